From an optimization exercise on the open Yosys and OpenROAD flow, aimed at small area, a short achievable clock period and few clock cycles per item; shortcuts taken in it are not production practice.
At most, simulation tests tie the RTL to the original design; equivalence was not proved.
The runs stand in the order in which they began. Some may have run side by side, so a run need not build on the results above it, and the first need not be the original design.
Not every run is shown, and edits may drop behaviour that the tests do not exercise.
The RTL of runs 1 to 4, 6, 7 and 10 to 15 was laid out without a check of its function.

==> flow/design.v <==
package cordic_pkg;
    localparam int XY_W = 16;
    localparam int ANGLE_W = 32;
    localparam int MAX_ITER = 32;  
    localparam logic signed [31:0] ANG_PI = 32'sh8000_0000;
    localparam logic signed [31:0] ANG_PI_2 = 32'sh4000_0000;
    localparam logic signed [15:0] KINV_Q15 = 16'sd19898;  
    localparam int KINV_SHIFT = 15;
    localparam real PI = 3.14159265358979323846;
    function automatic logic signed [MAX_ITER-1:0] atan_lut(input int unsigned idx);
        case (idx)
          0: atan_lut = 32'sh2000_0000;
          1: atan_lut = 32'sh12E4_051D;
          2: atan_lut = 32'sh09FB_385B;
          3: atan_lut = 32'sh0511_11D4;
          4: atan_lut = 32'sh028B_0D43;
          5: atan_lut = 32'sh0145_77E1;
          6: atan_lut = 32'sh00A2_EC1E;
          7: atan_lut = 32'sh0051_F155;
          8: atan_lut = 32'sh0028_F953;
          9: atan_lut = 32'sh0014_7E6E;
          10: atan_lut = 32'sh000A_7CC8;
          11: atan_lut = 32'sh0005_3E64;
          12: atan_lut = 32'sh0002_9F32;
          13: atan_lut = 32'sh0001_4F99;
          14: atan_lut = 32'sh0000_A7CC;
          15: atan_lut = 32'sh0000_53E6;
          default: atan_lut = 32'sd0;
        endcase
    endfunction
endpackage
module cordic_stage #(
    parameter int XYI = 19,
    parameter int ANGLE_W = 32,
    parameter int I = 0,
    parameter logic MODE = 1'b0  
)(
    input logic clk,
    input logic rst_n,
    input logic ce,
    input logic signed [XYI:0] x_in,
    input logic signed [XYI:0] y_in,
    input logic signed [ANGLE_W-1:0] z_in,
    output logic signed [XYI:0] x_out,
    output logic signed [XYI:0] y_out,
    output logic signed [ANGLE_W-1:0] z_out
);
    typedef enum logic {MODE_ROT = 1'b0, MODE_VEC = 1'b1} cordic_mode_e;
    logic signed [XYI:0] x_shr;
    logic signed [XYI:0] y_shr;
    logic signed [ANGLE_W-1:0] atan_i;
    logic dir;
    always_comb begin
        x_shr = x_in >>> I;
        y_shr = y_in >>> I;
        atan_i = $signed(cordic_pkg::atan_lut(I));
        dir = (MODE == MODE_ROT) ? z_in[ANGLE_W-1] : y_in[XYI];
    end
    always_ff @(posedge clk or negedge rst_n) begin
        if (!rst_n) begin
            x_out <= '0;
            y_out <= '0;
            z_out <= '0;
        end else if (ce) begin
            if (MODE == MODE_ROT) begin
                x_out <= dir ? (x_in + y_shr) : (x_in - y_shr);
                y_out <= dir ? (y_in - x_shr) : (y_in + x_shr);
                z_out <= dir ? (z_in + atan_i) : (z_in - atan_i);
            end else begin
                x_out <= dir ? (x_in - y_shr) : (x_in + y_shr);
                y_out <= dir ? (y_in + x_shr) : (y_in - x_shr);
                z_out <= dir ? (z_in - atan_i) : (z_in + atan_i);
            end
        end
      end
endmodule
module cordic_preproc #(
  parameter int XY_W = 16,
  parameter int XYI = 19,
  parameter int ANGLE_W = 32
)(
  input logic clk,
  input logic rst_n,
  input logic ce,
  input logic load,
  input logic signed [XY_W-1:0] x_in,
  input logic signed [XY_W-1:0] y_in,
  input logic [ANGLE_W-1:0] angle_in,
  output logic signed [XYI:0] x0,
  output logic signed [XYI:0] y0,
  output logic signed [ANGLE_W-1:0] z0
);
  logic signed [ANGLE_W-1:0] ang_s;
  logic [1:0] quadrant;
  logic signed [XYI:0] x_ext, y_ext;
  always_comb begin
    ang_s = $signed(angle_in);
    quadrant = ang_s[ANGLE_W-1 -: 2];
    x_ext = {{(XYI-XY_W+1){x_in[XY_W-1]}}, x_in};
    y_ext = {{(XYI-XY_W+1){y_in[XY_W-1]}}, y_in};
  end
  always_ff @(posedge clk or negedge rst_n) begin
    if (!rst_n) begin
      x0 <= '0;
      y0 <= '0;
      z0 <= '0;
    end else if (ce) begin
      if (load) begin
        unique case (quadrant)
          2'b00, 2'b11: begin
            x0 <= x_ext;
            y0 <= y_ext;
            z0 <= ang_s;
          end
          2'b01: begin
            x0 <= -y_ext;
            y0 <= x_ext;
            z0 <= ang_s - $signed(cordic_pkg::ANG_PI_2);
          end
          2'b10: begin
            x0 <= y_ext;
            y0 <= -x_ext;
            z0 <= ang_s + $signed(cordic_pkg::ANG_PI_2);
          end
        endcase
      end
    end
  end
endmodule
module cordic_rotator #(
    parameter int XY_W = 16,
    parameter int ANGLE_W = 32,
    parameter int ITER = 16,
    parameter int GUARD = 3,
    parameter int GAIN_COMP = 0
)(
    input logic clk,
    input logic rst_n,
    input logic in_valid,
    output logic in_ready,
    input logic signed [XY_W-1:0] x_start,
    input logic signed [XY_W-1:0] y_start,
    input logic signed [ANGLE_W-1:0] angle,
    output logic out_valid,
    input logic out_ready,
    output logic signed [XY_W-1:0] cosine,
    output logic signed [XY_W-1:0] sine
);
    logic stall;
    logic accept;
    assign stall = out_valid && !out_ready;
    assign in_ready = !stall;
    assign accept = in_valid && in_ready;
    logic [ITER:0] vld;
    always_ff @(posedge clk or negedge rst_n) begin
        if (!rst_n) begin
            vld <= '0;
        end else if (!stall) begin
            vld <= {vld[ITER-1:0], accept};
        end
    end
    assign out_valid = vld[ITER];
    localparam int XYI = XY_W + GUARD;
    logic signed [XYI:0] x0;
    logic signed [XYI:0] y0;
    logic signed [ANGLE_W-1:0] z0;
    cordic_preproc #(
        .XY_W(XY_W),
        .XYI(XYI),
        .ANGLE_W(ANGLE_W)
    ) u_preproc (
        .clk(clk),
        .rst_n(rst_n),
        .ce(!stall),
        .load(accept),
        .x_in(x_start),
        .y_in(y_start),
        .angle_in(angle),
        .x0(x0),
        .y0(y0),
        .z0(z0)
    );
    logic signed [XYI:0] x_pipe [0:ITER];
    logic signed [XYI:0] y_pipe [0:ITER];
    logic signed [ANGLE_W-1:0] z_pipe [0:ITER];
    assign x_pipe[0] = x0;
    assign y_pipe[0] = y0;
    assign z_pipe[0] = z0;
    genvar i;
    generate
        for (i = 0; i < ITER; i++) begin : STG
            cordic_stage #(
                .XYI(XYI),
                .ANGLE_W(ANGLE_W),
                .I(i),
                .MODE(1'b0) 
            ) u_stage (
                .clk(clk),
                .rst_n(rst_n),
                .ce(!stall),
                .x_in(x_pipe[i]),
                .y_in(y_pipe[i]),
                .z_in(z_pipe[i]),
                .x_out(x_pipe[i+1]),
                .y_out(y_pipe[i+1]),
                .z_out(z_pipe[i+1])
            );
         end
    endgenerate
    logic signed [XYI:0] cos_raw, sin_raw;
    assign cos_raw = x_pipe[ITER];
    assign sin_raw = y_pipe[ITER];
    localparam int MULT_W = (XYI+1) + 16;
    logic signed [MULT_W-1:0] cos_prod, sin_prod;
    logic signed [XYI:0] cos_sc, sin_sc;
    always_comb begin
        cos_prod = $signed(cos_raw) * $signed(cordic_pkg::KINV_Q15);
        sin_prod = $signed(sin_raw) * $signed(cordic_pkg::KINV_Q15);
        cos_sc = $signed(cos_prod >>> cordic_pkg::KINV_SHIFT);
        sin_sc = $signed(sin_prod >>> cordic_pkg::KINV_SHIFT);
    end
    logic signed [XYI:0] cos_sel, sin_sel;
    always_comb begin
      if (GAIN_COMP) begin
        cos_sel = cos_sc;
        sin_sel = sin_sc;
      end else begin
        cos_sel = cos_raw;
        sin_sel = sin_raw;
      end
    end
    assign cosine = cos_sel[XY_W-1:0];
    assign sine = sin_sel[XY_W-1:0];
endmodule
module cordic_rot_top (
    input logic clk,
    input logic rst_n,
    input logic in_valid,
    output logic in_ready,
    input logic signed [15:0] x_start,
    input logic signed [15:0] y_start,
    input logic signed [31:0] angle,
    output logic out_valid,
    input logic out_ready,
    output logic signed [15:0] cosine,
    output logic signed [15:0] sine
);
    cordic_rotator #(
        .XY_W(16),
        .ANGLE_W(32),
        .ITER(16),
        .GUARD(3),
        .GAIN_COMP(1)
    ) u_rot (
        .clk(clk),
        .rst_n(rst_n),
        .in_valid(in_valid),
        .in_ready(in_ready),
        .x_start(x_start),
        .y_start(y_start),
        .angle(angle),
        .out_valid(out_valid),
        .out_ready(out_ready),
        .cosine(cosine),
        .sine(sine)
    );
endmodule
==> flow/run.sh <==
#!/bin/bash
# synth_recipe.tcl (not shown) runs the flow's synth.tcl, then flattens the netlist and writes it again
# the make line also repeats each setting of config.mk as NAME=value (left out here)
make -C /OpenROAD-flow-scripts/flow DESIGN_CONFIG=/design/flow/config.mk WORK_HOME=/design/flow/orfs CLKGATE_MAP_FILE= SYNTH_SCRIPT=/design/flow/synth_recipe.tcl finish
==> flow/config.mk <==
export PLATFORM = sky130hd
export DESIGN_NAME = cordic_rot_top
export DESIGN_NICKNAME = cordic_rot_top
export VERILOG_FILES = /design/flow/design.v
export SDC_FILE = /design/flow/constraint.sdc
export NUM_CORES = 4
export LEC_CHECK = 0
export CAP_MARGIN = 20
export CORE_MARGIN = 2
export CORE_UTILIZATION = 40
export SLEW_MARGIN = 20
==> flow/constraint.sdc <==
create_clock -name core_clock -period 8.5 [get_ports {clk}]
set_input_delay 1.7000 -clock core_clock [delete_from_list [all_inputs] [get_ports {clk}]]
set_output_delay 1.7000 -clock core_clock [all_outputs]
set_load 0.01 [all_outputs]
==> impl_metrics.yaml, run 1 <==
synth:
  postSynth.asyncResetShare_pct: 100
  ys_top_cells_by_area: "sky130_fd_sc_hd__dfrtp_1, sky130_fd_sc_hd__ha_1, sky130_fd_sc_hd__a21oi_1, sky130_fd_sc_hd__xnor2_1, sky130_fd_sc_hd__fa_1"
  syn-instance-count: 12700
  ys_types: 90
  netlist_area_sq_mm: 0.106
  number_of_synthesized_flops_with_an_enable_pin: 0
  primary_ff_master_synth: "sky130_fd_sc_hd__dfrtp_1"
  syn-num-nets: 14400
  seq_cells_post_synth: 1175
  synth_top_cell_area_share_pct: 27.7
  yosysWarnings: 24
  yosys.area.top_type: "sky130_fd_sc_hd__dfrtp_1"
  part_of_the_yosys_area_used_for_sequential_elements_pct: 27.7
  avgSynthCellArea_sq_um: 8.38
setup_path:
  cp.required_ns: 6.80
  worst_setup_path_startpoint: "u_rot.STG[15].u_stage.x_out[9]"
  r2r-start: "u_rot.STG[2].u_stage.z_out[31]"
  critical_path.startpoint_type: "flip-flop"
  critPathArrivalTime_ns: 6.66
  worst-setup-path-type: "flip-flop to output port"
  cp_max_fo: 7
  crit_path_max_incr_delay_ns: 0.60
  buffering_stage_count_on_the_worst_path_with_inverters_included: 8
  setup.worst_path.end_class: "output port"
  cp_top_family: "adder cells"
  slowest_stage: "sky130_fd_sc_hd__fa_1"
placed_design:
  port-buffer-count: 101
  globalplace.congestion: 0.869
  hpwl_um: 209000
  placement.cell_area_sq_mm: 0.111
sta:
  worstMarginPinSlew_ns: 1.19
  final.setup_skew_ns: 0.0512
  finalWorstPathRequiredPeriod_ns: 8.36
  fmax_mhz: 120
  finalHoldViolCount: 0
  min_period_over_period_pct: 98.4
  fin_worst_hold_slack_ns: 0.466
  setup_viol: 0
  rsz0062_at_grt: "true"
  drv_slew: 0
  max_slew_margin_pct: 19.8
drt:
  detail-route-antenna-nets: 0
  drt_pre_antenna_iters: 5
  via_count: 86400
  drc: 0
  route.detailed.vias_per_inst: 5.28
  drt_wl_total_um: 269000
  first_iter_violations: 4260
  avgRoutedWirePerCell_um: 16.5
layout:
  drive_gt1_share_pct: 4.58
  fin_nets: 14400
  layout.cells.most_common_list: "sky130_fd_sc_hd__a21oi_1, sky130_fd_sc_hd__ha_1, sky130_fd_sc_hd__nand2_1"
  final_common_cell: "sky130_fd_sc_hd__a21oi_1"
  post-route-cell-area_sq_mm: 0.117
  area_growth_pct: 10.1
clocking:
  cts-htree-levels: 4
  numClockSinks: 1175
  clock_root_buffer: "sky130_fd_sc_hd__clkbuf_16"
  tritoncts: "done"
  clock_latency_ns: 0.83
  cts.path.max_buffers: 3
  clk_pin_slew_ns: 0.06
  cts_made_buffers: 150
floorplanning:
  floorplan.initialDensity_pct: 40.2
  io-pin-count: 102
  die_w_um: 519
  die_height_um: 519
  num_rows: 189
  fp.dieArea_sq_mm: 0.270
  core_region_area_sq_mm: 0.265
grt:
  antenna_found_initial: 10
  grt_start_max_net_pins: 198
  grt_pass1_vias: 84800
  grt_pass1_wl_um: 443000
  globalRoute.totalOverflow: 0
  globalRouteTotalUtil_pct: 19.7
worst_hold_path:
  hold_path_class: "flip-flop to flip-flop"
  hp-start: "u_rot.vld[14]"
flow_run:
  max-cap-violations: 0
outcome:
  status: "no timing/DRC/antenna violations"
==> cells in the mapped netlist, drive strengths merged (134+ instances only) <==
cell and instances:
nor2 1210, inv 817, a21oi 1422, dfrtp 1175, nor3 303, nand2b 176, nand3 165, a21o 336
xnor2 709, clkbuf 341, fa 256, o21ai 917, xor2 509, o21bai 134, nand2 1311, ha 1362
==> area by class of cell <==
cell class,instances,area (sq um)
Timing Repair Buffer,236,2130
Clock buffer,213,4300
Multi-Input combinational cell,10300,72800
Fill cell,26600,148000
Tap cell,3533,4420
Sequential cell,1175,29400
Inverter,823,3100
Clock inverter,57,805
Antenna cell,7,17.5
==> tightest hold or removal path, stage by stage, from the launching register on <==
cell and delay (ns):
sky130_fd_sc_hd__dfrtp_1 0.34, sky130_fd_sc_hd__nand2_1 0.05, sky130_fd_sc_hd__nand2_1 0.05
==> flip-flops by register name, summed over array words and instances (netlist names) <==
name / flops
u_rot.STG.u_stage.x_out: 319
u_rot.STG.u_stage.y_out: 320
u_rot.STG.u_stage.z_out: 447
u_rot.u_preproc.x0: 20
u_rot.u_preproc.y0: 20
u_rot.u_preproc.z0: 32
u_rot.vld: 17
==> path summary, 6_finish.rpt <==
check                                                 end  slack (ns)  depth (start not counted)
setup / recovery                               cosine[15]        0.14                         27
hold / removal                              u_rot.vld[14]        0.47                          2
setup reg to reg           u_rot.STG[3].u_stage.x_out[18]        3.65                         14
hold reg to reg                             u_rot.vld[14]        0.47                          2
max in group asynchronous   u_rot.STG[5].u_stage.x_out[5]        5.90                          3
min in group asynchronous  u_rot.STG[0].u_stage.z_out[19]        0.84                          1
==> metal layers <==
| layer | GRT usage, % | vias to the layer above | wire length [um] |
|---|---|---|---|
| met2 | 34.7 | 1051 | 131000 |
| met3 | 1.96 | 375 | 7260 |
| met1 | 25.7 | 40400 | 125000 |
| li1 | - | 44600 | - |
| met5 | 0 | - | 0 |
| met4 | 5.09 | 0 | 6480 |
==> cell families after synthesis <==
kind of cell               after synthesis  synth area share [%]
buffers and inverters                 1194                  4.22
adders and majority gates             1618                  20.9
AOI/OAI and AO/OA                     3683                  20.9
DFF                                   1175                  27.7
xor gates and xnor gates              1218                  10.0
muxes                                   78                 0.783
and+or+nand+nor                       3709                  15.6
==> metrics by stage <==
stage                      TNS, ns  std cells  util, %  worst slack (ns)
after floorplan                  0      12700        -             0.990
after global placement           0      16000     42.0            0.0640
after detailed placement   -0.0439      16000     42.0           -0.0439
after CTS                 -0.00487      16300     44.1          -0.00487
after global routing        -0.321      16400     44.2            -0.133
final                            0      16400     44.2             0.136
==> repair_timing <==
action / CTS / global route
pin swaps: 12 / 46
hold buffers: 0 / 0
setup buffers: 13 / 15
hold endpoints to repair: 0 / 0
endpoints found under the setup margin: 22 / 19
gates resized for setup: 66 / 78
Power of run 1 is left out: the tool's default activity adds up to more than one toggle a clock period on the data nets, which glitch-free logic cannot reach.
==> run 2: changes to the inputs <==
==> flow/design.v (replaced) <==
package cordic_pkg;
    localparam int XY_W = 16;
    localparam int ANGLE_W = 32;
    localparam int MAX_ITER = 32;  
    localparam logic signed [31:0] ANG_PI = 32'sh8000_0000;
    localparam logic signed [31:0] ANG_PI_2 = 32'sh4000_0000;
    localparam logic signed [15:0] KINV_Q15 = 16'sd19898;  
    localparam int KINV_SHIFT = 15;
    localparam real PI = 3.14159265358979323846;
    function automatic logic signed [MAX_ITER-1:0] atan_lut(input int unsigned idx);
        case (idx)
          0: atan_lut = 32'sh2000_0000;
          1: atan_lut = 32'sh12E4_051D;
          2: atan_lut = 32'sh09FB_385B;
          3: atan_lut = 32'sh0511_11D4;
          4: atan_lut = 32'sh028B_0D43;
          5: atan_lut = 32'sh0145_77E1;
          6: atan_lut = 32'sh00A2_EC1E;
          7: atan_lut = 32'sh0051_F155;
          8: atan_lut = 32'sh0028_F953;
          9: atan_lut = 32'sh0014_7E6E;
          10: atan_lut = 32'sh000A_7CC8;
          11: atan_lut = 32'sh0005_3E64;
          12: atan_lut = 32'sh0002_9F32;
          13: atan_lut = 32'sh0001_4F99;
          14: atan_lut = 32'sh0000_A7CC;
          15: atan_lut = 32'sh0000_53E6;
          default: atan_lut = 32'sd0;
        endcase
    endfunction
endpackage
module cordic_stage #(
    parameter int XW = 18,
    parameter int ZWI = 31,
    parameter int ZWO = 30,
    parameter int I = 0,
    parameter logic [31:0] ATAN = 32'h0
)(
    input  logic signed [XW-1:0]  x_in,
    input  logic signed [XW-1:0]  y_in,
    input  logic signed [ZWI-1:0] z_in,
    output logic signed [XW-1:0]  x_out,
    output logic signed [XW-1:0]  y_out,
    output logic signed [ZWO-1:0] z_out
);
    logic dir;
    logic [XW-1:0] xs, ys;
    logic [ZWO-1:0] zl, at;
    assign dir = z_in[ZWI-1];
    assign xs = x_in >>> I;
    assign ys = y_in >>> I;
    assign zl = z_in[ZWO-1:0];
    assign at = ATAN[ZWO-1:0];
    assign x_out = x_in + (dir ? ys : ~ys) + {{(XW-1){1'b0}}, ~dir};
    assign y_out = y_in + (dir ? ~xs : xs) + {{(XW-1){1'b0}}, dir};
    assign z_out = zl + (dir ? at : ~at) + {{(ZWO-1){1'b0}}, ~dir};
endmodule
module cordic_preproc (
    input  logic signed [15:0] x_in,
    input  logic signed [15:0] y_in,
    input  logic [31:0]        angle_in,
    output logic signed [16:0] x0,
    output logic signed [16:0] y0,
    output logic signed [30:0] z0
);
    logic signed [16:0] xe, ye;
    assign xe = {x_in[15], x_in};
    assign ye = {y_in[15], y_in};
    always_comb begin
        case (angle_in[31:30])
            2'b01: begin x0 = -ye; y0 = xe; end
            2'b10: begin x0 = ye;  y0 = -xe; end
            default: begin x0 = xe; y0 = ye; end
        endcase
    end
    assign z0 = {angle_in[31], angle_in[29:0]};
endmodule
module cordic_rotator #(
    parameter logic [16:0] CUT = 17'b1_0101_0101_0101_0100
)(
    input  logic               clk,
    input  logic               rst_n,
    input  logic               ce,
    input  logic               in_valid,
    input  logic signed [15:0] x_start,
    input  logic signed [15:0] y_start,
    input  logic [31:0]        angle,
    output logic               pv,
    output logic [15:0]        cos_o,
    output logic [15:0]        sin_o
);
    function automatic int zw(input int p);
        case (p)
            0: zw = 31;  1: zw = 30;  2: zw = 30;  3: zw = 29;
            4: zw = 28;  5: zw = 27;  6: zw = 26;  7: zw = 25;
            8: zw = 24;  9: zw = 23; 10: zw = 22; 11: zw = 21;
            12: zw = 20; 13: zw = 19; 14: zw = 18; 15: zw = 17;
            default: zw = 1;
        endcase
    endfunction
    function automatic int nregs(input logic [16:0] c);
        nregs = 1;
        for (int k = 0; k <= 16; k++) nregs += c[k];
    endfunction
    localparam int NR = nregs(CUT);
    logic [NR-1:0] v;
    always_ff @(posedge clk or negedge rst_n) begin
        if (!rst_n) v <= '0;
        else if (ce) v <= {v[NR-2:0], in_valid};
    end
    assign pv = v[NR-1];
    logic signed [15:0] xr, yr;
    logic [31:0] ar;
    always_ff @(posedge clk) begin
        if (ce) begin
            xr <= x_start;
            yr <= y_start;
            ar <= angle;
        end
    end
    logic signed [16:0] x0, y0;
    logic signed [30:0] z0;
    cordic_preproc u_pre (
        .x_in(xr), .y_in(yr), .angle_in(ar),
        .x0(x0), .y0(y0), .z0(z0)
    );
    logic signed [17:0] xc [0:16];
    logic signed [17:0] yc [0:16];
    logic signed [30:0] zc [0:16];
    logic signed [17:0] xq [0:16];
    logic signed [17:0] yq [0:16];
    logic signed [30:0] zq [0:16];
    assign xc[0] = 18'(x0);
    assign yc[0] = 18'(y0);
    assign zc[0] = z0;
    genvar p;
    generate
        for (p = 0; p <= 16; p++) begin : P
            localparam int ZW = zw(p);
            localparam int XW = (p == 0) ? 17 : 18;
            if (CUT[p]) begin : R
                logic signed [XW-1:0] xr_q, yr_q;
                logic signed [ZW-1:0] zr_q;
                always_ff @(posedge clk) begin
                    if (ce) begin
                        xr_q <= xc[p][XW-1:0];
                        yr_q <= yc[p][XW-1:0];
                        zr_q <= zc[p][ZW-1:0];
                    end
                end
                assign xq[p] = 18'(xr_q);
                assign yq[p] = 18'(yr_q);
                assign zq[p] = 31'(zr_q);
            end else begin : W
                assign xq[p] = xc[p];
                assign yq[p] = yc[p];
                assign zq[p] = zc[p];
            end
            if (p < 16) begin : S
                localparam int ZWO = (p < 15) ? zw(p + 1) : 1;
                logic signed [ZWO-1:0] zo;
                cordic_stage #(
                    .XW(18), .ZWI(ZW), .ZWO(ZWO), .I(p),
                    .ATAN(cordic_pkg::atan_lut(p))
                ) u_stage (
                    .x_in(xq[p]), .y_in(yq[p]), .z_in(zq[p][ZW-1:0]),
                    .x_out(xc[p+1]), .y_out(yc[p+1]), .z_out(zo)
                );
                assign zc[p+1] = 31'(zo);
            end
        end
    endgenerate
    logic signed [30:0] cprod, sprod;
    assign cprod = 31'(xq[16]) * 31'sd19898;
    assign sprod = 31'(yq[16]) * 31'sd19898;
    assign cos_o = cprod[30:15];
    assign sin_o = sprod[30:15];
endmodule
module cordic_rot_top (
    input logic clk,
    input logic rst_n,
    input logic in_valid,
    output logic in_ready,
    input logic signed [15:0] x_start,
    input logic signed [15:0] y_start,
    input logic signed [31:0] angle,
    output logic out_valid,
    input logic out_ready,
    output logic signed [15:0] cosine,
    output logic signed [15:0] sine
);
    logic ce;
    logic pv;
    logic [15:0] pc, ps;
    cordic_rotator u_rot (
        .clk(clk), .rst_n(rst_n), .ce(ce), .in_valid(in_valid),
        .x_start(x_start), .y_start(y_start), .angle(angle),
        .pv(pv), .cos_o(pc), .sin_o(ps)
    );
    logic [31:0] e0, e1;
    logic wp, rp, ov;
    logic [1:0] cnt, cnt_n;
    logic push, pop;
    assign push = ce & pv;
    assign pop = ov & out_ready;
    assign cnt_n = cnt + {1'b0, push} - {1'b0, pop};
    always_ff @(posedge clk) begin
        if (push & ~wp) e0 <= {pc, ps};
        if (push & wp) e1 <= {pc, ps};
    end
    always_ff @(posedge clk or negedge rst_n) begin
        if (!rst_n) begin
            wp <= 1'b0;
            rp <= 1'b0;
            cnt <= 2'd0;
            ov <= 1'b0;
            ce <= 1'b1;
        end else begin
            wp <= wp ^ push;
            rp <= rp ^ pop;
            cnt <= cnt_n;
            ov <= (cnt_n != 2'd0);
            ce <= (cnt_n != 2'd2);
        end
    end
    assign in_ready = ce;
    assign out_valid = ov;
    assign {cosine, sine} = rp ? e1 : e0;
endmodule
==> impl_metrics.yaml, run 2 <==
outcome:
  status: "no timing/DRC/antenna violations"
drt:
  detail-route-antenna-nets: 0
  drt_wl_total_um: 161000
  avgRoutedWirePerCell_um: 16.0
  via_count: 52900
  drt_pre_antenna_iters: 6
  route.detailed.vias_per_inst: 5.26
  drc: 0
  first_iter_violations: 2243
placed_design:
  globalplace.congestion: 0.908
  hpwl_um: 133000
  port-buffer-count: 101
setup_path:
  critPathMostFrequentCell: "sky130_fd_sc_hd__a21oi_1"
  slowest_stage: "sky130_fd_sc_hd__xor2_1"
  cp.required_ns: 9.00
  critPathArrivalTime_ns: 7.68
  setup.worst_path.end_class: "flip-flop"
  critical_path.startpoint_type: "flip-flop"
  cp_max_fo: 20
  worst-setup-path-type: "flip-flop to flip-flop"
  crit_path_max_incr_delay_ns: 0.68
clocking:
  clk_pin_slew_ns: 0.06
  clock_latency_ns: 0.73
  post-cts-setup-buffer-count: 0
  clock_root_buffer: "sky130_fd_sc_hd__clkbuf_16"
  cts.path.max_buffers: 3
  cts-htree-levels: 3
  post_cts_resized: 0
  numClockSinks: 597
  tritoncts: "done"
  cts-hold-fix-buffers: 0
  cts_made_buffers: 83
synth:
  seq_cells_post_synth: 597
  part_of_the_yosys_area_used_for_sequential_elements_pct: 25.1
  avgSynthCellArea_sq_um: 9.50
  primary_ff_master_synth: "sky130_fd_sc_hd__edfxtp_1"
  syn-instance-count: 7482
  number_of_synthesized_flops_with_an_enable_pin: 582
  yosysMostFrequentCell: "sky130_fd_sc_hd__ha_1"
  postSynth.asyncResetShare_pct: 2.51
  synth_top_cells_by_count: "sky130_fd_sc_hd__ha_1, sky130_fd_sc_hd__xnor2_1, sky130_fd_sc_hd__inv_1"
  ys_types: 99
  yosysWarnings: 15
  yosys.area.top_type: "sky130_fd_sc_hd__edfxtp_1"
  syn-num-nets: 8902
  synth_top_cell_area_share_pct: 24.6
  netlist_area_sq_mm: 0.0710
  ys_top_cells_by_area: "sky130_fd_sc_hd__edfxtp_1, sky130_fd_sc_hd__ha_1, sky130_fd_sc_hd__xnor2_1, sky130_fd_sc_hd__fa_1, sky130_fd_sc_hd__a21oi_1"
sta:
  worstMarginPinSlew_ns: 1.03
  final.setup_skew_ns: 0.0604
  rsz0062_at_grt: "false"
  max_slew_margin_pct: 29.3
  fin_setup_tns_ns: 0
  min_period_over_period_pct: 84.5
  fmax_mhz: 139
  finalHoldViolCount: 0
  drv_slew: 0
  finalWorstPathRequiredPeriod_ns: 7.19
  setup_viol: 0
floorplanning:
  die_w_um: 425
  io-pin-count: 102
  core_region_area_sq_mm: 0.176
  num_rows: 154
  fp.dieArea_sq_mm: 0.181
  die_height_um: 425
  floorplan.initialDensity_pct: 40.3
grt:
  antenna_found_initial: 0
  grt_pass1_wl_um: 265000
  grt_pass1_vias: 54000
  grt_start_max_net_pins: 82
  globalRoute.totalOverflow: 0
  globalRouteTotalUtil_pct: 17.7
flow_run:
  max-cap-violations: 0
layout:
  final_common_cell: "sky130_fd_sc_hd__ha_1"
  diodes: 0
  largest_register_ff_count: 166
  drive_gt1_share_pct: 4.20
  top_register: "u_rot.P.R.zr_q"
  layout.cells.most_common_list: "sky130_fd_sc_hd__ha_1, sky130_fd_sc_hd__xnor2_1, sky130_fd_sc_hd__inv_1"
  fin_nets: 9074
  area_growth_pct: 9.82
  layout_top_registers: "u_rot.P.R.zr_q x166, u_rot.P.R.xr_q x144, u_rot.P.R.yr_q x144"
worst_hold_path:
  hold_path_class: "flip-flop to flip-flop"
==> run 2: area by class of cell <==
| type | instances | area (sq um) |
|---|---|---|
| clock inverters | 56 | 736 |
| fillers | 16900 | 98300 |
| well taps | 2340 | 2930 |
| flip-flops and latches | 597 | 17900 |
| clock buffers | 95 | 2120 |
| repair buffers | 152 | 1410 |
| multi-input cells | 6149 | 50400 |
| inverters | 671 | 2520 |
==> run 2: through the flow <==
step	util [%]	hold WS, ns	setup WS (ns)	instances	area, sq um
finish	44.3	0.501	1.31	10100	78000
global route	44.3	0.520	0.763	10100	78000
CTS	44.2	0.506	1.24	10100	78000
detailed placement	42.6	0.494	1.26	9909	75200
global placement	42.6	0.488	1.43	9909	75200
floorplan	-	0.475	0.150	7482	71000
==> run 2: worst max-delay path: cells and delay by family, from the launching register on <==
kind                     cells  cell delay [ns]
flip-flops                   1             0.32
XOR/XNOR                     4             1.25
adder cells (fa/ha/maj)      2             0.92
buffers and inverters        1             0.28
AND/OR/NAND/NOR              2             0.21
AO/OA/AOI/OAI               18             3.96
==> run 2: logic make-up (layout without fill, tap and decap cells) <==
kind of cell / count (synthesis) / in the layout / synth area share [%]
multiplexers: 70 / 70 / 1.10
buffers and inverters: 736 / 974 / 3.92
AO/OA/AOI/OAI: 1988 / 1988 / 18.2
XOR/XNOR: 1136 / 1136 / 14.1
flip-flops: 597 / 597 / 25.1
AND/OR/NAND/NOR: 1603 / 1603 / 10.8
adder cells (fa/ha/maj): 1352 / 1352 / 26.7
==> run 2: worst paths after layout <==
path | start | end | slack, ns | depth (start not counted)
worst max-delay path | u_rot.P[14].R.zr_q[17] | u_rot.P[16].R.xr_q[16] | 1.31 | 27
worst min-delay path | u_rot.v[3] | u_rot.v[3] | 0.50 | 1
worst max register to register | u_rot.P[14].R.zr_q[17] | u_rot.P[16].R.xr_q[16] | 1.31 | 27
worst min register to register | u_rot.v[3] | u_rot.v[3] | 0.50 | 1
max in group asynchronous | rst_n | rp | 6.68 | 1
min in group asynchronous | rst_n | wp | 1.37 | 1
==> run 2: layer usage <==
layer,GRT usage (%),part of all wire (%),vias to the layer above
met4,6.10,3.5,0
met2,34.2,53,628
met1,19.6,41,24700
li1,-,-,27300
met3,2.13,2.3,301
met5,0,0,-
Power of run 2 is left out for the same reason.
==> run 3: changes to the inputs <==
==> flow/design.v (replaced) <==
package cordic_pkg;
    localparam int XY_W = 16;
    localparam int ANGLE_W = 32;
    localparam int MAX_ITER = 32;  
    localparam logic signed [31:0] ANG_PI = 32'sh8000_0000;
    localparam logic signed [31:0] ANG_PI_2 = 32'sh4000_0000;
    localparam logic signed [15:0] KINV_Q15 = 16'sd19898;  
    localparam int KINV_SHIFT = 15;
    localparam real PI = 3.14159265358979323846;
    function automatic logic signed [MAX_ITER-1:0] atan_lut(input int unsigned idx);
        case (idx)
          0: atan_lut = 32'sh2000_0000;
          1: atan_lut = 32'sh12E4_051D;
          2: atan_lut = 32'sh09FB_385B;
          3: atan_lut = 32'sh0511_11D4;
          4: atan_lut = 32'sh028B_0D43;
          5: atan_lut = 32'sh0145_77E1;
          6: atan_lut = 32'sh00A2_EC1E;
          7: atan_lut = 32'sh0051_F155;
          8: atan_lut = 32'sh0028_F953;
          9: atan_lut = 32'sh0014_7E6E;
          10: atan_lut = 32'sh000A_7CC8;
          11: atan_lut = 32'sh0005_3E64;
          12: atan_lut = 32'sh0002_9F32;
          13: atan_lut = 32'sh0001_4F99;
          14: atan_lut = 32'sh0000_A7CC;
          15: atan_lut = 32'sh0000_53E6;
          default: atan_lut = 32'sd0;
        endcase
    endfunction
endpackage
module addsub_rc #(
    parameter int W = 18
)(
    input  logic [W-1:0] a,
    input  logic [W-1:0] b,
    input  logic         sub,
    output logic [W-1:0] s
);
    logic [W:0] c;
    logic [W-1:0] bb;
    assign c[0] = sub;
    assign bb = b ^ {W{sub}};
    genvar j;
    generate
        for (j = 0; j < W; j++) begin : B
            assign s[j] = a[j] ^ bb[j] ^ c[j];
            assign c[j+1] = (a[j] & bb[j]) | (a[j] & c[j]) | (bb[j] & c[j]);
        end
    endgenerate
endmodule
module cordic_preproc (
    input  logic signed [15:0] x_in,
    input  logic signed [15:0] y_in,
    input  logic [1:0]         q,
    output logic signed [17:0] x0,
    output logic signed [17:0] y0
);
    logic signed [17:0] xe, ye;
    assign xe = 18'(x_in);
    assign ye = 18'(y_in);
    assign x0 = (q == 2'b01) ? -ye : (q == 2'b10) ? ye : xe;
    assign y0 = (q == 2'b01) ? xe : (q == 2'b10) ? -xe : ye;
endmodule
module cordic_rotator (
    input  logic        clk,
    input  logic        rst_n,
    input  logic        ce,
    input  logic        in_valid,
    input  logic [15:0] x_start,
    input  logic [15:0] y_start,
    input  logic [31:0] angle,
    output logic        pv,
    output logic [15:0] cos_o,
    output logic [15:0] sin_o
);
    logic [16:0] v;
    always_ff @(posedge clk or negedge rst_n) begin
        if (!rst_n) v <= '0;
        else if (ce) v <= {v[15:0], in_valid};
    end
    assign pv = v[16];
    logic [15:0] xr0, yr0;
    logic [31:0] ar0;
    always_ff @(posedge clk) if (ce) begin xr0 <= x_start; yr0 <= y_start; ar0 <= angle; end
    logic signed [17:0] x_0, y_0;
    cordic_preproc u_pre (.x_in(xr0), .y_in(yr0), .q(ar0[31:30]), .x0(x_0), .y0(y_0));
    logic d_0, d_1;
    assign d_0 = ar0[31];
    assign d_1 = ~ar0[29];
    logic [29:0] z_1;
    assign z_1 = {~ar0[29], ar0[28:0]};
    logic signed [17:0] x_1, y_1;
    logic signed [17:0] x_0_sh, y_0_sh;
    assign x_0_sh = x_0 >>> 0;
    assign y_0_sh = y_0 >>> 0;
    assign x_1 = x_0 + (d_0 ? y_0_sh : ~y_0_sh) + {17'd0, ~d_0};
    assign y_1 = y_0 + (d_0 ? ~x_0_sh : x_0_sh) + {17'd0, d_0};
    logic signed [17:0] x_1_r;
    always_ff @(posedge clk) if (ce) x_1_r <= x_1;
    logic signed [17:0] y_1_r;
    always_ff @(posedge clk) if (ce) y_1_r <= y_1;
    logic [29:0] z_1_r;
    always_ff @(posedge clk) if (ce) z_1_r <= z_1;
    logic d_1_s1;
    assign d_1_s1 = z_1_r[29];
    logic signed [17:0] x_2, y_2;
    logic signed [17:0] x_1_r_sh, y_1_r_sh;
    assign x_1_r_sh = x_1_r >>> 1;
    assign y_1_r_sh = y_1_r >>> 1;
    assign x_2 = x_1_r + (d_1_s1 ? y_1_r_sh : ~y_1_r_sh) + {17'd0, ~d_1_s1};
    assign y_2 = y_1_r + (d_1_s1 ? ~x_1_r_sh : x_1_r_sh) + {17'd0, d_1_s1};
    logic [29:0] z_2;
    assign z_2 = z_1_r[29:0] + (d_1_s1 ? 30'h12E4051D : ~30'h12E4051D) + {29'd0, ~d_1_s1};
    logic d_2;
    assign d_2 = z_2[29];
    logic signed [17:0] x_2_r;
    always_ff @(posedge clk) if (ce) x_2_r <= x_2;
    logic signed [17:0] y_2_r;
    always_ff @(posedge clk) if (ce) y_2_r <= y_2;
    logic [29:0] z_2_r;
    always_ff @(posedge clk) if (ce) z_2_r <= z_2;
    logic d_2_s2;
    assign d_2_s2 = z_2_r[29];
    logic signed [17:0] x_3, y_3;
    logic signed [17:0] x_2_r_sh, y_2_r_sh;
    assign x_2_r_sh = x_2_r >>> 2;
    assign y_2_r_sh = y_2_r >>> 2;
    assign x_3 = x_2_r + (d_2_s2 ? y_2_r_sh : ~y_2_r_sh) + {17'd0, ~d_2_s2};
    assign y_3 = y_2_r + (d_2_s2 ? ~x_2_r_sh : x_2_r_sh) + {17'd0, d_2_s2};
    logic [28:0] z_3;
    assign z_3 = z_2_r[28:0] + (d_2_s2 ? 29'h9FB385B : ~29'h9FB385B) + {28'd0, ~d_2_s2};
    logic d_3;
    assign d_3 = z_3[28];
    logic signed [17:0] x_3_r;
    always_ff @(posedge clk) if (ce) x_3_r <= x_3;
    logic signed [17:0] y_3_r;
    always_ff @(posedge clk) if (ce) y_3_r <= y_3;
    logic [28:0] z_3_r;
    always_ff @(posedge clk) if (ce) z_3_r <= z_3;
    logic d_3_s3;
    assign d_3_s3 = z_3_r[28];
    logic signed [17:0] x_4, y_4;
    logic signed [17:0] x_3_r_sh, y_3_r_sh;
    assign x_3_r_sh = x_3_r >>> 3;
    assign y_3_r_sh = y_3_r >>> 3;
    assign x_4 = x_3_r + (d_3_s3 ? y_3_r_sh : ~y_3_r_sh) + {17'd0, ~d_3_s3};
    assign y_4 = y_3_r + (d_3_s3 ? ~x_3_r_sh : x_3_r_sh) + {17'd0, d_3_s3};
    logic [27:0] z_4;
    assign z_4 = z_3_r[27:0] + (d_3_s3 ? 28'h51111D4 : ~28'h51111D4) + {27'd0, ~d_3_s3};
    logic d_4;
    assign d_4 = z_4[27];
    logic signed [17:0] x_4_r;
    always_ff @(posedge clk) if (ce) x_4_r <= x_4;
    logic signed [17:0] y_4_r;
    always_ff @(posedge clk) if (ce) y_4_r <= y_4;
    logic [27:0] z_4_r;
    always_ff @(posedge clk) if (ce) z_4_r <= z_4;
    logic d_4_s4;
    assign d_4_s4 = z_4_r[27];
    logic signed [17:0] x_5, y_5;
    logic signed [17:0] x_4_r_sh, y_4_r_sh;
    assign x_4_r_sh = x_4_r >>> 4;
    assign y_4_r_sh = y_4_r >>> 4;
    assign x_5 = x_4_r + (d_4_s4 ? y_4_r_sh : ~y_4_r_sh) + {17'd0, ~d_4_s4};
    assign y_5 = y_4_r + (d_4_s4 ? ~x_4_r_sh : x_4_r_sh) + {17'd0, d_4_s4};
    logic [26:0] z_5;
    assign z_5 = z_4_r[26:0] + (d_4_s4 ? 27'h28B0D43 : ~27'h28B0D43) + {26'd0, ~d_4_s4};
    logic d_5;
    assign d_5 = z_5[26];
    logic signed [17:0] x_5_r;
    always_ff @(posedge clk) if (ce) x_5_r <= x_5;
    logic signed [17:0] y_5_r;
    always_ff @(posedge clk) if (ce) y_5_r <= y_5;
    logic [26:0] z_5_r;
    always_ff @(posedge clk) if (ce) z_5_r <= z_5;
    logic d_5_s5;
    assign d_5_s5 = z_5_r[26];
    logic signed [17:0] x_6, y_6;
    logic signed [17:0] x_5_r_sh, y_5_r_sh;
    assign x_5_r_sh = x_5_r >>> 5;
    assign y_5_r_sh = y_5_r >>> 5;
    assign x_6 = x_5_r + (d_5_s5 ? y_5_r_sh : ~y_5_r_sh) + {17'd0, ~d_5_s5};
    assign y_6 = y_5_r + (d_5_s5 ? ~x_5_r_sh : x_5_r_sh) + {17'd0, d_5_s5};
    logic [25:0] z_6;
    assign z_6 = z_5_r[25:0] + (d_5_s5 ? 26'h14577E1 : ~26'h14577E1) + {25'd0, ~d_5_s5};
    logic d_6;
    assign d_6 = z_6[25];
    logic signed [17:0] x_6_r;
    always_ff @(posedge clk) if (ce) x_6_r <= x_6;
    logic signed [17:0] y_6_r;
    always_ff @(posedge clk) if (ce) y_6_r <= y_6;
    logic [25:0] z_6_r;
    always_ff @(posedge clk) if (ce) z_6_r <= z_6;
    logic d_6_s6;
    assign d_6_s6 = z_6_r[25];
    logic signed [17:0] x_7, y_7;
    logic signed [17:0] x_6_r_sh, y_6_r_sh;
    assign x_6_r_sh = x_6_r >>> 6;
    assign y_6_r_sh = y_6_r >>> 6;
    assign x_7 = x_6_r + (d_6_s6 ? y_6_r_sh : ~y_6_r_sh) + {17'd0, ~d_6_s6};
    assign y_7 = y_6_r + (d_6_s6 ? ~x_6_r_sh : x_6_r_sh) + {17'd0, d_6_s6};
    logic [24:0] z_7;
    assign z_7 = z_6_r[24:0] + (d_6_s6 ? 25'hA2EC1E : ~25'hA2EC1E) + {24'd0, ~d_6_s6};
    logic d_7;
    assign d_7 = z_7[24];
    logic signed [17:0] x_7_r;
    always_ff @(posedge clk) if (ce) x_7_r <= x_7;
    logic signed [17:0] y_7_r;
    always_ff @(posedge clk) if (ce) y_7_r <= y_7;
    logic [24:0] z_7_r;
    always_ff @(posedge clk) if (ce) z_7_r <= z_7;
    logic d_7_s7;
    assign d_7_s7 = z_7_r[24];
    logic signed [17:0] x_8, y_8;
    logic signed [17:0] x_7_r_sh, y_7_r_sh;
    assign x_7_r_sh = x_7_r >>> 7;
    assign y_7_r_sh = y_7_r >>> 7;
    assign x_8 = x_7_r + (d_7_s7 ? y_7_r_sh : ~y_7_r_sh) + {17'd0, ~d_7_s7};
    assign y_8 = y_7_r + (d_7_s7 ? ~x_7_r_sh : x_7_r_sh) + {17'd0, d_7_s7};
    logic [23:0] z_8;
    assign z_8 = z_7_r[23:0] + (d_7_s7 ? 24'h51F155 : ~24'h51F155) + {23'd0, ~d_7_s7};
    logic d_8;
    assign d_8 = z_8[23];
    logic signed [17:0] x_8_r;
    always_ff @(posedge clk) if (ce) x_8_r <= x_8;
    logic signed [17:0] y_8_r;
    always_ff @(posedge clk) if (ce) y_8_r <= y_8;
    logic [23:0] z_8_r;
    always_ff @(posedge clk) if (ce) z_8_r <= z_8;
    logic d_8_s8;
    assign d_8_s8 = z_8_r[23];
    logic signed [17:0] x_9, y_9;
    logic signed [17:0] x_8_r_sh, y_8_r_sh;
    assign x_8_r_sh = x_8_r >>> 8;
    assign y_8_r_sh = y_8_r >>> 8;
    assign x_9 = x_8_r + (d_8_s8 ? y_8_r_sh : ~y_8_r_sh) + {17'd0, ~d_8_s8};
    assign y_9 = y_8_r + (d_8_s8 ? ~x_8_r_sh : x_8_r_sh) + {17'd0, d_8_s8};
    logic [22:0] z_9;
    assign z_9 = z_8_r[22:0] + (d_8_s8 ? 23'h28F953 : ~23'h28F953) + {22'd0, ~d_8_s8};
    logic d_9;
    assign d_9 = z_9[22];
    logic signed [17:0] x_9_r;
    always_ff @(posedge clk) if (ce) x_9_r <= x_9;
    logic signed [17:0] y_9_r;
    always_ff @(posedge clk) if (ce) y_9_r <= y_9;
    logic [22:0] z_9_r;
    always_ff @(posedge clk) if (ce) z_9_r <= z_9;
    logic d_9_s9;
    assign d_9_s9 = z_9_r[22];
    logic signed [17:0] x_10, y_10;
    logic signed [17:0] x_9_r_sh, y_9_r_sh;
    assign x_9_r_sh = x_9_r >>> 9;
    assign y_9_r_sh = y_9_r >>> 9;
    assign x_10 = x_9_r + (d_9_s9 ? y_9_r_sh : ~y_9_r_sh) + {17'd0, ~d_9_s9};
    assign y_10 = y_9_r + (d_9_s9 ? ~x_9_r_sh : x_9_r_sh) + {17'd0, d_9_s9};
    logic [21:0] z_10;
    assign z_10 = z_9_r[21:0] + (d_9_s9 ? 22'h147E6E : ~22'h147E6E) + {21'd0, ~d_9_s9};
    logic d_10;
    assign d_10 = z_10[21];
    logic signed [17:0] x_10_r;
    always_ff @(posedge clk) if (ce) x_10_r <= x_10;
    logic signed [17:0] y_10_r;
    always_ff @(posedge clk) if (ce) y_10_r <= y_10;
    logic [21:0] z_10_r;
    always_ff @(posedge clk) if (ce) z_10_r <= z_10;
    logic d_10_s10;
    assign d_10_s10 = z_10_r[21];
    logic signed [17:0] x_11, y_11;
    logic signed [17:0] x_10_r_sh, y_10_r_sh;
    assign x_10_r_sh = x_10_r >>> 10;
    assign y_10_r_sh = y_10_r >>> 10;
    assign x_11 = x_10_r + (d_10_s10 ? y_10_r_sh : ~y_10_r_sh) + {17'd0, ~d_10_s10};
    assign y_11 = y_10_r + (d_10_s10 ? ~x_10_r_sh : x_10_r_sh) + {17'd0, d_10_s10};
    logic [20:0] z_11;
    assign z_11 = z_10_r[20:0] + (d_10_s10 ? 21'hA7CC8 : ~21'hA7CC8) + {20'd0, ~d_10_s10};
    logic d_11;
    assign d_11 = z_11[20];
    logic signed [17:0] x_11_r;
    always_ff @(posedge clk) if (ce) x_11_r <= x_11;
    logic signed [17:0] y_11_r;
    always_ff @(posedge clk) if (ce) y_11_r <= y_11;
    logic [20:0] z_11_r;
    always_ff @(posedge clk) if (ce) z_11_r <= z_11;
    logic d_11_s11;
    assign d_11_s11 = z_11_r[20];
    logic signed [17:0] x_12, y_12;
    logic signed [17:0] x_11_r_sh, y_11_r_sh;
    assign x_11_r_sh = x_11_r >>> 11;
    assign y_11_r_sh = y_11_r >>> 11;
    assign x_12 = x_11_r + (d_11_s11 ? y_11_r_sh : ~y_11_r_sh) + {17'd0, ~d_11_s11};
    assign y_12 = y_11_r + (d_11_s11 ? ~x_11_r_sh : x_11_r_sh) + {17'd0, d_11_s11};
    logic [19:0] z_12;
    assign z_12 = z_11_r[19:0] + (d_11_s11 ? 20'h53E64 : ~20'h53E64) + {19'd0, ~d_11_s11};
    logic d_12;
    assign d_12 = z_12[19];
    logic signed [17:0] x_12_r;
    always_ff @(posedge clk) if (ce) x_12_r <= x_12;
    logic signed [17:0] y_12_r;
    always_ff @(posedge clk) if (ce) y_12_r <= y_12;
    logic [19:0] z_12_r;
    always_ff @(posedge clk) if (ce) z_12_r <= z_12;
    logic d_12_s12;
    assign d_12_s12 = z_12_r[19];
    logic signed [17:0] x_13, y_13;
    logic signed [17:0] x_12_r_sh, y_12_r_sh;
    assign x_12_r_sh = x_12_r >>> 12;
    assign y_12_r_sh = y_12_r >>> 12;
    assign x_13 = x_12_r + (d_12_s12 ? y_12_r_sh : ~y_12_r_sh) + {17'd0, ~d_12_s12};
    assign y_13 = y_12_r + (d_12_s12 ? ~x_12_r_sh : x_12_r_sh) + {17'd0, d_12_s12};
    logic [18:0] z_13;
    assign z_13 = z_12_r[18:0] + (d_12_s12 ? 19'h29F32 : ~19'h29F32) + {18'd0, ~d_12_s12};
    logic d_13;
    assign d_13 = z_13[18];
    logic signed [17:0] x_13_r;
    always_ff @(posedge clk) if (ce) x_13_r <= x_13;
    logic signed [17:0] y_13_r;
    always_ff @(posedge clk) if (ce) y_13_r <= y_13;
    logic [18:0] z_13_r;
    always_ff @(posedge clk) if (ce) z_13_r <= z_13;
    logic d_13_s13;
    assign d_13_s13 = z_13_r[18];
    logic signed [17:0] x_14, y_14;
    logic signed [17:0] x_13_r_sh, y_13_r_sh;
    assign x_13_r_sh = x_13_r >>> 13;
    assign y_13_r_sh = y_13_r >>> 13;
    assign x_14 = x_13_r + (d_13_s13 ? y_13_r_sh : ~y_13_r_sh) + {17'd0, ~d_13_s13};
    assign y_14 = y_13_r + (d_13_s13 ? ~x_13_r_sh : x_13_r_sh) + {17'd0, d_13_s13};
    logic [17:0] z_14;
    assign z_14 = z_13_r[17:0] + (d_13_s13 ? 18'h14F99 : ~18'h14F99) + {17'd0, ~d_13_s13};
    logic d_14;
    assign d_14 = z_14[17];
    logic signed [17:0] x_14_r;
    always_ff @(posedge clk) if (ce) x_14_r <= x_14;
    logic signed [17:0] y_14_r;
    always_ff @(posedge clk) if (ce) y_14_r <= y_14;
    logic [17:0] z_14_r;
    always_ff @(posedge clk) if (ce) z_14_r <= z_14;
    logic d_14_s14;
    assign d_14_s14 = z_14_r[17];
    logic signed [17:0] x_15, y_15;
    logic signed [17:0] x_14_r_sh, y_14_r_sh;
    assign x_14_r_sh = x_14_r >>> 14;
    assign y_14_r_sh = y_14_r >>> 14;
    assign x_15 = x_14_r + (d_14_s14 ? y_14_r_sh : ~y_14_r_sh) + {17'd0, ~d_14_s14};
    assign y_15 = y_14_r + (d_14_s14 ? ~x_14_r_sh : x_14_r_sh) + {17'd0, d_14_s14};
    logic [16:0] z_15;
    assign z_15 = z_14_r[16:0] + (d_14_s14 ? 17'hA7CC : ~17'hA7CC) + {16'd0, ~d_14_s14};
    logic d_15;
    assign d_15 = z_15[16];
    logic [0:0] d_15_r;
    always_ff @(posedge clk) if (ce) d_15_r <= d_15;
    logic signed [17:0] x_15_r;
    always_ff @(posedge clk) if (ce) x_15_r <= x_15;
    logic signed [17:0] y_15_r;
    always_ff @(posedge clk) if (ce) y_15_r <= y_15;
    logic signed [17:0] x_16, y_16;
    logic signed [17:0] x_15_r_sh, y_15_r_sh;
    assign x_15_r_sh = x_15_r >>> 15;
    assign y_15_r_sh = y_15_r >>> 15;
    assign x_16 = x_15_r + (d_15_r ? y_15_r_sh : ~y_15_r_sh) + {17'd0, ~d_15_r};
    assign y_16 = y_15_r + (d_15_r ? ~x_15_r_sh : x_15_r_sh) + {17'd0, d_15_r};
    logic signed [17:0] x_16_r;
    always_ff @(posedge clk) if (ce) x_16_r <= x_16;
    logic signed [17:0] y_16_r;
    always_ff @(posedge clk) if (ce) y_16_r <= y_16;
    logic [30:0] cprod, sprod;
    assign cprod = 31'(x_16_r) * 31'd19898;
    assign sprod = 31'(y_16_r) * 31'd19898;
    assign cos_o = cprod[30:15];
    assign sin_o = sprod[30:15];
endmodule
module cordic_rot_top (
    input logic clk,
    input logic rst_n,
    input logic in_valid,
    output logic in_ready,
    input logic signed [15:0] x_start,
    input logic signed [15:0] y_start,
    input logic signed [31:0] angle,
    output logic out_valid,
    input logic out_ready,
    output logic signed [15:0] cosine,
    output logic signed [15:0] sine
);
    logic ce;
    logic pv;
    logic [15:0] pc, ps;
    cordic_rotator u_rot (
        .clk(clk), .rst_n(rst_n), .ce(ce), .in_valid(in_valid),
        .x_start(x_start), .y_start(y_start), .angle(angle),
        .pv(pv), .cos_o(pc), .sin_o(ps)
    );
    logic [31:0] e0, e1;
    logic wp, rp, ov;
    logic [1:0] cnt, cnt_n;
    logic push, pop;
    assign push = ce & pv;
    assign pop = ov & out_ready;
    assign cnt_n = cnt + {1'b0, push} - {1'b0, pop};
    always_ff @(posedge clk) begin
        if (push & ~wp) e0 <= {pc, ps};
        if (push & wp) e1 <= {pc, ps};
    end
    always_ff @(posedge clk or negedge rst_n) begin
        if (!rst_n) begin
            wp <= 1'b0;
            rp <= 1'b0;
            cnt <= 2'd0;
            ov <= 1'b0;
            ce <= 1'b1;
        end else begin
            wp <= wp ^ push;
            rp <= rp ^ pop;
            cnt <= cnt_n;
            ov <= (cnt_n != 2'd0);
            ce <= (cnt_n != 2'd2);
        end
    end
    assign in_ready = ce;
    assign out_valid = ov;
    assign {cosine, sine} = rp ? e1 : e0;
endmodule
--- a/flow/config.mk
+++ b/flow/config.mk
@@ -7,2 +7,3 @@
 export LEC_CHECK = 0
+export ABC_CLOCK_PERIOD_IN_PS = 3500
 export CAP_MARGIN = 20
@@ -10,2 +11,3 @@
 export CORE_UTILIZATION = 40
+export SETUP_SLACK_MARGIN = 5
 export SLEW_MARGIN = 20
==> impl_metrics.yaml, run 3 <==
outcome:
  status: "no timing/DRC/antenna violations"
clocking:
  cts-htree-levels: 4
  cts.path.max_buffers: 3
  clock_latency_ns: 0.80
  numClockSinks: 1069
  clk_pin_slew_ns: 0.06
  tritoncts: "done"
  cts_made_buffers: 132
  cts-hold-fix-buffers: 0
  clock_root_buffer: "sky130_fd_sc_hd__clkbuf_16"
synth:
  syn-instance-count: 8159
  ys_top_cells_by_area: "sky130_fd_sc_hd__edfxtp_1, sky130_fd_sc_hd__ha_1, sky130_fd_sc_hd__xnor2_1, sky130_fd_sc_hd__fa_1, sky130_fd_sc_hd__xor2_1"
  number_of_synthesized_flops_with_an_enable_pin: 1046
  primary_ff_master_synth: "sky130_fd_sc_hd__edfxtp_1"
  yosysWarnings: 2
  syn-num-nets: 9569
  ys_types: 90
  netlist_area_sq_mm: 0.0856
  synth_top_cell_area_share_pct: 36.7
  avgSynthCellArea_sq_um: 10.5
  yosysMostFrequentCell: "sky130_fd_sc_hd__ha_1"
  postSynth.asyncResetShare_pct: 2.15
  yosys.area.top_type: "sky130_fd_sc_hd__edfxtp_1"
  part_of_the_yosys_area_used_for_sequential_elements_pct: 37.4
  seq_cells_post_synth: 1069
  synth_top_cells_by_count: "sky130_fd_sc_hd__ha_1, sky130_fd_sc_hd__edfxtp_1, sky130_fd_sc_hd__inv_1"
setup_path:
  critPathArrivalTime_ns: 6.62
  worstPathCellList: "buf_6 > ha_1 > inv_1 > fa_1 > inv_1 > fa_1 > fa_1 > fa_1 > inv_1 > fa_1 > inv_1 > ha_1 > a21oi_2 > o21ai_2 > and2_1 > a221o_1 > o41a_1 > buf_4 > buf_6 > a21o_1 > o21ai_1 > nand2b_1 > xor2_1"
  worst-setup-path-type: "flip-flop to flip-flop"
  setup.worst_path.end_class: "flip-flop"
  crit_path_max_incr_delay_ns: 0.56
  buffering_stage_count_on_the_worst_path_with_inverters_included: 7
  cp_top_family: "adder cells"
  critical_path.startpoint_type: "flip-flop"
  ff2ff_setup_slack_ns: 2.41
  slowest_stage: "sky130_fd_sc_hd__fa_1"
  critPathMostFrequentCell: "sky130_fd_sc_hd__fa_1"
  cp_max_fo: 4
  cp.required_ns: 9.04
sta:
  fmax_mhz: 164
  min_period_over_period_pct: 71.6
  rsz0062_at_grt: "true"
  finalHoldViolCount: 0
  drv_slew: 0
  worstMarginPinSlew_ns: 1.06
  finalWorstPathRequiredPeriod_ns: 6.09
  fin_setup_tns_ns: 0
  setup_viol: 0
  final.setup_skew_ns: 0.0319
  max_slew_margin_pct: 29.3
drt:
  first_iter_violations: 3115
  drt_pre_antenna_iters: 8
  route.detailed.vias_per_inst: 5.24
  detail-route-antenna-nets: 0
  drc: 0
  drt_wl_total_um: 200000
  via_count: 61700
  avgRoutedWirePerCell_um: 17.0
grt:
  grt_pass1_vias: 62300
  antenna_found_initial: 2
  globalRouteTotalUtil_pct: 17.9
  grt_start_max_net_pins: 174
  globalRoute.totalOverflow: 0
  grt_pass1_wl_um: 318000
placed_design:
  port-buffer-count: 101
  hpwl_um: 138000
  globalplace.congestion: 0.861
layout:
  drive_gt1_share_pct: 17.3
  layout_top_registers: "e0 x32, e1 x32, u_rot.ar0 x32"
  layout.cells.most_common_list: "sky130_fd_sc_hd__edfxtp_1, sky130_fd_sc_hd__ha_1, sky130_fd_sc_hd__inv_1"
  area_growth_pct: 20.8
  fin_nets: 10200
  final_common_cell: "sky130_fd_sc_hd__edfxtp_1"
floorplanning:
  floorplan.initialDensity_pct: 40.3
  io-pin-count: 102
  die_height_um: 467
  die_w_um: 467
  num_rows: 169
  core_region_area_sq_mm: 0.212
  fp.dieArea_sq_mm: 0.218
worst_hold_path:
  hold_path_class: "flip-flop to flip-flop"
flow_run:
  max-cap-violations: 0
run 3: changes by cell type in the layout (fill, tap and decap cells not counted), sizes merged, moves of 50 or more:
cell and change:
a21oi -147, edfxtp +464, nor3 +76, o21a -50, inv +124, clkbuf +69, xor2 +122, nand2 +50
buf +490, xnor2 -201, o21bai -63
run 3: metal layers:
layer	global-route usage, %	share of wire, %	vias to the layer above
met1	20.1	40	29600
met4	7.07	3.9	0
met2	34.2	53	928
met5	0	0	-
met3	2.13	2.7	352
li1	-	-	30800
run 3: cells by family after synthesis:
family,share of synthesized area (%)
and+or+nand+nor,10.7
xor gates and xnor gates,10.8
buffers and inverters,3.95
DFF,37.4
adders and majority gates,22.0
muxes,0.924
AOI/OAI and AO/OA,14.3
run 3: what timing repair did:
item / 4_1_cts / 5_1_grt
pin swaps: 269 / 325
resized for setup: 786 / 505
setup buffers: 298 / 164
cloned: 20 / 5
endpoints found under the hold margin: 0 / 0
endpoints found under the setup margin: 555 / 453
run 3: cell type report:
class                   count  area, sq um
clock inverters            79          871
well taps                2821         3530
fillers                 19100       109000
clock buffers             160         3480
repair buffers            625         6320
diodes                      2         5.00
multi-input cells        6196        54100
inverters                 810         3140
flip-flops and latches   1069        32000
run 3: worst register-to-register path, delay by kind of cell (launching register included):
family / cells / cell delay (ns)
AO/OA/AOI/OAI: 6 / 1.25
XOR/XNOR: 1 / 0.15
adder cells (fa/ha/maj): 7 / 3.06
buffers and inverters: 7 / 0.67
flip-flops: 1 / 0.48
AND/OR/NAND/NOR: 2 / 0.23
run 3: through the flow:
| stage | hold WS (ns) | setup slack, ns | utilization [%] | area (sq um) | cells |
|---|---|---|---|---|---|
| after global placement | 0.403 | 1.65 | 42.5 | 90200 | 11000 |
| final | 0.417 | 2.41 | 48.7 | 103000 | 11800 |
| after global routing | 0.421 | 2.18 | 48.7 | 103000 | 11800 |
| after detailed placement | 0.405 | 1.60 | 42.5 | 90200 | 11000 |
| after floorplan | 0.400 | 0.488 | - | 85700 | 8159 |
| after CTS | 0.419 | 2.20 | 47.1 | 100000 | 11600 |
run 3: worst paths after layout:
kind,cells after the start,endpoint,from
hold / removal,0,u_rot.z_1_r[20],u_rot.ar0[20]
hold reg to reg,0,u_rot.z_1_r[20],u_rot.ar0[20]
setup / recovery,23,e1[12],u_rot.y_16_r[9]
max in group asynchronous,1,rp,rst_n
min in group asynchronous,1,rp,rst_n
setup reg to reg,23,e1[12],u_rot.y_16_r[9]
Power of run 3 is left out for the same reason.
==> run 4: changes to the inputs <==
==> flow/design.v (replaced) <==
package cordic_pkg;
    localparam int XY_W = 16;
    localparam int ANGLE_W = 32;
    localparam int MAX_ITER = 32;  
    localparam logic signed [31:0] ANG_PI = 32'sh8000_0000;
    localparam logic signed [31:0] ANG_PI_2 = 32'sh4000_0000;
    localparam logic signed [15:0] KINV_Q15 = 16'sd19898;  
    localparam int KINV_SHIFT = 15;
    localparam real PI = 3.14159265358979323846;
    function automatic logic signed [MAX_ITER-1:0] atan_lut(input int unsigned idx);
        case (idx)
          0: atan_lut = 32'sh2000_0000;
          1: atan_lut = 32'sh12E4_051D;
          2: atan_lut = 32'sh09FB_385B;
          3: atan_lut = 32'sh0511_11D4;
          4: atan_lut = 32'sh028B_0D43;
          5: atan_lut = 32'sh0145_77E1;
          6: atan_lut = 32'sh00A2_EC1E;
          7: atan_lut = 32'sh0051_F155;
          8: atan_lut = 32'sh0028_F953;
          9: atan_lut = 32'sh0014_7E6E;
          10: atan_lut = 32'sh000A_7CC8;
          11: atan_lut = 32'sh0005_3E64;
          12: atan_lut = 32'sh0002_9F32;
          13: atan_lut = 32'sh0001_4F99;
          14: atan_lut = 32'sh0000_A7CC;
          15: atan_lut = 32'sh0000_53E6;
          default: atan_lut = 32'sd0;
        endcase
    endfunction
endpackage
module addsub_rc #(
    parameter int W = 18
)(
    input  logic [W-1:0] a,
    input  logic [W-1:0] b,
    input  logic         sub,
    output logic [W-1:0] s
);
    logic [W:0] c;
    logic [W-1:0] bb;
    assign c[0] = sub;
    assign bb = b ^ {W{sub}};
    genvar j;
    generate
        for (j = 0; j < W; j++) begin : B
            assign s[j] = a[j] ^ bb[j] ^ c[j];
            assign c[j+1] = (a[j] & bb[j]) | (a[j] & c[j]) | (bb[j] & c[j]);
        end
    endgenerate
endmodule
module cordic_preproc (
    input  logic signed [15:0] x_in,
    input  logic signed [15:0] y_in,
    input  logic [1:0]         q,
    output logic signed [17:0] x0,
    output logic signed [17:0] y0
);
    logic signed [17:0] xe, ye;
    assign xe = 18'(x_in);
    assign ye = 18'(y_in);
    assign x0 = (q == 2'b01) ? -ye : (q == 2'b10) ? ye : xe;
    assign y0 = (q == 2'b01) ? xe : (q == 2'b10) ? -xe : ye;
endmodule
module cordic_rotator (
    input  logic        clk,
    input  logic        rst_n,
    input  logic        ce,
    input  logic        in_valid,
    input  logic [15:0] x_start,
    input  logic [15:0] y_start,
    input  logic [31:0] angle,
    output logic        pv,
    output logic [15:0] cos_o,
    output logic [15:0] sin_o
);
    logic [8:0] v;
    always_ff @(posedge clk or negedge rst_n) begin
        if (!rst_n) v <= '0;
        else if (ce) v <= {v[7:0], in_valid};
    end
    assign pv = v[8];
    logic [15:0] xr0, yr0;
    logic [31:0] ar0;
    always_ff @(posedge clk) if (ce) begin xr0 <= x_start; yr0 <= y_start; ar0 <= angle; end
    logic signed [17:0] x_0, y_0;
    cordic_preproc u_pre (.x_in(xr0), .y_in(yr0), .q(ar0[31:30]), .x0(x_0), .y0(y_0));
    logic d_0, d_1;
    assign d_0 = ar0[31];
    assign d_1 = ~ar0[29];
    logic [29:0] z_1;
    assign z_1 = {~ar0[29], ar0[28:0]};
    logic signed [17:0] x_1, y_1;
    logic signed [17:0] x_0_sh, y_0_sh;
    assign x_0_sh = x_0 >>> 0;
    assign y_0_sh = y_0 >>> 0;
    assign x_1 = x_0 + (d_0 ? y_0_sh : ~y_0_sh) + {17'd0, ~d_0};
    assign y_1 = y_0 + (d_0 ? ~x_0_sh : x_0_sh) + {17'd0, d_0};
    logic signed [17:0] x_2, y_2;
    logic signed [17:0] x_1_sh, y_1_sh;
    assign x_1_sh = x_1 >>> 1;
    assign y_1_sh = y_1 >>> 1;
    assign x_2 = x_1 + (d_1 ? y_1_sh : ~y_1_sh) + {17'd0, ~d_1};
    assign y_2 = y_1 + (d_1 ? ~x_1_sh : x_1_sh) + {17'd0, d_1};
    logic [29:0] z_2;
    assign z_2 = z_1[29:0] + (d_1 ? 30'h12E4051D : ~30'h12E4051D) + {29'd0, ~d_1};
    logic d_2;
    assign d_2 = z_2[29];
    logic [28:0] z_3;
    assign z_3 = z_2[28:0] + (d_2 ? 29'h9FB385B : ~29'h9FB385B) + {28'd0, ~d_2};
    logic d_3;
    assign d_3 = z_3[28];
    logic [0:0] d_2_r;
    always_ff @(posedge clk) if (ce) d_2_r <= d_2;
    logic signed [17:0] x_2_r;
    always_ff @(posedge clk) if (ce) x_2_r <= x_2;
    logic signed [17:0] y_2_r;
    always_ff @(posedge clk) if (ce) y_2_r <= y_2;
    logic [28:0] z_3_r;
    always_ff @(posedge clk) if (ce) z_3_r <= z_3;
    logic d_3_s1;
    assign d_3_s1 = z_3_r[28];
    logic signed [17:0] x_3, y_3;
    logic signed [17:0] x_2_r_sh, y_2_r_sh;
    assign x_2_r_sh = x_2_r >>> 2;
    assign y_2_r_sh = y_2_r >>> 2;
    assign x_3 = x_2_r + (d_2_r ? y_2_r_sh : ~y_2_r_sh) + {17'd0, ~d_2_r};
    assign y_3 = y_2_r + (d_2_r ? ~x_2_r_sh : x_2_r_sh) + {17'd0, d_2_r};
    logic signed [17:0] x_4, y_4;
    logic signed [17:0] x_3_sh, y_3_sh;
    assign x_3_sh = x_3 >>> 3;
    assign y_3_sh = y_3 >>> 3;
    assign x_4 = x_3 + (d_3_s1 ? y_3_sh : ~y_3_sh) + {17'd0, ~d_3_s1};
    assign y_4 = y_3 + (d_3_s1 ? ~x_3_sh : x_3_sh) + {17'd0, d_3_s1};
    logic [27:0] z_4;
    assign z_4 = z_3_r[27:0] + (d_3_s1 ? 28'h51111D4 : ~28'h51111D4) + {27'd0, ~d_3_s1};
    logic d_4;
    assign d_4 = z_4[27];
    logic [26:0] z_5;
    assign z_5 = z_4[26:0] + (d_4 ? 27'h28B0D43 : ~27'h28B0D43) + {26'd0, ~d_4};
    logic d_5;
    assign d_5 = z_5[26];
    logic [0:0] d_4_r;
    always_ff @(posedge clk) if (ce) d_4_r <= d_4;
    logic signed [17:0] x_4_r;
    always_ff @(posedge clk) if (ce) x_4_r <= x_4;
    logic signed [17:0] y_4_r;
    always_ff @(posedge clk) if (ce) y_4_r <= y_4;
    logic [26:0] z_5_r;
    always_ff @(posedge clk) if (ce) z_5_r <= z_5;
    logic d_5_s2;
    assign d_5_s2 = z_5_r[26];
    logic signed [17:0] x_5, y_5;
    logic signed [17:0] x_4_r_sh, y_4_r_sh;
    assign x_4_r_sh = x_4_r >>> 4;
    assign y_4_r_sh = y_4_r >>> 4;
    assign x_5 = x_4_r + (d_4_r ? y_4_r_sh : ~y_4_r_sh) + {17'd0, ~d_4_r};
    assign y_5 = y_4_r + (d_4_r ? ~x_4_r_sh : x_4_r_sh) + {17'd0, d_4_r};
    logic signed [17:0] x_6, y_6;
    logic signed [17:0] x_5_sh, y_5_sh;
    assign x_5_sh = x_5 >>> 5;
    assign y_5_sh = y_5 >>> 5;
    assign x_6 = x_5 + (d_5_s2 ? y_5_sh : ~y_5_sh) + {17'd0, ~d_5_s2};
    assign y_6 = y_5 + (d_5_s2 ? ~x_5_sh : x_5_sh) + {17'd0, d_5_s2};
    logic [25:0] z_6;
    assign z_6 = z_5_r[25:0] + (d_5_s2 ? 26'h14577E1 : ~26'h14577E1) + {25'd0, ~d_5_s2};
    logic d_6;
    assign d_6 = z_6[25];
    logic [24:0] z_7;
    assign z_7 = z_6[24:0] + (d_6 ? 25'hA2EC1E : ~25'hA2EC1E) + {24'd0, ~d_6};
    logic d_7;
    assign d_7 = z_7[24];
    logic [0:0] d_6_r;
    always_ff @(posedge clk) if (ce) d_6_r <= d_6;
    logic signed [17:0] x_6_r;
    always_ff @(posedge clk) if (ce) x_6_r <= x_6;
    logic signed [17:0] y_6_r;
    always_ff @(posedge clk) if (ce) y_6_r <= y_6;
    logic [24:0] z_7_r;
    always_ff @(posedge clk) if (ce) z_7_r <= z_7;
    logic d_7_s3;
    assign d_7_s3 = z_7_r[24];
    logic signed [17:0] x_7, y_7;
    logic signed [17:0] x_6_r_sh, y_6_r_sh;
    assign x_6_r_sh = x_6_r >>> 6;
    assign y_6_r_sh = y_6_r >>> 6;
    assign x_7 = x_6_r + (d_6_r ? y_6_r_sh : ~y_6_r_sh) + {17'd0, ~d_6_r};
    assign y_7 = y_6_r + (d_6_r ? ~x_6_r_sh : x_6_r_sh) + {17'd0, d_6_r};
    logic signed [17:0] x_8, y_8;
    logic signed [17:0] x_7_sh, y_7_sh;
    assign x_7_sh = x_7 >>> 7;
    assign y_7_sh = y_7 >>> 7;
    assign x_8 = x_7 + (d_7_s3 ? y_7_sh : ~y_7_sh) + {17'd0, ~d_7_s3};
    assign y_8 = y_7 + (d_7_s3 ? ~x_7_sh : x_7_sh) + {17'd0, d_7_s3};
    logic [23:0] z_8;
    assign z_8 = z_7_r[23:0] + (d_7_s3 ? 24'h51F155 : ~24'h51F155) + {23'd0, ~d_7_s3};
    logic d_8;
    assign d_8 = z_8[23];
    logic [22:0] z_9;
    assign z_9 = z_8[22:0] + (d_8 ? 23'h28F953 : ~23'h28F953) + {22'd0, ~d_8};
    logic d_9;
    assign d_9 = z_9[22];
    logic [0:0] d_8_r;
    always_ff @(posedge clk) if (ce) d_8_r <= d_8;
    logic signed [17:0] x_8_r;
    always_ff @(posedge clk) if (ce) x_8_r <= x_8;
    logic signed [17:0] y_8_r;
    always_ff @(posedge clk) if (ce) y_8_r <= y_8;
    logic [22:0] z_9_r;
    always_ff @(posedge clk) if (ce) z_9_r <= z_9;
    logic d_9_s4;
    assign d_9_s4 = z_9_r[22];
    logic signed [17:0] x_9, y_9;
    logic signed [17:0] x_8_r_sh, y_8_r_sh;
    assign x_8_r_sh = x_8_r >>> 8;
    assign y_8_r_sh = y_8_r >>> 8;
    assign x_9 = x_8_r + (d_8_r ? y_8_r_sh : ~y_8_r_sh) + {17'd0, ~d_8_r};
    assign y_9 = y_8_r + (d_8_r ? ~x_8_r_sh : x_8_r_sh) + {17'd0, d_8_r};
    logic signed [17:0] x_10, y_10;
    logic signed [17:0] x_9_sh, y_9_sh;
    assign x_9_sh = x_9 >>> 9;
    assign y_9_sh = y_9 >>> 9;
    assign x_10 = x_9 + (d_9_s4 ? y_9_sh : ~y_9_sh) + {17'd0, ~d_9_s4};
    assign y_10 = y_9 + (d_9_s4 ? ~x_9_sh : x_9_sh) + {17'd0, d_9_s4};
    logic [21:0] z_10;
    assign z_10 = z_9_r[21:0] + (d_9_s4 ? 22'h147E6E : ~22'h147E6E) + {21'd0, ~d_9_s4};
    logic d_10;
    assign d_10 = z_10[21];
    logic [20:0] z_11;
    assign z_11 = z_10[20:0] + (d_10 ? 21'hA7CC8 : ~21'hA7CC8) + {20'd0, ~d_10};
    logic d_11;
    assign d_11 = z_11[20];
    logic [0:0] d_10_r;
    always_ff @(posedge clk) if (ce) d_10_r <= d_10;
    logic signed [17:0] x_10_r;
    always_ff @(posedge clk) if (ce) x_10_r <= x_10;
    logic signed [17:0] y_10_r;
    always_ff @(posedge clk) if (ce) y_10_r <= y_10;
    logic [20:0] z_11_r;
    always_ff @(posedge clk) if (ce) z_11_r <= z_11;
    logic d_11_s5;
    assign d_11_s5 = z_11_r[20];
    logic signed [17:0] x_11, y_11;
    logic signed [17:0] x_10_r_sh, y_10_r_sh;
    assign x_10_r_sh = x_10_r >>> 10;
    assign y_10_r_sh = y_10_r >>> 10;
    assign x_11 = x_10_r + (d_10_r ? y_10_r_sh : ~y_10_r_sh) + {17'd0, ~d_10_r};
    assign y_11 = y_10_r + (d_10_r ? ~x_10_r_sh : x_10_r_sh) + {17'd0, d_10_r};
    logic signed [17:0] x_12, y_12;
    logic signed [17:0] x_11_sh, y_11_sh;
    assign x_11_sh = x_11 >>> 11;
    assign y_11_sh = y_11 >>> 11;
    assign x_12 = x_11 + (d_11_s5 ? y_11_sh : ~y_11_sh) + {17'd0, ~d_11_s5};
    assign y_12 = y_11 + (d_11_s5 ? ~x_11_sh : x_11_sh) + {17'd0, d_11_s5};
    logic [19:0] z_12;
    assign z_12 = z_11_r[19:0] + (d_11_s5 ? 20'h53E64 : ~20'h53E64) + {19'd0, ~d_11_s5};
    logic d_12;
    assign d_12 = z_12[19];
    logic [18:0] z_13;
    assign z_13 = z_12[18:0] + (d_12 ? 19'h29F32 : ~19'h29F32) + {18'd0, ~d_12};
    logic d_13;
    assign d_13 = z_13[18];
    logic [0:0] d_12_r;
    always_ff @(posedge clk) if (ce) d_12_r <= d_12;
    logic signed [17:0] x_12_r;
    always_ff @(posedge clk) if (ce) x_12_r <= x_12;
    logic signed [17:0] y_12_r;
    always_ff @(posedge clk) if (ce) y_12_r <= y_12;
    logic [18:0] z_13_r;
    always_ff @(posedge clk) if (ce) z_13_r <= z_13;
    logic d_13_s6;
    assign d_13_s6 = z_13_r[18];
    logic signed [17:0] x_13, y_13;
    logic signed [17:0] x_12_r_sh, y_12_r_sh;
    assign x_12_r_sh = x_12_r >>> 12;
    assign y_12_r_sh = y_12_r >>> 12;
    assign x_13 = x_12_r + (d_12_r ? y_12_r_sh : ~y_12_r_sh) + {17'd0, ~d_12_r};
    assign y_13 = y_12_r + (d_12_r ? ~x_12_r_sh : x_12_r_sh) + {17'd0, d_12_r};
    logic signed [17:0] x_14, y_14;
    logic signed [17:0] x_13_sh, y_13_sh;
    assign x_13_sh = x_13 >>> 13;
    assign y_13_sh = y_13 >>> 13;
    assign x_14 = x_13 + (d_13_s6 ? y_13_sh : ~y_13_sh) + {17'd0, ~d_13_s6};
    assign y_14 = y_13 + (d_13_s6 ? ~x_13_sh : x_13_sh) + {17'd0, d_13_s6};
    logic [17:0] z_14;
    assign z_14 = z_13_r[17:0] + (d_13_s6 ? 18'h14F99 : ~18'h14F99) + {17'd0, ~d_13_s6};
    logic d_14;
    assign d_14 = z_14[17];
    logic [16:0] z_15;
    assign z_15 = z_14[16:0] + (d_14 ? 17'hA7CC : ~17'hA7CC) + {16'd0, ~d_14};
    logic d_15;
    assign d_15 = z_15[16];
    logic [0:0] d_14_r;
    always_ff @(posedge clk) if (ce) d_14_r <= d_14;
    logic [0:0] d_15_r;
    always_ff @(posedge clk) if (ce) d_15_r <= d_15;
    logic signed [17:0] x_14_r;
    always_ff @(posedge clk) if (ce) x_14_r <= x_14;
    logic signed [17:0] y_14_r;
    always_ff @(posedge clk) if (ce) y_14_r <= y_14;
    logic signed [17:0] x_15, y_15;
    logic signed [17:0] x_14_r_sh, y_14_r_sh;
    assign x_14_r_sh = x_14_r >>> 14;
    assign y_14_r_sh = y_14_r >>> 14;
    assign x_15 = x_14_r + (d_14_r ? y_14_r_sh : ~y_14_r_sh) + {17'd0, ~d_14_r};
    assign y_15 = y_14_r + (d_14_r ? ~x_14_r_sh : x_14_r_sh) + {17'd0, d_14_r};
    logic signed [17:0] x_16, y_16;
    logic signed [17:0] x_15_sh, y_15_sh;
    assign x_15_sh = x_15 >>> 15;
    assign y_15_sh = y_15 >>> 15;
    assign x_16 = x_15 + (d_15_r ? y_15_sh : ~y_15_sh) + {17'd0, ~d_15_r};
    assign y_16 = y_15 + (d_15_r ? ~x_15_sh : x_15_sh) + {17'd0, d_15_r};
    logic signed [17:0] x_16_r;
    always_ff @(posedge clk) if (ce) x_16_r <= x_16;
    logic signed [17:0] y_16_r;
    always_ff @(posedge clk) if (ce) y_16_r <= y_16;
    logic [30:0] cprod, sprod;
    assign cprod = 31'(x_16_r) * 31'd19898;
    assign sprod = 31'(y_16_r) * 31'd19898;
    assign cos_o = cprod[30:15];
    assign sin_o = sprod[30:15];
endmodule
module cordic_rot_top (
    input logic clk,
    input logic rst_n,
    input logic in_valid,
    output logic in_ready,
    input logic signed [15:0] x_start,
    input logic signed [15:0] y_start,
    input logic signed [31:0] angle,
    output logic out_valid,
    input logic out_ready,
    output logic signed [15:0] cosine,
    output logic signed [15:0] sine
);
    logic ce;
    logic pv;
    logic [15:0] pc, ps;
    cordic_rotator u_rot (
        .clk(clk), .rst_n(rst_n), .ce(ce), .in_valid(in_valid),
        .x_start(x_start), .y_start(y_start), .angle(angle),
        .pv(pv), .cos_o(pc), .sin_o(ps)
    );
    logic [31:0] e0, e1;
    logic wp, rp, ov;
    logic [1:0] cnt, cnt_n;
    logic push, pop;
    assign push = ce & pv;
    assign pop = ov & out_ready;
    assign cnt_n = cnt + {1'b0, push} - {1'b0, pop};
    always_ff @(posedge clk) begin
        if (push & ~wp) e0 <= {pc, ps};
        if (push & wp) e1 <= {pc, ps};
    end
    always_ff @(posedge clk or negedge rst_n) begin
        if (!rst_n) begin
            wp <= 1'b0;
            rp <= 1'b0;
            cnt <= 2'd0;
            ov <= 1'b0;
            ce <= 1'b1;
        end else begin
            wp <= wp ^ push;
            rp <= rp ^ pop;
            cnt <= cnt_n;
            ov <= (cnt_n != 2'd0);
            ce <= (cnt_n != 2'd2);
        end
    end
    assign in_ready = ce;
    assign out_valid = ov;
    assign {cosine, sine} = rp ? e1 : e0;
endmodule
==> impl_metrics.yaml, run 4 <==
outcome:
  status: "no timing/DRC/antenna violations"
synth:
  ys_types: 85
  yosys.area.top_type: "sky130_fd_sc_hd__edfxtp_1"
  part_of_the_yosys_area_used_for_sequential_elements_pct: 25.1
  syn-num-nets: 8657
  avgSynthCellArea_sq_um: 9.54
  syn-instance-count: 7268
  seq_cells_post_synth: 583
  ys_top_cells_by_area: "sky130_fd_sc_hd__edfxtp_1, sky130_fd_sc_hd__ha_1, sky130_fd_sc_hd__xnor2_1, sky130_fd_sc_hd__fa_1, sky130_fd_sc_hd__a21oi_1"
  yosysMostFrequentCell: "sky130_fd_sc_hd__ha_1"
  synth_top_cells_by_count: "sky130_fd_sc_hd__ha_1, sky130_fd_sc_hd__xnor2_1, sky130_fd_sc_hd__inv_1"
  yosysWarnings: 2
  number_of_synthesized_flops_with_an_enable_pin: 568
  synth_top_cell_area_share_pct: 24.6
  primary_ff_master_synth: "sky130_fd_sc_hd__edfxtp_1"
  netlist_area_sq_mm: 0.0693
  postSynth.asyncResetShare_pct: 2.57
placed_design:
  placement.setup.worst_slack_ns: 1.40
  hpwl_um: 122000
  globalplace.congestion: 0.866
  place_inst: 9614
  port-buffer-count: 101
grt:
  globalRoute.totalOverflow: 0
  grt_start_max_net_pins: 163
  grt_pass1_vias: 58500
  globalRouteTotalUtil_pct: 19.6
  antenna_found_initial: 2
  grt_pass1_wl_um: 287000
drt:
  drc: 0
  avgRoutedWirePerCell_um: 16.9
  via_count: 58200
  detail-route-antenna-nets: 0
  drt_wl_total_um: 186000
  first_iter_violations: 2650
  route.detailed.vias_per_inst: 5.29
  drt_pre_antenna_iters: 5
clocking:
  cts_made_buffers: 78
  numClockSinks: 583
  cts-hold-fix-buffers: 0
  clock_root_buffer: "sky130_fd_sc_hd__clkbuf_16"
  cts-htree-levels: 3
  clock_latency_ns: 0.71
  clk_pin_slew_ns: 0.06
  cts.path.max_buffers: 3
  tritoncts: "done"
sta:
  setup_viol: 0
  final.setup_skew_ns: 0.0494
  drv_slew: 0
  rsz0062_at_grt: "true"
  finalHoldViolCount: 0
  finalWorstPathRequiredPeriod_ns: 6.10
  fmax_mhz: 164
  fin_setup_tns_ns: 0
  postLayoutSetupSlackWorst_ns: 2.40
  max_slew_margin_pct: 21.2
  min_period_over_period_pct: 71.7
  worstMarginPinSlew_ns: 1.17
layout:
  final_common_cell: "sky130_fd_sc_hd__buf_4"
  drive_gt1_share_pct: 35.8
  layout.cells.most_common_list: "sky130_fd_sc_hd__buf_4, sky130_fd_sc_hd__ha_1, sky130_fd_sc_hd__inv_1"
  area_growth_pct: 43.2
  final_cell_count_no_fill: 11000
  layout_top_registers: "e0 x32, e1 x32, u_rot.ar0 x32"
  filler_cell_count: 13900
  fin_nets: 10000
  post-route-util_pct: 57.8
worst_hold_path:
  min_path_cells: 1
  hold_path_class: "flip-flop to flip-flop"
floorplanning:
  die_w_um: 420
  num_rows: 152
  fp.dieArea_sq_mm: 0.177
  die_height_um: 420
  io-pin-count: 102
  floorplan.initialDensity_pct: 40.3
  core_region_area_sq_mm: 0.172
setup_path:
  reg2regPathDepth: 29
  slowest_stage: "sky130_fd_sc_hd__edfxtp_1"
  stages_on_worst_setup_path: 29
  cp_top_family: "compound AO/OA/AOI/OAI gates"
  buffering_stage_count_on_the_worst_path_with_inverters_included: 4
  critPathArrivalTime_ns: 6.55
  worst-setup-path-type: "flip-flop to flip-flop"
  setup.worst_path.end_class: "flip-flop"
  cp_max_fo: 4
  cp.required_ns: 8.95
  critical_path.startpoint_type: "flip-flop"
  crit_path_max_incr_delay_ns: 0.45
flow_run:
  max-cap-violations: 0
## run 4: cell count changes after synthesis, moves of 77 or more
| cell | delta |
|---|---|
| sky130_fd_sc_hd__xor2_1 | -92 |
| sky130_fd_sc_hd__o21bai_1 | +77 |
| sky130_fd_sc_hd__xnor2_1 | +127 |
| sky130_fd_sc_hd__inv_1 | -94 |
| sky130_fd_sc_hd__edfxtp_1 | -478 |
| sky130_fd_sc_hd__nor2_1 | -162 |
| sky130_fd_sc_hd__a21oi_1 | +153 |
## run 4: final timing paths
check	startpoint	to	slack (ns)
setup / recovery	u_rot.z_7_r[24]	u_rot.z_9_r[21]	2.40
hold / removal	u_rot.v[6]	u_rot.v[6]	0.52
setup reg to reg	u_rot.z_7_r[24]	u_rot.z_9_r[21]	2.40
hold reg to reg	u_rot.v[6]	u_rot.v[6]	0.52
max in group asynchronous	rst_n	rp	6.60
min in group asynchronous	rst_n	u_rot.v[2]	1.41
## run 4: timing repair
action,4_1_cts,5_1_grt
endpoints found under the setup margin,506,491
cloned,23,6
setup buffers,851,372
pin swaps,760,734
resized for setup,1157,798
## run 4: final cells by class
type / instances / area (sq um) / area share (%)
clock inverters: 51 / 676 / 0.680
well taps: 2310 / 2890 / 2.91
diodes: 1 / 2.50 / 0.00252
inverters: 722 / 2950 / 2.97
repair inverters: 8 / 88.8 / 0.0895
multi-input cells: 5872 / 60200 / 60.6
repair buffers: 1371 / 13000 / 13.1
clock buffers: 91 / 2080 / 2.10
flip-flops and latches: 583 / 17400 / 17.6
## run 4: logic make-up after synthesis
family | Yosys count | share of synthesized area (%)
compound gates | 1916 | 17.8
xor+xnor | 1107 | 14.3
fa+ha+maj | 1321 | 26.9
buf+inv | 815 | 4.44
flops | 583 | 25.1
mux | 71 | 1.13
simple gates | 1455 | 10.3
## run 4: metal layers
layer	global-route usage, %	routed length, um	vias to the layer above
met1	21.6	73500	28100
li1	-	-	28900
met5	0	0	-
met4	7.20	6980	0
met2	38.0	100000	884
met3	2.34	4950	349
## run 4: through the flow
step,hold WS [ns],area (sq um)
2_1_floorplan,0.482,73400
3_3_place_gp,0.491,76800
3_5_place_dp,0.496,76800
4_1_cts,0.517,92300
5_1_grt,0.534,99300
6_report,0.518,99300
Power of run 4 is left out for the same reason.
==> run 5: changes to the inputs <==
==> flow/design.v (replaced) <==
package cordic_pkg;
    localparam int XY_W = 16;
    localparam int ANGLE_W = 32;
    localparam int MAX_ITER = 32;  
    localparam logic signed [31:0] ANG_PI = 32'sh8000_0000;
    localparam logic signed [31:0] ANG_PI_2 = 32'sh4000_0000;
    localparam logic signed [15:0] KINV_Q15 = 16'sd19898;  
    localparam int KINV_SHIFT = 15;
    localparam real PI = 3.14159265358979323846;
    function automatic logic signed [MAX_ITER-1:0] atan_lut(input int unsigned idx);
        case (idx)
          0: atan_lut = 32'sh2000_0000;
          1: atan_lut = 32'sh12E4_051D;
          2: atan_lut = 32'sh09FB_385B;
          3: atan_lut = 32'sh0511_11D4;
          4: atan_lut = 32'sh028B_0D43;
          5: atan_lut = 32'sh0145_77E1;
          6: atan_lut = 32'sh00A2_EC1E;
          7: atan_lut = 32'sh0051_F155;
          8: atan_lut = 32'sh0028_F953;
          9: atan_lut = 32'sh0014_7E6E;
          10: atan_lut = 32'sh000A_7CC8;
          11: atan_lut = 32'sh0005_3E64;
          12: atan_lut = 32'sh0002_9F32;
          13: atan_lut = 32'sh0001_4F99;
          14: atan_lut = 32'sh0000_A7CC;
          15: atan_lut = 32'sh0000_53E6;
          default: atan_lut = 32'sd0;
        endcase
    endfunction
endpackage
module cordic_preproc (
    input  logic signed [15:0] x_in,
    input  logic signed [15:0] y_in,
    input  logic [1:0]         q,
    output logic signed [17:0] x0,
    output logic signed [17:0] y0
);
    logic signed [17:0] xe, ye;
    assign xe = 18'(x_in);
    assign ye = 18'(y_in);
    assign x0 = (q == 2'b01) ? -ye : (q == 2'b10) ? ye : xe;
    assign y0 = (q == 2'b01) ? xe : (q == 2'b10) ? -xe : ye;
endmodule
module cordic_rotator (
    input  logic        clk,
    input  logic        rst_n,
    input  logic        ir,
    input  logic        ce,
    input  logic        in_valid,
    input  logic [15:0] x_start,
    input  logic [15:0] y_start,
    input  logic [31:0] angle,
    output logic        pv,
    output logic [31:0] res
);
    logic [17:0] v;
    always_ff @(posedge clk or negedge rst_n) begin
        if (!rst_n) v[0] <= 1'b0;
        else if (ir) v[0] <= in_valid;
    end
    always_ff @(posedge clk or negedge rst_n) begin
        if (!rst_n) v[17:1] <= '0;
        else if (ce) v[17:1] <= v[16:0];
    end
    assign pv = v[17];
    logic signed [17:0] x_0, y_0;
    cordic_preproc u_pre (.x_in(x_start), .y_in(y_start), .q(angle[31:30]), .x0(x_0), .y0(y_0));
    logic [29:0] z_1;
    assign z_1 = {~angle[29], angle[28:0]};
    logic d_0, d_1;
    assign d_0 = angle[31];
    assign d_1 = ~angle[29];
    logic [0:0] d_0_r;
    always_ff @(posedge clk) if (ir) d_0_r <= d_0;
    logic [16:0] x_0_r_q;
    always_ff @(posedge clk) if (ir) x_0_r_q <= x_0[16:0];
    logic signed [17:0] x_0_r;
    assign x_0_r = {{1{x_0_r_q[16]}}, x_0_r_q};
    logic [16:0] y_0_r_q;
    always_ff @(posedge clk) if (ir) y_0_r_q <= y_0[16:0];
    logic signed [17:0] y_0_r;
    assign y_0_r = {{1{y_0_r_q[16]}}, y_0_r_q};
    logic [29:0] z_1_r;
    always_ff @(posedge clk) if (ir) z_1_r <= z_1;
    logic d_1_s0;
    assign d_1_s0 = z_1_r[29];
    logic signed [17:0] x_1, y_1;
    logic signed [17:0] x_0_r_sh, y_0_r_sh;
    assign x_0_r_sh = x_0_r >>> 0;
    assign y_0_r_sh = y_0_r >>> 0;
    logic [18:0] x_1_w, y_1_w;
    assign x_1_w = {x_0_r, 1'b1} + {(d_0_r ? y_0_r_sh : ~y_0_r_sh), ~d_0_r};
    assign y_1_w = {y_0_r, 1'b1} + {(d_0_r ? ~x_0_r_sh : x_0_r_sh), d_0_r};
    assign x_1 = x_1_w[18:1];
    assign y_1 = y_1_w[18:1];
    logic signed [17:0] x_1_r;
    always_ff @(posedge clk) if (ce) x_1_r <= x_1;
    logic signed [17:0] y_1_r;
    always_ff @(posedge clk) if (ce) y_1_r <= y_1;
    logic [29:0] z_1_r_r;
    always_ff @(posedge clk) if (ce) z_1_r_r <= z_1_r;
    logic d_1_s1;
    assign d_1_s1 = z_1_r_r[29];
    logic signed [17:0] x_2, y_2;
    logic signed [17:0] x_1_r_sh, y_1_r_sh;
    assign x_1_r_sh = x_1_r >>> 1;
    assign y_1_r_sh = y_1_r >>> 1;
    logic [18:0] x_2_w, y_2_w;
    assign x_2_w = {x_1_r, 1'b1} + {(d_1_s1 ? y_1_r_sh : ~y_1_r_sh), ~d_1_s1};
    assign y_2_w = {y_1_r, 1'b1} + {(d_1_s1 ? ~x_1_r_sh : x_1_r_sh), d_1_s1};
    assign x_2 = x_2_w[18:1];
    assign y_2 = y_2_w[18:1];
    logic [29:0] z_2;
    assign z_2 = z_1_r_r[29:0] + (d_1_s1 ? 30'h12E4051D : 30'h2D1BFAE3);
    logic d_2;
    assign d_2 = z_2[29];
    logic signed [17:0] x_2_r;
    always_ff @(posedge clk) if (ce) x_2_r <= x_2;
    logic signed [17:0] y_2_r;
    always_ff @(posedge clk) if (ce) y_2_r <= y_2;
    logic [29:0] z_2_r;
    always_ff @(posedge clk) if (ce) z_2_r <= z_2;
    logic d_2_s2;
    assign d_2_s2 = z_2_r[29];
    logic signed [17:0] x_3, y_3;
    logic signed [17:0] x_2_r_sh, y_2_r_sh;
    assign x_2_r_sh = x_2_r >>> 2;
    assign y_2_r_sh = y_2_r >>> 2;
    logic [18:0] x_3_w, y_3_w;
    assign x_3_w = {x_2_r, 1'b1} + {(d_2_s2 ? y_2_r_sh : ~y_2_r_sh), ~d_2_s2};
    assign y_3_w = {y_2_r, 1'b1} + {(d_2_s2 ? ~x_2_r_sh : x_2_r_sh), d_2_s2};
    assign x_3 = x_3_w[18:1];
    assign y_3 = y_3_w[18:1];
    logic [28:0] z_3;
    assign z_3 = z_2_r[28:0] + (d_2_s2 ? 29'h9FB385B : 29'h1604C7A5);
    logic d_3;
    assign d_3 = z_3[28];
    logic signed [17:0] x_3_r;
    always_ff @(posedge clk) if (ce) x_3_r <= x_3;
    logic signed [17:0] y_3_r;
    always_ff @(posedge clk) if (ce) y_3_r <= y_3;
    logic [28:0] z_3_r;
    always_ff @(posedge clk) if (ce) z_3_r <= z_3;
    logic d_3_s3;
    assign d_3_s3 = z_3_r[28];
    logic signed [17:0] x_4, y_4;
    logic signed [17:0] x_3_r_sh, y_3_r_sh;
    assign x_3_r_sh = x_3_r >>> 3;
    assign y_3_r_sh = y_3_r >>> 3;
    logic [18:0] x_4_w, y_4_w;
    assign x_4_w = {x_3_r, 1'b1} + {(d_3_s3 ? y_3_r_sh : ~y_3_r_sh), ~d_3_s3};
    assign y_4_w = {y_3_r, 1'b1} + {(d_3_s3 ? ~x_3_r_sh : x_3_r_sh), d_3_s3};
    assign x_4 = x_4_w[18:1];
    assign y_4 = y_4_w[18:1];
    logic [27:0] z_4;
    assign z_4 = z_3_r[27:0] + (d_3_s3 ? 28'h51111D4 : 28'hAEEEE2C);
    logic d_4;
    assign d_4 = z_4[27];
    logic signed [17:0] x_4_r;
    always_ff @(posedge clk) if (ce) x_4_r <= x_4;
    logic signed [17:0] y_4_r;
    always_ff @(posedge clk) if (ce) y_4_r <= y_4;
    logic [27:0] z_4_r;
    always_ff @(posedge clk) if (ce) z_4_r <= z_4;
    logic d_4_s4;
    assign d_4_s4 = z_4_r[27];
    logic signed [17:0] x_5, y_5;
    logic signed [17:0] x_4_r_sh, y_4_r_sh;
    assign x_4_r_sh = x_4_r >>> 4;
    assign y_4_r_sh = y_4_r >>> 4;
    logic [18:0] x_5_w, y_5_w;
    assign x_5_w = {x_4_r, 1'b1} + {(d_4_s4 ? y_4_r_sh : ~y_4_r_sh), ~d_4_s4};
    assign y_5_w = {y_4_r, 1'b1} + {(d_4_s4 ? ~x_4_r_sh : x_4_r_sh), d_4_s4};
    assign x_5 = x_5_w[18:1];
    assign y_5 = y_5_w[18:1];
    logic [26:0] z_5;
    assign z_5 = z_4_r[26:0] + (d_4_s4 ? 27'h28B0D43 : 27'h574F2BD);
    logic d_5;
    assign d_5 = z_5[26];
    logic signed [17:0] x_5_r;
    always_ff @(posedge clk) if (ce) x_5_r <= x_5;
    logic signed [17:0] y_5_r;
    always_ff @(posedge clk) if (ce) y_5_r <= y_5;
    logic [26:0] z_5_r;
    always_ff @(posedge clk) if (ce) z_5_r <= z_5;
    logic d_5_s5;
    assign d_5_s5 = z_5_r[26];
    logic signed [17:0] x_6, y_6;
    logic signed [17:0] x_5_r_sh, y_5_r_sh;
    assign x_5_r_sh = x_5_r >>> 5;
    assign y_5_r_sh = y_5_r >>> 5;
    logic [18:0] x_6_w, y_6_w;
    assign x_6_w = {x_5_r, 1'b1} + {(d_5_s5 ? y_5_r_sh : ~y_5_r_sh), ~d_5_s5};
    assign y_6_w = {y_5_r, 1'b1} + {(d_5_s5 ? ~x_5_r_sh : x_5_r_sh), d_5_s5};
    assign x_6 = x_6_w[18:1];
    assign y_6 = y_6_w[18:1];
    logic [25:0] z_6;
    assign z_6 = z_5_r[25:0] + (d_5_s5 ? 26'h14577E1 : 26'h2BA881F);
    logic d_6;
    assign d_6 = z_6[25];
    logic signed [17:0] x_6_r;
    always_ff @(posedge clk) if (ce) x_6_r <= x_6;
    logic signed [17:0] y_6_r;
    always_ff @(posedge clk) if (ce) y_6_r <= y_6;
    logic [25:0] z_6_r;
    always_ff @(posedge clk) if (ce) z_6_r <= z_6;
    logic d_6_s6;
    assign d_6_s6 = z_6_r[25];
    logic signed [17:0] x_7, y_7;
    logic signed [17:0] x_6_r_sh, y_6_r_sh;
    assign x_6_r_sh = x_6_r >>> 6;
    assign y_6_r_sh = y_6_r >>> 6;
    logic [18:0] x_7_w, y_7_w;
    assign x_7_w = {x_6_r, 1'b1} + {(d_6_s6 ? y_6_r_sh : ~y_6_r_sh), ~d_6_s6};
    assign y_7_w = {y_6_r, 1'b1} + {(d_6_s6 ? ~x_6_r_sh : x_6_r_sh), d_6_s6};
    assign x_7 = x_7_w[18:1];
    assign y_7 = y_7_w[18:1];
    logic [24:0] z_7;
    assign z_7 = z_6_r[24:0] + (d_6_s6 ? 25'hA2EC1E : 25'h15D13E2);
    logic d_7;
    assign d_7 = z_7[24];
    logic signed [17:0] x_7_r;
    always_ff @(posedge clk) if (ce) x_7_r <= x_7;
    logic signed [17:0] y_7_r;
    always_ff @(posedge clk) if (ce) y_7_r <= y_7;
    logic [24:0] z_7_r;
    always_ff @(posedge clk) if (ce) z_7_r <= z_7;
    logic d_7_s7;
    assign d_7_s7 = z_7_r[24];
    logic signed [17:0] x_8, y_8;
    logic signed [17:0] x_7_r_sh, y_7_r_sh;
    assign x_7_r_sh = x_7_r >>> 7;
    assign y_7_r_sh = y_7_r >>> 7;
    logic [18:0] x_8_w, y_8_w;
    assign x_8_w = {x_7_r, 1'b1} + {(d_7_s7 ? y_7_r_sh : ~y_7_r_sh), ~d_7_s7};
    assign y_8_w = {y_7_r, 1'b1} + {(d_7_s7 ? ~x_7_r_sh : x_7_r_sh), d_7_s7};
    assign x_8 = x_8_w[18:1];
    assign y_8 = y_8_w[18:1];
    logic [23:0] z_8;
    assign z_8 = z_7_r[23:0] + (d_7_s7 ? 24'h51F155 : 24'hAE0EAB);
    logic d_8;
    assign d_8 = z_8[23];
    logic signed [17:0] x_8_r;
    always_ff @(posedge clk) if (ce) x_8_r <= x_8;
    logic signed [17:0] y_8_r;
    always_ff @(posedge clk) if (ce) y_8_r <= y_8;
    logic [23:0] z_8_r;
    always_ff @(posedge clk) if (ce) z_8_r <= z_8;
    logic d_8_s8;
    assign d_8_s8 = z_8_r[23];
    logic signed [17:0] x_9, y_9;
    logic signed [17:0] x_8_r_sh, y_8_r_sh;
    assign x_8_r_sh = x_8_r >>> 8;
    assign y_8_r_sh = y_8_r >>> 8;
    logic [18:0] x_9_w, y_9_w;
    assign x_9_w = {x_8_r, 1'b1} + {(d_8_s8 ? y_8_r_sh : ~y_8_r_sh), ~d_8_s8};
    assign y_9_w = {y_8_r, 1'b1} + {(d_8_s8 ? ~x_8_r_sh : x_8_r_sh), d_8_s8};
    assign x_9 = x_9_w[18:1];
    assign y_9 = y_9_w[18:1];
    logic [22:0] z_9;
    assign z_9 = z_8_r[22:0] + (d_8_s8 ? 23'h28F953 : 23'h5706AD);
    logic d_9;
    assign d_9 = z_9[22];
    logic signed [17:0] x_9_r;
    always_ff @(posedge clk) if (ce) x_9_r <= x_9;
    logic signed [17:0] y_9_r;
    always_ff @(posedge clk) if (ce) y_9_r <= y_9;
    logic [22:0] z_9_r;
    always_ff @(posedge clk) if (ce) z_9_r <= z_9;
    logic d_9_s9;
    assign d_9_s9 = z_9_r[22];
    logic signed [17:0] x_10, y_10;
    logic signed [17:0] x_9_r_sh, y_9_r_sh;
    assign x_9_r_sh = x_9_r >>> 9;
    assign y_9_r_sh = y_9_r >>> 9;
    logic [18:0] x_10_w, y_10_w;
    assign x_10_w = {x_9_r, 1'b1} + {(d_9_s9 ? y_9_r_sh : ~y_9_r_sh), ~d_9_s9};
    assign y_10_w = {y_9_r, 1'b1} + {(d_9_s9 ? ~x_9_r_sh : x_9_r_sh), d_9_s9};
    assign x_10 = x_10_w[18:1];
    assign y_10 = y_10_w[18:1];
    logic [21:0] z_10;
    assign z_10 = z_9_r[21:0] + (d_9_s9 ? 22'h147E6E : 22'h2B8192);
    logic d_10;
    assign d_10 = z_10[21];
    logic signed [17:0] x_10_r;
    always_ff @(posedge clk) if (ce) x_10_r <= x_10;
    logic signed [17:0] y_10_r;
    always_ff @(posedge clk) if (ce) y_10_r <= y_10;
    logic [21:0] z_10_r;
    always_ff @(posedge clk) if (ce) z_10_r <= z_10;
    logic d_10_s10;
    assign d_10_s10 = z_10_r[21];
    logic signed [17:0] x_11, y_11;
    logic signed [17:0] x_10_r_sh, y_10_r_sh;
    assign x_10_r_sh = x_10_r >>> 10;
    assign y_10_r_sh = y_10_r >>> 10;
    logic [18:0] x_11_w, y_11_w;
    assign x_11_w = {x_10_r, 1'b1} + {(d_10_s10 ? y_10_r_sh : ~y_10_r_sh), ~d_10_s10};
    assign y_11_w = {y_10_r, 1'b1} + {(d_10_s10 ? ~x_10_r_sh : x_10_r_sh), d_10_s10};
    assign x_11 = x_11_w[18:1];
    assign y_11 = y_11_w[18:1];
    logic [20:0] z_11;
    assign z_11 = z_10_r[20:0] + (d_10_s10 ? 21'hA7CC8 : 21'h158338);
    logic d_11;
    assign d_11 = z_11[20];
    logic signed [17:0] x_11_r;
    always_ff @(posedge clk) if (ce) x_11_r <= x_11;
    logic signed [17:0] y_11_r;
    always_ff @(posedge clk) if (ce) y_11_r <= y_11;
    logic [20:0] z_11_r;
    always_ff @(posedge clk) if (ce) z_11_r <= z_11;
    logic d_11_s11;
    assign d_11_s11 = z_11_r[20];
    logic signed [17:0] x_12, y_12;
    logic signed [17:0] x_11_r_sh, y_11_r_sh;
    assign x_11_r_sh = x_11_r >>> 11;
    assign y_11_r_sh = y_11_r >>> 11;
    logic [18:0] x_12_w, y_12_w;
    assign x_12_w = {x_11_r, 1'b1} + {(d_11_s11 ? y_11_r_sh : ~y_11_r_sh), ~d_11_s11};
    assign y_12_w = {y_11_r, 1'b1} + {(d_11_s11 ? ~x_11_r_sh : x_11_r_sh), d_11_s11};
    assign x_12 = x_12_w[18:1];
    assign y_12 = y_12_w[18:1];
    logic [19:0] z_12;
    assign z_12 = z_11_r[19:0] + (d_11_s11 ? 20'h53E64 : 20'hAC19C);
    logic d_12;
    assign d_12 = z_12[19];
    logic signed [17:0] x_12_r;
    always_ff @(posedge clk) if (ce) x_12_r <= x_12;
    logic signed [17:0] y_12_r;
    always_ff @(posedge clk) if (ce) y_12_r <= y_12;
    logic [19:0] z_12_r;
    always_ff @(posedge clk) if (ce) z_12_r <= z_12;
    logic d_12_s12;
    assign d_12_s12 = z_12_r[19];
    logic signed [17:0] x_13, y_13;
    logic signed [17:0] x_12_r_sh, y_12_r_sh;
    assign x_12_r_sh = x_12_r >>> 12;
    assign y_12_r_sh = y_12_r >>> 12;
    logic [18:0] x_13_w, y_13_w;
    assign x_13_w = {x_12_r, 1'b1} + {(d_12_s12 ? y_12_r_sh : ~y_12_r_sh), ~d_12_s12};
    assign y_13_w = {y_12_r, 1'b1} + {(d_12_s12 ? ~x_12_r_sh : x_12_r_sh), d_12_s12};
    assign x_13 = x_13_w[18:1];
    assign y_13 = y_13_w[18:1];
    logic [18:0] z_13;
    assign z_13 = z_12_r[18:0] + (d_12_s12 ? 19'h29F32 : 19'h560CE);
    logic d_13;
    assign d_13 = z_13[18];
    logic signed [17:0] x_13_r;
    always_ff @(posedge clk) if (ce) x_13_r <= x_13;
    logic signed [17:0] y_13_r;
    always_ff @(posedge clk) if (ce) y_13_r <= y_13;
    logic [18:0] z_13_r;
    always_ff @(posedge clk) if (ce) z_13_r <= z_13;
    logic d_13_s13;
    assign d_13_s13 = z_13_r[18];
    logic signed [17:0] x_14, y_14;
    logic signed [17:0] x_13_r_sh, y_13_r_sh;
    assign x_13_r_sh = x_13_r >>> 13;
    assign y_13_r_sh = y_13_r >>> 13;
    logic [18:0] x_14_w, y_14_w;
    assign x_14_w = {x_13_r, 1'b1} + {(d_13_s13 ? y_13_r_sh : ~y_13_r_sh), ~d_13_s13};
    assign y_14_w = {y_13_r, 1'b1} + {(d_13_s13 ? ~x_13_r_sh : x_13_r_sh), d_13_s13};
    assign x_14 = x_14_w[18:1];
    assign y_14 = y_14_w[18:1];
    logic [17:0] z_14;
    assign z_14 = z_13_r[17:0] + (d_13_s13 ? 18'h14F99 : 18'h2B067);
    logic d_14;
    assign d_14 = z_14[17];
    logic signed [17:0] x_14_r;
    always_ff @(posedge clk) if (ce) x_14_r <= x_14;
    logic signed [17:0] y_14_r;
    always_ff @(posedge clk) if (ce) y_14_r <= y_14;
    logic [17:0] z_14_r;
    always_ff @(posedge clk) if (ce) z_14_r <= z_14;
    logic d_14_s14;
    assign d_14_s14 = z_14_r[17];
    logic signed [17:0] x_15, y_15;
    logic signed [17:0] x_14_r_sh, y_14_r_sh;
    assign x_14_r_sh = x_14_r >>> 14;
    assign y_14_r_sh = y_14_r >>> 14;
    logic [18:0] x_15_w, y_15_w;
    assign x_15_w = {x_14_r, 1'b1} + {(d_14_s14 ? y_14_r_sh : ~y_14_r_sh), ~d_14_s14};
    assign y_15_w = {y_14_r, 1'b1} + {(d_14_s14 ? ~x_14_r_sh : x_14_r_sh), d_14_s14};
    assign x_15 = x_15_w[18:1];
    assign y_15 = y_15_w[18:1];
    logic [16:0] z_15;
    assign z_15 = z_14_r[16:0] + (d_14_s14 ? 17'hA7CC : 17'h15834);
    logic d_15;
    assign d_15 = z_15[16];
    logic [0:0] d_15_r;
    always_ff @(posedge clk) if (ce) d_15_r <= d_15;
    logic signed [17:0] x_15_r;
    always_ff @(posedge clk) if (ce) x_15_r <= x_15;
    logic signed [17:0] y_15_r;
    always_ff @(posedge clk) if (ce) y_15_r <= y_15;
    logic signed [17:0] x_16, y_16;
    logic signed [17:0] x_15_r_sh, y_15_r_sh;
    assign x_15_r_sh = x_15_r >>> 15;
    assign y_15_r_sh = y_15_r >>> 15;
    logic [18:0] x_16_w, y_16_w;
    assign x_16_w = {x_15_r, 1'b1} + {(d_15_r ? y_15_r_sh : ~y_15_r_sh), ~d_15_r};
    assign y_16_w = {y_15_r, 1'b1} + {(d_15_r ? ~x_15_r_sh : x_15_r_sh), d_15_r};
    assign x_16 = x_16_w[18:1];
    assign y_16 = y_16_w[18:1];
    logic signed [17:0] x_16_r;
    always_ff @(posedge clk) if (ce) x_16_r <= x_16;
    logic signed [17:0] y_16_r;
    always_ff @(posedge clk) if (ce) y_16_r <= y_16;
    logic [30:0] c_e;
    assign c_e = 31'(x_16_r);
    logic [30:0] c_t [0:5];
    assign c_t[0] = c_e << 14;
    assign c_t[1] = c_e << 12;
    assign c_t[2] = (~c_e) << 9;
    assign c_t[3] = (~c_e) << 6;
    assign c_t[4] = (~c_e) << 3;
    assign c_t[5] = c_e << 1;
    logic [17:0] c_lo;
    assign c_lo = 18'(c_t[0][14:0]) + 18'(c_t[1][14:0]) + 18'(c_t[2][14:0]) + 18'(c_t[3][14:0]) + 18'(c_t[4][14:0]) + 18'(c_t[5][14:0]) + 18'd584;
    logic [15:0] c_ha, c_hb;
    assign c_ha = c_t[0][30:15] + c_t[1][30:15] + c_t[2][30:15];
    assign c_hb = c_t[3][30:15] + c_t[4][30:15] + c_t[5][30:15];
    logic [2:0] c_cr;
    logic [15:0] c_har, c_hbr;
    always_ff @(posedge clk) if (ce) begin c_cr <= c_lo[17:15]; c_har <= c_ha; c_hbr <= c_hb; end
    logic [15:0] c_o;
    assign c_o = c_har + c_hbr + 16'(c_cr);
    logic [30:0] s_e;
    assign s_e = 31'(y_16_r);
    logic [30:0] s_t [0:5];
    assign s_t[0] = s_e << 14;
    assign s_t[1] = s_e << 12;
    assign s_t[2] = (~s_e) << 9;
    assign s_t[3] = (~s_e) << 6;
    assign s_t[4] = (~s_e) << 3;
    assign s_t[5] = s_e << 1;
    logic [17:0] s_lo;
    assign s_lo = 18'(s_t[0][14:0]) + 18'(s_t[1][14:0]) + 18'(s_t[2][14:0]) + 18'(s_t[3][14:0]) + 18'(s_t[4][14:0]) + 18'(s_t[5][14:0]) + 18'd584;
    logic [15:0] s_ha, s_hb;
    assign s_ha = s_t[0][30:15] + s_t[1][30:15] + s_t[2][30:15];
    assign s_hb = s_t[3][30:15] + s_t[4][30:15] + s_t[5][30:15];
    logic [2:0] s_cr;
    logic [15:0] s_har, s_hbr;
    always_ff @(posedge clk) if (ce) begin s_cr <= s_lo[17:15]; s_har <= s_ha; s_hbr <= s_hb; end
    logic [15:0] s_o;
    assign s_o = s_har + s_hbr + 16'(s_cr);
    assign res = {c_o, s_o};
endmodule
module cordic_rot_top (
    input logic clk,
    input logic rst_n,
    input logic in_valid,
    output logic in_ready,
    input logic signed [15:0] x_start,
    input logic signed [15:0] y_start,
    input logic signed [31:0] angle,
    output logic out_valid,
    input logic out_ready,
    output logic signed [15:0] cosine,
    output logic signed [15:0] sine
);
    logic ir, ce;
    logic pv;
    logic [31:0] pres;
    cordic_rotator u_rot (
        .clk(clk), .rst_n(rst_n), .ir(ir), .ce(ce), .in_valid(in_valid),
        .x_start(x_start), .y_start(y_start), .angle(angle),
        .pv(pv), .res(pres)
    );
    logic [31:0] main_q, skid_q;
    logic ov, sv;
    logic push, pop, sv_n;
    assign push = ce & pv;
    assign pop = ov & out_ready;
    assign sv_n = sv ? ~pop : (push & ov & ~pop);
    always_ff @(posedge clk) begin
        if (push) skid_q <= pres;
        if (~ov | out_ready) main_q <= sv ? skid_q : pres;
    end
    always_ff @(posedge clk or negedge rst_n) begin
        if (!rst_n) begin
            ov <= 1'b0;
            sv <= 1'b0;
            ir <= 1'b1;
            ce <= 1'b0;
        end else begin
            if (~ov | out_ready) ov <= sv | push;
            sv <= sv_n;
            ir <= ~sv_n;
            ce <= ~sv_n;
        end
    end
    assign in_ready = ir;
    assign out_valid = ov;
    assign cosine = main_q[31:16];
    assign sine = main_q[15:0];
endmodule
--- a/flow/config.mk
+++ b/flow/config.mk
@@ -7,3 +7,3 @@
 export LEC_CHECK = 0
-export ABC_CLOCK_PERIOD_IN_PS = 3500
+export ABC_CLOCK_PERIOD_IN_PS = 3000
 export CAP_MARGIN = 20
==> impl_metrics.yaml, run 5 <==
outcome:
  status: "no timing/DRC/antenna violations"
clocking:
  cts-hold-fix-buffers: 0
  cts_made_buffers: 138
  cts-htree-levels: 4
  clock_latency_ns: 0.78
  numClockSinks: 1136
  cts.path.max_buffers: 3
  clk_pin_slew_ns: 0.06
  tritoncts: "done"
  clock_root_buffer: "sky130_fd_sc_hd__clkbuf_16"
drt:
  avgRoutedWirePerCell_um: 16.2
  drc: 0
  detail-route-antenna-nets: 0
  via_count: 59400
  drt_wl_total_um: 180000
  drt_pre_antenna_iters: 9
  first_iter_violations: 3019
  route.detailed.vias_per_inst: 5.33
grt:
  grt_pass1_wl_um: 294000
  globalRoute.totalOverflow: 0
  globalRouteTotalUtil_pct: 16.3
  antenna_found_initial: 1
  grt_start_max_net_pins: 197
  grt_pass1_vias: 59300
sta:
  fin_setup_tns_ns: 0
  final.setup_skew_ns: 0.0334
  setup_viol: 0
  worstMarginPinSlew_ns: 1.14
  min_period_over_period_pct: 41.3
  finalWorstPathRequiredPeriod_ns: 3.51
  rsz0062_at_grt: "true"
  drv_slew: 0
  max_slew_margin_pct: 23.7
  fmax_mhz: 285
  finalHoldViolCount: 0
setup_path:
  worst-setup-path-type: "flip-flop to flip-flop"
  cp_max_fo: 2
  critical_path.startpoint_type: "flip-flop"
  setup.worst_path.end_class: "flip-flop"
  critPathArrivalTime_ns: 4.02
  cp.required_ns: 9.01
floorplanning:
  die_w_um: 463
  io-pin-count: 102
  floorplan.initialDensity_pct: 40.2
  fp.dieArea_sq_mm: 0.214
  die_height_um: 463
  num_rows: 168
  core_region_area_sq_mm: 0.209
layout:
  post-route-cell-area_sq_mm: 0.0951
  fin_nets: 9388
  multiInputGateArea_sq_mm: 0.0490
  post-route-util_pct: 45.4
  filler_cell_count: 19400
  layout.cells.most_common_list: "sky130_fd_sc_hd__edfxtp_1, sky130_fd_sc_hd__ha_1, sky130_fd_sc_hd__xnor2_1"
  final_common_cell: "sky130_fd_sc_hd__edfxtp_1"
  layout_top_registers: "main_q x32, skid_q x32"
  drive_gt1_share_pct: 7.18
  sequential_cell_area_sq_mm: 0.0340
  area_growth_pct: 12.9
placed_design:
  globalplace.congestion: 0.846
  hpwl_um: 135000
  placement.cell_area_sq_mm: 0.0889
  port-buffer-count: 101
synth:
  synth_top_cells_by_count: "sky130_fd_sc_hd__edfxtp_1, sky130_fd_sc_hd__ha_1, sky130_fd_sc_hd__xnor2_1"
  avgSynthCellArea_sq_um: 10.6
  yosysMostFrequentCell: "sky130_fd_sc_hd__edfxtp_1"
  synth_top_cell_area_share_pct: 39.7
  yosysWarnings: 4
  syn-instance-count: 7945
  ys_types: 96
  netlist_area_sq_mm: 0.0842
  seq_cells_post_synth: 1136
  yosys.area.top_type: "sky130_fd_sc_hd__edfxtp_1"
  primary_ff_master_synth: "sky130_fd_sc_hd__edfxtp_1"
  syn-num-nets: 9106
  ys_top_cells_by_area: "sky130_fd_sc_hd__edfxtp_1, sky130_fd_sc_hd__ha_1, sky130_fd_sc_hd__xnor2_1, sky130_fd_sc_hd__xor2_1, sky130_fd_sc_hd__a21oi_1"
  part_of_the_yosys_area_used_for_sequential_elements_pct: 40.4
  number_of_synthesized_flops_with_an_enable_pin: 1114
  postSynth.asyncResetShare_pct: 1.94
flow_run:
  max-cap-violations: 0
worst_hold_path:
  hold_path_class: "flip-flop to flip-flop"
-- run 5: kinds of logic after synthesis --
family                   share of synthesized area [%]
AO/OA/AOI/OAI                                     16.2
multiplexers                                      1.27
XOR/XNOR                                          12.0
AND/OR/NAND/NOR                                   10.6
adder cells (fa/ha/maj)                           17.1
flip-flops                                        40.4
buffers and inverters                             2.38
-- run 5: final timing paths --
path	start	end	slack, ns	cells past startpoint
min	u_rot.z_1_r[14]	u_rot.z_1_r_r[14]	0.41	0
max in group asynchronous	rst_n	ce	6.35	1
min in group asynchronous	rst_n	ov	1.46	1
max	u_rot.x_16_r[0]	u_rot.c_cr[1]	4.99	14
min reg2reg	u_rot.z_1_r[14]	u_rot.z_1_r_r[14]	0.41	0
max reg2reg	u_rot.x_16_r[0]	u_rot.c_cr[1]	4.99	14
-- run 5: cell type report --
cell class	instances	share of cell area, %
multi-input combinational	6282	51.5
antenna	1	0.00263
inverter	440	1.81
clock inverter	73	0.825
clock buffer	178	4.01
tap	2805	3.69
sequential	1136	35.8
timing repair buffer	229	2.37
-- run 5: critical path: stages, from the launching register on --
cell                       delay (ns)
sky130_fd_sc_hd__edfxtp_1        0.41
sky130_fd_sc_hd__ha_1            0.31
sky130_fd_sc_hd__inv_2           0.04
sky130_fd_sc_hd__fa_1            0.54
sky130_fd_sc_hd__inv_2           0.04
sky130_fd_sc_hd__fa_1            0.46
sky130_fd_sc_hd__fa_1            0.50
sky130_fd_sc_hd__inv_2           0.05
sky130_fd_sc_hd__ha_4            0.26
sky130_fd_sc_hd__nand4_1         0.08
sky130_fd_sc_hd__nor3_2          0.17
sky130_fd_sc_hd__nor2_1          0.05
sky130_fd_sc_hd__nand2_1         0.11
sky130_fd_sc_hd__a21oi_2         0.09
sky130_fd_sc_hd__xor2_1          0.14
-- run 5: per-stage QoR --
stage / hold slack [ns] / instances / setup WS, ns
after floorplan: 0.400 / 7945 / 0.369
after global placement: 0.402 / 10800 / 4.06
after detailed placement: 0.405 / 10800 / 4.09
after CTS: 0.418 / 11100 / 5.00
after global routing: 0.420 / 11100 / 4.83
final: 0.412 / 11100 / 4.99
-- run 5: routing by layer --
metal | vias up | part of all wire [%] | GRT usage (%)
met5 | - | 0 | 0
met4 | 0 | 3.1 | 5.25
met3 | 295 | 2.9 | 2.32
met2 | 757 | 49 | 29.2
met1 | 28200 | 45 | 20.2
li1 | 30200 | - | -
-- run 5: what timing repair did --
action | in CTS | in global routing
gates cloned | 1 | 5
setup buffers | 44 | 42
resized for setup | 66 | 125
pin swaps | 16 | 51
endpoints found under the setup margin | 214 | 134
Testbench counts for the RTL of run 5, summed over its fixed seeds: cycles 16,152, items 16,000.
Power of run 5 is left out for the same reason.
==> run 6: changes to the inputs <==
--- a/flow/design.v
+++ b/flow/design.v
@@ -31,3 +31,3 @@
 endpackage
-module cordic_preproc (
+module cordic_preproc0 (
     input  logic signed [15:0] x_in,
@@ -44,2 +44,29 @@
 endmodule
+module cordic_preproc (
+    input  logic signed [15:0] x_in,
+    input  logic signed [15:0] y_in,
+    input  logic [1:0]         q,
+    output logic signed [17:0] x1,
+    output logic signed [17:0] y1
+);
+    logic signed [17:0] xe, ye, nxe;
+    logic swap;                  
+    assign xe = 18'(x_in);
+    assign ye = 18'(y_in);
+    assign nxe = -xe;
+    assign swap = q[1] ^ q[0];
+    logic [17:0] ax, bx, ay, by;
+    logic cx, cy;
+    assign ax = swap ? nxe : xe;
+    assign bx = q[1] ? ye : ~ye;
+    assign cx = ~q[1];
+    assign ay = q[1] ? nxe : xe;
+    assign by = swap ? ~ye : ye;
+    assign cy = swap;
+    logic [18:0] sx, sy;
+    assign sx = {ax, 1'b1} + {bx, cx};
+    assign sy = {ay, 1'b1} + {by, cy};
+    assign x1 = sx[18:1];
+    assign y1 = sy[18:1];
+endmodule
 module cordic_rotator (
@@ -56,3 +83,3 @@
 );
-    logic [17:0] v;
+    logic [16:0] v;
     always_ff @(posedge clk or negedge rst_n) begin
@@ -62,8 +89,8 @@
     always_ff @(posedge clk or negedge rst_n) begin
-        if (!rst_n) v[17:1] <= '0;
-        else if (ce) v[17:1] <= v[16:0];
+        if (!rst_n) v[16:1] <= '0;
+        else if (ce) v[16:1] <= v[15:0];
     end
-    assign pv = v[17];
-    logic signed [17:0] x_0, y_0;
-    cordic_preproc u_pre (.x_in(x_start), .y_in(y_start), .q(angle[31:30]), .x0(x_0), .y0(y_0));
+    assign pv = v[16];
+    logic signed [17:0] x_1, y_1;
+    cordic_preproc u_pre (.x_in(x_start), .y_in(y_start), .q(angle[31:30]), .x1(x_1), .y1(y_1));
     logic [29:0] z_1;
@@ -73,12 +100,6 @@
     assign d_1 = ~angle[29];
-    logic [0:0] d_0_r;
-    always_ff @(posedge clk) if (ir) d_0_r <= d_0;
-    logic [16:0] x_0_r_q;
-    always_ff @(posedge clk) if (ir) x_0_r_q <= x_0[16:0];
-    logic signed [17:0] x_0_r;
-    assign x_0_r = {{1{x_0_r_q[16]}}, x_0_r_q};
-    logic [16:0] y_0_r_q;
-    always_ff @(posedge clk) if (ir) y_0_r_q <= y_0[16:0];
-    logic signed [17:0] y_0_r;
-    assign y_0_r = {{1{y_0_r_q[16]}}, y_0_r_q};
+    logic signed [17:0] x_1_r;
+    always_ff @(posedge clk) if (ir) x_1_r <= x_1;
+    logic signed [17:0] y_1_r;
+    always_ff @(posedge clk) if (ir) y_1_r <= y_1;
     logic [29:0] z_1_r;
@@ -87,19 +108,2 @@
     assign d_1_s0 = z_1_r[29];
-    logic signed [17:0] x_1, y_1;
-    logic signed [17:0] x_0_r_sh, y_0_r_sh;
-    assign x_0_r_sh = x_0_r >>> 0;
-    assign y_0_r_sh = y_0_r >>> 0;
-    logic [18:0] x_1_w, y_1_w;
-    assign x_1_w = {x_0_r, 1'b1} + {(d_0_r ? y_0_r_sh : ~y_0_r_sh), ~d_0_r};
-    assign y_1_w = {y_0_r, 1'b1} + {(d_0_r ? ~x_0_r_sh : x_0_r_sh), d_0_r};
-    assign x_1 = x_1_w[18:1];
-    assign y_1 = y_1_w[18:1];
-    logic signed [17:0] x_1_r;
-    always_ff @(posedge clk) if (ce) x_1_r <= x_1;
-    logic signed [17:0] y_1_r;
-    always_ff @(posedge clk) if (ce) y_1_r <= y_1;
-    logic [29:0] z_1_r_r;
-    always_ff @(posedge clk) if (ce) z_1_r_r <= z_1_r;
-    logic d_1_s1;
-    assign d_1_s1 = z_1_r_r[29];
     logic signed [17:0] x_2, y_2;
@@ -109,4 +113,4 @@
     logic [18:0] x_2_w, y_2_w;
-    assign x_2_w = {x_1_r, 1'b1} + {(d_1_s1 ? y_1_r_sh : ~y_1_r_sh), ~d_1_s1};
-    assign y_2_w = {y_1_r, 1'b1} + {(d_1_s1 ? ~x_1_r_sh : x_1_r_sh), d_1_s1};
+    assign x_2_w = {x_1_r, 1'b1} + {(d_1_s0 ? y_1_r_sh : ~y_1_r_sh), ~d_1_s0};
+    assign y_2_w = {y_1_r, 1'b1} + {(d_1_s0 ? ~x_1_r_sh : x_1_r_sh), d_1_s0};
     assign x_2 = x_2_w[18:1];
@@ -114,3 +118,3 @@
     logic [29:0] z_2;
-    assign z_2 = z_1_r_r[29:0] + (d_1_s1 ? 30'h12E4051D : 30'h2D1BFAE3);
+    assign z_2 = z_1_r[29:0] + (d_1_s0 ? 30'h12E4051D : 30'h2D1BFAE3);
     logic d_2;
@@ -123,4 +127,4 @@
     always_ff @(posedge clk) if (ce) z_2_r <= z_2;
-    logic d_2_s2;
-    assign d_2_s2 = z_2_r[29];
+    logic d_2_s1;
+    assign d_2_s1 = z_2_r[29];
     logic signed [17:0] x_3, y_3;
@@ -130,4 +134,4 @@
     logic [18:0] x_3_w, y_3_w;
-    assign x_3_w = {x_2_r, 1'b1} + {(d_2_s2 ? y_2_r_sh : ~y_2_r_sh), ~d_2_s2};
-    assign y_3_w = {y_2_r, 1'b1} + {(d_2_s2 ? ~x_2_r_sh : x_2_r_sh), d_2_s2};
+    assign x_3_w = {x_2_r, 1'b1} + {(d_2_s1 ? y_2_r_sh : ~y_2_r_sh), ~d_2_s1};
+    assign y_3_w = {y_2_r, 1'b1} + {(d_2_s1 ? ~x_2_r_sh : x_2_r_sh), d_2_s1};
     assign x_3 = x_3_w[18:1];
@@ -135,3 +139,3 @@
     logic [28:0] z_3;
-    assign z_3 = z_2_r[28:0] + (d_2_s2 ? 29'h9FB385B : 29'h1604C7A5);
+    assign z_3 = z_2_r[28:0] + (d_2_s1 ? 29'h9FB385B : 29'h1604C7A5);
     logic d_3;
@@ -144,4 +148,4 @@
     always_ff @(posedge clk) if (ce) z_3_r <= z_3;
-    logic d_3_s3;
-    assign d_3_s3 = z_3_r[28];
+    logic d_3_s2;
+    assign d_3_s2 = z_3_r[28];
     logic signed [17:0] x_4, y_4;
@@ -151,4 +155,4 @@
     logic [18:0] x_4_w, y_4_w;
-    assign x_4_w = {x_3_r, 1'b1} + {(d_3_s3 ? y_3_r_sh : ~y_3_r_sh), ~d_3_s3};
-    assign y_4_w = {y_3_r, 1'b1} + {(d_3_s3 ? ~x_3_r_sh : x_3_r_sh), d_3_s3};
+    assign x_4_w = {x_3_r, 1'b1} + {(d_3_s2 ? y_3_r_sh : ~y_3_r_sh), ~d_3_s2};
+    assign y_4_w = {y_3_r, 1'b1} + {(d_3_s2 ? ~x_3_r_sh : x_3_r_sh), d_3_s2};
     assign x_4 = x_4_w[18:1];
@@ -156,3 +160,3 @@
     logic [27:0] z_4;
-    assign z_4 = z_3_r[27:0] + (d_3_s3 ? 28'h51111D4 : 28'hAEEEE2C);
+    assign z_4 = z_3_r[27:0] + (d_3_s2 ? 28'h51111D4 : 28'hAEEEE2C);
     logic d_4;
@@ -165,4 +169,4 @@
     always_ff @(posedge clk) if (ce) z_4_r <= z_4;
-    logic d_4_s4;
-    assign d_4_s4 = z_4_r[27];
+    logic d_4_s3;
+    assign d_4_s3 = z_4_r[27];
     logic signed [17:0] x_5, y_5;
@@ -172,4 +176,4 @@
     logic [18:0] x_5_w, y_5_w;
-    assign x_5_w = {x_4_r, 1'b1} + {(d_4_s4 ? y_4_r_sh : ~y_4_r_sh), ~d_4_s4};
-    assign y_5_w = {y_4_r, 1'b1} + {(d_4_s4 ? ~x_4_r_sh : x_4_r_sh), d_4_s4};
+    assign x_5_w = {x_4_r, 1'b1} + {(d_4_s3 ? y_4_r_sh : ~y_4_r_sh), ~d_4_s3};
+    assign y_5_w = {y_4_r, 1'b1} + {(d_4_s3 ? ~x_4_r_sh : x_4_r_sh), d_4_s3};
     assign x_5 = x_5_w[18:1];
@@ -177,3 +181,3 @@
     logic [26:0] z_5;
-    assign z_5 = z_4_r[26:0] + (d_4_s4 ? 27'h28B0D43 : 27'h574F2BD);
+    assign z_5 = z_4_r[26:0] + (d_4_s3 ? 27'h28B0D43 : 27'h574F2BD);
     logic d_5;
@@ -186,4 +190,4 @@
     always_ff @(posedge clk) if (ce) z_5_r <= z_5;
-    logic d_5_s5;
-    assign d_5_s5 = z_5_r[26];
+    logic d_5_s4;
+    assign d_5_s4 = z_5_r[26];
     logic signed [17:0] x_6, y_6;
@@ -193,4 +197,4 @@
     logic [18:0] x_6_w, y_6_w;
-    assign x_6_w = {x_5_r, 1'b1} + {(d_5_s5 ? y_5_r_sh : ~y_5_r_sh), ~d_5_s5};
-    assign y_6_w = {y_5_r, 1'b1} + {(d_5_s5 ? ~x_5_r_sh : x_5_r_sh), d_5_s5};
+    assign x_6_w = {x_5_r, 1'b1} + {(d_5_s4 ? y_5_r_sh : ~y_5_r_sh), ~d_5_s4};
+    assign y_6_w = {y_5_r, 1'b1} + {(d_5_s4 ? ~x_5_r_sh : x_5_r_sh), d_5_s4};
     assign x_6 = x_6_w[18:1];
@@ -198,3 +202,3 @@
     logic [25:0] z_6;
-    assign z_6 = z_5_r[25:0] + (d_5_s5 ? 26'h14577E1 : 26'h2BA881F);
+    assign z_6 = z_5_r[25:0] + (d_5_s4 ? 26'h14577E1 : 26'h2BA881F);
     logic d_6;
@@ -207,4 +211,4 @@
     always_ff @(posedge clk) if (ce) z_6_r <= z_6;
-    logic d_6_s6;
-    assign d_6_s6 = z_6_r[25];
+    logic d_6_s5;
+    assign d_6_s5 = z_6_r[25];
     logic signed [17:0] x_7, y_7;
@@ -214,4 +218,4 @@
     logic [18:0] x_7_w, y_7_w;
-    assign x_7_w = {x_6_r, 1'b1} + {(d_6_s6 ? y_6_r_sh : ~y_6_r_sh), ~d_6_s6};
-    assign y_7_w = {y_6_r, 1'b1} + {(d_6_s6 ? ~x_6_r_sh : x_6_r_sh), d_6_s6};
+    assign x_7_w = {x_6_r, 1'b1} + {(d_6_s5 ? y_6_r_sh : ~y_6_r_sh), ~d_6_s5};
+    assign y_7_w = {y_6_r, 1'b1} + {(d_6_s5 ? ~x_6_r_sh : x_6_r_sh), d_6_s5};
     assign x_7 = x_7_w[18:1];
@@ -219,3 +223,3 @@
     logic [24:0] z_7;
-    assign z_7 = z_6_r[24:0] + (d_6_s6 ? 25'hA2EC1E : 25'h15D13E2);
+    assign z_7 = z_6_r[24:0] + (d_6_s5 ? 25'hA2EC1E : 25'h15D13E2);
     logic d_7;
@@ -228,4 +232,4 @@
     always_ff @(posedge clk) if (ce) z_7_r <= z_7;
-    logic d_7_s7;
-    assign d_7_s7 = z_7_r[24];
+    logic d_7_s6;
+    assign d_7_s6 = z_7_r[24];
     logic signed [17:0] x_8, y_8;
@@ -235,4 +239,4 @@
     logic [18:0] x_8_w, y_8_w;
-    assign x_8_w = {x_7_r, 1'b1} + {(d_7_s7 ? y_7_r_sh : ~y_7_r_sh), ~d_7_s7};
-    assign y_8_w = {y_7_r, 1'b1} + {(d_7_s7 ? ~x_7_r_sh : x_7_r_sh), d_7_s7};
+    assign x_8_w = {x_7_r, 1'b1} + {(d_7_s6 ? y_7_r_sh : ~y_7_r_sh), ~d_7_s6};
+    assign y_8_w = {y_7_r, 1'b1} + {(d_7_s6 ? ~x_7_r_sh : x_7_r_sh), d_7_s6};
     assign x_8 = x_8_w[18:1];
@@ -240,3 +244,3 @@
     logic [23:0] z_8;
-    assign z_8 = z_7_r[23:0] + (d_7_s7 ? 24'h51F155 : 24'hAE0EAB);
+    assign z_8 = z_7_r[23:0] + (d_7_s6 ? 24'h51F155 : 24'hAE0EAB);
     logic d_8;
@@ -249,4 +253,4 @@
     always_ff @(posedge clk) if (ce) z_8_r <= z_8;
-    logic d_8_s8;
-    assign d_8_s8 = z_8_r[23];
+    logic d_8_s7;
+    assign d_8_s7 = z_8_r[23];
     logic signed [17:0] x_9, y_9;
@@ -256,4 +260,4 @@
     logic [18:0] x_9_w, y_9_w;
-    assign x_9_w = {x_8_r, 1'b1} + {(d_8_s8 ? y_8_r_sh : ~y_8_r_sh), ~d_8_s8};
-    assign y_9_w = {y_8_r, 1'b1} + {(d_8_s8 ? ~x_8_r_sh : x_8_r_sh), d_8_s8};
+    assign x_9_w = {x_8_r, 1'b1} + {(d_8_s7 ? y_8_r_sh : ~y_8_r_sh), ~d_8_s7};
+    assign y_9_w = {y_8_r, 1'b1} + {(d_8_s7 ? ~x_8_r_sh : x_8_r_sh), d_8_s7};
     assign x_9 = x_9_w[18:1];
@@ -261,3 +265,3 @@
     logic [22:0] z_9;
-    assign z_9 = z_8_r[22:0] + (d_8_s8 ? 23'h28F953 : 23'h5706AD);
+    assign z_9 = z_8_r[22:0] + (d_8_s7 ? 23'h28F953 : 23'h5706AD);
     logic d_9;
@@ -270,4 +274,4 @@
     always_ff @(posedge clk) if (ce) z_9_r <= z_9;
-    logic d_9_s9;
-    assign d_9_s9 = z_9_r[22];
+    logic d_9_s8;
+    assign d_9_s8 = z_9_r[22];
     logic signed [17:0] x_10, y_10;
@@ -277,4 +281,4 @@
     logic [18:0] x_10_w, y_10_w;
-    assign x_10_w = {x_9_r, 1'b1} + {(d_9_s9 ? y_9_r_sh : ~y_9_r_sh), ~d_9_s9};
-    assign y_10_w = {y_9_r, 1'b1} + {(d_9_s9 ? ~x_9_r_sh : x_9_r_sh), d_9_s9};
+    assign x_10_w = {x_9_r, 1'b1} + {(d_9_s8 ? y_9_r_sh : ~y_9_r_sh), ~d_9_s8};
+    assign y_10_w = {y_9_r, 1'b1} + {(d_9_s8 ? ~x_9_r_sh : x_9_r_sh), d_9_s8};
     assign x_10 = x_10_w[18:1];
@@ -282,3 +286,3 @@
     logic [21:0] z_10;
-    assign z_10 = z_9_r[21:0] + (d_9_s9 ? 22'h147E6E : 22'h2B8192);
+    assign z_10 = z_9_r[21:0] + (d_9_s8 ? 22'h147E6E : 22'h2B8192);
     logic d_10;
@@ -291,4 +295,4 @@
     always_ff @(posedge clk) if (ce) z_10_r <= z_10;
-    logic d_10_s10;
-    assign d_10_s10 = z_10_r[21];
+    logic d_10_s9;
+    assign d_10_s9 = z_10_r[21];
     logic signed [17:0] x_11, y_11;
@@ -298,4 +302,4 @@
     logic [18:0] x_11_w, y_11_w;
-    assign x_11_w = {x_10_r, 1'b1} + {(d_10_s10 ? y_10_r_sh : ~y_10_r_sh), ~d_10_s10};
-    assign y_11_w = {y_10_r, 1'b1} + {(d_10_s10 ? ~x_10_r_sh : x_10_r_sh), d_10_s10};
+    assign x_11_w = {x_10_r, 1'b1} + {(d_10_s9 ? y_10_r_sh : ~y_10_r_sh), ~d_10_s9};
+    assign y_11_w = {y_10_r, 1'b1} + {(d_10_s9 ? ~x_10_r_sh : x_10_r_sh), d_10_s9};
     assign x_11 = x_11_w[18:1];
@@ -303,3 +307,3 @@
     logic [20:0] z_11;
-    assign z_11 = z_10_r[20:0] + (d_10_s10 ? 21'hA7CC8 : 21'h158338);
+    assign z_11 = z_10_r[20:0] + (d_10_s9 ? 21'hA7CC8 : 21'h158338);
     logic d_11;
@@ -312,4 +316,4 @@
     always_ff @(posedge clk) if (ce) z_11_r <= z_11;
-    logic d_11_s11;
-    assign d_11_s11 = z_11_r[20];
+    logic d_11_s10;
+    assign d_11_s10 = z_11_r[20];
     logic signed [17:0] x_12, y_12;
@@ -319,4 +323,4 @@
     logic [18:0] x_12_w, y_12_w;
-    assign x_12_w = {x_11_r, 1'b1} + {(d_11_s11 ? y_11_r_sh : ~y_11_r_sh), ~d_11_s11};
-    assign y_12_w = {y_11_r, 1'b1} + {(d_11_s11 ? ~x_11_r_sh : x_11_r_sh), d_11_s11};
+    assign x_12_w = {x_11_r, 1'b1} + {(d_11_s10 ? y_11_r_sh : ~y_11_r_sh), ~d_11_s10};
+    assign y_12_w = {y_11_r, 1'b1} + {(d_11_s10 ? ~x_11_r_sh : x_11_r_sh), d_11_s10};
     assign x_12 = x_12_w[18:1];
@@ -324,3 +328,3 @@
     logic [19:0] z_12;
-    assign z_12 = z_11_r[19:0] + (d_11_s11 ? 20'h53E64 : 20'hAC19C);
+    assign z_12 = z_11_r[19:0] + (d_11_s10 ? 20'h53E64 : 20'hAC19C);
     logic d_12;
@@ -333,4 +337,4 @@
     always_ff @(posedge clk) if (ce) z_12_r <= z_12;
-    logic d_12_s12;
-    assign d_12_s12 = z_12_r[19];
+    logic d_12_s11;
+    assign d_12_s11 = z_12_r[19];
     logic signed [17:0] x_13, y_13;
@@ -340,4 +344,4 @@
     logic [18:0] x_13_w, y_13_w;
-    assign x_13_w = {x_12_r, 1'b1} + {(d_12_s12 ? y_12_r_sh : ~y_12_r_sh), ~d_12_s12};
-    assign y_13_w = {y_12_r, 1'b1} + {(d_12_s12 ? ~x_12_r_sh : x_12_r_sh), d_12_s12};
+    assign x_13_w = {x_12_r, 1'b1} + {(d_12_s11 ? y_12_r_sh : ~y_12_r_sh), ~d_12_s11};
+    assign y_13_w = {y_12_r, 1'b1} + {(d_12_s11 ? ~x_12_r_sh : x_12_r_sh), d_12_s11};
     assign x_13 = x_13_w[18:1];
@@ -345,3 +349,3 @@
     logic [18:0] z_13;
-    assign z_13 = z_12_r[18:0] + (d_12_s12 ? 19'h29F32 : 19'h560CE);
+    assign z_13 = z_12_r[18:0] + (d_12_s11 ? 19'h29F32 : 19'h560CE);
     logic d_13;
@@ -354,4 +358,4 @@
     always_ff @(posedge clk) if (ce) z_13_r <= z_13;
-    logic d_13_s13;
-    assign d_13_s13 = z_13_r[18];
+    logic d_13_s12;
+    assign d_13_s12 = z_13_r[18];
     logic signed [17:0] x_14, y_14;
@@ -361,4 +365,4 @@
     logic [18:0] x_14_w, y_14_w;
-    assign x_14_w = {x_13_r, 1'b1} + {(d_13_s13 ? y_13_r_sh : ~y_13_r_sh), ~d_13_s13};
-    assign y_14_w = {y_13_r, 1'b1} + {(d_13_s13 ? ~x_13_r_sh : x_13_r_sh), d_13_s13};
+    assign x_14_w = {x_13_r, 1'b1} + {(d_13_s12 ? y_13_r_sh : ~y_13_r_sh), ~d_13_s12};
+    assign y_14_w = {y_13_r, 1'b1} + {(d_13_s12 ? ~x_13_r_sh : x_13_r_sh), d_13_s12};
     assign x_14 = x_14_w[18:1];
@@ -366,3 +370,3 @@
     logic [17:0] z_14;
-    assign z_14 = z_13_r[17:0] + (d_13_s13 ? 18'h14F99 : 18'h2B067);
+    assign z_14 = z_13_r[17:0] + (d_13_s12 ? 18'h14F99 : 18'h2B067);
     logic d_14;
@@ -375,4 +379,4 @@
     always_ff @(posedge clk) if (ce) z_14_r <= z_14;
-    logic d_14_s14;
-    assign d_14_s14 = z_14_r[17];
+    logic d_14_s13;
+    assign d_14_s13 = z_14_r[17];
     logic signed [17:0] x_15, y_15;
@@ -382,4 +386,4 @@
     logic [18:0] x_15_w, y_15_w;
-    assign x_15_w = {x_14_r, 1'b1} + {(d_14_s14 ? y_14_r_sh : ~y_14_r_sh), ~d_14_s14};
-    assign y_15_w = {y_14_r, 1'b1} + {(d_14_s14 ? ~x_14_r_sh : x_14_r_sh), d_14_s14};
+    assign x_15_w = {x_14_r, 1'b1} + {(d_14_s13 ? y_14_r_sh : ~y_14_r_sh), ~d_14_s13};
+    assign y_15_w = {y_14_r, 1'b1} + {(d_14_s13 ? ~x_14_r_sh : x_14_r_sh), d_14_s13};
     assign x_15 = x_15_w[18:1];
@@ -387,3 +391,3 @@
     logic [16:0] z_15;
-    assign z_15 = z_14_r[16:0] + (d_14_s14 ? 17'hA7CC : 17'h15834);
+    assign z_15 = z_14_r[16:0] + (d_14_s13 ? 17'hA7CC : 17'h15834);
     logic d_15;
==> impl_metrics.yaml, run 6 <==
floorplanning:
  die_height_um: 450
  floorplan.initialDensity_pct: 40.3
  die_w_um: 450
  num_rows: 163
  fp.dieArea_sq_mm: 0.203
  core_region_area_sq_mm: 0.198
  io-pin-count: 102
synth:
  synth_xor_xnor_area_share_pct: 13.6
  yosysWarnings: 4
  simple_gate_share_of_the_synthesized_area_pct: 9.43
  ys_types: 82
  synthAdderAreaFrac_pct: 18.1
  syn-instance-count: 7414
  postSynth.asyncResetShare_pct: 1.96
  seq_cells_post_synth: 1069
  synth_top_cells_by_count: "sky130_fd_sc_hd__edfxtp_1, sky130_fd_sc_hd__ha_1, sky130_fd_sc_hd__xnor2_1"
  part_of_the_yosys_area_used_for_sequential_elements_pct: 40.2
  synth_top_cell_area_share_pct: 39.5
  syn-num-nets: 8574
  netlist_area_sq_mm: 0.0797
  yosysMostFrequentCell: "sky130_fd_sc_hd__edfxtp_1"
  main_combinational_cell_family_by_area_after_synthesis: "adder cells"
  synth_compound_area_share_pct: 15.7
  portion_of_netlist_area_occupied_by_mux_cells_pct: 0.794
  yosys.area.top_type: "sky130_fd_sc_hd__edfxtp_1"
  number_of_synthesized_flops_with_an_enable_pin: 1048
  avgSynthCellArea_sq_um: 10.7
  primary_ff_master_synth: "sky130_fd_sc_hd__edfxtp_1"
  ys_top_cells_by_area: "sky130_fd_sc_hd__edfxtp_1, sky130_fd_sc_hd__ha_1, sky130_fd_sc_hd__xnor2_1, sky130_fd_sc_hd__xor2_1, sky130_fd_sc_hd__a21oi_1"
layout:
  area_growth_pct: 15.6
  drive_gt1_share_pct: 10.7
  final_cell_count_no_fill: 10600
  post-route-util_pct: 46.6
  fin_nets: 8984
  final_common_cell: "sky130_fd_sc_hd__edfxtp_1"
  layout_top_registers: "main_q x32, skid_q x32"
  filler_cell_count: 17900
  layout.cells.most_common_list: "sky130_fd_sc_hd__edfxtp_1, sky130_fd_sc_hd__ha_1, sky130_fd_sc_hd__xnor2_1"
grt:
  antenna_found_initial: 1
  global_route.usage.met1_pct: 19.0
  met2_usage_pct: 30.4
  grt_start_max_net_pins: 186
  grt_pass1_vias: 56100
  grt_busiest_layer: "met2"
  grt_use_met3_pct: 2.10
  globalRoute.totalOverflow: 0
  grt_pass1_wl_um: 277000
  globalRouteTotalUtil_pct: 16.4
setup_path:
  worstPathCellList: "buf_8 > or3_4 > or3_4 > or3_4 > or3_4 > buf_4 > nand2_4 > xnor2_2 > ha_1 > and2_4 > a311oi_2 > o21ai_2 > and4_4 > a2111oi_4 > o2bb2ai_2 > xnor2_1"
  slowest_stage: "sky130_fd_sc_hd__or3_4"
  cp.required_ns: 9.00
  critical_path.startpoint_type: "input port"
  worst-setup-path-type: "input port to flip-flop"
  critPathArrivalTime_ns: 5.04
  crit_path_max_incr_delay_ns: 0.38
  cp_max_fo: 3
  cp_top_family: "simple AND/OR/NAND/NOR gates"
  setup.worst_path.end_class: "flip-flop"
  buffering_stage_count_on_the_worst_path_with_inverters_included: 2
  critPathMostFrequentCell: "sky130_fd_sc_hd__or3_4"
placed_design:
  placement.setup.worst_slack_ns: 2.39
  port-buffer-count: 101
  place_inst: 10100
  globalplace.congestion: 0.853
  hpwl_um: 127000
clocking:
  clock_latency_ns: 0.77
  cts.path.max_buffers: 3
  cts-htree-levels: 4
  numClockSinks: 1069
  clock_root_buffer: "sky130_fd_sc_hd__clkbuf_16"
  cts-hold-fix-buffers: 0
  cts_made_buffers: 132
  clk_pin_slew_ns: 0.06
  tritoncts: "done"
sta:
  finalWorstPathRequiredPeriod_ns: 4.55
  fmax_mhz: 220
  setup_viol: 0
  postLayoutSetupSlackWorst_ns: 3.95
  rsz0062_at_grt: "true"
  drv_slew: 0
  min_period_over_period_pct: 53.5
  finalHoldViolCount: 0
  final.setup_skew_ns: 0.0275
  fin_setup_tns_ns: 0
  max_slew_margin_pct: 19.5
  worstMarginPinSlew_ns: 1.21
drt:
  drt_pre_antenna_iters: 7
  first_iter_violations: 2476
  via_count: 56000
  drc: 0
  detail-route-antenna-nets: 0
  avgRoutedWirePerCell_um: 16.4
  drt_wl_total_um: 173000
  route.detailed.vias_per_inst: 5.30
worst_hold_path:
  hold_path_class: "flip-flop to flip-flop"
flow_run:
  max-cap-violations: 0
outcome:
  status: "no timing/DRC/antenna violations"
run 6: changes by cell type in the layout (fill, tap and decap cells not counted), moves of 47 or more:
cell	delta
sky130_fd_sc_hd__nand2_1	-50
sky130_fd_sc_hd__xnor2_1	+53
sky130_fd_sc_hd__nor2b_1	-78
sky130_fd_sc_hd__buf_4	+102
sky130_fd_sc_hd__nand3_1	-88
sky130_fd_sc_hd__nor3_1	-61
sky130_fd_sc_hd__a221oi_1	-48
sky130_fd_sc_hd__inv_1	-47
sky130_fd_sc_hd__o21ai_1	-50
sky130_fd_sc_hd__nor2_1	-92
sky130_fd_sc_hd__o211ai_1	-49
sky130_fd_sc_hd__edfxtp_1	-66
run 6: cells by family (layout without fill, tap and decap cells):
| kind of cell | Yosys count | in the layout |
|---|---|---|
| AO/OA/AOI/OAI | 1950 | 1950 |
| XOR/XNOR | 1239 | 1240 |
| multiplexers | 58 | 58 |
| flip-flops | 1069 | 1069 |
| buffers and inverters | 469 | 984 |
| other | 0 | 2 |
| AND/OR/NAND/NOR | 1537 | 1537 |
| adder cells (fa/ha/maj) | 1092 | 1092 |
run 6: per-stage QoR:
stage | instance area (sq um) | hold WS (ns)
final | 92100 | 0.428
after global routing | 92100 | 0.435
after CTS | 90200 | 0.433
after floorplan | 80000 | 0.400
after detailed placement | 84300 | 0.416
after global placement | 84300 | 0.406
run 6: final timing paths:
| check | start | endpoint | slack [ns] | cells after the start |
|---|---|---|---|---|
| setup / recovery | x_start[2] | u_rot.x_1_r[16] | 3.95 | 16 |
| hold reg to reg | u_rot.z_3_r[1] | u_rot.z_4_r[1] | 0.43 | 0 |
| setup reg to reg | u_rot.y_16_r[5] | u_rot.s_har[5] | 4.95 | 20 |
| max in group asynchronous | rst_n | ce | 7.23 | 1 |
| min in group asynchronous | rst_n | ov | 0.89 | 1 |
| hold / removal | u_rot.z_3_r[1] | u_rot.z_4_r[1] | 0.43 | 0 |
run 6: final cells by class:
class | count | area, sq um | area share, %
antenna | 2 | 5.00 | 0.00543
clock inverter | 82 | 800 | 0.868
timing repair inverter | 1 | 5.00 | 0.00543
sequential | 1069 | 32000 | 34.8
inverter | 391 | 1540 | 1.67
tap | 2640 | 3300 | 3.59
clock buffer | 158 | 3420 | 3.72
multi-input combinational | 5877 | 47500 | 51.6
timing repair buffer | 352 | 3480 | 3.78
run 6: repair_timing:
item                       CTS  global route
pin swaps                   59           121
gates resized for setup    208           245
setup endpoints to repair  230           164
cloned                       4             8
setup buffers              112            85
run 6: layer usage:
metal,part of all wire [%],wire (um),vias to the layer above
li1,-,-,28300
met1,42,72600,26600
met2,51,89200,798
met3,2.7,4710,341
met4,4.0,6950,0
met5,0,0,-
Power of run 6 is left out for the same reason.
==> run 7: changes to the inputs <==
--- a/flow/design.v
+++ b/flow/design.v
@@ -83,3 +83,3 @@
 );
-    logic [16:0] v;
+    logic [15:0] v;
     always_ff @(posedge clk or negedge rst_n) begin
@@ -89,6 +89,6 @@
     always_ff @(posedge clk or negedge rst_n) begin
-        if (!rst_n) v[16:1] <= '0;
-        else if (ce) v[16:1] <= v[15:0];
+        if (!rst_n) v[15:1] <= '0;
+        else if (ce) v[15:1] <= v[14:0];
     end
-    assign pv = v[16];
+    assign pv = v[15];
     logic signed [17:0] x_1, y_1;
@@ -422,12 +422,6 @@
     assign c_t[5] = c_e << 1;
-    logic [17:0] c_lo;
-    assign c_lo = 18'(c_t[0][14:0]) + 18'(c_t[1][14:0]) + 18'(c_t[2][14:0]) + 18'(c_t[3][14:0]) + 18'(c_t[4][14:0]) + 18'(c_t[5][14:0]) + 18'd584;
-    logic [15:0] c_ha, c_hb;
-    assign c_ha = c_t[0][30:15] + c_t[1][30:15] + c_t[2][30:15];
-    assign c_hb = c_t[3][30:15] + c_t[4][30:15] + c_t[5][30:15];
-    logic [2:0] c_cr;
-    logic [15:0] c_har, c_hbr;
-    always_ff @(posedge clk) if (ce) begin c_cr <= c_lo[17:15]; c_har <= c_ha; c_hbr <= c_hb; end
+    logic [30:0] c_p;
+    assign c_p = c_t[0] + c_t[1] + c_t[2] + c_t[3] + c_t[4] + c_t[5] + 31'd584;
     logic [15:0] c_o;
-    assign c_o = c_har + c_hbr + 16'(c_cr);
+    assign c_o = c_p[30:15];
     logic [30:0] s_e;
@@ -441,12 +435,6 @@
     assign s_t[5] = s_e << 1;
-    logic [17:0] s_lo;
-    assign s_lo = 18'(s_t[0][14:0]) + 18'(s_t[1][14:0]) + 18'(s_t[2][14:0]) + 18'(s_t[3][14:0]) + 18'(s_t[4][14:0]) + 18'(s_t[5][14:0]) + 18'd584;
-    logic [15:0] s_ha, s_hb;
-    assign s_ha = s_t[0][30:15] + s_t[1][30:15] + s_t[2][30:15];
-    assign s_hb = s_t[3][30:15] + s_t[4][30:15] + s_t[5][30:15];
-    logic [2:0] s_cr;
-    logic [15:0] s_har, s_hbr;
-    always_ff @(posedge clk) if (ce) begin s_cr <= s_lo[17:15]; s_har <= s_ha; s_hbr <= s_hb; end
+    logic [30:0] s_p;
+    assign s_p = s_t[0] + s_t[1] + s_t[2] + s_t[3] + s_t[4] + s_t[5] + 31'd584;
     logic [15:0] s_o;
-    assign s_o = s_har + s_hbr + 16'(s_cr);
+    assign s_o = s_p[30:15];
     assign res = {c_o, s_o};
==> impl_metrics.yaml, run 7 <==
outcome:
  status: "no timing/DRC/antenna violations"
setup_path:
  slowest_stage: "sky130_fd_sc_hd__fa_1"
  critPathMostFrequentCell: "sky130_fd_sc_hd__fa_1"
  crit_path_max_incr_delay_ns: 0.53
  buffering_stage_count_on_the_worst_path_with_inverters_included: 4
  cp_max_fo: 4
  critPathArrivalTime_ns: 4.99
  worst-setup-path-type: "flip-flop to flip-flop"
  cp.required_ns: 9.01
  critical_path.startpoint_type: "flip-flop"
  worstPathCellList: "clkinvlp_4 > fa_1 > inv_2 > fa_1 > inv_1 > fa_1 > inv_2 > ha_4 > and3_4 > o2111ai_4 > o21ai_4 > a21oi_4 > o31ai_4 > o211ai_1 > nand3b_1 > xor2_1 > mux2_4"
  setup.worst_path.end_class: "flip-flop"
  cp_top_family: "adder cells"
sta:
  finalHoldViolCount: 0
  worstMarginPinSlew_ns: 1.11
  fmax_mhz: 223
  min_period_over_period_pct: 52.7
  finalWorstPathRequiredPeriod_ns: 4.48
  fin_setup_tns_ns: 0
  final.setup_skew_ns: 0.0450
  drv_slew: 0
  setup_viol: 0
  max_slew_margin_pct: 26.0
  rsz0062_at_grt: "true"
worst_hold_path:
  hold_path_class: "flip-flop to flip-flop"
layout:
  fin_nets: 8950
  final_common_cell: "sky130_fd_sc_hd__edfxtp_1"
  layout.cells.most_common_list: "sky130_fd_sc_hd__edfxtp_1, sky130_fd_sc_hd__ha_1, sky130_fd_sc_hd__xnor2_1"
  multiInputGateArea_sq_mm: 0.0485
  filler_cell_count: 17400
  diodes: 0
  sequential_cell_area_sq_mm: 0.0299
  drive_gt1_share_pct: 12.0
  area_growth_pct: 17.0
  layout_top_registers: "main_q x32, skid_q x32"
synth:
  synth_top_cells_by_count: "sky130_fd_sc_hd__edfxtp_1, sky130_fd_sc_hd__ha_1, sky130_fd_sc_hd__xnor2_1"
  part_of_the_yosys_area_used_for_sequential_elements_pct: 38.5
  synthAdderAreaFrac_pct: 18.6
  postSynth.asyncResetShare_pct: 2.00
  synth_compound_area_share_pct: 16.1
  simple_gate_share_of_the_synthesized_area_pct: 10.6
  yosys.area.top_type: "sky130_fd_sc_hd__edfxtp_1"
  avgSynthCellArea_sq_um: 10.5
  yosysMostFrequentCell: "sky130_fd_sc_hd__edfxtp_1"
  syn-num-nets: 8527
  netlist_area_sq_mm: 0.0778
  synth_xor_xnor_area_share_pct: 13.0
  main_combinational_cell_family_by_area_after_synthesis: "adder cells"
  yosysWarnings: 4
  ys_top_cells_by_area: "sky130_fd_sc_hd__edfxtp_1, sky130_fd_sc_hd__ha_1, sky130_fd_sc_hd__xnor2_1, sky130_fd_sc_hd__xor2_1, sky130_fd_sc_hd__a21oi_1"
  primary_ff_master_synth: "sky130_fd_sc_hd__edfxtp_1"
  portion_of_netlist_area_occupied_by_mux_cells_pct: 0.889
  ys_types: 88
  number_of_synthesized_flops_with_an_enable_pin: 980
  synth_top_cell_area_share_pct: 37.8
  seq_cells_post_synth: 1000
  syn-instance-count: 7383
clocking:
  cts-htree-levels: 3
  clock_root_buffer: "sky130_fd_sc_hd__clkbuf_16"
  cts.path.max_buffers: 3
  tritoncts: "done"
  numClockSinks: 1000
  clk_pin_slew_ns: 0.06
  clock_latency_ns: 0.76
  cts_made_buffers: 120
grt:
  grt_pass1_wl_um: 276000
  globalRouteTotalUtil_pct: 16.9
  globalRoute.totalOverflow: 0
  grt_start_max_net_pins: 171
  grt_pass1_vias: 55300
  antenna_found_initial: 3
placed_design:
  globalplace.congestion: 0.866
  port-buffer-count: 101
  hpwl_um: 126000
floorplanning:
  num_rows: 161
  die_w_um: 445
  fp.dieArea_sq_mm: 0.198
  floorplan.initialDensity_pct: 40.3
  io-pin-count: 102
  core_region_area_sq_mm: 0.193
  die_height_um: 445
drt:
  drc: 0
  first_iter_violations: 2381
  route.detailed.vias_per_inst: 5.34
  avgRoutedWirePerCell_um: 16.6
  drt_pre_antenna_iters: 5
  detail-route-antenna-nets: 0
  drt_wl_total_um: 174000
  via_count: 55700
flow_run:
  max-cap-violations: 0
[run 7: final cells by class]
class / count / area share, %
clock buffers: 147 / 3.58
clock inverters: 76 / 0.937
inverters: 387 / 1.72
multi-input cells: 5909 / 53.2
flip-flops and latches: 1000 / 32.9
well taps: 2526 / 3.47
repair buffers: 388 / 4.22
[run 7: kinds of logic (layout without fill, tap and decap cells)]
logic type               after synthesis  after routing
multiplexers                          63             63
AND/OR/NAND/NOR                     1687           1687
buffers and inverters                474            998
XOR/XNOR                            1152           1152
flip-flops                          1000           1000
adder cells (fa/ha/maj)             1076           1076
AO/OA/AOI/OAI                       1931           1931
[run 7: per-stage QoR]
| stage | hold slack [ns] | area [sq um] | setup WS [ns] | instances | util, % |
|---|---|---|---|---|---|
| floorplan | 0.400 | 78200 | 1.42 | 7383 | - |
| global placement | 0.404 | 82200 | 2.76 | 9957 | 42.6 |
| detailed placement | 0.405 | 82200 | 2.82 | 9957 | 42.6 |
| global route | 0.421 | 91100 | 3.84 | 10400 | 47.2 |
| finish | 0.411 | 91100 | 4.02 | 10400 | 47.2 |
| CTS | 0.401 | 89100 | 4.09 | 10300 | 46.2 |
[run 7: routing by layer]
layer	routed length (um)	part of all wire (%)	track usage, %
met4	6830	3.9	6.44
met5	0	0	0
met2	87200	50	30.6
met1	73900	43	20.3
met3	5560	3.2	2.15
[run 7: path summary, 6_finish.rpt]
check	from	endpoint	slack [ns]	cells after the start
worst max-delay path	u_rot.x_16_r[13]	main_q[31]	4.02	17
worst min-delay path	u_rot.z_3_r[0]	u_rot.z_4_r[0]	0.41	0
worst max register to register	u_rot.x_16_r[13]	main_q[31]	4.02	17
worst min register to register	u_rot.z_3_r[0]	u_rot.z_4_r[0]	0.41	0
max in group asynchronous	rst_n	ce	6.42	1
min in group asynchronous	rst_n	ov	1.44	1
[run 7: what timing repair did]
action | in CTS | in global routing
pin swaps | 115 | 86
buffers inserted | 149 | 90
gates resized for setup | 362 | 245
cloned | 9 | 5
hold buffers | 0 | 0
setup endpoints to repair | 355 | 241
Power of run 7 is left out for the same reason.
==> run 8: changes to the inputs <==
--- a/flow/design.v
+++ b/flow/design.v
@@ -83,3 +83,3 @@
 );
-    logic [15:0] v;
+    logic [17:0] v;
     always_ff @(posedge clk or negedge rst_n) begin
@@ -89,8 +89,8 @@
     always_ff @(posedge clk or negedge rst_n) begin
-        if (!rst_n) v[15:1] <= '0;
-        else if (ce) v[15:1] <= v[14:0];
+        if (!rst_n) v[17:1] <= '0;
+        else if (ce) v[17:1] <= v[16:0];
     end
-    assign pv = v[15];
-    logic signed [17:0] x_1, y_1;
-    cordic_preproc u_pre (.x_in(x_start), .y_in(y_start), .q(angle[31:30]), .x1(x_1), .y1(y_1));
+    assign pv = v[17];
+    logic signed [17:0] x_0, y_0;
+    cordic_preproc0 u_pre (.x_in(x_start), .y_in(y_start), .q(angle[31:30]), .x0(x_0), .y0(y_0));
     logic [29:0] z_1;
@@ -100,6 +100,12 @@
     assign d_1 = ~angle[29];
-    logic signed [17:0] x_1_r;
-    always_ff @(posedge clk) if (ir) x_1_r <= x_1;
-    logic signed [17:0] y_1_r;
-    always_ff @(posedge clk) if (ir) y_1_r <= y_1;
+    logic [0:0] d_0_r;
+    always_ff @(posedge clk) if (ir) d_0_r <= d_0;
+    logic [16:0] x_0_r_q;
+    always_ff @(posedge clk) if (ir) x_0_r_q <= x_0[16:0];
+    logic signed [17:0] x_0_r;
+    assign x_0_r = {{1{x_0_r_q[16]}}, x_0_r_q};
+    logic [16:0] y_0_r_q;
+    always_ff @(posedge clk) if (ir) y_0_r_q <= y_0[16:0];
+    logic signed [17:0] y_0_r;
+    assign y_0_r = {{1{y_0_r_q[16]}}, y_0_r_q};
     logic [29:0] z_1_r;
@@ -108,2 +114,19 @@
     assign d_1_s0 = z_1_r[29];
+    logic signed [17:0] x_1, y_1;
+    logic signed [17:0] x_0_r_sh, y_0_r_sh;
+    assign x_0_r_sh = x_0_r >>> 0;
+    assign y_0_r_sh = y_0_r >>> 0;
+    logic [18:0] x_1_w, y_1_w;
+    assign x_1_w = {x_0_r, 1'b1} + {(d_0_r ? y_0_r_sh : ~y_0_r_sh), ~d_0_r};
+    assign y_1_w = {y_0_r, 1'b1} + {(d_0_r ? ~x_0_r_sh : x_0_r_sh), d_0_r};
+    assign x_1 = x_1_w[18:1];
+    assign y_1 = y_1_w[18:1];
+    logic signed [17:0] x_1_r;
+    always_ff @(posedge clk) if (ce) x_1_r <= x_1;
+    logic signed [17:0] y_1_r;
+    always_ff @(posedge clk) if (ce) y_1_r <= y_1;
+    logic [29:0] z_1_r_r;
+    always_ff @(posedge clk) if (ce) z_1_r_r <= z_1_r;
+    logic d_1_s1;
+    assign d_1_s1 = z_1_r_r[29];
     logic signed [17:0] x_2, y_2;
@@ -113,4 +136,4 @@
     logic [18:0] x_2_w, y_2_w;
-    assign x_2_w = {x_1_r, 1'b1} + {(d_1_s0 ? y_1_r_sh : ~y_1_r_sh), ~d_1_s0};
-    assign y_2_w = {y_1_r, 1'b1} + {(d_1_s0 ? ~x_1_r_sh : x_1_r_sh), d_1_s0};
+    assign x_2_w = {x_1_r, 1'b1} + {(d_1_s1 ? y_1_r_sh : ~y_1_r_sh), ~d_1_s1};
+    assign y_2_w = {y_1_r, 1'b1} + {(d_1_s1 ? ~x_1_r_sh : x_1_r_sh), d_1_s1};
     assign x_2 = x_2_w[18:1];
@@ -118,3 +141,3 @@
     logic [29:0] z_2;
-    assign z_2 = z_1_r[29:0] + (d_1_s0 ? 30'h12E4051D : 30'h2D1BFAE3);
+    assign z_2 = z_1_r_r[29:0] + (d_1_s1 ? 30'h12E4051D : 30'h2D1BFAE3);
     logic d_2;
@@ -127,4 +150,4 @@
     always_ff @(posedge clk) if (ce) z_2_r <= z_2;
-    logic d_2_s1;
-    assign d_2_s1 = z_2_r[29];
+    logic d_2_s2;
+    assign d_2_s2 = z_2_r[29];
     logic signed [17:0] x_3, y_3;
@@ -134,4 +157,4 @@
     logic [18:0] x_3_w, y_3_w;
-    assign x_3_w = {x_2_r, 1'b1} + {(d_2_s1 ? y_2_r_sh : ~y_2_r_sh), ~d_2_s1};
-    assign y_3_w = {y_2_r, 1'b1} + {(d_2_s1 ? ~x_2_r_sh : x_2_r_sh), d_2_s1};
+    assign x_3_w = {x_2_r, 1'b1} + {(d_2_s2 ? y_2_r_sh : ~y_2_r_sh), ~d_2_s2};
+    assign y_3_w = {y_2_r, 1'b1} + {(d_2_s2 ? ~x_2_r_sh : x_2_r_sh), d_2_s2};
     assign x_3 = x_3_w[18:1];
@@ -139,3 +162,3 @@
     logic [28:0] z_3;
-    assign z_3 = z_2_r[28:0] + (d_2_s1 ? 29'h9FB385B : 29'h1604C7A5);
+    assign z_3 = z_2_r[28:0] + (d_2_s2 ? 29'h9FB385B : 29'h1604C7A5);
     logic d_3;
@@ -148,4 +171,4 @@
     always_ff @(posedge clk) if (ce) z_3_r <= z_3;
-    logic d_3_s2;
-    assign d_3_s2 = z_3_r[28];
+    logic d_3_s3;
+    assign d_3_s3 = z_3_r[28];
     logic signed [17:0] x_4, y_4;
@@ -155,4 +178,4 @@
     logic [18:0] x_4_w, y_4_w;
-    assign x_4_w = {x_3_r, 1'b1} + {(d_3_s2 ? y_3_r_sh : ~y_3_r_sh), ~d_3_s2};
-    assign y_4_w = {y_3_r, 1'b1} + {(d_3_s2 ? ~x_3_r_sh : x_3_r_sh), d_3_s2};
+    assign x_4_w = {x_3_r, 1'b1} + {(d_3_s3 ? y_3_r_sh : ~y_3_r_sh), ~d_3_s3};
+    assign y_4_w = {y_3_r, 1'b1} + {(d_3_s3 ? ~x_3_r_sh : x_3_r_sh), d_3_s3};
     assign x_4 = x_4_w[18:1];
@@ -160,3 +183,3 @@
     logic [27:0] z_4;
-    assign z_4 = z_3_r[27:0] + (d_3_s2 ? 28'h51111D4 : 28'hAEEEE2C);
+    assign z_4 = z_3_r[27:0] + (d_3_s3 ? 28'h51111D4 : 28'hAEEEE2C);
     logic d_4;
@@ -169,4 +192,4 @@
     always_ff @(posedge clk) if (ce) z_4_r <= z_4;
-    logic d_4_s3;
-    assign d_4_s3 = z_4_r[27];
+    logic d_4_s4;
+    assign d_4_s4 = z_4_r[27];
     logic signed [17:0] x_5, y_5;
@@ -176,4 +199,4 @@
     logic [18:0] x_5_w, y_5_w;
-    assign x_5_w = {x_4_r, 1'b1} + {(d_4_s3 ? y_4_r_sh : ~y_4_r_sh), ~d_4_s3};
-    assign y_5_w = {y_4_r, 1'b1} + {(d_4_s3 ? ~x_4_r_sh : x_4_r_sh), d_4_s3};
+    assign x_5_w = {x_4_r, 1'b1} + {(d_4_s4 ? y_4_r_sh : ~y_4_r_sh), ~d_4_s4};
+    assign y_5_w = {y_4_r, 1'b1} + {(d_4_s4 ? ~x_4_r_sh : x_4_r_sh), d_4_s4};
     assign x_5 = x_5_w[18:1];
@@ -181,3 +204,3 @@
     logic [26:0] z_5;
-    assign z_5 = z_4_r[26:0] + (d_4_s3 ? 27'h28B0D43 : 27'h574F2BD);
+    assign z_5 = z_4_r[26:0] + (d_4_s4 ? 27'h28B0D43 : 27'h574F2BD);
     logic d_5;
@@ -190,4 +213,4 @@
     always_ff @(posedge clk) if (ce) z_5_r <= z_5;
-    logic d_5_s4;
-    assign d_5_s4 = z_5_r[26];
+    logic d_5_s5;
+    assign d_5_s5 = z_5_r[26];
     logic signed [17:0] x_6, y_6;
@@ -197,4 +220,4 @@
     logic [18:0] x_6_w, y_6_w;
-    assign x_6_w = {x_5_r, 1'b1} + {(d_5_s4 ? y_5_r_sh : ~y_5_r_sh), ~d_5_s4};
-    assign y_6_w = {y_5_r, 1'b1} + {(d_5_s4 ? ~x_5_r_sh : x_5_r_sh), d_5_s4};
+    assign x_6_w = {x_5_r, 1'b1} + {(d_5_s5 ? y_5_r_sh : ~y_5_r_sh), ~d_5_s5};
+    assign y_6_w = {y_5_r, 1'b1} + {(d_5_s5 ? ~x_5_r_sh : x_5_r_sh), d_5_s5};
     assign x_6 = x_6_w[18:1];
@@ -202,3 +225,3 @@
     logic [25:0] z_6;
-    assign z_6 = z_5_r[25:0] + (d_5_s4 ? 26'h14577E1 : 26'h2BA881F);
+    assign z_6 = z_5_r[25:0] + (d_5_s5 ? 26'h14577E1 : 26'h2BA881F);
     logic d_6;
@@ -211,4 +234,4 @@
     always_ff @(posedge clk) if (ce) z_6_r <= z_6;
-    logic d_6_s5;
-    assign d_6_s5 = z_6_r[25];
+    logic d_6_s6;
+    assign d_6_s6 = z_6_r[25];
     logic signed [17:0] x_7, y_7;
@@ -218,4 +241,4 @@
     logic [18:0] x_7_w, y_7_w;
-    assign x_7_w = {x_6_r, 1'b1} + {(d_6_s5 ? y_6_r_sh : ~y_6_r_sh), ~d_6_s5};
-    assign y_7_w = {y_6_r, 1'b1} + {(d_6_s5 ? ~x_6_r_sh : x_6_r_sh), d_6_s5};
+    assign x_7_w = {x_6_r, 1'b1} + {(d_6_s6 ? y_6_r_sh : ~y_6_r_sh), ~d_6_s6};
+    assign y_7_w = {y_6_r, 1'b1} + {(d_6_s6 ? ~x_6_r_sh : x_6_r_sh), d_6_s6};
     assign x_7 = x_7_w[18:1];
@@ -223,3 +246,3 @@
     logic [24:0] z_7;
-    assign z_7 = z_6_r[24:0] + (d_6_s5 ? 25'hA2EC1E : 25'h15D13E2);
+    assign z_7 = z_6_r[24:0] + (d_6_s6 ? 25'hA2EC1E : 25'h15D13E2);
     logic d_7;
@@ -232,4 +255,4 @@
     always_ff @(posedge clk) if (ce) z_7_r <= z_7;
-    logic d_7_s6;
-    assign d_7_s6 = z_7_r[24];
+    logic d_7_s7;
+    assign d_7_s7 = z_7_r[24];
     logic signed [17:0] x_8, y_8;
@@ -239,4 +262,4 @@
     logic [18:0] x_8_w, y_8_w;
-    assign x_8_w = {x_7_r, 1'b1} + {(d_7_s6 ? y_7_r_sh : ~y_7_r_sh), ~d_7_s6};
-    assign y_8_w = {y_7_r, 1'b1} + {(d_7_s6 ? ~x_7_r_sh : x_7_r_sh), d_7_s6};
+    assign x_8_w = {x_7_r, 1'b1} + {(d_7_s7 ? y_7_r_sh : ~y_7_r_sh), ~d_7_s7};
+    assign y_8_w = {y_7_r, 1'b1} + {(d_7_s7 ? ~x_7_r_sh : x_7_r_sh), d_7_s7};
     assign x_8 = x_8_w[18:1];
@@ -244,3 +267,3 @@
     logic [23:0] z_8;
-    assign z_8 = z_7_r[23:0] + (d_7_s6 ? 24'h51F155 : 24'hAE0EAB);
+    assign z_8 = z_7_r[23:0] + (d_7_s7 ? 24'h51F155 : 24'hAE0EAB);
     logic d_8;
@@ -253,4 +276,4 @@
     always_ff @(posedge clk) if (ce) z_8_r <= z_8;
-    logic d_8_s7;
-    assign d_8_s7 = z_8_r[23];
+    logic d_8_s8;
+    assign d_8_s8 = z_8_r[23];
     logic signed [17:0] x_9, y_9;
@@ -260,4 +283,4 @@
     logic [18:0] x_9_w, y_9_w;
-    assign x_9_w = {x_8_r, 1'b1} + {(d_8_s7 ? y_8_r_sh : ~y_8_r_sh), ~d_8_s7};
-    assign y_9_w = {y_8_r, 1'b1} + {(d_8_s7 ? ~x_8_r_sh : x_8_r_sh), d_8_s7};
+    assign x_9_w = {x_8_r, 1'b1} + {(d_8_s8 ? y_8_r_sh : ~y_8_r_sh), ~d_8_s8};
+    assign y_9_w = {y_8_r, 1'b1} + {(d_8_s8 ? ~x_8_r_sh : x_8_r_sh), d_8_s8};
     assign x_9 = x_9_w[18:1];
@@ -265,3 +288,3 @@
     logic [22:0] z_9;
-    assign z_9 = z_8_r[22:0] + (d_8_s7 ? 23'h28F953 : 23'h5706AD);
+    assign z_9 = z_8_r[22:0] + (d_8_s8 ? 23'h28F953 : 23'h5706AD);
     logic d_9;
@@ -274,4 +297,4 @@
     always_ff @(posedge clk) if (ce) z_9_r <= z_9;
-    logic d_9_s8;
-    assign d_9_s8 = z_9_r[22];
+    logic d_9_s9;
+    assign d_9_s9 = z_9_r[22];
     logic signed [17:0] x_10, y_10;
@@ -281,4 +304,4 @@
     logic [18:0] x_10_w, y_10_w;
-    assign x_10_w = {x_9_r, 1'b1} + {(d_9_s8 ? y_9_r_sh : ~y_9_r_sh), ~d_9_s8};
-    assign y_10_w = {y_9_r, 1'b1} + {(d_9_s8 ? ~x_9_r_sh : x_9_r_sh), d_9_s8};
+    assign x_10_w = {x_9_r, 1'b1} + {(d_9_s9 ? y_9_r_sh : ~y_9_r_sh), ~d_9_s9};
+    assign y_10_w = {y_9_r, 1'b1} + {(d_9_s9 ? ~x_9_r_sh : x_9_r_sh), d_9_s9};
     assign x_10 = x_10_w[18:1];
@@ -286,3 +309,3 @@
     logic [21:0] z_10;
-    assign z_10 = z_9_r[21:0] + (d_9_s8 ? 22'h147E6E : 22'h2B8192);
+    assign z_10 = z_9_r[21:0] + (d_9_s9 ? 22'h147E6E : 22'h2B8192);
     logic d_10;
@@ -295,4 +318,4 @@
     always_ff @(posedge clk) if (ce) z_10_r <= z_10;
-    logic d_10_s9;
-    assign d_10_s9 = z_10_r[21];
+    logic d_10_s10;
+    assign d_10_s10 = z_10_r[21];
     logic signed [17:0] x_11, y_11;
@@ -302,4 +325,4 @@
     logic [18:0] x_11_w, y_11_w;
-    assign x_11_w = {x_10_r, 1'b1} + {(d_10_s9 ? y_10_r_sh : ~y_10_r_sh), ~d_10_s9};
-    assign y_11_w = {y_10_r, 1'b1} + {(d_10_s9 ? ~x_10_r_sh : x_10_r_sh), d_10_s9};
+    assign x_11_w = {x_10_r, 1'b1} + {(d_10_s10 ? y_10_r_sh : ~y_10_r_sh), ~d_10_s10};
+    assign y_11_w = {y_10_r, 1'b1} + {(d_10_s10 ? ~x_10_r_sh : x_10_r_sh), d_10_s10};
     assign x_11 = x_11_w[18:1];
@@ -307,3 +330,3 @@
     logic [20:0] z_11;
-    assign z_11 = z_10_r[20:0] + (d_10_s9 ? 21'hA7CC8 : 21'h158338);
+    assign z_11 = z_10_r[20:0] + (d_10_s10 ? 21'hA7CC8 : 21'h158338);
     logic d_11;
@@ -316,4 +339,4 @@
     always_ff @(posedge clk) if (ce) z_11_r <= z_11;
-    logic d_11_s10;
-    assign d_11_s10 = z_11_r[20];
+    logic d_11_s11;
+    assign d_11_s11 = z_11_r[20];
     logic signed [17:0] x_12, y_12;
@@ -323,4 +346,4 @@
     logic [18:0] x_12_w, y_12_w;
-    assign x_12_w = {x_11_r, 1'b1} + {(d_11_s10 ? y_11_r_sh : ~y_11_r_sh), ~d_11_s10};
-    assign y_12_w = {y_11_r, 1'b1} + {(d_11_s10 ? ~x_11_r_sh : x_11_r_sh), d_11_s10};
+    assign x_12_w = {x_11_r, 1'b1} + {(d_11_s11 ? y_11_r_sh : ~y_11_r_sh), ~d_11_s11};
+    assign y_12_w = {y_11_r, 1'b1} + {(d_11_s11 ? ~x_11_r_sh : x_11_r_sh), d_11_s11};
     assign x_12 = x_12_w[18:1];
@@ -328,3 +351,3 @@
     logic [19:0] z_12;
-    assign z_12 = z_11_r[19:0] + (d_11_s10 ? 20'h53E64 : 20'hAC19C);
+    assign z_12 = z_11_r[19:0] + (d_11_s11 ? 20'h53E64 : 20'hAC19C);
     logic d_12;
@@ -337,4 +360,4 @@
     always_ff @(posedge clk) if (ce) z_12_r <= z_12;
-    logic d_12_s11;
-    assign d_12_s11 = z_12_r[19];
+    logic d_12_s12;
+    assign d_12_s12 = z_12_r[19];
     logic signed [17:0] x_13, y_13;
@@ -344,4 +367,4 @@
     logic [18:0] x_13_w, y_13_w;
-    assign x_13_w = {x_12_r, 1'b1} + {(d_12_s11 ? y_12_r_sh : ~y_12_r_sh), ~d_12_s11};
-    assign y_13_w = {y_12_r, 1'b1} + {(d_12_s11 ? ~x_12_r_sh : x_12_r_sh), d_12_s11};
+    assign x_13_w = {x_12_r, 1'b1} + {(d_12_s12 ? y_12_r_sh : ~y_12_r_sh), ~d_12_s12};
+    assign y_13_w = {y_12_r, 1'b1} + {(d_12_s12 ? ~x_12_r_sh : x_12_r_sh), d_12_s12};
     assign x_13 = x_13_w[18:1];
@@ -349,3 +372,3 @@
     logic [18:0] z_13;
-    assign z_13 = z_12_r[18:0] + (d_12_s11 ? 19'h29F32 : 19'h560CE);
+    assign z_13 = z_12_r[18:0] + (d_12_s12 ? 19'h29F32 : 19'h560CE);
     logic d_13;
@@ -358,4 +381,4 @@
     always_ff @(posedge clk) if (ce) z_13_r <= z_13;
-    logic d_13_s12;
-    assign d_13_s12 = z_13_r[18];
+    logic d_13_s13;
+    assign d_13_s13 = z_13_r[18];
     logic signed [17:0] x_14, y_14;
@@ -365,4 +388,4 @@
     logic [18:0] x_14_w, y_14_w;
-    assign x_14_w = {x_13_r, 1'b1} + {(d_13_s12 ? y_13_r_sh : ~y_13_r_sh), ~d_13_s12};
-    assign y_14_w = {y_13_r, 1'b1} + {(d_13_s12 ? ~x_13_r_sh : x_13_r_sh), d_13_s12};
+    assign x_14_w = {x_13_r, 1'b1} + {(d_13_s13 ? y_13_r_sh : ~y_13_r_sh), ~d_13_s13};
+    assign y_14_w = {y_13_r, 1'b1} + {(d_13_s13 ? ~x_13_r_sh : x_13_r_sh), d_13_s13};
     assign x_14 = x_14_w[18:1];
@@ -370,3 +393,3 @@
     logic [17:0] z_14;
-    assign z_14 = z_13_r[17:0] + (d_13_s12 ? 18'h14F99 : 18'h2B067);
+    assign z_14 = z_13_r[17:0] + (d_13_s13 ? 18'h14F99 : 18'h2B067);
     logic d_14;
@@ -379,4 +402,4 @@
     always_ff @(posedge clk) if (ce) z_14_r <= z_14;
-    logic d_14_s13;
-    assign d_14_s13 = z_14_r[17];
+    logic d_14_s14;
+    assign d_14_s14 = z_14_r[17];
     logic signed [17:0] x_15, y_15;
@@ -386,4 +409,4 @@
     logic [18:0] x_15_w, y_15_w;
-    assign x_15_w = {x_14_r, 1'b1} + {(d_14_s13 ? y_14_r_sh : ~y_14_r_sh), ~d_14_s13};
-    assign y_15_w = {y_14_r, 1'b1} + {(d_14_s13 ? ~x_14_r_sh : x_14_r_sh), d_14_s13};
+    assign x_15_w = {x_14_r, 1'b1} + {(d_14_s14 ? y_14_r_sh : ~y_14_r_sh), ~d_14_s14};
+    assign y_15_w = {y_14_r, 1'b1} + {(d_14_s14 ? ~x_14_r_sh : x_14_r_sh), d_14_s14};
     assign x_15 = x_15_w[18:1];
@@ -391,3 +414,3 @@
     logic [16:0] z_15;
-    assign z_15 = z_14_r[16:0] + (d_14_s13 ? 17'hA7CC : 17'h15834);
+    assign z_15 = z_14_r[16:0] + (d_14_s14 ? 17'hA7CC : 17'h15834);
     logic d_15;
@@ -422,6 +445,12 @@
     assign c_t[5] = c_e << 1;
-    logic [30:0] c_p;
-    assign c_p = c_t[0] + c_t[1] + c_t[2] + c_t[3] + c_t[4] + c_t[5] + 31'd584;
+    logic [17:0] c_lo;
+    assign c_lo = 18'(c_t[0][14:0]) + 18'(c_t[1][14:0]) + 18'(c_t[2][14:0]) + 18'(c_t[3][14:0]) + 18'(c_t[4][14:0]) + 18'(c_t[5][14:0]) + 18'd584;
+    logic [15:0] c_ha, c_hb;
+    assign c_ha = c_t[0][30:15] + c_t[1][30:15] + c_t[2][30:15];
+    assign c_hb = c_t[3][30:15] + c_t[4][30:15] + c_t[5][30:15];
+    logic [2:0] c_cr;
+    logic [15:0] c_har, c_hbr;
+    always_ff @(posedge clk) if (ce) begin c_cr <= c_lo[17:15]; c_har <= c_ha; c_hbr <= c_hb; end
     logic [15:0] c_o;
-    assign c_o = c_p[30:15];
+    assign c_o = c_har + c_hbr + 16'(c_cr);
     logic [30:0] s_e;
@@ -435,6 +464,12 @@
     assign s_t[5] = s_e << 1;
-    logic [30:0] s_p;
-    assign s_p = s_t[0] + s_t[1] + s_t[2] + s_t[3] + s_t[4] + s_t[5] + 31'd584;
+    logic [17:0] s_lo;
+    assign s_lo = 18'(s_t[0][14:0]) + 18'(s_t[1][14:0]) + 18'(s_t[2][14:0]) + 18'(s_t[3][14:0]) + 18'(s_t[4][14:0]) + 18'(s_t[5][14:0]) + 18'd584;
+    logic [15:0] s_ha, s_hb;
+    assign s_ha = s_t[0][30:15] + s_t[1][30:15] + s_t[2][30:15];
+    assign s_hb = s_t[3][30:15] + s_t[4][30:15] + s_t[5][30:15];
+    logic [2:0] s_cr;
+    logic [15:0] s_har, s_hbr;
+    always_ff @(posedge clk) if (ce) begin s_cr <= s_lo[17:15]; s_har <= s_ha; s_hbr <= s_hb; end
     logic [15:0] s_o;
-    assign s_o = s_p[30:15];
+    assign s_o = s_har + s_hbr + 16'(s_cr);
     assign res = {c_o, s_o};
--- a/flow/config.mk
+++ b/flow/config.mk
@@ -10,3 +10,3 @@
 export CORE_MARGIN = 2
-export CORE_UTILIZATION = 40
+export CORE_UTILIZATION = 60
 export SETUP_SLACK_MARGIN = 5
==> impl_metrics.yaml, run 8 <==
drt:
  drc: 0
  route.detailed.vias_per_inst: 5.90
  drt_pre_antenna_iters: 8
  avgRoutedWirePerCell_um: 17.6
  detail-route-antenna-nets: 0
  first_iter_violations: 3769
  drt_wl_total_um: 180000
  via_count: 60300
synth:
  yosysMostFrequentCell: "sky130_fd_sc_hd__edfxtp_1"
  synth_top_cell_area_share_pct: 39.7
  primary_ff_master_synth: "sky130_fd_sc_hd__edfxtp_1"
  netlist_area_sq_mm: 0.0842
  seq_cells_post_synth: 1136
  part_of_the_yosys_area_used_for_sequential_elements_pct: 40.4
  ys_types: 96
  number_of_synthesized_flops_with_an_enable_pin: 1114
  syn-instance-count: 7945
  yosys.area.top_type: "sky130_fd_sc_hd__edfxtp_1"
  avgSynthCellArea_sq_um: 10.6
  synth_top_cells_by_count: "sky130_fd_sc_hd__edfxtp_1, sky130_fd_sc_hd__ha_1, sky130_fd_sc_hd__xnor2_1"
  ys_top_cells_by_area: "sky130_fd_sc_hd__edfxtp_1, sky130_fd_sc_hd__ha_1, sky130_fd_sc_hd__xnor2_1, sky130_fd_sc_hd__xor2_1, sky130_fd_sc_hd__a21oi_1"
  syn-num-nets: 9106
  postSynth.asyncResetShare_pct: 1.94
  yosysWarnings: 4
outcome:
  status: "no timing/DRC/antenna violations"
sta:
  final.setup_skew_ns: 0.0269
  max_slew_margin_pct: 32.8
  min_period_over_period_pct: 41.2
  finalHoldViolCount: 0
  postLayoutSetupSlackWorst_ns: 5.00
  worstMarginPinSlew_ns: 1.01
  fin_setup_tns_ns: 0
  rsz0062_at_grt: "true"
  drv_slew: 0
  setup_viol: 0
  fmax_mhz: 286
  finalWorstPathRequiredPeriod_ns: 3.50
grt:
  grt_pass1_vias: 57700
  antenna_found_initial: 3
  globalRoute.totalOverflow: 0
  globalRouteTotalUtil_pct: 24.4
  grt_start_max_net_pins: 191
  grt_pass1_wl_um: 287000
setup_path:
  worstPathCellList: "ha_4 > inv_2 > fa_1 > inv_1 > fa_1 > fa_1 > inv_2 > ha_4 > nand4_1 > nor3_2 > nor2_1 > nand2_1 > a21oi_2 > xor2_1"
  setup.worst_path.end_class: "flip-flop"
  cp_top_family: "adder cells"
  critPathMostFrequentCell: "sky130_fd_sc_hd__fa_1"
  crit_path_max_incr_delay_ns: 0.51
  slowest_stage: "sky130_fd_sc_hd__fa_1"
  critPathArrivalTime_ns: 3.99
  stages_on_worst_setup_path: 14
  cp_max_fo: 3
  critical_path.startpoint_type: "flip-flop"
  reg2regPathDepth: 14
  buffering_stage_count_on_the_worst_path_with_inverters_included: 3
  worst-setup-path-type: "flip-flop to flip-flop"
  cp.required_ns: 8.99
floorplanning:
  floorplan.initialDensity_pct: 60.4
  die_w_um: 379
  fp.dieArea_sq_mm: 0.143
  die_height_um: 379
  core_region_area_sq_mm: 0.139
  num_rows: 137
  io-pin-count: 102
placed_design:
  port-buffer-count: 101
  place_inst: 9872
  placement.setup.worst_slack_ns: 4.08
  hpwl_um: 132000
  placement.cell_area_sq_mm: 0.0877
  globalplace.congestion: 0.889
clocking:
  cts_made_buffers: 137
  cts.path.max_buffers: 3
  clock_root_buffer: "sky130_fd_sc_hd__clkbuf_16"
  clk_pin_slew_ns: 0.06
  numClockSinks: 1136
  cts-hold-fix-buffers: 0
  cts-htree-levels: 4
  clock_latency_ns: 0.77
  tritoncts: "done"
layout:
  final_common_cell: "sky130_fd_sc_hd__edfxtp_1"
  final_cell_count_no_fill: 10200
  fin_nets: 9408
  drive_gt1_share_pct: 7.39
  layout_top_registers: "main_q x32, skid_q x32"
  layout.cells.most_common_list: "sky130_fd_sc_hd__edfxtp_1, sky130_fd_sc_hd__ha_1, sky130_fd_sc_hd__xnor2_1"
  post-route-cell-area_sq_mm: 0.0940
  area_growth_pct: 11.6
worst_hold_path:
  hold_path_class: "flip-flop to flip-flop"
  min_path_cells: 0
flow_run:
  max-cap-violations: 0
## run 8: changes by cell type in the layout (fill, tap and decap cells not counted), sizes merged, moves of 40 or more
cell    previous run  this run
buf              283       142
edfxtp           980      1114
inv              366       433
a21oi            586       651
nand2b           115        55
ha               936       993
nor2b            135       181
nor3             163       209
mux2i             17        60
nor2             478       519
fa               140       100
nand2            326       366
## run 8: layout make-up
class | instances | area, sq um
repair buffers | 250 | 2480
fillers | 10800 | 45400
multi-input cells | 6282 | 49000
well taps | 1876 | 2350
flip-flops and latches | 1136 | 34000
clock inverters | 76 | 762
clock buffers | 167 | 3660
inverters | 440 | 1720
diodes | 3 | 7.51
## run 8: timing repair
action,4_1_cts,5_1_grt
gates cloned,1,7
pin swaps,14,34
resized for setup,72,132
endpoints found under the hold margin,0,0
setup endpoints to repair,196,129
setup buffers,53,50
## run 8: worst paths after layout
check | start | end | slack [ns]
min | u_rot.z_1_r[15] | u_rot.z_1_r_r[15] | 0.41
max reg2reg | u_rot.x_16_r[0] | u_rot.c_cr[1] | 5.00
min in group asynchronous | rst_n | ov | 1.47
max | u_rot.x_16_r[0] | u_rot.c_cr[1] | 5.00
min reg2reg | u_rot.z_1_r[15] | u_rot.z_1_r_r[15] | 0.41
max in group asynchronous | rst_n | ce | 6.35
## run 8: logic make-up (layout without fill, tap and decap cells)
group	after synthesis	in the layout	share of synthesized area (%)
AO/OA/AOI/OAI	2086	2086	16.2
adder cells (fa/ha/maj)	1093	1093	17.1
AND/OR/NAND/NOR	1845	1845	10.6
XOR/XNOR	1157	1157	12.0
other	0	3	0
flip-flops	1136	1136	40.4
multiplexers	101	101	1.27
buffers and inverters	527	933	2.38
## run 8: worst register-to-register path: cells and delay by family (launching register included)
family / cells / cell delay [ns]
adders and majority gates: 5 / 2.00
DFF: 1 / 0.46
and+or+nand+nor: 4 / 0.45
xor gates and xnor gates: 1 / 0.14
buffers and inverters: 3 / 0.13
AOI/OAI and AO/OA: 1 / 0.08
## run 8: per-stage QoR
stage / hold slack (ns) / util [%]
3_5_place_dp: 0.405 / 63.0
4_1_cts: 0.416 / 66.6
6_report: 0.412 / 67.4
2_1_floorplan: 0.400 / -
3_3_place_gp: 0.401 / 63.0
5_1_grt: 0.424 / 67.4
## run 8: layer usage
layer	vias to the layer above	wire (um)	global-route usage (%)
li1	30200	-	-
met1	28800	84000	33.7
met5	-	0	0
met2	1027	85200	40.4
met4	0	4130	6.95
met3	256	6870	3.12
Testbench counts for the RTL of run 8, summed over its fixed seeds: cycles 16,152, items 16,000.
Power of run 8 is left out for the same reason.
==> run 9: changes to the inputs <==
--- a/flow/config.mk
+++ b/flow/config.mk
@@ -10,3 +10,5 @@
 export CORE_MARGIN = 2
-export CORE_UTILIZATION = 60
+export CORE_UTILIZATION = 40
+export CTS_CLUSTER_DIAMETER = 100
+export CTS_CLUSTER_SIZE = 24
 export SETUP_SLACK_MARGIN = 5
==> impl_metrics.yaml, run 9 <==
clocking:
  cts-htree-levels: 2
  cts_made_buffers: 61
  cts-hold-fix-buffers: 0
  numClockSinks: 1136
  tritoncts: "done"
  cts.path.max_buffers: 3
  clock_latency_ns: 0.76
  clock_root_buffer: "sky130_fd_sc_hd__clkbuf_16"
  clk_pin_slew_ns: 0.10
grt:
  antenna_found_initial: 1
  grt_pass1_vias: 58300
  grt_pass1_wl_um: 291000
  globalRouteTotalUtil_pct: 16.0
  grt_start_max_net_pins: 179
  globalRoute.totalOverflow: 0
sta:
  final.setup_skew_ns: 0.0382
  worstMarginPinSlew_ns: 1.04
  min_period_over_period_pct: 41.2
  postLayoutSetupSlackWorst_ns: 5.00
  rsz0062_at_grt: "true"
  setup_viol: 0
  fin_worst_hold_slack_ns: 0.424
  fin_setup_tns_ns: 0
  max_slew_margin_pct: 30.7
  finalWorstPathRequiredPeriod_ns: 3.50
  fmax_mhz: 286
  drv_slew: 0
  finalHoldViolCount: 0
setup_path:
  slowest_stage: "sky130_fd_sc_hd__fa_1"
  setup.worst_path.end_class: "flip-flop"
  cp.required_ns: 9.01
  critPathArrivalTime_ns: 4.00
  crit_path_max_incr_delay_ns: 0.54
  critical_path.startpoint_type: "flip-flop"
  worstPathCellList: "clkinvlp_4 > fa_1 > fa_1 > ha_1 > ha_4 > a21o_1 > a21oi_4 > o21ai_4 > a2111oi_4 > nor3_2 > buf_4 > xor2_1"
  critPathMostFrequentCell: "sky130_fd_sc_hd__fa_1"
  ff2ff_setup_slack_ns: 5.00
  cp_max_fo: 3
  worst-setup-path-type: "flip-flop to flip-flop"
floorplanning:
  die_w_um: 463
  num_rows: 168
  die_height_um: 463
  fp.dieArea_sq_mm: 0.214
  floorplan.initialDensity_pct: 40.2
  io-pin-count: 102
  core_region_area_sq_mm: 0.209
synth:
  ys_top_cells_by_area: "sky130_fd_sc_hd__edfxtp_1, sky130_fd_sc_hd__ha_1, sky130_fd_sc_hd__xnor2_1, sky130_fd_sc_hd__xor2_1, sky130_fd_sc_hd__a21oi_1"
  synth_top_cell_area_share_pct: 39.7
  primary_ff_master_synth: "sky130_fd_sc_hd__edfxtp_1"
  avgSynthCellArea_sq_um: 10.6
  number_of_synthesized_flops_with_an_enable_pin: 1114
  syn-instance-count: 7945
  yosysMostFrequentCell: "sky130_fd_sc_hd__edfxtp_1"
  syn-num-nets: 9106
  yosys.area.top_type: "sky130_fd_sc_hd__edfxtp_1"
  ys_types: 96
  postSynth.asyncResetShare_pct: 1.94
  seq_cells_post_synth: 1136
  synth_top_cells_by_count: "sky130_fd_sc_hd__edfxtp_1, sky130_fd_sc_hd__ha_1, sky130_fd_sc_hd__xnor2_1"
  part_of_the_yosys_area_used_for_sequential_elements_pct: 40.4
  yosysWarnings: 4
  netlist_area_sq_mm: 0.0842
drt:
  drt_wl_total_um: 179000
  detail-route-antenna-nets: 0
  drc: 0
  first_iter_violations: 2892
  route.detailed.vias_per_inst: 5.35
  avgRoutedWirePerCell_um: 16.3
  drt_pre_antenna_iters: 6
  via_count: 58900
worst_hold_path:
  hold_path_class: "flip-flop to flip-flop"
placed_design:
  globalplace.congestion: 0.854
  hpwl_um: 136000
  placement.setup.worst_slack_ns: 4.08
  port-buffer-count: 101
layout:
  drive_gt1_share_pct: 6.16
  final_common_cell: "sky130_fd_sc_hd__edfxtp_1"
  filler_cell_count: 19700
  layout_top_registers: "main_q x32, skid_q x32"
  fin_nets: 9315
  area_growth_pct: 9.81
  layout.cells.most_common_list: "sky130_fd_sc_hd__edfxtp_1, sky130_fd_sc_hd__ha_1, sky130_fd_sc_hd__xnor2_1"
outcome:
  status: "no timing/DRC/antenna violations"
flow_run:
  max-cap-violations: 0
[run 9: cell counts after synthesis]
Identical to the previous run, type by type.
[run 9: critical path: cells and delay by family (launching register included)]
family,cells,cell delay (ns)
AOI/OAI and AO/OA,4,0.78
xor gates and xnor gates,1,0.13
adders and majority gates,4,1.51
and+or+nand+nor,1,0.11
DFF,1,0.42
buffers and inverters,2,0.30
[run 9: routing by layer]
metal  share of wire (%)  track usage, %  wire, um
met5                   0               0         0
met1                  45            20.2     80500
met2                  50            29.3     89700
met4                 2.4            3.80      4210
met3                 2.4            1.60      4360
[run 9: what timing repair did]
action | in CTS | in global routing
gates resized for setup | 76 | 141
buffers inserted | 43 | 45
pin swaps | 19 | 51
setup endpoints to repair | 171 | 139
cloned | 0 | 5
[run 9: final timing paths]
kind                                 start           endpoint  depth (start not counted)
min                        u_rot.z_1_r[28]  u_rot.z_1_r_r[28]                          0
max in group asynchronous            rst_n                 ce                          1
max                        u_rot.y_16_r[4]      u_rot.s_cr[0]                         12
max reg2reg                u_rot.y_16_r[4]      u_rot.s_cr[0]                         12
min in group asynchronous            rst_n        u_rot.v[17]                          1
min reg2reg                u_rot.z_1_r[28]  u_rot.z_1_r_r[28]                          0
[run 9: logic make-up after synthesis]
kind of cell	after synthesis	share of synthesized area, %
xor gates and xnor gates	1157	12.0
and+or+nand+nor	1845	10.6
adders and majority gates	1093	17.1
DFF	1136	40.4
muxes	101	1.27
AOI/OAI and AO/OA	2086	16.2
buffers and inverters	527	2.38
[run 9: metrics by stage]
stage / utilization (%) / instances / area [sq um]
floorplan: - / 7945 / 84500
global placement: 42.5 / 10800 / 88900
detailed placement: 42.5 / 10800 / 88900
CTS: 43.7 / 10900 / 91400
global route: 44.2 / 11000 / 92500
finish: 44.2 / 11000 / 92500
[run 9: cell type report]
| cell class | instances | area, sq um | share of cell area [%] |
|---|---|---|---|
| flip-flops and latches | 1136 | 34000 | 36.8 |
| diodes | 1 | 2.50 | 0.00271 |
| multi-input cells | 6282 | 49100 | 53.1 |
| clock buffers | 64 | 1540 | 1.66 |
| well taps | 2805 | 3510 | 3.80 |
| repair buffers | 233 | 2310 | 2.50 |
| inverters | 440 | 1720 | 1.86 |
| clock inverters | 32 | 290 | 0.314 |
Power of run 9 is left out for the same reason.
==> run 10: changes to the inputs <==
--- a/flow/design.v
+++ b/flow/design.v
@@ -447,4 +447,5 @@
     assign c_lo = 18'(c_t[0][14:0]) + 18'(c_t[1][14:0]) + 18'(c_t[2][14:0]) + 18'(c_t[3][14:0]) + 18'(c_t[4][14:0]) + 18'(c_t[5][14:0]) + 18'd584;
-    logic [15:0] c_ha, c_hb;
+    logic [15:0] c_ha;
     assign c_ha = c_t[0][30:15] + c_t[1][30:15] + c_t[2][30:15];
+    logic [15:0] c_hb;
     assign c_hb = c_t[3][30:15] + c_t[4][30:15] + c_t[5][30:15];
@@ -466,4 +467,5 @@
     assign s_lo = 18'(s_t[0][14:0]) + 18'(s_t[1][14:0]) + 18'(s_t[2][14:0]) + 18'(s_t[3][14:0]) + 18'(s_t[4][14:0]) + 18'(s_t[5][14:0]) + 18'd584;
-    logic [15:0] s_ha, s_hb;
+    logic [15:0] s_ha;
     assign s_ha = s_t[0][30:15] + s_t[1][30:15] + s_t[2][30:15];
+    logic [15:0] s_hb;
     assign s_hb = s_t[3][30:15] + s_t[4][30:15] + s_t[5][30:15];
--- a/flow/config.mk
+++ b/flow/config.mk
@@ -11,4 +11,4 @@
 export CORE_UTILIZATION = 40
-export CTS_CLUSTER_DIAMETER = 100
-export CTS_CLUSTER_SIZE = 24
+export CTS_CLUSTER_DIAMETER = 80
+export CTS_CLUSTER_SIZE = 30
 export SETUP_SLACK_MARGIN = 5
==> impl_metrics.yaml, run 10 <==
setup_path:
  worst-setup-path-type: "flip-flop to flip-flop"
  critPathArrivalTime_ns: 3.97
  cp_max_fo: 4
  critical_path.startpoint_type: "flip-flop"
  setup.worst_path.end_class: "flip-flop"
  cp.required_ns: 9.00
drt:
  drt_wl_total_um: 180000
  route.detailed.vias_per_inst: 5.35
  via_count: 59200
  detail-route-antenna-nets: 0
  drt_pre_antenna_iters: 8
  first_iter_violations: 3060
  avgRoutedWirePerCell_um: 16.3
  drc: 0
synth:
  synth_xor_xnor_area_share_pct: 12.0
  synth_compound_area_share_pct: 16.2
  avgSynthCellArea_sq_um: 10.6
  seq_cells_post_synth: 1136
  ys_top_cells_by_area: "sky130_fd_sc_hd__edfxtp_1, sky130_fd_sc_hd__ha_1, sky130_fd_sc_hd__xnor2_1, sky130_fd_sc_hd__xor2_1, sky130_fd_sc_hd__a21oi_1"
  main_combinational_cell_family_by_area_after_synthesis: "adder cells"
  synthAdderAreaFrac_pct: 17.1
  number_of_synthesized_flops_with_an_enable_pin: 1114
  part_of_the_yosys_area_used_for_sequential_elements_pct: 40.4
  synth_top_cells_by_count: "sky130_fd_sc_hd__edfxtp_1, sky130_fd_sc_hd__ha_1, sky130_fd_sc_hd__xnor2_1"
  ys_types: 96
  netlist_area_sq_mm: 0.0842
  yosysMostFrequentCell: "sky130_fd_sc_hd__edfxtp_1"
  portion_of_netlist_area_occupied_by_mux_cells_pct: 1.27
  simple_gate_share_of_the_synthesized_area_pct: 10.6
  syn-instance-count: 7945
  postSynth.asyncResetShare_pct: 1.94
  yosysWarnings: 4
  synth_top_cell_area_share_pct: 39.7
  yosys.area.top_type: "sky130_fd_sc_hd__edfxtp_1"
  syn-num-nets: 9106
  primary_ff_master_synth: "sky130_fd_sc_hd__edfxtp_1"
grt:
  globalRouteTotalUtil_pct: 16.2
  antenna_found_initial: 1
  grt_pass1_wl_um: 292000
  grt_pass1_vias: 58700
  grt_start_max_net_pins: 179
  globalRoute.totalOverflow: 0
sta:
  rsz0062_at_grt: "true"
  drv_slew: 0
  finalHoldViolCount: 0
  fmax_mhz: 288
  min_period_over_period_pct: 40.9
  final.setup_skew_ns: 0.0432
  fin_setup_tns_ns: 0
  finalWorstPathRequiredPeriod_ns: 3.48
  worstMarginPinSlew_ns: 1.05
  setup_viol: 0
  max_slew_margin_pct: 29.7
clocking:
  tritoncts: "done"
  numClockSinks: 1136
  cts.path.max_buffers: 3
  cts-hold-fix-buffers: 0
  clock_latency_ns: 0.74
  clk_pin_slew_ns: 0.08
  clock_root_buffer: "sky130_fd_sc_hd__clkbuf_16"
  cts-htree-levels: 3
  cts_made_buffers: 89
outcome:
  status: "no timing/DRC/antenna violations"
layout:
  fin_nets: 9343
  area_growth_pct: 11.6
  post-route-cell-area_sq_mm: 0.0940
  final_common_cell: "sky130_fd_sc_hd__edfxtp_1"
  drive_gt1_share_pct: 7.06
  layout_top_registers: "main_q x32, skid_q x32"
  layout.cells.most_common_list: "sky130_fd_sc_hd__edfxtp_1, sky130_fd_sc_hd__ha_1, sky130_fd_sc_hd__xnor2_1"
  final_cell_count_no_fill: 11100
  post-route-util_pct: 44.9
placed_design:
  port-buffer-count: 101
  placement.cell_area_sq_mm: 0.0889
  place_inst: 10800
  globalplace.congestion: 0.854
  hpwl_um: 136000
floorplanning:
  fp.dieArea_sq_mm: 0.214
  floorplan.initialDensity_pct: 40.2
  io-pin-count: 102
  num_rows: 168
  die_w_um: 463
  die_height_um: 463
  core_region_area_sq_mm: 0.209
flow_run:
  max-cap-violations: 0
worst_hold_path:
  hold_path_class: "flip-flop to flip-flop"
## run 10: cell types whose count changed in the layout (fill, tap and decap cells not counted), moves of 4 or more
cell | previous run | this run
sky130_fd_sc_hd__a21oi_1 | 619 | 623
sky130_fd_sc_hd__clkinvlp_4 | 19 | 23
sky130_fd_sc_hd__clkbuf_16 | 66 | 98
sky130_fd_sc_hd__inv_8 | 3 | 10
sky130_fd_sc_hd__inv_6 | 4 | 10
sky130_fd_sc_hd__bufinv_16 | 0 | 4
sky130_fd_sc_hd__clkinv_1 | 6 | 2
sky130_fd_sc_hd__inv_12 | 1 | 9
sky130_fd_sc_hd__clkinv_8 | 2 | 18
## run 10: layout make-up
cell class | instances | area [sq um]
Antenna cell | 1 | 2.50
Clock inverter | 73 | 1040
Inverter | 440 | 1720
Multi-Input combinational cell | 6282 | 49100
Tap cell | 2805 | 3510
Clock buffer | 94 | 2310
Fill cell | 19600 | 115000
Timing Repair Buffer | 233 | 2330
Sequential cell | 1136 | 34000
## run 10: worst max-delay path, stage by stage (launching register included)
cell                       delay [ns]
sky130_fd_sc_hd__edfxtp_1        0.47
sky130_fd_sc_hd__inv_1           0.15
sky130_fd_sc_hd__fa_1            0.60
sky130_fd_sc_hd__fa_1            0.46
sky130_fd_sc_hd__fa_1            0.48
sky130_fd_sc_hd__ha_1            0.33
sky130_fd_sc_hd__a21oi_2         0.19
sky130_fd_sc_hd__nor2b_4         0.05
sky130_fd_sc_hd__o21ai_2         0.14
sky130_fd_sc_hd__nand2_2         0.09
sky130_fd_sc_hd__a21oi_2         0.17
sky130_fd_sc_hd__o21bai_1        0.09
## run 10: worst paths after layout
kind / from / to / slack [ns] / cells past startpoint
max: u_rot.x_16_r[3] / u_rot.c_cr[2] / 5.02 / 11
min: u_rot.z_1_r[28] / u_rot.z_1_r_r[28] / 0.42 / 0
max reg2reg: u_rot.x_16_r[3] / u_rot.c_cr[2] / 5.02 / 11
min reg2reg: u_rot.z_1_r[28] / u_rot.z_1_r_r[28] / 0.42 / 0
max in group asynchronous: rst_n / ce / 7.22 / 1
min in group asynchronous: rst_n / u_rot.v[17] / 0.92 / 1
## run 10: kinds of logic (layout without fill, tap and decap cells)
family / after synthesis / in the layout
compound gates: 2086 / 2086
xor+xnor: 1157 / 1157
fa+ha+maj: 1093 / 1093
buf+inv: 527 / 840
flops: 1136 / 1136
mux: 101 / 101
other cells: 0 / 1
simple gates: 1845 / 1845
## run 10: layer usage
metal | GRT usage [%] | wire length, um
met5 | 0 | 0
met1 | 20.1 | 80100
met2 | 29.4 | 90100
met3 | 1.92 | 4930
met4 | 4.36 | 4680
## run 10: repair_timing
item                       in CTS  in global routing
setup endpoints to repair     165                137
resized for setup              68                151
cloned                          0                  6
pin swaps                      18                 48
buffers inserted               44                 43
hold endpoints to repair        0                  0
## run 10: metrics by stage
stage,hold WS (ns),worst slack (ns)
global placement,0.402,4.05
detailed placement,0.405,4.08
global route,0.433,4.88
floorplan,0.400,0.369
CTS,0.425,4.92
finish,0.423,5.02
Power of run 10 is left out for the same reason.
==> run 11: changes to the inputs <==
--- a/flow/design.v
+++ b/flow/design.v
@@ -83,3 +83,3 @@
 );
-    logic [17:0] v;
+    logic [16:0] v;
     always_ff @(posedge clk or negedge rst_n) begin
@@ -89,6 +89,6 @@
     always_ff @(posedge clk or negedge rst_n) begin
-        if (!rst_n) v[17:1] <= '0;
-        else if (ce) v[17:1] <= v[16:0];
+        if (!rst_n) v[16:1] <= '0;
+        else if (ce) v[16:1] <= v[15:0];
     end
-    assign pv = v[17];
+    assign pv = v[16];
     logic signed [17:0] x_0, y_0;
@@ -423,17 +423,4 @@
     always_ff @(posedge clk) if (ce) y_15_r <= y_15;
-    logic signed [17:0] x_16, y_16;
-    logic signed [17:0] x_15_r_sh, y_15_r_sh;
-    assign x_15_r_sh = x_15_r >>> 15;
-    assign y_15_r_sh = y_15_r >>> 15;
-    logic [18:0] x_16_w, y_16_w;
-    assign x_16_w = {x_15_r, 1'b1} + {(d_15_r ? y_15_r_sh : ~y_15_r_sh), ~d_15_r};
-    assign y_16_w = {y_15_r, 1'b1} + {(d_15_r ? ~x_15_r_sh : x_15_r_sh), d_15_r};
-    assign x_16 = x_16_w[18:1];
-    assign y_16 = y_16_w[18:1];
-    logic signed [17:0] x_16_r;
-    always_ff @(posedge clk) if (ce) x_16_r <= x_16;
-    logic signed [17:0] y_16_r;
-    always_ff @(posedge clk) if (ce) y_16_r <= y_16;
     logic [30:0] c_e;
-    assign c_e = 31'(x_16_r);
+    assign c_e = 31'(x_15_r);
     logic [30:0] c_t [0:5];
@@ -445,8 +432,26 @@
     assign c_t[5] = c_e << 1;
+    logic signed [3:0] c_dv;
+    logic signed [17:0] c_o15;
+    assign c_o15 = y_15_r >>> 15;
+    assign c_dv = d_15_r ? 4'(c_o15) : -(4'(c_o15));
+    logic [30:0] c_kd;
+    always_comb begin
+        case (c_dv)
+            -4'sd4: c_kd = 31'h7FFEC918;
+            -4'sd3: c_kd = 31'h7FFF16D2;
+            -4'sd2: c_kd = 31'h7FFF648C;
+            -4'sd1: c_kd = 31'h7FFFB246;
+            4'sd0: c_kd = 31'h0;
+            4'sd1: c_kd = 31'h4DBA;
+            4'sd2: c_kd = 31'h9B74;
+            4'sd3: c_kd = 31'hE92E;
+            4'sd4: c_kd = 31'h136E8;
+            default: c_kd = 31'h0;
+        endcase
+    end
     logic [17:0] c_lo;
-    assign c_lo = 18'(c_t[0][14:0]) + 18'(c_t[1][14:0]) + 18'(c_t[2][14:0]) + 18'(c_t[3][14:0]) + 18'(c_t[4][14:0]) + 18'(c_t[5][14:0]) + 18'd584;
-    logic [15:0] c_ha;
+    assign c_lo = 18'(c_t[0][14:0]) + 18'(c_t[1][14:0]) + 18'(c_t[2][14:0]) + 18'(c_t[3][14:0]) + 18'(c_t[4][14:0]) + 18'(c_t[5][14:0]) + 18'(c_kd[14:0]) + 18'd584;
+    logic [15:0] c_ha, c_hb;
     assign c_ha = c_t[0][30:15] + c_t[1][30:15] + c_t[2][30:15];
-    logic [15:0] c_hb;
-    assign c_hb = c_t[3][30:15] + c_t[4][30:15] + c_t[5][30:15];
+    assign c_hb = c_t[3][30:15] + c_t[4][30:15] + c_t[5][30:15] + c_kd[30:15];
     logic [2:0] c_cr;
@@ -457,3 +462,3 @@
     logic [30:0] s_e;
-    assign s_e = 31'(y_16_r);
+    assign s_e = 31'(y_15_r);
     logic [30:0] s_t [0:5];
@@ -465,8 +470,26 @@
     assign s_t[5] = s_e << 1;
+    logic signed [3:0] s_dv;
+    logic signed [17:0] s_o15;
+    assign s_o15 = x_15_r >>> 15;
+    assign s_dv = d_15_r ? -(4'(s_o15)) : 4'(s_o15);
+    logic [30:0] s_kd;
+    always_comb begin
+        case (s_dv)
+            -4'sd4: s_kd = 31'h7FFEC918;
+            -4'sd3: s_kd = 31'h7FFF16D2;
+            -4'sd2: s_kd = 31'h7FFF648C;
+            -4'sd1: s_kd = 31'h7FFFB246;
+            4'sd0: s_kd = 31'h0;
+            4'sd1: s_kd = 31'h4DBA;
+            4'sd2: s_kd = 31'h9B74;
+            4'sd3: s_kd = 31'hE92E;
+            4'sd4: s_kd = 31'h136E8;
+            default: s_kd = 31'h0;
+        endcase
+    end
     logic [17:0] s_lo;
-    assign s_lo = 18'(s_t[0][14:0]) + 18'(s_t[1][14:0]) + 18'(s_t[2][14:0]) + 18'(s_t[3][14:0]) + 18'(s_t[4][14:0]) + 18'(s_t[5][14:0]) + 18'd584;
-    logic [15:0] s_ha;
+    assign s_lo = 18'(s_t[0][14:0]) + 18'(s_t[1][14:0]) + 18'(s_t[2][14:0]) + 18'(s_t[3][14:0]) + 18'(s_t[4][14:0]) + 18'(s_t[5][14:0]) + 18'(s_kd[14:0]) + 18'd584;
+    logic [15:0] s_ha, s_hb;
     assign s_ha = s_t[0][30:15] + s_t[1][30:15] + s_t[2][30:15];
-    logic [15:0] s_hb;
-    assign s_hb = s_t[3][30:15] + s_t[4][30:15] + s_t[5][30:15];
+    assign s_hb = s_t[3][30:15] + s_t[4][30:15] + s_t[5][30:15] + s_kd[30:15];
     logic [2:0] s_cr;
--- a/flow/config.mk
+++ b/flow/config.mk
@@ -11,4 +11,4 @@
 export CORE_UTILIZATION = 40
-export CTS_CLUSTER_DIAMETER = 80
-export CTS_CLUSTER_SIZE = 30
+export CTS_CLUSTER_DIAMETER = 100
+export CTS_CLUSTER_SIZE = 24
 export SETUP_SLACK_MARGIN = 5
==> impl_metrics.yaml, run 11 <==
synth:
  seq_cells_post_synth: 1101
  postSynth.asyncResetShare_pct: 1.91
  ys_top_cells_by_area: "sky130_fd_sc_hd__edfxtp_1, sky130_fd_sc_hd__ha_1, sky130_fd_sc_hd__xnor2_1, sky130_fd_sc_hd__xor2_1, sky130_fd_sc_hd__a21oi_1"
  part_of_the_yosys_area_used_for_sequential_elements_pct: 39.8
  number_of_synthesized_flops_with_an_enable_pin: 1080
  syn-num-nets: 9044
  netlist_area_sq_mm: 0.0829
  synth_top_cell_area_share_pct: 39.1
  synth_top_cells_by_count: "sky130_fd_sc_hd__edfxtp_1, sky130_fd_sc_hd__ha_1, sky130_fd_sc_hd__xnor2_1"
  ys_types: 91
  yosysMostFrequentCell: "sky130_fd_sc_hd__edfxtp_1"
  yosysWarnings: 4
  yosys.area.top_type: "sky130_fd_sc_hd__edfxtp_1"
  avgSynthCellArea_sq_um: 10.6
  syn-instance-count: 7849
  primary_ff_master_synth: "sky130_fd_sc_hd__edfxtp_1"
setup_path:
  cp.required_ns: 9.09
  cp_max_fo: 4
  slowest_stage: "sky130_fd_sc_hd__fa_1"
  crit-reg2reg-capture: "u_rot.s_hbr[11]"
  critPathArrivalTime_ns: 5.42
  stages_on_worst_setup_path: 21
  setup.worst_path.end_class: "flip-flop"
  cp_top_family: "adder cells"
  r2r-start: "u_rot.x_15_r[16]"
  crit_path_max_incr_delay_ns: 0.52
  reg2regPathDepth: 21
  ff2ff_setup_slack_ns: 3.67
  buffering_stage_count_on_the_worst_path_with_inverters_included: 3
  critPathMostFrequentCell: "sky130_fd_sc_hd__o21ai_2"
  timing.critical_path.to: "u_rot.s_hbr[11]"
  critical_path.startpoint_type: "flip-flop"
  worst-setup-path-type: "flip-flop to flip-flop"
  worstPathCellList: "clkinvlp_4 > buf_6 > ha_4 > a21o_4 > xnor2_4 > nand2_1 > a21oi_2 > fa_1 > fa_1 > ha_2 > inv_2 > fa_2 > nor2b_2 > o21ai_2 > a21boi_2 > o21ai_2 > a21boi_2 > o21a_1 > o21ai_2 > and4b_1 > a2111oi_2"
  worst_setup_path_startpoint: "u_rot.x_15_r[16]"
floorplanning:
  num_rows: 167
  die_height_um: 459
  io-pin-count: 102
  floorplan.initialDensity_pct: 40.1
  fp.dieArea_sq_mm: 0.211
  core_region_area_sq_mm: 0.207
  die_w_um: 459
sta:
  final.setup_skew_ns: 0.0647
  worstMarginPinSlew_ns: 1.06
  max_slew_margin_pct: 28.7
  finalWorstPathRequiredPeriod_ns: 4.83
  min_period_over_period_pct: 56.8
  setup_viol: 0
  rsz0062_at_grt: "true"
  finalHoldViolCount: 0
  fmax_mhz: 207
  fin_setup_tns_ns: 0
  drv_slew: 0
drt:
  via_count: 59400
  route.detailed.vias_per_inst: 5.40
  drc: 0
  avgRoutedWirePerCell_um: 17.2
  drt_pre_antenna_iters: 5
  first_iter_violations: 3396
  drt_wl_total_um: 189000
  detail-route-antenna-nets: 0
layout:
  area_growth_pct: 13.5
  layout_top_registers: "main_q x32, skid_q x32"
  drive_gt1_share_pct: 10.4
  layout.cells.most_common_list: "sky130_fd_sc_hd__edfxtp_1, sky130_fd_sc_hd__ha_1, sky130_fd_sc_hd__xnor2_1"
  filler_cell_count: 18900
  final_common_cell: "sky130_fd_sc_hd__edfxtp_1"
  fin_nets: 9448
worst_hold_path:
  hold_path_class: "flip-flop to flip-flop"
clocking:
  numClockSinks: 1101
  cts-htree-levels: 2
  cts_made_buffers: 59
  clk_pin_slew_ns: 0.10
  cts.path.max_buffers: 3
  cts-hold-fix-buffers: 0
  clock_latency_ns: 0.78
  clock_root_buffer: "sky130_fd_sc_hd__clkbuf_16"
  tritoncts: "done"
grt:
  global_route.usage.met1_pct: 22.5
  grt_busiest_layer: "met2"
  grt_use_met3_pct: 1.46
  globalRoute.totalOverflow: 0
  grt_pass1_wl_um: 298000
  grt_start_max_net_pins: 174
  grt_pass1_vias: 58100
  antenna_found_initial: 2
  met2_usage_pct: 30.3
  globalRouteTotalUtil_pct: 17.1
outcome:
  status: "no timing/DRC/antenna violations"
placed_design:
  port-buffer-count: 101
  globalplace.congestion: 0.846
  hpwl_um: 137000
flow_run:
  max-cap-violations: 0
run 11: cell types whose count changed after synthesis, sizes merged, moves of 35 or more:
| cell | change |
|---|---|
| and3 | +35 |
| o211ai | -44 |
| xnor2 | -38 |
| fa | +44 |
| nand2b | +55 |
| a221oi | -52 |
| a2111oi | +43 |
| nand3 | -60 |
| nand2 | +55 |
| a21o | -86 |
| nor2b | -64 |
run 11: through the flow:
stage	cells	setup WS, ns	cell area (sq um)	util [%]	hold WS [ns]
global placement	10600	2.43	87500	42.3	0.405
finish	11000	3.67	94100	45.5	0.396
floorplan	7849	0.626	83100	-	0.400
detailed placement	10600	2.31	87500	42.3	0.405
global route	11000	3.40	94100	45.5	0.390
CTS	10900	3.73	92100	44.6	0.389
run 11: worst min path at each step:
| stage | depth (start not counted) | slack [ns] | start | end |
|---|---|---|---|---|
| detailed placement | 0 | 0.40 | u_rot.z_1_r[7] | u_rot.z_1_r_r[7] |
| CTS | 0 | 0.39 | u_rot.z_10_r[1] | u_rot.z_11_r[1] |
| finish | 0 | 0.40 | u_rot.z_10_r[1] | u_rot.z_11_r[1] |
| floorplan | 0 | 0.40 | u_rot.z_9_r[0] | u_rot.z_10_r[0] |
| global route | 0 | 0.39 | u_rot.z_10_r[1] | u_rot.z_11_r[1] |
| global placement | 0 | 0.40 | u_rot.z_10_r[1] | u_rot.z_11_r[1] |
run 11: metal layers:
layer / wire, um / share of wire, %
met3: 5270 / 2.8
met1: 86300 / 46
met4: 4240 / 2.2
met2: 93300 / 49
met5: 0 / 0
run 11: cells by family (layout without fill, tap and decap cells):
| family | Yosys count | in the layout | synth area share [%] |
|---|---|---|---|
| other | 0 | 2 | 0 |
| AND/OR/NAND/NOR | 1955 | 1955 | 11.7 |
| buffers and inverters | 558 | 1003 | 2.56 |
| AO/OA/AOI/OAI | 1871 | 1871 | 14.4 |
| XOR/XNOR | 1150 | 1150 | 12.1 |
| flip-flops | 1101 | 1101 | 39.8 |
| multiplexers | 87 | 87 | 1.11 |
| adder cells (fa/ha/maj) | 1127 | 1127 | 18.3 |
run 11: area by class of cell:
| class | count | area, sq um | share of cell area (%) |
|---|---|---|---|
| clock inverter | 21 | 260 | 0.277 |
| antenna | 2 | 5.00 | 0.00532 |
| inverter | 466 | 1850 | 1.97 |
| clock buffer | 81 | 1660 | 1.76 |
| sequential | 1101 | 33000 | 35.0 |
| timing repair buffer | 435 | 4340 | 4.61 |
| tap | 2704 | 3380 | 3.60 |
| multi-input combinational | 6190 | 49600 | 52.7 |
run 11: what timing repair did:
action,in CTS,in global routing
setup buffers,182,94
hold endpoints to repair,0,0
pin swaps,132,145
endpoints found under the setup margin,228,176
resized for setup,262,245
cloned,6,9
Power of run 11 is left out for the same reason.
==> run 12: changes to the inputs <==
--- a/flow/design.v
+++ b/flow/design.v
@@ -93,4 +93,2 @@
     assign pv = v[16];
-    logic signed [17:0] x_0, y_0;
-    cordic_preproc0 u_pre (.x_in(x_start), .y_in(y_start), .q(angle[31:30]), .x0(x_0), .y0(y_0));
     logic [29:0] z_1;
@@ -100,12 +98,23 @@
     assign d_1 = ~angle[29];
-    logic [0:0] d_0_r;
-    always_ff @(posedge clk) if (ir) d_0_r <= d_0;
-    logic [16:0] x_0_r_q;
-    always_ff @(posedge clk) if (ir) x_0_r_q <= x_0[16:0];
-    logic signed [17:0] x_0_r;
-    assign x_0_r = {{1{x_0_r_q[16]}}, x_0_r_q};
-    logic [16:0] y_0_r_q;
-    always_ff @(posedge clk) if (ir) y_0_r_q <= y_0[16:0];
-    logic signed [17:0] y_0_r;
-    assign y_0_r = {{1{y_0_r_q[16]}}, y_0_r_q};
+    logic ns_in, nt_in;
+    assign ns_in = angle[31] ^ angle[30];
+    assign nt_in = angle[31];
+    logic signed [17:0] s_in, t_in;
+    logic [17:0] sx_e, sy_e, s_a, s_b;
+    assign sx_e = 18'($signed(x_start));
+    assign sy_e = 18'($signed(y_start));
+    assign s_a = sx_e + sy_e;
+    assign s_b = ~(sx_e ^ sy_e) + {sx_e[16:0] | sy_e[16:0], 1'b0};
+    assign s_in = ns_in ? s_b : s_a;
+    logic [17:0] t_w;
+    assign t_w = {17'($signed(x_start)), 1'b1} + {~(17'($signed(y_start))), ~nt_in};
+    assign t_in = 18'($signed(t_w[17:1]));
+    logic [1:0] q_in;
+    assign q_in = angle[31:30];
+    logic [1:0] q_in_r;
+    always_ff @(posedge clk) if (ir) q_in_r <= q_in;
+    logic signed [17:0] s_in_r;
+    always_ff @(posedge clk) if (ir) s_in_r <= s_in;
+    logic signed [17:0] t_in_r;
+    always_ff @(posedge clk) if (ir) t_in_r <= t_in;
     logic [29:0] z_1_r;
@@ -115,25 +124,17 @@
     logic signed [17:0] x_1, y_1;
-    logic signed [17:0] x_0_r_sh, y_0_r_sh;
-    assign x_0_r_sh = x_0_r >>> 0;
-    assign y_0_r_sh = y_0_r >>> 0;
-    logic [18:0] x_1_w, y_1_w;
-    assign x_1_w = {x_0_r, 1'b1} + {(d_0_r ? y_0_r_sh : ~y_0_r_sh), ~d_0_r};
-    assign y_1_w = {y_0_r, 1'b1} + {(d_0_r ? ~x_0_r_sh : x_0_r_sh), d_0_r};
-    assign x_1 = x_1_w[18:1];
-    assign y_1 = y_1_w[18:1];
-    logic signed [17:0] x_1_r;
-    always_ff @(posedge clk) if (ce) x_1_r <= x_1;
-    logic signed [17:0] y_1_r;
-    always_ff @(posedge clk) if (ce) y_1_r <= y_1;
-    logic [29:0] z_1_r_r;
-    always_ff @(posedge clk) if (ce) z_1_r_r <= z_1_r;
-    logic d_1_s1;
-    assign d_1_s1 = z_1_r_r[29];
+    always_comb begin
+        case (q_in_r)
+            2'b00: begin x_1 = t_in_r; y_1 = s_in_r; end
+            2'b11: begin x_1 = s_in_r; y_1 = ~t_in_r; end
+            2'b01: begin x_1 = ~s_in_r; y_1 = t_in_r; end
+            default: begin x_1 = ~t_in_r; y_1 = ~s_in_r; end
+        endcase
+    end
     logic signed [17:0] x_2, y_2;
-    logic signed [17:0] x_1_r_sh, y_1_r_sh;
-    assign x_1_r_sh = x_1_r >>> 1;
-    assign y_1_r_sh = y_1_r >>> 1;
+    logic signed [17:0] x_1_sh, y_1_sh;
+    assign x_1_sh = x_1 >>> 1;
+    assign y_1_sh = y_1 >>> 1;
     logic [18:0] x_2_w, y_2_w;
-    assign x_2_w = {x_1_r, 1'b1} + {(d_1_s1 ? y_1_r_sh : ~y_1_r_sh), ~d_1_s1};
-    assign y_2_w = {y_1_r, 1'b1} + {(d_1_s1 ? ~x_1_r_sh : x_1_r_sh), d_1_s1};
+    assign x_2_w = {x_1, 1'b1} + {(d_1_s0 ? y_1_sh : ~y_1_sh), ~d_1_s0};
+    assign y_2_w = {y_1, 1'b1} + {(d_1_s0 ? ~x_1_sh : x_1_sh), d_1_s0};
     assign x_2 = x_2_w[18:1];
@@ -141,3 +142,3 @@
     logic [29:0] z_2;
-    assign z_2 = z_1_r_r[29:0] + (d_1_s1 ? 30'h12E4051D : 30'h2D1BFAE3);
+    assign z_2 = z_1_r[29:0] + (d_1_s0 ? 30'h12E4051D : 30'h2D1BFAE3);
     logic d_2;
@@ -150,4 +151,4 @@
     always_ff @(posedge clk) if (ce) z_2_r <= z_2;
-    logic d_2_s2;
-    assign d_2_s2 = z_2_r[29];
+    logic d_2_s1;
+    assign d_2_s1 = z_2_r[29];
     logic signed [17:0] x_3, y_3;
@@ -157,4 +158,4 @@
     logic [18:0] x_3_w, y_3_w;
-    assign x_3_w = {x_2_r, 1'b1} + {(d_2_s2 ? y_2_r_sh : ~y_2_r_sh), ~d_2_s2};
-    assign y_3_w = {y_2_r, 1'b1} + {(d_2_s2 ? ~x_2_r_sh : x_2_r_sh), d_2_s2};
+    assign x_3_w = {x_2_r, 1'b1} + {(d_2_s1 ? y_2_r_sh : ~y_2_r_sh), ~d_2_s1};
+    assign y_3_w = {y_2_r, 1'b1} + {(d_2_s1 ? ~x_2_r_sh : x_2_r_sh), d_2_s1};
     assign x_3 = x_3_w[18:1];
@@ -162,3 +163,3 @@
     logic [28:0] z_3;
-    assign z_3 = z_2_r[28:0] + (d_2_s2 ? 29'h9FB385B : 29'h1604C7A5);
+    assign z_3 = z_2_r[28:0] + (d_2_s1 ? 29'h9FB385B : 29'h1604C7A5);
     logic d_3;
@@ -171,4 +172,4 @@
     always_ff @(posedge clk) if (ce) z_3_r <= z_3;
-    logic d_3_s3;
-    assign d_3_s3 = z_3_r[28];
+    logic d_3_s2;
+    assign d_3_s2 = z_3_r[28];
     logic signed [17:0] x_4, y_4;
@@ -178,4 +179,4 @@
     logic [18:0] x_4_w, y_4_w;
-    assign x_4_w = {x_3_r, 1'b1} + {(d_3_s3 ? y_3_r_sh : ~y_3_r_sh), ~d_3_s3};
-    assign y_4_w = {y_3_r, 1'b1} + {(d_3_s3 ? ~x_3_r_sh : x_3_r_sh), d_3_s3};
+    assign x_4_w = {x_3_r, 1'b1} + {(d_3_s2 ? y_3_r_sh : ~y_3_r_sh), ~d_3_s2};
+    assign y_4_w = {y_3_r, 1'b1} + {(d_3_s2 ? ~x_3_r_sh : x_3_r_sh), d_3_s2};
     assign x_4 = x_4_w[18:1];
@@ -183,3 +184,3 @@
     logic [27:0] z_4;
-    assign z_4 = z_3_r[27:0] + (d_3_s3 ? 28'h51111D4 : 28'hAEEEE2C);
+    assign z_4 = z_3_r[27:0] + (d_3_s2 ? 28'h51111D4 : 28'hAEEEE2C);
     logic d_4;
@@ -192,4 +193,4 @@
     always_ff @(posedge clk) if (ce) z_4_r <= z_4;
-    logic d_4_s4;
-    assign d_4_s4 = z_4_r[27];
+    logic d_4_s3;
+    assign d_4_s3 = z_4_r[27];
     logic signed [17:0] x_5, y_5;
@@ -199,4 +200,4 @@
     logic [18:0] x_5_w, y_5_w;
-    assign x_5_w = {x_4_r, 1'b1} + {(d_4_s4 ? y_4_r_sh : ~y_4_r_sh), ~d_4_s4};
-    assign y_5_w = {y_4_r, 1'b1} + {(d_4_s4 ? ~x_4_r_sh : x_4_r_sh), d_4_s4};
+    assign x_5_w = {x_4_r, 1'b1} + {(d_4_s3 ? y_4_r_sh : ~y_4_r_sh), ~d_4_s3};
+    assign y_5_w = {y_4_r, 1'b1} + {(d_4_s3 ? ~x_4_r_sh : x_4_r_sh), d_4_s3};
     assign x_5 = x_5_w[18:1];
@@ -204,3 +205,3 @@
     logic [26:0] z_5;
-    assign z_5 = z_4_r[26:0] + (d_4_s4 ? 27'h28B0D43 : 27'h574F2BD);
+    assign z_5 = z_4_r[26:0] + (d_4_s3 ? 27'h28B0D43 : 27'h574F2BD);
     logic d_5;
@@ -213,4 +214,4 @@
     always_ff @(posedge clk) if (ce) z_5_r <= z_5;
-    logic d_5_s5;
-    assign d_5_s5 = z_5_r[26];
+    logic d_5_s4;
+    assign d_5_s4 = z_5_r[26];
     logic signed [17:0] x_6, y_6;
@@ -220,4 +221,4 @@
     logic [18:0] x_6_w, y_6_w;
-    assign x_6_w = {x_5_r, 1'b1} + {(d_5_s5 ? y_5_r_sh : ~y_5_r_sh), ~d_5_s5};
-    assign y_6_w = {y_5_r, 1'b1} + {(d_5_s5 ? ~x_5_r_sh : x_5_r_sh), d_5_s5};
+    assign x_6_w = {x_5_r, 1'b1} + {(d_5_s4 ? y_5_r_sh : ~y_5_r_sh), ~d_5_s4};
+    assign y_6_w = {y_5_r, 1'b1} + {(d_5_s4 ? ~x_5_r_sh : x_5_r_sh), d_5_s4};
     assign x_6 = x_6_w[18:1];
@@ -225,3 +226,3 @@
     logic [25:0] z_6;
-    assign z_6 = z_5_r[25:0] + (d_5_s5 ? 26'h14577E1 : 26'h2BA881F);
+    assign z_6 = z_5_r[25:0] + (d_5_s4 ? 26'h14577E1 : 26'h2BA881F);
     logic d_6;
@@ -234,4 +235,4 @@
     always_ff @(posedge clk) if (ce) z_6_r <= z_6;
-    logic d_6_s6;
-    assign d_6_s6 = z_6_r[25];
+    logic d_6_s5;
+    assign d_6_s5 = z_6_r[25];
     logic signed [17:0] x_7, y_7;
@@ -241,4 +242,4 @@
     logic [18:0] x_7_w, y_7_w;
-    assign x_7_w = {x_6_r, 1'b1} + {(d_6_s6 ? y_6_r_sh : ~y_6_r_sh), ~d_6_s6};
-    assign y_7_w = {y_6_r, 1'b1} + {(d_6_s6 ? ~x_6_r_sh : x_6_r_sh), d_6_s6};
+    assign x_7_w = {x_6_r, 1'b1} + {(d_6_s5 ? y_6_r_sh : ~y_6_r_sh), ~d_6_s5};
+    assign y_7_w = {y_6_r, 1'b1} + {(d_6_s5 ? ~x_6_r_sh : x_6_r_sh), d_6_s5};
     assign x_7 = x_7_w[18:1];
@@ -246,3 +247,3 @@
     logic [24:0] z_7;
-    assign z_7 = z_6_r[24:0] + (d_6_s6 ? 25'hA2EC1E : 25'h15D13E2);
+    assign z_7 = z_6_r[24:0] + (d_6_s5 ? 25'hA2EC1E : 25'h15D13E2);
     logic d_7;
@@ -255,4 +256,4 @@
     always_ff @(posedge clk) if (ce) z_7_r <= z_7;
-    logic d_7_s7;
-    assign d_7_s7 = z_7_r[24];
+    logic d_7_s6;
+    assign d_7_s6 = z_7_r[24];
     logic signed [17:0] x_8, y_8;
@@ -262,4 +263,4 @@
     logic [18:0] x_8_w, y_8_w;
-    assign x_8_w = {x_7_r, 1'b1} + {(d_7_s7 ? y_7_r_sh : ~y_7_r_sh), ~d_7_s7};
-    assign y_8_w = {y_7_r, 1'b1} + {(d_7_s7 ? ~x_7_r_sh : x_7_r_sh), d_7_s7};
+    assign x_8_w = {x_7_r, 1'b1} + {(d_7_s6 ? y_7_r_sh : ~y_7_r_sh), ~d_7_s6};
+    assign y_8_w = {y_7_r, 1'b1} + {(d_7_s6 ? ~x_7_r_sh : x_7_r_sh), d_7_s6};
     assign x_8 = x_8_w[18:1];
@@ -267,3 +268,3 @@
     logic [23:0] z_8;
-    assign z_8 = z_7_r[23:0] + (d_7_s7 ? 24'h51F155 : 24'hAE0EAB);
+    assign z_8 = z_7_r[23:0] + (d_7_s6 ? 24'h51F155 : 24'hAE0EAB);
     logic d_8;
@@ -276,4 +277,4 @@
     always_ff @(posedge clk) if (ce) z_8_r <= z_8;
-    logic d_8_s8;
-    assign d_8_s8 = z_8_r[23];
+    logic d_8_s7;
+    assign d_8_s7 = z_8_r[23];
     logic signed [17:0] x_9, y_9;
@@ -283,4 +284,4 @@
     logic [18:0] x_9_w, y_9_w;
-    assign x_9_w = {x_8_r, 1'b1} + {(d_8_s8 ? y_8_r_sh : ~y_8_r_sh), ~d_8_s8};
-    assign y_9_w = {y_8_r, 1'b1} + {(d_8_s8 ? ~x_8_r_sh : x_8_r_sh), d_8_s8};
+    assign x_9_w = {x_8_r, 1'b1} + {(d_8_s7 ? y_8_r_sh : ~y_8_r_sh), ~d_8_s7};
+    assign y_9_w = {y_8_r, 1'b1} + {(d_8_s7 ? ~x_8_r_sh : x_8_r_sh), d_8_s7};
     assign x_9 = x_9_w[18:1];
@@ -288,3 +289,3 @@
     logic [22:0] z_9;
-    assign z_9 = z_8_r[22:0] + (d_8_s8 ? 23'h28F953 : 23'h5706AD);
+    assign z_9 = z_8_r[22:0] + (d_8_s7 ? 23'h28F953 : 23'h5706AD);
     logic d_9;
@@ -297,4 +298,4 @@
     always_ff @(posedge clk) if (ce) z_9_r <= z_9;
-    logic d_9_s9;
-    assign d_9_s9 = z_9_r[22];
+    logic d_9_s8;
+    assign d_9_s8 = z_9_r[22];
     logic signed [17:0] x_10, y_10;
@@ -304,4 +305,4 @@
     logic [18:0] x_10_w, y_10_w;
-    assign x_10_w = {x_9_r, 1'b1} + {(d_9_s9 ? y_9_r_sh : ~y_9_r_sh), ~d_9_s9};
-    assign y_10_w = {y_9_r, 1'b1} + {(d_9_s9 ? ~x_9_r_sh : x_9_r_sh), d_9_s9};
+    assign x_10_w = {x_9_r, 1'b1} + {(d_9_s8 ? y_9_r_sh : ~y_9_r_sh), ~d_9_s8};
+    assign y_10_w = {y_9_r, 1'b1} + {(d_9_s8 ? ~x_9_r_sh : x_9_r_sh), d_9_s8};
     assign x_10 = x_10_w[18:1];
@@ -309,3 +310,3 @@
     logic [21:0] z_10;
-    assign z_10 = z_9_r[21:0] + (d_9_s9 ? 22'h147E6E : 22'h2B8192);
+    assign z_10 = z_9_r[21:0] + (d_9_s8 ? 22'h147E6E : 22'h2B8192);
     logic d_10;
@@ -318,4 +319,4 @@
     always_ff @(posedge clk) if (ce) z_10_r <= z_10;
-    logic d_10_s10;
-    assign d_10_s10 = z_10_r[21];
+    logic d_10_s9;
+    assign d_10_s9 = z_10_r[21];
     logic signed [17:0] x_11, y_11;
@@ -325,4 +326,4 @@
     logic [18:0] x_11_w, y_11_w;
-    assign x_11_w = {x_10_r, 1'b1} + {(d_10_s10 ? y_10_r_sh : ~y_10_r_sh), ~d_10_s10};
-    assign y_11_w = {y_10_r, 1'b1} + {(d_10_s10 ? ~x_10_r_sh : x_10_r_sh), d_10_s10};
+    assign x_11_w = {x_10_r, 1'b1} + {(d_10_s9 ? y_10_r_sh : ~y_10_r_sh), ~d_10_s9};
+    assign y_11_w = {y_10_r, 1'b1} + {(d_10_s9 ? ~x_10_r_sh : x_10_r_sh), d_10_s9};
     assign x_11 = x_11_w[18:1];
@@ -330,3 +331,3 @@
     logic [20:0] z_11;
-    assign z_11 = z_10_r[20:0] + (d_10_s10 ? 21'hA7CC8 : 21'h158338);
+    assign z_11 = z_10_r[20:0] + (d_10_s9 ? 21'hA7CC8 : 21'h158338);
     logic d_11;
@@ -339,4 +340,4 @@
     always_ff @(posedge clk) if (ce) z_11_r <= z_11;
-    logic d_11_s11;
-    assign d_11_s11 = z_11_r[20];
+    logic d_11_s10;
+    assign d_11_s10 = z_11_r[20];
     logic signed [17:0] x_12, y_12;
@@ -346,4 +347,4 @@
     logic [18:0] x_12_w, y_12_w;
-    assign x_12_w = {x_11_r, 1'b1} + {(d_11_s11 ? y_11_r_sh : ~y_11_r_sh), ~d_11_s11};
-    assign y_12_w = {y_11_r, 1'b1} + {(d_11_s11 ? ~x_11_r_sh : x_11_r_sh), d_11_s11};
+    assign x_12_w = {x_11_r, 1'b1} + {(d_11_s10 ? y_11_r_sh : ~y_11_r_sh), ~d_11_s10};
+    assign y_12_w = {y_11_r, 1'b1} + {(d_11_s10 ? ~x_11_r_sh : x_11_r_sh), d_11_s10};
     assign x_12 = x_12_w[18:1];
@@ -351,3 +352,3 @@
     logic [19:0] z_12;
-    assign z_12 = z_11_r[19:0] + (d_11_s11 ? 20'h53E64 : 20'hAC19C);
+    assign z_12 = z_11_r[19:0] + (d_11_s10 ? 20'h53E64 : 20'hAC19C);
     logic d_12;
@@ -360,4 +361,4 @@
     always_ff @(posedge clk) if (ce) z_12_r <= z_12;
-    logic d_12_s12;
-    assign d_12_s12 = z_12_r[19];
+    logic d_12_s11;
+    assign d_12_s11 = z_12_r[19];
     logic signed [17:0] x_13, y_13;
@@ -367,4 +368,4 @@
     logic [18:0] x_13_w, y_13_w;
-    assign x_13_w = {x_12_r, 1'b1} + {(d_12_s12 ? y_12_r_sh : ~y_12_r_sh), ~d_12_s12};
-    assign y_13_w = {y_12_r, 1'b1} + {(d_12_s12 ? ~x_12_r_sh : x_12_r_sh), d_12_s12};
+    assign x_13_w = {x_12_r, 1'b1} + {(d_12_s11 ? y_12_r_sh : ~y_12_r_sh), ~d_12_s11};
+    assign y_13_w = {y_12_r, 1'b1} + {(d_12_s11 ? ~x_12_r_sh : x_12_r_sh), d_12_s11};
     assign x_13 = x_13_w[18:1];
@@ -372,3 +373,3 @@
     logic [18:0] z_13;
-    assign z_13 = z_12_r[18:0] + (d_12_s12 ? 19'h29F32 : 19'h560CE);
+    assign z_13 = z_12_r[18:0] + (d_12_s11 ? 19'h29F32 : 19'h560CE);
     logic d_13;
@@ -381,4 +382,4 @@
     always_ff @(posedge clk) if (ce) z_13_r <= z_13;
-    logic d_13_s13;
-    assign d_13_s13 = z_13_r[18];
+    logic d_13_s12;
+    assign d_13_s12 = z_13_r[18];
     logic signed [17:0] x_14, y_14;
@@ -388,4 +389,4 @@
     logic [18:0] x_14_w, y_14_w;
-    assign x_14_w = {x_13_r, 1'b1} + {(d_13_s13 ? y_13_r_sh : ~y_13_r_sh), ~d_13_s13};
-    assign y_14_w = {y_13_r, 1'b1} + {(d_13_s13 ? ~x_13_r_sh : x_13_r_sh), d_13_s13};
+    assign x_14_w = {x_13_r, 1'b1} + {(d_13_s12 ? y_13_r_sh : ~y_13_r_sh), ~d_13_s12};
+    assign y_14_w = {y_13_r, 1'b1} + {(d_13_s12 ? ~x_13_r_sh : x_13_r_sh), d_13_s12};
     assign x_14 = x_14_w[18:1];
@@ -393,3 +394,3 @@
     logic [17:0] z_14;
-    assign z_14 = z_13_r[17:0] + (d_13_s13 ? 18'h14F99 : 18'h2B067);
+    assign z_14 = z_13_r[17:0] + (d_13_s12 ? 18'h14F99 : 18'h2B067);
     logic d_14;
@@ -402,4 +403,4 @@
     always_ff @(posedge clk) if (ce) z_14_r <= z_14;
-    logic d_14_s14;
-    assign d_14_s14 = z_14_r[17];
+    logic d_14_s13;
+    assign d_14_s13 = z_14_r[17];
     logic signed [17:0] x_15, y_15;
@@ -409,4 +410,4 @@
     logic [18:0] x_15_w, y_15_w;
-    assign x_15_w = {x_14_r, 1'b1} + {(d_14_s14 ? y_14_r_sh : ~y_14_r_sh), ~d_14_s14};
-    assign y_15_w = {y_14_r, 1'b1} + {(d_14_s14 ? ~x_14_r_sh : x_14_r_sh), d_14_s14};
+    assign x_15_w = {x_14_r, 1'b1} + {(d_14_s13 ? y_14_r_sh : ~y_14_r_sh), ~d_14_s13};
+    assign y_15_w = {y_14_r, 1'b1} + {(d_14_s13 ? ~x_14_r_sh : x_14_r_sh), d_14_s13};
     assign x_15 = x_15_w[18:1];
@@ -414,3 +415,3 @@
     logic [16:0] z_15;
-    assign z_15 = z_14_r[16:0] + (d_14_s14 ? 17'hA7CC : 17'h15834);
+    assign z_15 = z_14_r[16:0] + (d_14_s13 ? 17'hA7CC : 17'h15834);
     logic d_15;
@@ -423,4 +424,17 @@
     always_ff @(posedge clk) if (ce) y_15_r <= y_15;
+    logic signed [17:0] x_16, y_16;
+    logic signed [17:0] x_15_r_sh, y_15_r_sh;
+    assign x_15_r_sh = x_15_r >>> 15;
+    assign y_15_r_sh = y_15_r >>> 15;
+    logic [18:0] x_16_w, y_16_w;
+    assign x_16_w = {x_15_r, 1'b1} + {(d_15_r ? y_15_r_sh : ~y_15_r_sh), ~d_15_r};
+    assign y_16_w = {y_15_r, 1'b1} + {(d_15_r ? ~x_15_r_sh : x_15_r_sh), d_15_r};
+    assign x_16 = x_16_w[18:1];
+    assign y_16 = y_16_w[18:1];
+    logic signed [17:0] x_16_r;
+    always_ff @(posedge clk) if (ce) x_16_r <= x_16;
+    logic signed [17:0] y_16_r;
+    always_ff @(posedge clk) if (ce) y_16_r <= y_16;
     logic [30:0] c_e;
-    assign c_e = 31'(x_15_r);
+    assign c_e = 31'(x_16_r);
     logic [30:0] c_t [0:5];
@@ -432,26 +446,8 @@
     assign c_t[5] = c_e << 1;
-    logic signed [3:0] c_dv;
-    logic signed [17:0] c_o15;
-    assign c_o15 = y_15_r >>> 15;
-    assign c_dv = d_15_r ? 4'(c_o15) : -(4'(c_o15));
-    logic [30:0] c_kd;
-    always_comb begin
-        case (c_dv)
-            -4'sd4: c_kd = 31'h7FFEC918;
-            -4'sd3: c_kd = 31'h7FFF16D2;
-            -4'sd2: c_kd = 31'h7FFF648C;
-            -4'sd1: c_kd = 31'h7FFFB246;
-            4'sd0: c_kd = 31'h0;
-            4'sd1: c_kd = 31'h4DBA;
-            4'sd2: c_kd = 31'h9B74;
-            4'sd3: c_kd = 31'hE92E;
-            4'sd4: c_kd = 31'h136E8;
-            default: c_kd = 31'h0;
-        endcase
-    end
     logic [17:0] c_lo;
-    assign c_lo = 18'(c_t[0][14:0]) + 18'(c_t[1][14:0]) + 18'(c_t[2][14:0]) + 18'(c_t[3][14:0]) + 18'(c_t[4][14:0]) + 18'(c_t[5][14:0]) + 18'(c_kd[14:0]) + 18'd584;
-    logic [15:0] c_ha, c_hb;
+    assign c_lo = 18'(c_t[0][14:0]) + 18'(c_t[1][14:0]) + 18'(c_t[2][14:0]) + 18'(c_t[3][14:0]) + 18'(c_t[4][14:0]) + 18'(c_t[5][14:0]) + 18'd584;
+    logic [15:0] c_ha;
     assign c_ha = c_t[0][30:15] + c_t[1][30:15] + c_t[2][30:15];
-    assign c_hb = c_t[3][30:15] + c_t[4][30:15] + c_t[5][30:15] + c_kd[30:15];
+    logic [15:0] c_hb;
+    assign c_hb = c_t[3][30:15] + c_t[4][30:15] + c_t[5][30:15];
     logic [2:0] c_cr;
@@ -462,3 +458,3 @@
     logic [30:0] s_e;
-    assign s_e = 31'(y_15_r);
+    assign s_e = 31'(y_16_r);
     logic [30:0] s_t [0:5];
@@ -470,26 +466,8 @@
     assign s_t[5] = s_e << 1;
-    logic signed [3:0] s_dv;
-    logic signed [17:0] s_o15;
-    assign s_o15 = x_15_r >>> 15;
-    assign s_dv = d_15_r ? -(4'(s_o15)) : 4'(s_o15);
-    logic [30:0] s_kd;
-    always_comb begin
-        case (s_dv)
-            -4'sd4: s_kd = 31'h7FFEC918;
-            -4'sd3: s_kd = 31'h7FFF16D2;
-            -4'sd2: s_kd = 31'h7FFF648C;
-            -4'sd1: s_kd = 31'h7FFFB246;
-            4'sd0: s_kd = 31'h0;
-            4'sd1: s_kd = 31'h4DBA;
-            4'sd2: s_kd = 31'h9B74;
-            4'sd3: s_kd = 31'hE92E;
-            4'sd4: s_kd = 31'h136E8;
-            default: s_kd = 31'h0;
-        endcase
-    end
     logic [17:0] s_lo;
-    assign s_lo = 18'(s_t[0][14:0]) + 18'(s_t[1][14:0]) + 18'(s_t[2][14:0]) + 18'(s_t[3][14:0]) + 18'(s_t[4][14:0]) + 18'(s_t[5][14:0]) + 18'(s_kd[14:0]) + 18'd584;
-    logic [15:0] s_ha, s_hb;
+    assign s_lo = 18'(s_t[0][14:0]) + 18'(s_t[1][14:0]) + 18'(s_t[2][14:0]) + 18'(s_t[3][14:0]) + 18'(s_t[4][14:0]) + 18'(s_t[5][14:0]) + 18'd584;
+    logic [15:0] s_ha;
     assign s_ha = s_t[0][30:15] + s_t[1][30:15] + s_t[2][30:15];
-    assign s_hb = s_t[3][30:15] + s_t[4][30:15] + s_t[5][30:15] + s_kd[30:15];
+    logic [15:0] s_hb;
+    assign s_hb = s_t[3][30:15] + s_t[4][30:15] + s_t[5][30:15];
     logic [2:0] s_cr;
==> impl_metrics.yaml, run 12 <==
outcome:
  status: "no timing/DRC/antenna violations"
setup_path:
  critical_path.startpoint_type: "flip-flop"
  reg2regPathDepth: 13
  stages_on_worst_setup_path: 13
  ff2ff_setup_slack_ns: 4.94
  worstPathCellList: "buf_4 > buf_6 > fa_2 > fa_1 > inv_2 > fa_1 > ha_1 > a21o_1 > a21o_1 > a21oi_1 > o2111a_2 > o21bai_4 > xor2_1"
  crit_path_max_incr_delay_ns: 0.50
  critPathArrivalTime_ns: 4.07
  r2r-start: "u_rot.x_16_r[5]"
  buffering_stage_count_on_the_worst_path_with_inverters_included: 3
  worst-setup-path-type: "flip-flop to flip-flop"
  setup.worst_path.end_class: "flip-flop"
  cp_top_family: "adder cells"
  slowest_stage: "sky130_fd_sc_hd__fa_1"
  cp_max_fo: 2
  cp.required_ns: 9.00
  crit-reg2reg-capture: "u_rot.c_cr[1]"
sta:
  min_period_over_period_pct: 41.9
  drv_slew: 0
  fin_setup_tns_ns: 0
  rsz0062_at_grt: "true"
  finalWorstPathRequiredPeriod_ns: 3.56
  fmax_mhz: 281
  setup_viol: 0
  max_slew_margin_pct: 27.3
  finalHoldViolCount: 0
  final.setup_skew_ns: 0.0401
  worstMarginPinSlew_ns: 1.09
  fin_worst_hold_slack_ns: 0.425
synth:
  ys_types: 92
  yosys.area.top_type: "sky130_fd_sc_hd__edfxtp_1"
  number_of_synthesized_flops_with_an_enable_pin: 1050
  syn-num-nets: 8811
  ys_top_cells_by_area: "sky130_fd_sc_hd__edfxtp_1, sky130_fd_sc_hd__ha_1, sky130_fd_sc_hd__xnor2_1, sky130_fd_sc_hd__xor2_1, sky130_fd_sc_hd__a21oi_1"
  yosysMostFrequentCell: "sky130_fd_sc_hd__edfxtp_1"
  yosysWarnings: 4
  postSynth.asyncResetShare_pct: 1.96
  syn-instance-count: 7620
  primary_ff_master_synth: "sky130_fd_sc_hd__edfxtp_1"
  seq_cells_post_synth: 1071
  synth_top_cells_by_count: "sky130_fd_sc_hd__edfxtp_1, sky130_fd_sc_hd__ha_1, sky130_fd_sc_hd__xnor2_1"
  netlist_area_sq_mm: 0.0812
  avgSynthCellArea_sq_um: 10.7
  part_of_the_yosys_area_used_for_sequential_elements_pct: 39.5
  synth_top_cell_area_share_pct: 38.8
placed_design:
  globalplace.congestion: 0.857
  hpwl_um: 127000
  port-buffer-count: 101
  place_inst: 10300
grt:
  grt_start_max_net_pins: 191
  grt_pass1_wl_um: 273000
  globalRouteTotalUtil_pct: 15.8
  grt_pass1_vias: 55200
  globalRoute.totalOverflow: 0
  antenna_found_initial: 1
floorplanning:
  die_w_um: 455
  num_rows: 165
  floorplan.initialDensity_pct: 40.2
  fp.dieArea_sq_mm: 0.207
  die_height_um: 455
  core_region_area_sq_mm: 0.202
  io-pin-count: 102
drt:
  avgRoutedWirePerCell_um: 16.0
  drc: 0
  via_count: 55900
  route.detailed.vias_per_inst: 5.26
  drt_wl_total_um: 170000
  first_iter_violations: 2634
  detail-route-antenna-nets: 0
  drt_pre_antenna_iters: 5
clocking:
  numClockSinks: 1071
  clock_latency_ns: 0.74
  clk_pin_slew_ns: 0.10
  clock_root_buffer: "sky130_fd_sc_hd__clkbuf_16"
  cts-htree-levels: 2
  cts-hold-fix-buffers: 0
  cts.path.max_buffers: 3
  tritoncts: "done"
  cts_made_buffers: 59
flow_run:
  max-cap-violations: 0
worst_hold_path:
  hold_path_class: "flip-flop to flip-flop"
  worstHoldEndpoint: "u_rot.z_4_r[0]"
  min_path_cells: 0
  hp-start: "u_rot.z_3_r[0]"
layout:
  layout.cells.most_common_list: "sky130_fd_sc_hd__edfxtp_1, sky130_fd_sc_hd__ha_1, sky130_fd_sc_hd__xnor2_1"
  fin_nets: 9099
  area_growth_pct: 12.0
  layout_top_registers: "main_q x32, skid_q x32"
  post-route-util_pct: 45.0
  drive_gt1_share_pct: 9.12
  final_cell_count_no_fill: 10600
  final_common_cell: "sky130_fd_sc_hd__edfxtp_1"
[run 12: cell count changes after synthesis, sizes merged, moves of 75 or more]
cell / previous run / this run
nor3: 233 / 129
a21o: 171 / 290
o21ai: 391 / 306
nor2: 495 / 420
inv: 466 / 567
nand2: 421 / 303
[run 12: worst max path at each step]
stage	start	endpoint	slack, ns
final	u_rot.x_16_r[5]	u_rot.c_cr[1]	4.94
after global routing	u_rot.x_16_r[5]	u_rot.c_cr[1]	4.83
after CTS	u_rot.x_16_r[4]	u_rot.c_cr[1]	4.94
after detailed placement	y_start[1]	u_rot.s_in_r[15]	3.46
after global placement	y_start[1]	u_rot.s_in_r[15]	3.44
after floorplan	ce	ce	0.84
[run 12: stage by stage]
| stage | worst slack, ns | area (sq um) |
|---|---|---|
| after floorplan | 0.835 | 81600 |
| after global placement | 3.44 | 85800 |
| after detailed placement | 3.46 | 85800 |
| after CTS | 4.94 | 89200 |
| after global routing | 4.83 | 90900 |
| final | 4.94 | 90900 |
[run 12: worst register-to-register path, delay by kind of cell (launching register included)]
family / cells / cell delay, ns
AO/OA/AOI/OAI: 5 / 0.82
XOR/XNOR: 1 / 0.15
adder cells (fa/ha/maj): 4 / 1.63
buffers and inverters: 3 / 0.30
flip-flops: 1 / 0.41
[run 12: logic make-up after synthesis]
| kind of cell | share of synthesized area (%) |
|---|---|
| AO/OA/AOI/OAI | 16.1 |
| AND/OR/NAND/NOR | 9.38 |
| multiplexers | 1.08 |
| XOR/XNOR | 12.6 |
| adder cells (fa/ha/maj) | 18.3 |
| buffers and inverters | 3.12 |
| flip-flops | 39.5 |
[run 12: routing by layer]
metal	share of wire (%)	up-vias	GRT usage, %
met5	0	-	0
li1	-	28500	-
met4	2.7	0	4.04
met1	44	26400	19.2
met2	51	696	29.4
met3	2.6	213	1.68
[run 12: area by class of cell]
cell class / instances / area, sq um
Inverter: 570 / 2240
Fill cell: 18600 / 111000
Antenna cell: 1 / 2.50
Timing Repair Buffer: 325 / 3120
Clock inverter: 34 / 444
Tap cell: 2672 / 3340
Multi-Input combinational cell: 5881 / 48100
Clock buffer: 76 / 1580
Sequential cell: 1071 / 32100
[run 12: timing repair]
item,4_1_cts,5_1_grt
gates resized for setup,205,228
cloned,2,8
endpoints found under the setup margin,220,163
pin swaps,52,137
buffers inserted,76,98
Power of run 12 is left out for the same reason.
==> run 13: changes to the inputs <==
--- a/flow/config.mk
+++ b/flow/config.mk
@@ -13,3 +13,3 @@
 export CTS_CLUSTER_SIZE = 24
-export SETUP_SLACK_MARGIN = 5
+export SETUP_SLACK_MARGIN = 4.6
 export SLEW_MARGIN = 20
==> impl_metrics.yaml, run 13 <==
drt:
  route.detailed.vias_per_inst: 5.24
  detail-route-antenna-nets: 0
  via_count: 55000
  drt_pre_antenna_iters: 5
  first_iter_violations: 2667
  drc: 0
  drt_wl_total_um: 164000
  avgRoutedWirePerCell_um: 15.7
setup_path:
  crit_path_max_incr_delay_ns: 0.40
  slowest_stage: "sky130_fd_sc_hd__fa_2"
  setup.worst_path.end_class: "flip-flop"
  critPathMostFrequentCell: "sky130_fd_sc_hd__a31oi_4"
  critical_path.startpoint_type: "input port"
  cp.required_ns: 8.95
  cp_max_fo: 5
  cp_top_family: "compound AO/OA/AOI/OAI gates"
  worstPathCellList: "clkdlybuf4s15_1 > inv_1 > ha_4 > inv_2 > fa_2 > a21o_1 > a31oi_4 > o21ai_2 > nand2b_1 > a31oi_4 > a31oi_4 > xnor2_1 > a221o_1"
  worst-setup-path-type: "input port to flip-flop"
  buffering_stage_count_on_the_worst_path_with_inverters_included: 3
  critPathArrivalTime_ns: 4.33
grt:
  globalRouteTotalUtil_pct: 15.7
  grt_start_max_net_pins: 195
  globalRoute.totalOverflow: 0
  grt_pass1_wl_um: 268000
  antenna_found_initial: 6
  grt_pass1_vias: 54900
layout:
  final_cell_count_no_fill: 10500
  drive_gt1_share_pct: 5.06
  final_common_cell: "sky130_fd_sc_hd__edfxtp_1"
  area_growth_pct: 9.22
  layout_top_registers: "main_q x32, skid_q x32"
  fin_nets: 8966
  layout.cells.most_common_list: "sky130_fd_sc_hd__edfxtp_1, sky130_fd_sc_hd__ha_1, sky130_fd_sc_hd__xnor2_1"
synth:
  part_of_the_yosys_area_used_for_sequential_elements_pct: 39.5
  primary_ff_master_synth: "sky130_fd_sc_hd__edfxtp_1"
  ys_types: 92
  yosysWarnings: 4
  synth_top_cell_area_share_pct: 38.8
  syn-num-nets: 8811
  postSynth.asyncResetShare_pct: 1.96
  seq_cells_post_synth: 1071
  number_of_synthesized_flops_with_an_enable_pin: 1050
  yosysMostFrequentCell: "sky130_fd_sc_hd__edfxtp_1"
  syn-instance-count: 7620
  ys_top_cells_by_area: "sky130_fd_sc_hd__edfxtp_1, sky130_fd_sc_hd__ha_1, sky130_fd_sc_hd__xnor2_1, sky130_fd_sc_hd__xor2_1, sky130_fd_sc_hd__a21oi_1"
  avgSynthCellArea_sq_um: 10.7
  netlist_area_sq_mm: 0.0812
  synth_top_cells_by_count: "sky130_fd_sc_hd__edfxtp_1, sky130_fd_sc_hd__ha_1, sky130_fd_sc_hd__xnor2_1"
  yosys.area.top_type: "sky130_fd_sc_hd__edfxtp_1"
floorplanning:
  die_w_um: 455
  fp.dieArea_sq_mm: 0.207
  floorplan.initialDensity_pct: 40.2
  num_rows: 165
  core_region_area_sq_mm: 0.202
  io-pin-count: 102
  die_height_um: 455
clocking:
  clk_pin_slew_ns: 0.09
  cts.path.max_buffers: 3
  clock_root_buffer: "sky130_fd_sc_hd__clkbuf_16"
  tritoncts: "done"
  cts_made_buffers: 67
  cts-hold-fix-buffers: 0
  cts-htree-levels: 3
  numClockSinks: 1071
  clock_latency_ns: 0.73
sta:
  rsz0062_at_grt: "false"
  setup_viol: 0
  final.setup_skew_ns: 0.0500
  max_slew_margin_pct: 19.4
  finalWorstPathRequiredPeriod_ns: 3.87
  drv_slew: 0
  min_period_over_period_pct: 45.6
  fmax_mhz: 258
  finalHoldViolCount: 0
  postLayoutSetupSlackWorst_ns: 4.63
  worstMarginPinSlew_ns: 1.21
  fin_setup_tns_ns: 0
flow_run:
  max-cap-violations: 0
placed_design:
  placement.setup.worst_slack_ns: 3.38
  hpwl_um: 126000
  globalplace.congestion: 0.864
  place_inst: 10300
  port-buffer-count: 101
worst_hold_path:
  hold_path_class: "flip-flop to flip-flop"
outcome:
  status: "no timing/DRC/antenna violations"
==> run 13: worst reg2reg max path, delay by kind of cell, from the launching register on <==
kind / cells / cell delay [ns]
flip-flops: 1 / 0.35
AO/OA/AOI/OAI: 6 / 1.51
AND/OR/NAND/NOR: 2 / 0.26
XOR/XNOR: 1 / 0.15
buffers and inverters: 3 / 0.82
adder cells (fa/ha/maj): 1 / 0.46
==> run 13: cell families after synthesis <==
group                    after synthesis  synth area share [%]
buffers and inverters                668                  3.12
AND/OR/NAND/NOR                     1522                  9.38
XOR/XNOR                            1168                  12.6
AO/OA/AOI/OAI                       1987                  16.1
flip-flops                          1071                  39.5
adder cells (fa/ha/maj)             1123                  18.3
multiplexers                          81                  1.08
==> run 13: through the flow <==
step | hold slack, ns | util [%] | cell area [sq um]
6_report | 0.425 | 43.9 | 88700
5_1_grt | 0.434 | 43.9 | 88700
4_1_cts | 0.426 | 43.7 | 88200
3_5_place_dp | 0.405 | 42.4 | 85600
3_3_place_gp | 0.406 | 42.4 | 85600
2_1_floorplan | 0.400 | - | 81300
==> run 13: path summary, 6_finish.rpt <==
check	start	endpoint	slack, ns	depth (start not counted)
max	y_start[2]	u_rot.s_in_r[15]	4.63	13
min	u_rot.z_9_r[0]	u_rot.z_10_r[0]	0.43	0
max reg2reg	u_rot.z_7_r[24]	u_rot.z_8_r[22]	4.71	13
min reg2reg	u_rot.z_9_r[0]	u_rot.z_10_r[0]	0.43	0
max in group asynchronous	rst_n	ce	7.17	1
min in group asynchronous	rst_n	ce	0.95	1
==> run 13: timing repair <==
| action | CTS | global route |
|---|---|---|
| setup endpoints to repair | 61 | 69 |
| setup buffers | 15 | 29 |
| gates resized for setup | 47 | 72 |
| endpoints found under the hold margin | 0 | 0 |
| pin swaps | 3 | 12 |
==> run 13: area by class of cell <==
cell class              instances  area (sq um)
diodes                          2          5.00
flip-flops and latches       1071         32100
clock inverters                39           561
repair buffers                184          1780
multi-input cells            5881         47000
well taps                    2672          3340
inverters                     570          2180
fillers                     18800        113000
clock buffers                  76          1730
==> run 13: per-layer routing <==
layer  track usage [%]  vias to the layer above  wire (um)
met5                 0                        -          9
met4              5.45                        2       6040
met3              1.96                      272       4270
met2              29.7                      698      84400
met1              17.9                    25700      69600
li1                  -                    28300          -
Power of run 13 is left out for the same reason.
==> run 14: changes to the inputs <==
==> flow/design.v: back to that of run 10 <==
--- a/flow/config.mk
+++ b/flow/config.mk
@@ -13,3 +13,4 @@
 export CTS_CLUSTER_SIZE = 24
-export SETUP_SLACK_MARGIN = 4.6
+export PLACE_DENSITY = 0.8
+export SETUP_SLACK_MARGIN = 5
 export SLEW_MARGIN = 20
==> impl_metrics.yaml, run 14 <==
outcome:
  status: "no timing/DRC/antenna violations"
setup_path:
  worstPathCellList: "ha_1 > inv_1 > fa_1 > inv_1 > fa_1 > fa_1 > inv_2 > ha_4 > nand4_1 > nor3_2 > nor2_1 > nand2_2 > a21oi_2 > xor2_1"
  critical_path.startpoint_type: "flip-flop"
  worst-setup-path-type: "flip-flop to flip-flop"
  setup.worst_path.end_class: "flip-flop"
  critPathArrivalTime_ns: 4.03
  crit_path_max_incr_delay_ns: 0.51
  critPathMostFrequentCell: "sky130_fd_sc_hd__fa_1"
  slowest_stage: "sky130_fd_sc_hd__fa_1"
  cp_max_fo: 4
  cp.required_ns: 9.00
sta:
  fin_worst_hold_slack_ns: 0.419
  max_slew_margin_pct: 35.2
  finalHoldViolCount: 0
  finalWorstPathRequiredPeriod_ns: 3.53
  fmax_mhz: 283
  fin_setup_tns_ns: 0
  final.setup_skew_ns: 0.0612
  min_period_over_period_pct: 41.6
  drv_slew: 0
  worstMarginPinSlew_ns: 0.972
  setup_viol: 0
  rsz0062_at_grt: "true"
clocking:
  clock_latency_ns: 0.75
  cts-htree-levels: 2
  cts-hold-fix-buffers: 0
  clock_root_buffer: "sky130_fd_sc_hd__clkbuf_16"
  numClockSinks: 1136
  clk_pin_slew_ns: 0.10
  cts.path.max_buffers: 3
  cts_made_buffers: 55
  tritoncts: "done"
synth:
  netlist_area_sq_mm: 0.0842
  primary_ff_master_synth: "sky130_fd_sc_hd__edfxtp_1"
  postSynth.asyncResetShare_pct: 1.94
  yosys.area.top_type: "sky130_fd_sc_hd__edfxtp_1"
  syn-num-nets: 9106
  ys_top_cells_by_area: "sky130_fd_sc_hd__edfxtp_1, sky130_fd_sc_hd__ha_1, sky130_fd_sc_hd__xnor2_1, sky130_fd_sc_hd__xor2_1, sky130_fd_sc_hd__a21oi_1"
  avgSynthCellArea_sq_um: 10.6
  synth_top_cell_area_share_pct: 39.7
  seq_cells_post_synth: 1136
  syn-instance-count: 7945
  part_of_the_yosys_area_used_for_sequential_elements_pct: 40.4
  yosysMostFrequentCell: "sky130_fd_sc_hd__edfxtp_1"
  number_of_synthesized_flops_with_an_enable_pin: 1114
  ys_types: 96
  yosysWarnings: 4
  synth_top_cells_by_count: "sky130_fd_sc_hd__edfxtp_1, sky130_fd_sc_hd__ha_1, sky130_fd_sc_hd__xnor2_1"
layout:
  area_growth_pct: 9.64
  post-route-util_pct: 44.1
  layout.cells.most_common_list: "sky130_fd_sc_hd__edfxtp_1, sky130_fd_sc_hd__ha_1, sky130_fd_sc_hd__xnor2_1"
  final_cell_count_no_fill: 11000
  drive_gt1_share_pct: 5.85
  fin_nets: 9324
  final_common_cell: "sky130_fd_sc_hd__edfxtp_1"
  layout_top_registers: "main_q x32, skid_q x32"
  filler_cell_count: 18900
floorplanning:
  io-pin-count: 102
  core_region_area_sq_mm: 0.209
  floorplan.initialDensity_pct: 40.2
  num_rows: 168
  fp.dieArea_sq_mm: 0.214
  die_height_um: 463
  die_w_um: 463
drt:
  route.detailed.vias_per_inst: 5.51
  detail-route-antenna-nets: 0
  first_iter_violations: 3382
  drt_wl_total_um: 179000
  drt_pre_antenna_iters: 8
  via_count: 60500
  avgRoutedWirePerCell_um: 16.3
  drc: 0
placed_design:
  port-buffer-count: 101
  globalplace.congestion: 0.913
  hpwl_um: 136000
  place_inst: 10800
worst_hold_path:
  hold_path_class: "flip-flop to flip-flop"
grt:
  grt_pass1_wl_um: 286000
  antenna_found_initial: 1
  grt_start_max_net_pins: 206
  globalRouteTotalUtil_pct: 15.7
  globalRoute.totalOverflow: 0
  grt_pass1_vias: 61200
flow_run:
  max-cap-violations: 0
==> run 14: changes by cell type after synthesis, sizes merged, moves of 36 or more <==
cell    change
a21oi      +54
a221oi     +51
edfxtp     +64
inv       -127
nand2      +63
nand3      +44
nor2       +99
nor2b      +99
nor3       +80
o211ai     +36
o21ai      +62
o21bai     -61
==> run 14: logic make-up after synthesis <==
logic type                 after synthesis  share of synthesized area, %
xor gates and xnor gates              1157                          12.0
AOI/OAI and AO/OA                     2086                          16.2
muxes                                  101                          1.27
adders and majority gates             1093                          17.1
DFF                                   1136                          40.4
and+or+nand+nor                       1845                          10.6
buffers and inverters                  527                          2.38
==> run 14: layout make-up <==
cell class / count / area (sq um) / area share (%)
multi-input cells: 6282 / 49000 / 53.1
flip-flops and latches: 1136 / 34000 / 36.8
well taps: 2805 / 3510 / 3.80
repair buffers: 248 / 2470 / 2.68
inverters: 440 / 1710 / 1.86
clock buffers: 68 / 1430 / 1.54
clock inverters: 11 / 176 / 0.191
diodes: 1 / 2.50 / 0.00271
==> run 14: per-stage QoR <==
| step | setup WS, ns | instance area, sq um |
|---|---|---|
| floorplan | 0.369 | 84500 |
| detailed placement | 4.02 | 88900 |
| global route | 4.84 | 92300 |
| finish | 4.97 | 92300 |
| CTS | 4.91 | 91100 |
| global placement | 3.93 | 88900 |
==> run 14: critical path, delay by kind of cell, from the launching register on <==
family | cells | cell delay, ns
buffers and inverters | 3 | 0.14
flip-flops | 1 | 0.48
AND/OR/NAND/NOR | 4 | 0.41
adder cells (fa/ha/maj) | 5 | 2.01
AO/OA/AOI/OAI | 1 | 0.07
XOR/XNOR | 1 | 0.16
==> run 14: path summary, 6_finish.rpt <==
check	from	endpoint	slack (ns)	depth (start not counted)
max	u_rot.x_16_r[0]	u_rot.c_cr[1]	4.97	14
min	u_rot.z_1_r[26]	u_rot.z_1_r_r[26]	0.42	0
max reg2reg	u_rot.x_16_r[0]	u_rot.c_cr[1]	4.97	14
min reg2reg	u_rot.z_1_r[26]	u_rot.z_1_r_r[26]	0.42	0
max in group asynchronous	rst_n	ir	6.88	2
min in group asynchronous	rst_n	ce	1.33	2
==> run 14: repair_timing <==
action	4_1_cts	5_1_grt
cloned	0	7
resized for setup	71	126
setup buffers	41	58
endpoints found under the setup margin	258	191
pin swaps	15	51
==> run 14: routing by layer <==
layer	vias up	global-route usage [%]	routed length, um
met1	28600	15.3	65000
met4	0	8.95	11100
li1	30000	-	-
met5	-	0	0
met2	1415	31.6	97400
met3	551	1.58	5410
Power of run 14 is left out for the same reason.
==> run 15: changes to the inputs <==
==> flow/design.v: back to that of run 12 <==
==> impl_metrics.yaml, run 15 <==
outcome:
  status: "no timing/DRC/antenna violations"
floorplanning:
  core_region_area_sq_mm: 0.202
  die_height_um: 455
  io-pin-count: 102
  die_w_um: 455
  fp.dieArea_sq_mm: 0.207
  floorplan.initialDensity_pct: 40.2
  num_rows: 165
grt:
  antenna_found_initial: 0
  grt_start_max_net_pins: 208
  grt_pass1_wl_um: 262000
  globalRoute.totalOverflow: 0
  grt_pass1_vias: 57500
  globalRouteTotalUtil_pct: 14.9
setup_path:
  cp_max_fo: 3
  critPathArrivalTime_ns: 4.08
  cp.required_ns: 8.95
  critical_path.startpoint_type: "input port"
  worst-setup-path-type: "input port to flip-flop"
  setup.worst_path.end_class: "flip-flop"
synth:
  yosys.area.top_type: "sky130_fd_sc_hd__edfxtp_1"
  netlist_area_sq_mm: 0.0812
  yosysMostFrequentCell: "sky130_fd_sc_hd__edfxtp_1"
  ys_top_cells_by_area: "sky130_fd_sc_hd__edfxtp_1, sky130_fd_sc_hd__ha_1, sky130_fd_sc_hd__xnor2_1, sky130_fd_sc_hd__xor2_1, sky130_fd_sc_hd__a21oi_1"
  seq_cells_post_synth: 1071
  number_of_synthesized_flops_with_an_enable_pin: 1050
  synth_top_cells_by_count: "sky130_fd_sc_hd__edfxtp_1, sky130_fd_sc_hd__ha_1, sky130_fd_sc_hd__xnor2_1"
  primary_ff_master_synth: "sky130_fd_sc_hd__edfxtp_1"
  syn-instance-count: 7620
  syn-num-nets: 8811
  avgSynthCellArea_sq_um: 10.7
  synth_top_cell_area_share_pct: 38.8
  part_of_the_yosys_area_used_for_sequential_elements_pct: 39.5
  postSynth.asyncResetShare_pct: 1.96
  yosysWarnings: 4
  ys_types: 92
clocking:
  cts-hold-fix-buffers: 0
  tritoncts: "done"
  cts_made_buffers: 52
  cts-htree-levels: 2
  clock_root_buffer: "sky130_fd_sc_hd__clkbuf_16"
  clk_pin_slew_ns: 0.10
  clock_latency_ns: 0.71
  numClockSinks: 1071
  cts.path.max_buffers: 3
drt:
  avgRoutedWirePerCell_um: 15.4
  routed_met1_length_um: 61900
  drt_wl_total_um: 163000
  detailroute.wirelength.met2_um: 89000
  top_layer_used: "met4"
  met3_length_um: 4110
  detail-route-antenna-nets: 0
  route.detailed.vias_per_inst: 5.40
  drt_pre_antenna_iters: 6
  first_iter_violations: 2911
  drc: 0
  via_count: 57200
placed_design:
  globalplace.congestion: 0.935
  placement.setup.worst_slack_ns: 3.39
  port-buffer-count: 101
  place_inst: 10300
  hpwl_um: 122000
sta:
  drv_slew: 0
  max_slew_margin_pct: 25.2
  fmax_mhz: 275
  finalWorstPathRequiredPeriod_ns: 3.63
  fin_setup_tns_ns: 0
  postLayoutSetupSlackWorst_ns: 4.87
  worstMarginPinSlew_ns: 1.12
  min_period_over_period_pct: 42.7
  rsz0062_at_grt: "true"
  finalHoldViolCount: 0
  setup_viol: 0
  final.setup_skew_ns: 0.0379
layout:
  layout.cells.most_common_list: "sky130_fd_sc_hd__edfxtp_1, sky130_fd_sc_hd__ha_1, sky130_fd_sc_hd__xnor2_1"
  layout_top_registers: "main_q x32, skid_q x32"
  fin_nets: 9076
  diodes: 0
  filler_cell_count: 17900
  final_common_cell: "sky130_fd_sc_hd__edfxtp_1"
  area_growth_pct: 11.2
  post-route-util_pct: 44.7
  final_cell_count_no_fill: 10600
  drive_gt1_share_pct: 8.70
worst_hold_path:
  hold_path_class: "flip-flop to flip-flop"
flow_run:
  max-cap-violations: 0
-- run 15: cell count changes after synthesis, sizes merged, moves of 61 or more --
cell | previous run | this run
nand2 | 366 | 303
nor2 | 519 | 420
o21bai | 110 | 171
inv | 440 | 567
nor3 | 209 | 129
edfxtp | 1114 | 1050
o21ai | 368 | 306
nor2b | 181 | 82
-- run 15: final cells by class --
type | count | area (sq um) | area share (%)
flip-flops and latches | 1071 | 32100 | 35.5
well taps | 2672 | 3340 | 3.70
inverters | 570 | 2240 | 2.48
clock inverters | 13 | 176 | 0.195
clock buffers | 64 | 1350 | 1.49
multi-input cells | 5881 | 48200 | 53.4
repair buffers | 309 | 2920 | 3.24
-- run 15: final timing paths --
| path | cells past startpoint | slack [ns] | startpoint | endpoint |
|---|---|---|---|---|
| max | 14 | 4.87 | y_start[1] | u_rot.s_in_r[15] |
| max reg2reg | 15 | 4.92 | u_rot.y_16_r[4] | u_rot.s_cr[2] |
| min | 0 | 0.42 | u_rot.z_10_r[0] | u_rot.z_11_r[0] |
| min in group asynchronous | 1 | 0.96 | rst_n | sv |
| min reg2reg | 0 | 0.42 | u_rot.z_10_r[0] | u_rot.z_11_r[0] |
| max in group asynchronous | 1 | 7.12 | rst_n | ce |
-- run 15: cells by family after synthesis --
logic type	Yosys count	share of synthesized area (%)
buffers and inverters	668	3.12
AO/OA/AOI/OAI	1987	16.1
multiplexers	81	1.08
XOR/XNOR	1168	12.6
adder cells (fa/ha/maj)	1123	18.3
flip-flops	1071	39.5
AND/OR/NAND/NOR	1522	9.38
-- run 15: worst max-delay path, stage by stage --
cell and delay (ns):
sky130_fd_sc_hd__buf_8 0.08, sky130_fd_sc_hd__clkinvlp_4 0.10, sky130_fd_sc_hd__ha_4 0.30, sky130_fd_sc_hd__inv_4 0.04, sky130_fd_sc_hd__ha_4 0.16, sky130_fd_sc_hd__fa_2 0.34, sky130_fd_sc_hd__a21o_1 0.23, sky130_fd_sc_hd__a31oi_4 0.19
sky130_fd_sc_hd__o21ai_4 0.09, sky130_fd_sc_hd__nand2b_4 0.10, sky130_fd_sc_hd__a31oi_4 0.10, sky130_fd_sc_hd__a31oi_4 0.25, sky130_fd_sc_hd__xnor2_2 0.10, sky130_fd_sc_hd__a221o_1 0.32
-- run 15: per-stage QoR --
step	hold slack, ns	cell area (sq um)
3_3_place_gp	0.406	85800
3_5_place_dp	0.405	85800
5_1_grt	0.433	90300
6_report	0.421	90300
4_1_cts	0.428	88700
2_1_floorplan	0.400	81600
-- run 15: what timing repair did --
| action | 4_1_cts | 5_1_grt |
|---|---|---|
| pin swaps | 69 | 110 |
| gates cloned | 1 | 8 |
| endpoints found under the setup margin | 250 | 162 |
| setup buffers | 74 | 84 |
| resized for setup | 211 | 216 |
-- run 15: per-layer routing --
metal / GRT usage (%) / vias up
li1: - / 28400
met1: 15.1 / 27200
met4: 6.57 / 0
met3: 1.40 / 426
met2: 30.2 / 1087
met5: 0 / -
Power of run 15 is left out for the same reason.

[static timing again, ports no longer ideal]
The flow's constraints put no driver on any port. The routed layouts listed below were extracted and timed again, unchanged, in two steps. Step 1 sets driving cells, clkbuf_16 on the clock port and buf_2 on the other inputs (assumed; they add their load-dependent delay and slew). Step 2 moves the port delays by t, midway between the first and last clock arrival at a register: inputs arrive t later, outputs are due t later. That takes back most of the time a late clock gives input paths. a / b / c = ideal / step 1 / step 2; a / b = the first two.
run | t, ns | slack for setup (ns) | worst hold slack (ns)
run 1 | 0.889 | 0.136 / 0.046 / 0.935 | 0.466 / 0.466 / 0.466
run 2 | 0.791 | 1.314 / 1.314 / 1.314 | 0.501 / 0.501 / 0.501
run 3 | 0.867 | 2.413 / 2.413 / 2.413 | 0.417 / 0.417 / 0.417
run 4 | 0.778 | 2.403 / 2.403 / 2.403 | 0.518 / 0.518 / 0.518
run 5 | 0.859 | 4.990 / 4.990 / 4.314 | 0.412 / 0.412 / 0.412
run 6 | 0.857 | 3.955 / 4.011 / 3.155 | 0.428 / 0.428 / 0.428
run 7 | 0.819 | 4.022 / 4.022 / 3.486 | 0.411 / 0.411 / 0.411
run 8 | 0.837 | 4.999 / 4.996 / 4.216 | 0.412 / 0.412 / 0.412
run 9 | 0.829 | 5.002 / 5.002 / 4.422 | 0.424 / 0.424 / 0.424
run 10 | 0.822 | 5.025 / 5.025 / 4.435 | 0.423 / 0.423 / 0.423
run 11 | 0.837 | 3.674 / 3.674 / 3.674 | 0.396 / 0.396 / 0.396
run 12 | 0.818 | 4.936 / 4.936 / 4.163 | 0.425 / 0.425 / 0.425
run 13 | 0.780 | 4.626 / 4.581 / 3.801 | 0.425 / 0.425 / 0.425
run 14 | 0.789 | 4.966 / 4.966 / 4.375 | 0.419 / 0.419 / 0.419
run 15 | 0.770 | 4.870 / 4.894 / 4.124 | 0.421 / 0.421 / 0.421
After both steps setup and hold are still met in every run listed. For run 13, which loses most, drivers alone change the setup slack by -0.045 ns; drivers and shift together by -0.825 ns.
